This is an optimization exercise on Yosys and OpenROAD, whose aim is small area, not a production implementation. RTL that was checked went through simulation tests only; none was proved equivalent to the original. Runs are listed by start time; runs that overlapped did not see each other's results, and the first one shown may already differ from the original design. The series may have gaps, and a smaller design here may also do less where the tests do not look. Function not checked in runs 1 to 6, 9 and 10: the RTL went through the layout flow alone. No driver is modelled on the clock port, so clocking that relies on it looks cheaper here than on a real chip.

===== design/flow/design.v =====
module fft_8point(
    input clk,
    input rst,
    input  signed [15:0] x_real_0, input signed [15:0] x_imag_0,
    input  signed [15:0] x_real_1, input signed [15:0] x_imag_1,
    input  signed [15:0] x_real_2, input signed [15:0] x_imag_2,
    input  signed [15:0] x_real_3, input signed [15:0] x_imag_3,
    input  signed [15:0] x_real_4, input signed [15:0] x_imag_4,
    input  signed [15:0] x_real_5, input signed [15:0] x_imag_5,
    input  signed [15:0] x_real_6, input signed [15:0] x_imag_6,
    input  signed [15:0] x_real_7, input signed [15:0] x_imag_7,
    output signed [15:0] X_real_0, output signed [15:0] X_imag_0,
    output signed [15:0] X_real_1, output signed [15:0] X_imag_1,
    output signed [15:0] X_real_2, output signed [15:0] X_imag_2,
    output signed [15:0] X_real_3, output signed [15:0] X_imag_3,
    output signed [15:0] X_real_4, output signed [15:0] X_imag_4,
    output signed [15:0] X_real_5, output signed [15:0] X_imag_5,
    output signed [15:0] X_real_6, output signed [15:0] X_imag_6,
    output signed [15:0] X_real_7, output signed [15:0] X_imag_7
);
    reg signed [15:0] stage1_real [7:0], stage1_imag [7:0];
    reg signed [15:0] stage2_real [7:0], stage2_imag [7:0];
    reg signed [15:0] stage3_real [7:0], stage3_imag [7:0];
    wire signed [15:0] W_real_0, W_real_1, W_real_2, W_real_3;
    wire signed [15:0] W_imag_0, W_imag_1, W_imag_2, W_imag_3;
    twiddle_rom tw_rom(
        .W_real_0(W_real_0), .W_real_1(W_real_1), .W_real_2(W_real_2), .W_real_3(W_real_3),
        .W_imag_0(W_imag_0), .W_imag_1(W_imag_1), .W_imag_2(W_imag_2), .W_imag_3(W_imag_3)
    );
    integer i;
    wire signed [15:0] x_real [7:0];
    wire signed [15:0] x_imag [7:0];
    assign x_real[0] = x_real_0; assign x_imag[0] = x_imag_0;
    assign x_real[1] = x_real_1; assign x_imag[1] = x_imag_1;
    assign x_real[2] = x_real_2; assign x_imag[2] = x_imag_2;
    assign x_real[3] = x_real_3; assign x_imag[3] = x_imag_3;
    assign x_real[4] = x_real_4; assign x_imag[4] = x_imag_4;
    assign x_real[5] = x_real_5; assign x_imag[5] = x_imag_5;
    assign x_real[6] = x_real_6; assign x_imag[6] = x_imag_6;
    assign x_real[7] = x_real_7; assign x_imag[7] = x_imag_7;
    always @(posedge clk or posedge rst) begin
        if (rst) begin
            for (i = 0; i < 8; i = i + 1) begin
                stage1_real[i] <= 0;
                stage1_imag[i] <= 0;
            end
        end else begin
            for (i = 0; i < 4; i = i + 1) begin
                stage1_real[i]     <= x_real[i] + x_real[i+4];
                stage1_imag[i]     <= x_imag[i] + x_imag[i+4];
                stage1_real[i+4]   <= x_real[i] - x_real[i+4];
                stage1_imag[i+4]   <= x_imag[i] - x_imag[i+4];
            end
        end
    end
    wire signed [15:0] mult2_out_real [1:0], mult2_out_imag [1:0];
    genvar g;
    generate
        for (g = 0; g < 2; g = g + 1) begin : g_stage2_mult
            complex_mult u_mult2(
                .a_real(stage1_real[g+6]), .a_imag(stage1_imag[g+6]),
                .b_real(W_real_2), .b_imag(W_imag_2),
                .out_real(mult2_out_real[g]), .out_imag(mult2_out_imag[g])
            );
        end
    endgenerate
    always @(posedge clk or posedge rst) begin
        if (rst) begin
            for (i = 0; i < 8; i = i + 1) begin
                stage2_real[i] <= 0;
                stage2_imag[i] <= 0;
            end
        end else begin
            for (i = 0; i < 2; i = i + 1) begin
                stage2_real[i]     <= stage1_real[i] + stage1_real[i+2];
                stage2_imag[i]     <= stage1_imag[i] + stage1_imag[i+2];
                stage2_real[i+2]   <= stage1_real[i] - stage1_real[i+2];
                stage2_imag[i+2]   <= stage1_imag[i] - stage1_imag[i+2];
                stage2_real[i+4]   <= stage1_real[i+4] + mult2_out_real[i];
                stage2_imag[i+4]   <= stage1_imag[i+4] + mult2_out_imag[i];
                stage2_real[i+6]   <= stage1_real[i+4] - mult2_out_real[i];
                stage2_imag[i+6]   <= stage1_imag[i+4] - mult2_out_imag[i];
            end
        end
    end
    wire signed [15:0] E_real [3:0], E_imag [3:0];
    wire signed [15:0] O_real [3:0], O_imag [3:0];
    assign E_real[0] = stage2_real[0]; assign E_imag[0] = stage2_imag[0];
    assign E_real[1] = stage2_real[4]; assign E_imag[1] = stage2_imag[4];
    assign E_real[2] = stage2_real[2]; assign E_imag[2] = stage2_imag[2];
    assign E_real[3] = stage2_real[6]; assign E_imag[3] = stage2_imag[6];
    assign O_real[0] = stage2_real[1]; assign O_imag[0] = stage2_imag[1];
    assign O_real[1] = stage2_real[5]; assign O_imag[1] = stage2_imag[5];
    assign O_real[2] = stage2_real[3]; assign O_imag[2] = stage2_imag[3];
    assign O_real[3] = stage2_real[7]; assign O_imag[3] = stage2_imag[7];
    wire signed [15:0] Wr [3:0], Wi [3:0];
    assign Wr[0] = W_real_0; assign Wi[0] = W_imag_0;
    assign Wr[1] = W_real_1; assign Wi[1] = W_imag_1;
    assign Wr[2] = W_real_2; assign Wi[2] = W_imag_2;
    assign Wr[3] = W_real_3; assign Wi[3] = W_imag_3;
    wire signed [15:0] mult3_out_real [3:0], mult3_out_imag [3:0];
    generate
        for (g = 0; g < 4; g = g + 1) begin : g_stage3_mult
            complex_mult u_mult3(
                .a_real(O_real[g]), .a_imag(O_imag[g]),
                .b_real(Wr[g]), .b_imag(Wi[g]),
                .out_real(mult3_out_real[g]), .out_imag(mult3_out_imag[g])
            );
        end
    endgenerate
    always @(posedge clk or posedge rst) begin
        if (rst) begin
            for (i = 0; i < 8; i = i + 1) begin
                stage3_real[i] <= 0;
                stage3_imag[i] <= 0;
            end
        end else begin
            for (i = 0; i < 4; i = i + 1) begin
                stage3_real[i]     <= E_real[i] + mult3_out_real[i];
                stage3_imag[i]     <= E_imag[i] + mult3_out_imag[i];
                stage3_real[i+4]   <= E_real[i] - mult3_out_real[i];
                stage3_imag[i+4]   <= E_imag[i] - mult3_out_imag[i];
            end
        end
    end
    assign X_real_0 = stage3_real[0]; assign X_imag_0 = stage3_imag[0];
    assign X_real_1 = stage3_real[1]; assign X_imag_1 = stage3_imag[1];
    assign X_real_2 = stage3_real[2]; assign X_imag_2 = stage3_imag[2];
    assign X_real_3 = stage3_real[3]; assign X_imag_3 = stage3_imag[3];
    assign X_real_4 = stage3_real[4]; assign X_imag_4 = stage3_imag[4];
    assign X_real_5 = stage3_real[5]; assign X_imag_5 = stage3_imag[5];
    assign X_real_6 = stage3_real[6]; assign X_imag_6 = stage3_imag[6];
    assign X_real_7 = stage3_real[7]; assign X_imag_7 = stage3_imag[7];
endmodule
module twiddle_rom(
    output signed [15:0] W_real_0, W_real_1, W_real_2, W_real_3,
    output signed [15:0] W_imag_0, W_imag_1, W_imag_2, W_imag_3
);
    assign W_real_0 = 16'sh7FFF; assign W_imag_0 = 16'sh0000;  
    assign W_real_1 = 16'sh5A82; assign W_imag_1 = 16'shA57E;  
    assign W_real_2 = 16'sh0000; assign W_imag_2 = 16'sh8000;  
    assign W_real_3 = 16'shA57E; assign W_imag_3 = 16'shA57E;  
endmodule
module complex_mult(
    input signed [15:0] a_real, a_imag, b_real, b_imag,
    output signed [15:0] out_real, out_imag
);
    wire signed [31:0] real_part, imag_part;
    assign real_part = (a_real * b_real - a_imag * b_imag) >>> 15;
    assign imag_part = (a_real * b_imag + a_imag * b_real) >>> 15;
    assign out_real = real_part[15:0];
    assign out_imag = imag_part[15:0];
endmodule

===== design/flow/run.sh =====
#!/bin/bash
# synth_recipe.tcl (not shown) runs the flow's synth.tcl, then flattens the netlist and writes it again
# the make line also repeats each setting of config.mk as NAME=value (left out here)
make -C /OpenROAD-flow-scripts/flow DESIGN_CONFIG=/design/flow/config.mk WORK_HOME=/design/flow/orfs CLKGATE_MAP_FILE= SYNTH_SCRIPT=/design/flow/synth_recipe.tcl finish

===== design/flow/constraint.sdc =====
create_clock -name core_clock -period 10.0 [get_ports {clk}]
set_input_delay 2.0000 -clock core_clock [delete_from_list [all_inputs] [get_ports {clk}]]
set_output_delay 2.0000 -clock core_clock [all_outputs]
set_load 0.01 [all_outputs]

===== design/flow/config.mk =====
export PLATFORM = sky130hd
export DESIGN_NAME = fft_8point
export DESIGN_NICKNAME = fft_8point
export VERILOG_FILES = /design/flow/design.v
export SDC_FILE = /design/flow/constraint.sdc
export NUM_CORES = 4
export LEC_CHECK = 0
export CAP_MARGIN = 20
export CORE_MARGIN = 2
export CORE_UTILIZATION = 40
export SLEW_MARGIN = 20

==> metrics.md, run 1 <==
| Metric | Value |
|---|---|
| Outcome | finished clean |
| Post-CTS Resized | 0 |
| Reg area | 18600 um^2 |
| NumNets Final | 14000 |
| Worst Setup End Kind | flip-flop |
| Worst Tran Pin Value | 1100 ps |
| Die height | 500 um |
| Number of synthesized flops with an enable pin | 0 |
| Worst clock skew | 58.7 ps |
| Largest net degree at the start of global routing | 158 |
| DP HPWL | 270 mm |
| Core area | 245000 um^2 |
| Number of global-route vias before repair | 75800 |
| Post-synthesis register bit count | 744 |
| Startpoint types | flip-flop |
| Antenna Nets Post-Route | 0 |
| Wire length per cell | 21.7 um |
| First-pass GRT wire length | 472 mm |
| Die area | 250000 um^2 |
| WL final | 312 mm |
| Cts hold-fix bufs | 0 |
| WS Path Type | reg -> reg |
| Fin cells | 14400 |
| Hold Path End | stage3_real[0][4] |
| Hold depth | 2 |
| # IOs | 514 |
| Initial core utilization | 0.402 |
| Placed cells | 14200 |
| Share of layout cells above drive strength 1 | 0.0356 |
| FF-to-FF path depth | 37 |
| GP Congestion | 0.985 |
| Initial antenna violation count | 56 |
| Syn Nets | 13500 |
| Cts bufs inserted | 99 |
| WP data required | 10590 ps |
| Largest delay contributor family on the critical path | adder cells |
| Worst-path clk slew | 60 ps |
| Gate Count Post-Synth | 10500 |
| Sequential area share after synthesis | 0.189 |
| Die Wd | 500 um |
| Pins Over Slew Limit | 0 |
| Vias/cell | 5.13 |
| DR DRC count | 0 |
| Global route overflow | 0 |
| H-tree depth | 3 |
| Vias | 74000 |
| Max-slew headroom | 0.260 |
| Ys flop type | dfrtp_1 |
| Synth Warn # | 13 |
| Synth cell types | 89 |
| Max Cap Viol | 0 |
| Filler cells | 23300 |
| Fmax | 107 MHz |
| Port Buffer Count | 513 |
| Critical path buffers and inverters | 5 |
| Max Fanout on Critical Path | 9 |
| Final setup vio count | 0 |
| Clk root buf | clkbuf_16 |
| Slowest-stage cell, CP | fa_1 |
| Critical R2R Capture | stage3_imag[5][14] |
| Clock Latency Late Sink | 790 ps |
| Min Tclk post-route | 9360 ps |
| Gr usage total | 0.249 |
| CP most frequent cell | fa_1 |
| RR Startpoint | stage2_real[5][14] |
| Footprint of the multi-input gates | 71000 um^2 |
| Final worst slack | 635 ps |
| Area grow syn2layout | 13.2% |
| First-pass detailed-route iteration total | 8 |
| Average cell area after synthesis | 9.34 um^2 |
| Rows | 182 |
| CTS sink cnt | 744 |
| Asr flop ratio synth | 1.00 |
| Hold Crit Start | stage2_real[0][4] |
| Final hold viol count | 0 |
| Unrepaired setup endpoints after global routing | no |
| Clock tree buffer depth | 3 |
| Tcrit/Tclk final | 0.936 |
| Synthesized area | 98500 um^2 |
| DR iter-0 viols | 4785 |
| Worst reg-to-reg setup slack | 640 ps |
| Min-Delay Path Class | reg -> reg |
| Worst Path Arrival | 9960 ps |
| Crit path largest cell delay | 520 ps |
| Pre-CTS WS | 459 ps |
| TritonCTS clock tree | built |
| Postcts setup bufs | 0 |
worst register-to-register path: cells and delay by family (launching register included):
| family | cells | cell delay (ps) |
|---|---|---|
| DFF | 1 | 390 |
| adders and majority gates | 9 | 4110 |
| AOI/OAI and AO/OA | 12 | 2640 |
| and+or+nand+nor | 8 | 1060 |
| buffers and inverters | 5 | 450 |
| xor gates and xnor gates | 3 | 520 |
cell usage after synthesis, types with 25 or more instances:
| library cell | n | area, um^2 |
|---|---|---|
| o211ai_1 | 56 | 420 |
| nor3_1 | 254 | 1270 |
| clkbuf_1 | 132 | 495 |
| o311ai_0 | 36 | 315 |
| o31ai_1 | 39 | 293 |
| or2_2 | 75 | 469 |
| nand4_1 | 31 | 194 |
| xor2_1 | 287 | 2510 |
| fa_1 | 904 | 18100 |
| inv_1 | 2216 | 8320 |
| o21a_1 | 52 | 390 |
| nor4_1 | 33 | 206 |
| or3_1 | 57 | 357 |
| ha_1 | 1780 | 22300 |
| and3_1 | 90 | 563 |
| xnor2_1 | 767 | 6720 |
| nor3b_1 | 32 | 240 |
| nor2_1 | 459 | 1720 |
| a31oi_1 | 72 | 450 |
| nand2b_1 | 109 | 682 |
| nand3_1 | 137 | 686 |
| o21bai_1 | 152 | 1140 |
| nor2b_1 | 164 | 1030 |
| o21ai_0 | 315 | 1580 |
| nand3b_1 | 25 | 188 |
| a21o_1 | 118 | 886 |
| nand2_1 | 327 | 1230 |
| and2_1 | 34 | 213 |
| a211oi_1 | 53 | 398 |
| a21oi_1 | 586 | 2930 |
| dfrtp_1 | 744 | 18600 |
cell usage in the layout, fill, tap and decap left out, drive strengths merged, types with 34 or more instances in the layout:
| cell | n |
|---|---|
| inv | 2223 |
| ha | 1780 |
| fa | 904 |
| xnor2 | 767 |
| dfrtp | 744 |
| a21oi | 587 |
| clkdlybuf4s50 | 513 |
| nor2 | 459 |
| nand2 | 327 |
| o21ai | 327 |
| xor2 | 287 |
| nor3 | 255 |
| nor2b | 164 |
| o21bai | 153 |
| nand3 | 137 |
| a21o | 118 |
| clkbuf | 110 |
| nand2b | 109 |
| and3 | 90 |
| buf | 80 |
| or2 | 76 |
| a31oi | 72 |
| or3 | 57 |
| o211ai | 56 |
| a211oi | 53 |
| o21a | 52 |
| diode | 43 |
| o31ai | 41 |
| o311ai | 39 |
| clkinv | 35 |
| and2 | 34 |
| nor4 | 34 |
state kept, by name, summed over array words and instances, names as in the netlist:
register / flops
stage1_imag: 124
stage1_real: 124
stage2_imag: 124
stage2_real: 124
stage3_imag: 124
stage3_real: 124
logic make-up (layout without fill, tap and decap cells):
group,count (synthesis),in the layout,share of synthesized area
AND/OR/NAND/NOR,1878,1878,0.0963
other,0,43,0
flip-flops,744,744,0.189
multiplexers,24,24,0.00248
AO/OA/AOI/OAI,1773,1773,0.116
XOR/XNOR,1060,1060,0.0951
adder cells (fa/ha/maj),2684,2684,0.410
buffers and inverters,2378,2996,0.0911
routing by layer:
metal / routed length [um] / GRT usage
met4: 13400 / 0.105
met2: 143000 / 0.395
met3: 13000 / 0.0266
met5: 82 / 0
met1: 143000 / 0.345
worst max-delay path by stage:
stage | start | cells past startpoint | end
after floorplan | rst | 1 | stage1_imag[0][10]
after global placement | stage2_real[7][3] | 32 | stage3_real[3][14]
after detailed placement | stage2_real[7][3] | 33 | stage3_real[3][14]
after CTS | stage2_real[7][3] | 33 | stage3_real[3][14]
after global routing | stage2_imag[5][10] | 41 | stage3_real[1][15]
final | stage2_real[5][14] | 37 | stage3_imag[5][14]
through the flow:
step	hold WS [ps]	setup TNS, ps	util	area, um^2
2_1_floorplan	596	-1634890	-	98500
3_3_place_gp	653	0	0.439	108000
3_5_place_dp	660	0	0.439	108000
4_1_cts	676	0	0.454	111000
5_1_grt	713	0	0.455	111000
6_report	686	0	0.455	112000
area by class of cell:
class	count	area share
diodes	43	0.000965
clock buffers	110	0.0230
clock inverters	73	0.00971
inverters	2220	0.0748
multi-input cells	7419	0.636
flip-flops and latches	744	0.167
well taps	3220	0.0361
repair buffers	593	0.0521
Power of run 1 is not shown: default switching activity piles up to over one toggle a cycle in this logic, so the estimate is an artifact.
==> run 2: too many edits to list; what changed since run 1 <==
design/flow/design.v: 153 -> 2921 lines; modules unchanged: 0
  fft_8point: edited, 134 -> 2913 lines, shown in part
  fa: new, 4 lines
  ha: new, 4 lines
  removed: twiddle_rom, complex_mult
==> module fft_8point as of run 2, first 36 of 2913 lines <==
module fft_8point(
    input clk,
    input rst,
    input  signed [15:0] x_real_0, input signed [15:0] x_imag_0,
    input  signed [15:0] x_real_1, input signed [15:0] x_imag_1,
    input  signed [15:0] x_real_2, input signed [15:0] x_imag_2,
    input  signed [15:0] x_real_3, input signed [15:0] x_imag_3,
    input  signed [15:0] x_real_4, input signed [15:0] x_imag_4,
    input  signed [15:0] x_real_5, input signed [15:0] x_imag_5,
    input  signed [15:0] x_real_6, input signed [15:0] x_imag_6,
    input  signed [15:0] x_real_7, input signed [15:0] x_imag_7,
    output signed [15:0] X_real_0, output signed [15:0] X_imag_0,
    output signed [15:0] X_real_1, output signed [15:0] X_imag_1,
    output signed [15:0] X_real_2, output signed [15:0] X_imag_2,
    output signed [15:0] X_real_3, output signed [15:0] X_imag_3,
    output signed [15:0] X_real_4, output signed [15:0] X_imag_4,
    output signed [15:0] X_real_5, output signed [15:0] X_imag_5,
    output signed [15:0] X_real_6, output signed [15:0] X_imag_6,
    output signed [15:0] X_real_7, output signed [15:0] X_imag_7
);
  wire n1, n2;
  ha u_n1(.a(x_real_0[0]), .b(x_real_4[0]), .s(n1), .co(n2));
  wire n3, n4;
  fa u_n3(.a(x_real_0[1]), .b(x_real_4[1]), .c(n2), .s(n3), .co(n4));
  wire n5, n6;
  fa u_n5(.a(x_real_0[2]), .b(x_real_4[2]), .c(n4), .s(n5), .co(n6));
  wire n7, n8;
  fa u_n7(.a(x_real_0[3]), .b(x_real_4[3]), .c(n6), .s(n7), .co(n8));
  wire n9, n10;
  fa u_n9(.a(x_real_0[4]), .b(x_real_4[4]), .c(n8), .s(n9), .co(n10));
  wire n11, n12;
  fa u_n11(.a(x_real_0[5]), .b(x_real_4[5]), .c(n10), .s(n11), .co(n12));
  wire n13, n14;
  fa u_n13(.a(x_real_0[6]), .b(x_real_4[6]), .c(n12), .s(n13), .co(n14));
  wire n15, n16;
  fa u_n15(.a(x_real_0[7]), .b(x_real_4[7]), .c(n14), .s(n15), .co(n16));
==> module fa as of run 2 <==
module fa(input a, input b, input c, output s, output co);
  assign s = a ^ b ^ c;
  assign co = (a & b) | (a & c) | (b & c);
endmodule
==> module ha as of run 2 <==
module ha(input a, input b, output s, output co);
  assign s = a ^ b;
  assign co = a & b;
endmodule
--- a/design/flow/config.mk
+++ b/design/flow/config.mk
@@ -9,3 +9,5 @@
 export CORE_MARGIN = 2
 export CORE_UTILIZATION = 40
 export SLEW_MARGIN = 20
+export SYNTH_HIERARCHICAL = 1
+export SYNTH_MINIMUM_KEEP_SIZE = 0
==> run 2 against run 1 <==
Clock skew down 36 ps. Global-route usage down 4.5 points. Critical path type unchanged. Count of clock-buffer cells in the layout up 10. Via count down 72%. Register-to-register slack worse by 450 ps. Critical endpoint is now r3_m3i[15]. Cell count down 68%.
==> metrics.md, run 2 <==
| Metric | Value |
|---|---|
| Cts bufs inserted | 84 |
| DP HPWL | 96.8 mm |
| Largest area contributor in the netlist | fa_1 |
| Largest regs | r2_sd1: 33 flops, r2_sd3: 33 flops |
| WL final | 111 mm |
| Final core utilization | 0.478 |
| Die area | 114000 um^2 |
| Die height | 337 um |
| Gate Count Post-Synth | 2730 |
| Met1 WL | 43.6 mm |
| Max Cap Viol | 0 |
| WS Path Type | reg -> reg |
| Asr flop ratio synth | 1.00 |
| Global route overflow | 0 |
| Worst Tran Pin Value | 1270 ps |
| TritonCTS clock tree | built |
| Ys flop type | dfrtp_1 |
| Unrepaired setup endpoints after global routing | yes |
| Gr usage total | 0.204 |
| Commonest non-fill, non-tap cell in the layout | fa_1 |
| Synth cell types | 41 |
| Die Wd | 337 um |
| Worst Setup End Kind | flip-flop |
| Largest net degree at the start of global routing | 144 |
| Min Tclk post-route | 9820 ps |
| Core area | 110000 um^2 |
| Initial core utilization | 0.403 |
| Wire length per cell | 23.8 um |
| DR iter-0 viols | 1097 |
| Final hold viol count | 0 |
| Clock tree buffer depth | 3 |
| Synthesized area | 44400 um^2 |
| Met2 WL | 57.1 mm |
| Pins Over Slew Limit | 0 |
| First-pass GRT wire length | 163 mm |
| Vias/cell | 4.44 |
| Average cell area after synthesis | 16.3 um^2 |
| Antenna Nets Post-Route | 0 |
| Vias | 20700 |
| Worst-path clk slew | 60 ps |
| CTS sink cnt | 753 |
| First-pass detailed-route iteration total | 5 |
| Number of synthesized flops with an enable pin | 0 |
| DR DRC count | 0 |
| Startpoint types | flip-flop |
| Crit path largest cell delay | 550 ps |
| Area grow syn2layout | 18.7% |
| Cts hold-fix bufs | 0 |
| Share of layout cells above drive strength 1 | 0.0608 |
| WL met3 | 6.75 mm |
| Initial antenna violation count | 27 |
| Sequential area share after synthesis | 0.424 |
| Critical path buffers and inverters | 0 |
| Outcome | finished clean |
| Max-slew headroom | 0.145 |
| Clock Latency Late Sink | 650 ps |
| Max Fanout on Critical Path | 4 |
| Final setup vio count | 0 |
| Rows | 122 |
| NumNets Final | 4376 |
| GP Congestion | 0.864 |
| WP data required | 10520 ps |
| Ranking of synthesized cells by area | fa_1 44%, dfrtp_1 42%, buf_4 4.3% |
| Max Used Layer | met5 |
| Top-count cell post-synth | fa_1 |
| Post-synthesis register bit count | 753 |
| Number of global-route vias before repair | 24800 |
| # IOs | 514 |
| Synth top cells by count | 978 x fa_1, 753 x dfrtp_1, 443 x inv_1 |
| Clk root buf | clkbuf_16 |
| Tcrit/Tclk final | 0.982 |
| Min-Delay Path Class | reg -> reg |
| Synth top area share | 0.441 |
| Worst clock skew | 22.4 ps |
| CP most frequent cell | fa_1 |
| Largest delay contributor family on the critical path | adder cells |
| Worst Path Arrival | 10340 ps |
| H-tree depth | 3 |
| Most frequent cells in the layout | 960 x fa_1, 749 x dfrtp_1, 510 x clkdlybuf4s50_1 |
| Fmax | 102 MHz |
| Port Buffer Count | 513 |
| Syn Nets | 4014 |
| Synth Warn # | 7 |
| Slowest-stage cell, CP | fa_1 |
-- run 2: cell count changes in the layout (fill, tap and decap cells not counted), sizes merged, moves of 319 or more --
cell   before  now
inv      2223  447
ha       1780   48
xnor2     767   43
a21oi     587    3
nor2      459   20
o21ai     327    8
-- run 2: through the flow --
stage | instances | worst slack, ps | setup TNS [ps] | hold WS, ps | area, um^2
after CTS | 4640 | 27.1 | 0 | 340 | 52600
after global routing | 4647 | -87.9 | -89.7 | 352 | 52700
after global placement | 4488 | 207 | 0 | 332 | 49700
after detailed placement | 4488 | 91.6 | 0 | 335 | 49700
after floorplan | 2730 | -2320 | -1749460 | 331 | 44400
final | 4651 | 185 | 0 | 337 | 52700
-- run 2: area by class of cell --
cell class,count,area [um^2]
clock buffers,120,2440
multi-input cells,1278,22100
clock inverters,32,490
well taps,1488,1860
repair buffers,532,5340
flip-flops and latches,753,18800
fillers,9468,57600
diodes,5,12.5
inverters,443,1670
-- run 2: worst register-to-register path: stages, from the launching register on --
cell	delay (ps)
dfrtp_1	440
ha_1	240
fa_1	380
fa_1	390
fa_1	550
fa_1	440
fa_1	470
maj3_1	370
o2bb2ai_1	140
o2bb2ai_1	150
fa_1	390
fa_1	390
fa_1	390
fa_1	390
fa_1	390
fa_1	390
fa_1	390
fa_1	390
fa_1	390
fa_1	400
fa_1	390
fa_1	380
fa_1	390
fa_1	410
fa_2	370
xnor2_2	150
xnor2_1	130
-- run 2: cells by family after synthesis --
family                     synth area share
AOI/OAI and AO/OA                   0.00668
xor gates and xnor gates             0.0211
adders and majority gates             0.456
buffers and inverters                0.0807
DFF                                   0.424
and+or+nand+nor                      0.0118
-- run 2: layer usage --
metal,track usage,vias to the layer above
met3,0.0484,151
met4,0.0565,26
met5,0,-
li1,-,8533
met2,0.346,544
met1,0.263,11400
-- run 2: timing repair --
action	4_1_cts	5_1_grt
resized for setup	3	33
setup buffers	0	6
pin swaps	0	5
endpoints found under the setup margin	3	16
-- run 2: path summary, 6_finish.rpt --
check                      startpoint  cells after the start  slack [ps]         end
min in group asynchronous         rst                      2        1830  r2_46i[11]
max reg2reg                 r2_sd3[2]                     26         180  r3_m3i[15]
min                        r2_46r[26]                      0         340  r3_46r[26]
max in group asynchronous         rst                      4        6120    r1r2[21]
max                         r2_sd3[2]                     26         180  r3_m3i[15]
min reg2reg                r2_46r[26]                      0         340  r3_46r[26]
-- run 2: modules after synthesis, one instance, submodules excluded --
module,cells inside,cell area (um^2)
fa,1,20.0
fft_8point,1715,24400
ha,1,12.5
Power of run 2 is left out for the same reason.
==> run 3, diff against run 2 <==
--- a/design/flow/config.mk
+++ b/design/flow/config.mk
@@ -5,9 +5,10 @@
 export SDC_FILE = /design/flow/constraint.sdc
 export NUM_CORES = 4
 export LEC_CHECK = 0
+export ABC_AREA = 1
 export CAP_MARGIN = 20
 export CORE_MARGIN = 2
-export CORE_UTILIZATION = 40
+export CORE_UTILIZATION = 65
 export SLEW_MARGIN = 20
 export SYNTH_HIERARCHICAL = 1
 export SYNTH_MINIMUM_KEEP_SIZE = 0
==> run 3 against run 2 <==
Still clean. Core utilization rose by 28 points. Cell count down 11%. Fmax shrank 0.72%. Worst hold slack barely moved. Routed wire length decreased by 9.0%. Critical path depth down 9. Non-clock buffer count down 12. Global-route usage is 10 points higher. Highest routed layer unchanged.
==> metrics.md, run 3 <==
| Metric | Value |
|---|---|
| Outcome | finished clean |
| RR Startpoint | r2_sd1[18] |
| Fmax | 101 MHz |
| Worst-path clk slew | 60 ps |
| Hold Crit Start | r2_46r[8] |
| Most frequent cells in the layout | 961 x fa_1, 751 x dfrtp_1, 509 x clkdlybuf4s50_1 |
| Vias | 21400 |
| FF-to-FF path depth | 24 |
| Setup TNS Final | 0 ps |
| Syn Nets | 4150 |
| Wire length per cell | 24.3 um |
| Port Buffer Count | 513 |
| Number of global-route vias before repair | 26200 |
| Asr flop ratio synth | 1.00 |
| Largest family of logic cells by synthesized area | adder cells |
| First-pass GRT wire length | 155 mm |
| WS Path Type | reg -> out |
| XOR/XNOR share of the synthesized area | 0.0162 |
| Commonest non-fill, non-tap cell in the layout | fa_1 |
| GP Congestion | 0.908 |
| Max-slew headroom | 0.346 |
| Largest area contributor in the netlist | fa_1 |
| Ys flop type | dfrtp_1 |
| Synth cell types | 32 |
| Min-Delay Path Class | reg -> reg |
| Synth Warn # | 7 |
| Post-Synth Simple-Gate Area | 0.0208 |
| Clock Latency Late Sink | 630 ps |
| DP HPWL | 86.2 mm |
| Average cell area after synthesis | 15.6 um^2 |
| Gr usage total | 0.309 |
| Sequential area share after synthesis | 0.421 |
| Worst Path Arrival | 7890 ps |
| Initial antenna violation count | 10 |
| Hold depth | 0 |
| Final hold viol count | 0 |
| TritonCTS clock tree | built |
| Top-count cell post-synth | fa_1 |
| Worst Tran Pin Value | 982 ps |
| DR iter-0 viols | 1358 |
| NumNets Final | 4490 |
| Vias/cell | 5.16 |
| Hold Path End | r3_46r[8] |
| Clock tree buffer depth | 3 |
| Die area | 70900 um^2 |
| Worst clock skew | 24.3 ps |
| Worst reg-to-reg setup slack | 270 ps |
| Die Wd | 266 um |
| Synth top cells by count | 978 x fa_1, 753 x dfrtp_1, 507 x inv_1 |
| Cts hold-fix bufs | 0 |
| Synthesized area | 44700 um^2 |
| Area after DPL | 49100 um^2 |
| Initial core utilization | 0.655 |
| Die height | 266 um |
| Largest regs | r2_sd1: 33 flops, r2_sd3: 33 flops |
| Ranking of synthesized cells by area | fa_1 44%, dfrtp_1 42%, buf_4 4.3% |
| WL final | 101 mm |
| Max Fanout on Critical Path | 3 |
| Final setup vio count | 0 |
| Rows | 96 |
| Pins Over Slew Limit | 0 |
| Synth Area in Compound Gates | 0.00448 |
| H-tree depth | 3 |
| Final core utilization | 0.758 |
| Max Cap Viol | 0 |
| Global route overflow | 0 |
| Share of layout cells above drive strength 1 | 0.0509 |
| Mux share of post-synthesis cell area | 0 |
| # IOs | 514 |
| Post-route cell area | 51800 um^2 |
| Worst Setup End Kind | output port |
| Post-synthesis register bit count | 753 |
| Area grow syn2layout | 15.9% |
| Synth top area share | 0.438 |
| Number of synthesized flops with an enable pin | 0 |
| CTS sink cnt | 753 |
| Critical R2R Capture | r3_u1i[15] |
| First-pass detailed-route iteration total | 5 |
| Antenna Nets Post-Route | 0 |
| Startpoint types | flip-flop |
| Gate Count Post-Synth | 2866 |
| WP data required | 8000 ps |
| Post-Synth Adder-Cell Area | 0.451 |
| Clk root buf | clkbuf_16 |
| Cts bufs inserted | 78 |
| Core area | 68300 um^2 |
| Postcts setup bufs | 0 |
| Largest net degree at the start of global routing | 177 |
| Tcrit/Tclk final | 0.989 |
| Min Tclk post-route | 9890 ps |
| DR DRC count | 0 |
run 3: changes by cell type in the layout (fill, tap and decap cells not counted), moves of 7 or more:
cell      change
nand2b_1     -12
inv_1        +65
clkbuf_8     -12
nand2_1     +101
xnor2_1       +8
xor2_1       -32
o21ai_0       +7
nand3_1      +11
buf_4        -12
run 3: how the worst max path moves through the flow:
stage / from / endpoint / slack (ps) / depth (start not counted)
2_1_floorplan: rst / r1i0[0] / -2320 / 1
3_3_place_gp: r2_sd3[0] / r3_u3r[15] / 380 / 24
3_5_place_dp: r2_sd3[0] / r3_u3r[15] / 80 / 24
4_1_cts: r3_46i[0] / X_imag_7[15] / 0.3 / 17
5_1_grt: r3_46r[0] / X_real_1[15] / -80 / 17
6_report: r3_46r[0] / X_real_1[15] / 110 / 17
run 3: through the flow:
step                std cells  hold WS, ps  setup slack (ps)
finish                   4148          337               114
global route             4146          350             -76.6
CTS                      4144          341             0.334
detailed placement       4008          335              76.2
global placement         4008          333               375
floorplan                2866          331             -2320
run 3: critical path, stage by stage, from the launching register on:
cell and delay [ps]:
dfrtp_1 420, ha_1 220, fa_1 400, fa_1 390
fa_1 390, fa_1 390, fa_1 420, fa_1 490
fa_1 440, fa_1 430, fa_1 400, fa_1 420
fa_1 400, fa_1 400, fa_1 410, fa_1 390
xnor2_1 260, clkdlybuf4s50_1 590
run 3: per-module statistics from Yosys (local to each module, per instance):
module,times used,flops+latches
fa,978,0
ha,37,0
fft_8point,1,753
run 3: layer usage:
layer / global-route usage / part of all wire
met5: 0 / 0.00032
met2: 0.542 / 0.55
met3: 0.0497 / 0.048
met4: 0.120 / 0.045
met1: 0.391 / 0.36
run 3: cells by family (layout without fill, tap and decap cells):
group	after synthesis	count (layout)
simple gates	202	202
other cells	0	4
xor+xnor	82	82
compound gates	36	36
buf+inv	767	1163
fa+ha+maj	1026	1026
flops	753	753
run 3: what timing repair did:
| action | CTS | global route |
|---|---|---|
| endpoints found under the hold margin | 0 | 0 |
| resized for setup | 1 | 24 |
| setup endpoints to repair | 1 | 15 |
run 3: layout make-up:
| cell class | instances | area [um^2] |
|---|---|---|
| Clock inverter | 35 | 489 |
| Tap cell | 882 | 1100 |
| Antenna cell | 4 | 10.0 |
| Inverter | 507 | 1910 |
| Clock buffer | 101 | 2140 |
| Fill cell | 4124 | 16500 |
| Sequential cell | 753 | 18800 |
| Timing Repair Buffer | 520 | 5240 |
| Multi-Input combinational cell | 1346 | 22100 |
Power of run 3 is left out for the same reason.
==> run 4, diff against run 3 <==
--- a/design/flow/design.v
+++ b/design/flow/design.v
@@ -2810,106 +2810,82 @@
   wire n2762, n2763;
   fa u_n2762(.a(r3_46i[14]), .b(n2761), .c(n2760), .s(n2762), .co(n2763));
   wire n2764 = ~(r3_46i[15] ^ r3_m3i[15] ^ n2763);
-  always @(posedge clk or posedge rst)
-    if (rst) r1r0 <= 31'd0;
-    else r1r0 <= {n77, n75, n72, n69, n66, n63, n60, n57, n54, n51, n48, n45, n42, n39, n36, n31, n29, n27, n25, n23, n21, n19, n17, n15, n13, n11, n9, n7, n5, n3, n1};
-  always @(posedge clk or posedge rst)
-    if (rst) r1i0 <= 31'd0;
-    else r1i0 <= {n154, n152, n149, n146, n143, n140, n137, n134, n131, n128, n125, n122, n119, n116, n113, n108, n106, n104, n102, n100, n98, n96, n94, n92, n90, n88, n86, n84, n82, n80, n78};
-  always @(posedge clk or posedge rst)
-    if (rst) r1r1 <= 31'd0;
-    else r1r1 <= {n231, n229, n226, n223, n220, n217, n214, n211, n208, n205, n202, n199, n196, n193, n190, n185, n183, n181, n179, n177, n175, n173, n171, n169, n167, n165, n163, n161, n159, n157, n155};
-  always @(posedge clk or posedge rst)
-    if (rst) r1i1 <= 31'd0;
-    else r1i1 <= {n308, n306, n303, n300, n297, n294, n291, n288, n285, n282, n279, n276, n273, n270, n267, n262, n260, n258, n256, n254, n252, n250, n248, n246, n244, n242, n240, n238, n236, n234, n232};
-  always @(posedge clk or posedge rst)
-    if (rst) r1r2 <= 31'd0;
-    else r1r2 <= {n385, n383, n380, n377, n374, n371, n368, n365, n362, n359, n356, n353, n350, n347, n344, n339, n337, n335, n333, n331, n329, n327, n325, n323, n321, n319, n317, n315, n313, n311, n309};
-  always @(posedge clk or posedge rst)
-    if (rst) r1i2 <= 31'd0;
-    else r1i2 <= {n462, n460, n457, n454, n451, n448, n445, n442, n439, n436, n433, n430, n427, n424, n421, n416, n414, n412, n410, n408, n406, n404, n402, n400, n398, n396, n394, n392, n390, n388, n386};
-  always @(posedge clk or posedge rst)
-    if (rst) r1r3 <= 31'd0;
-    else r1r3 <= {n539, n537, n534, n531, n528, n525, n522, n519, n516, n513, n510, n507, n504, n501, n498, n493, n491, n489, n487, n485, n483, n481, n479, n477, n475, n473, n471, n469, n467, n465, n463};
-  always @(posedge clk or posedge rst)
-    if (rst) r1i3 <= 31'd0;
-    else r1i3 <= {n616, n614, n611, n608, n605, n602, n599, n596, n593, n590, n587, n584, n581, n578, n575, n570, n568, n566, n564, n562, n560, n558, n556, n554, n552, n550, n548, n546, n544, n542, n540};
-  always @(posedge clk or posedge rst)
-    if (rst) r2_02r <= 31'd0;
-    else r2_02r <= {n693, n691, n688, n685, n682, n679, n676, n673, n670, n667, n664, n661, n658, n655, n652, n647, n645, n643, n641, n639, n637, n635, n633, n631, n629, n627, n625, n623, n621, n619, n617};
-  always @(posedge clk or posedge rst)
-    if (rst) r2_02i <= 31'd0;
-    else r2_02i <= {n770, n768, n765, n762, n759, n756, n753, n750, n747, n744, n741, n738, n735, n732, n729, n724, n722, n720, n718, n716, n714, n712, n710, n708, n706, n704, n702, n700, n698, n696, n694};
-  always @(posedge clk or posedge rst)
-    if (rst) r2_13r <= 31'd0;
-    else r2_13r <= {n847, n845, n842, n839, n836, n833, n830, n827, n824, n821, n818, n815, n812, n809, n806, n801, n799, n797, n795, n793, n791, n789, n787, n785, n783, n781, n779, n777, n775, n773, n771};
-  always @(posedge clk or posedge rst)
-    if (rst) r2_13i <= 31'd0;
-    else r2_13i <= {n924, n922, n919, n916, n913, n910, n907, n904, n901, n898, n895, n892, n889, n886, n883, n878, n876, n874, n872, n870, n868, n866, n864, n862, n860, n858, n856, n854, n852, n850, n848};
-  always @(posedge clk or posedge rst)
-    if (rst) r2_46r <= 31'd0;
-    else r2_46r <= {n1001, n999, n996, n993, n990, n987, n984, n981, n978, n975, n972, n969, n966, n963, n960, n955, n953, n951, n949, n947, n945, n943, n941, n939, n937, n935, n933, n931, n929, n927, n925};
-  always @(posedge clk or posedge rst)
-    if (rst) r2_46i <= 31'd0;
-    else r2_46i <= {n1078, n1076, n1073, n1070, n1067, n1064, n1061, n1058, n1055, n1052, n1049, n1046, n1043, n1040, n1037, n1032, n1030, n1028, n1026, n1024, n1022, n1020, n1018, n1016, n1014, n1012, n1010, n1008, n1006, n1004, n1002};
-  always @(posedge clk or posedge rst)
-    if (rst) r2_sd1 <= 33'd0;
-    else r2_sd1 <= {n1314, n1312, n1309, n1306, n1303, n1300, n1297, n1294, n1291, n1288, n1285, n1282, n1279, n1276, n1273, n1270, n1265, n1263, n1261, n1259, n1257, n1255, n1253, n1251, n1249, n1247, n1245, n1243, n1241, n1239, n1237, n1235, n1233};
-  always @(posedge clk or posedge rst)
-    if (rst) r2_sd3 <= 33'd0;
-    else r2_sd3 <= {n1396, n1394, n1391, n1388, n1385, n1382, n1379, n1376, n1373, n1370, n1367, n1364, n1361, n1358, n1355, n1352, n1347, n1345, n1343, n1341, n1339, n1337, n1335, n1333, n1331, n1329, n1327, n1325, n1323, n1321, n1319, n1317, n1315};
-  always @(posedge clk or posedge rst)
-    if (rst) r3_02r <= 31'd0;
-    else r3_02r <= {r2_02r[30], r2_02r[29], r2_02r[28], r2_02r[27], r2_02r[26], r2_02r[25], r2_02r[24], r2_02r[23], r2_02r[22], r2_02r[21], r2_02r[20], r2_02r[19], r2_02r[18], r2_02r[17], r2_02r[16], r2_02r[15], r2_02r[14], r2_02r[13], r2_02r[12], r2_02r[11], r2_02r[10], r2_02r[9], r2_02r[8], r2_02r[7], r2_02r[6], r2_02r[5], r2_02r[4], r2_02r[3], r2_02r[2], r2_02r[1], r2_02r[0]};
-  always @(posedge clk or posedge rst)
-    if (rst) r3_02i <= 31'd0;
-    else r3_02i <= {r2_02i[30], r2_02i[29], r2_02i[28], r2_02i[27], r2_02i[26], r2_02i[25], r2_02i[24], r2_02i[23], r2_02i[22], r2_02i[21], r2_02i[20], r2_02i[19], r2_02i[18], r2_02i[17], r2_02i[16], r2_02i[15], r2_02i[14], r2_02i[13], r2_02i[12], r2_02i[11], r2_02i[10], r2_02i[9], r2_02i[8], r2_02i[7], r2_02i[6], r2_02i[5], r2_02i[4], r2_02i[3], r2_02i[2], r2_02i[1], r2_02i[0]};
-  always @(posedge clk or posedge rst)
-    if (rst) r3_46r <= 31'd0;
-    else r3_46r <= {r2_46r[30], r2_46r[29], r2_46r[28], r2_46r[27], r2_46r[26], r2_46r[25], r2_46r[24], r2_46r[23], r2_46r[22], r2_46r[21], r2_46r[20], r2_46r[19], r2_46r[18], r2_46r[17], r2_46r[16], r2_46r[15], r2_46r[14], r2_46r[13], r2_46r[12], r2_46r[11], r2_46r[10], r2_46r[9], r2_46r[8], r2_46r[7], r2_46r[6], r2_46r[5], r2_46r[4], r2_46r[3], r2_46r[2], r2_46r[1], r2_46r[0]};
-  always @(posedge clk or posedge rst)
-    if (rst) r3_46i <= 31'd0;
-    else r3_46i <= {r2_46i[30], r2_46i[29], r2_46i[28], r2_46i[27], r2_46i[26], r2_46i[25], r2_46i[24], r2_46i[23], r2_46i[22], r2_46i[21], r2_46i[20], r2_46i[19], r2_46i[18], r2_46i[17], r2_46i[16], r2_46i[15], r2_46i[14], r2_46i[13], r2_46i[12], r2_46i[11], r2_46i[10], r2_46i[9], r2_46i[8], r2_46i[7], r2_46i[6], r2_46i[5], r2_46i[4], r2_46i[3], r2_46i[2], r2_46i[1], r2_46i[0]};
-  always @(posedge clk or posedge rst)
-    if (rst) r3_u0r <= 16'd0;
-    else r3_u0r <= {r2_13r[15], n1457, n1455, n1453, n1451, n1449, n1447, n1445, n1443, n1441, n1439, n1437, n1435, n1433, n1431, n1459};
-  always @(posedge clk or posedge rst)
-    if (rst) r3_u0i <= 16'd0;
-    else r3_u0i <= {r2_13i[15], n1520, n1518, n1516, n1514, n1512, n1510, n1508, n1506, n1504, n1502, n1500, n1498, n1496, n1494, n1522};
-  always @(posedge clk or posedge rst)
-    if (rst) r3_u1r <= 16'd0;
-    else r3_u1r <= {n1675, n1673, n1671, n1669, n1667, n1665, n1663, n1661, n1659, n1657, n1655, n1653, n1651, n1649, n1647, n1645};
-  always @(posedge clk or posedge rst)
-    if (rst) r3_u1i <= 16'd0;
-    else r3_u1i <= {n1828, n1826, n1824, n1822, n1820, n1818, n1816, n1814, n1812, n1810, n1808, n1806, n1804, n1802, n1800, n1798};
-  always @(posedge clk or posedge rst)
-    if (rst) r3_b3i <= 16'd0;
-    else r3_b3i <= {r2_13i[30], r2_13i[29], r2_13i[28], r2_13i[27], r2_13i[26], r2_13i[25], r2_13i[24], r2_13i[23], r2_13i[22], r2_13i[21], r2_13i[20], r2_13i[19], r2_13i[18], r2_13i[17], r2_13i[16], r2_13i[0]};
-  always @(posedge clk or posedge rst)
-    if (rst) r3_b3r <= 16'd0;
-    else r3_b3r <= {r2_13r[30], r2_13r[29], r2_13r[28], r2_13r[27], r2_13r[26], r2_13r[25], r2_13r[24], r2_13r[23], r2_13r[22], r2_13r[21], r2_13r[20], r2_13r[19], r2_13r[18], r2_13r[17], r2_13r[16], r2_13r[0]};
-  always @(posedge clk or posedge rst)
-    if (rst) r3_u3r <= 16'd0;
-    else r3_u3r <= {n1981, n1979, n1977, n1975, n1973, n1971, n1969, n1967, n1965, n1963, n1961, n1959, n1957, n1955, n1953, n1951};
-  always @(posedge clk or posedge rst)
-    if (rst) r3_m3i <= 17'd0;
-    else r3_m3i <= {n2147, n2134, n2132, n2130, n2128, n2126, n2124, n2122, n2120, n2118, n2116, n2114, n2112, n2110, n2108, n2106, n2104};
-  assign X_real_0 = {n2178, n2176, n2174, n2172, n2170, n2168, n2166, n2164, n2162, n2160, n2158, n2156, n2154, n2152, n2150, n2148};
-  assign X_imag_0 = {n2255, n2253, n2251, n2249, n2247, n2245, n2243, n2241, n2239, n2237, n2235, n2233, n2231, n2229, n2227, n2225};
-  assign X_real_1 = {n2332, n2330, n2328, n2326, n2324, n2322, n2320, n2318, n2316, n2314, n2312, n2310, n2308, n2306, n2304, n2302};
-  assign X_imag_1 = {n2409, n2407, n2405, n2403, n2401, n2399, n2397, n2395, n2393, n2391, n2389, n2387, n2385, n2383, n2381, n2379};
-  assign X_real_2 = {n2486, n2484, n2482, n2480, n2478, n2476, n2474, n2472, n2470, n2468, n2466, n2464, n2462, n2460, n2458, n2456};
-  assign X_imag_2 = {n2609, n2607, n2604, n2601, n2598, n2595, n2592, n2589, n2586, n2583, n2580, n2577, n2574, n2571, n2568, n2564};
-  assign X_real_3 = {n2640, n2638, n2636, n2634, n2632, n2630, n2628, n2626, n2624, n2622, n2620, n2618, n2616, n2614, n2612, n2610};
-  assign X_imag_3 = {n2764, n2762, n2759, n2756, n2753, n2750, n2747, n2744, n2741, n2738, n2735, n2732, n2729, n2726, n2723, n2720};
-  assign X_real_4 = {n2224, n2222, n2219, n2216, n2213, n2210, n2207, n2204, n2201, n2198, n2195, n2192, n2189, n2186, n2183, n2179};
-  assign X_imag_4 = {n2301, n2299, n2296, n2293, n2290, n2287, n2284, n2281, n2278, n2275, n2272, n2269, n2266, n2263, n2260, n2256};
-  assign X_real_5 = {n2378, n2376, n2373, n2370, n2367, n2364, n2361, n2358, n2355, n2352, n2349, n2346, n2343, n2340, n2337, n2333};
-  assign X_imag_5 = {n2455, n2453, n2450, n2447, n2444, n2441, n2438, n2435, n2432, n2429, n2426, n2423, n2420, n2417, n2414, n2410};
-  assign X_real_6 = {n2532, n2530, n2527, n2524, n2521, n2518, n2515, n2512, n2509, n2506, n2503, n2500, n2497, n2494, n2491, n2487};
-  assign X_imag_6 = {n2563, n2561, n2559, n2557, n2555, n2553, n2551, n2549, n2547, n2545, n2543, n2541, n2539, n2537, n2535, n2533};
-  assign X_real_7 = {n2686, n2684, n2681, n2678, n2675, n2672, n2669, n2666, n2663, n2660, n2657, n2654, n2651, n2648, n2645, n2641};
-  assign X_imag_7 = {n2717, n2715, n2713, n2711, n2709, n2707, n2705, n2703, n2701, n2699, n2697, n2695, n2693, n2691, n2689, n2687};
+  always @(posedge clk)
+    r1r0 <= {n77, n75, n72, n69, n66, n63, n60, n57, n54, n51, n48, n45, n42, n39, n36, n31, n29, n27, n25, n23, n21, n19, n17, n15, n13, n11, n9, n7, n5, n3, n1};
+  always @(posedge clk)
+    r1i0 <= {n154, n152, n149, n146, n143, n140, n137, n134, n131, n128, n125, n122, n119, n116, n113, n108, n106, n104, n102, n100, n98, n96, n94, n92, n90, n88, n86, n84, n82, n80, n78};
+  always @(posedge clk)
+    r1r1 <= {n231, n229, n226, n223, n220, n217, n214, n211, n208, n205, n202, n199, n196, n193, n190, n185, n183, n181, n179, n177, n175, n173, n171, n169, n167, n165, n163, n161, n159, n157, n155};
+  always @(posedge clk)
+    r1i1 <= {n308, n306, n303, n300, n297, n294, n291, n288, n285, n282, n279, n276, n273, n270, n267, n262, n260, n258, n256, n254, n252, n250, n248, n246, n244, n242, n240, n238, n236, n234, n232};
+  always @(posedge clk)
+    r1r2 <= {n385, n383, n380, n377, n374, n371, n368, n365, n362, n359, n356, n353, n350, n347, n344, n339, n337, n335, n333, n331, n329, n327, n325, n323, n321, n319, n317, n315, n313, n311, n309};
+  always @(posedge clk)
+    r1i2 <= {n462, n460, n457, n454, n451, n448, n445, n442, n439, n436, n433, n430, n427, n424, n421, n416, n414, n412, n410, n408, n406, n404, n402, n400, n398, n396, n394, n392, n390, n388, n386};
+  always @(posedge clk)
+    r1r3 <= {n539, n537, n534, n531, n528, n525, n522, n519, n516, n513, n510, n507, n504, n501, n498, n493, n491, n489, n487, n485, n483, n481, n479, n477, n475, n473, n471, n469, n467, n465, n463};
+  always @(posedge clk)
+    r1i3 <= {n616, n614, n611, n608, n605, n602, n599, n596, n593, n590, n587, n584, n581, n578, n575, n570, n568, n566, n564, n562, n560, n558, n556, n554, n552, n550, n548, n546, n544, n542, n540};
+  always @(posedge clk)
+    r2_02r <= {n693, n691, n688, n685, n682, n679, n676, n673, n670, n667, n664, n661, n658, n655, n652, n647, n645, n643, n641, n639, n637, n635, n633, n631, n629, n627, n625, n623, n621, n619, n617};
+  always @(posedge clk)
+    r2_02i <= {n770, n768, n765, n762, n759, n756, n753, n750, n747, n744, n741, n738, n735, n732, n729, n724, n722, n720, n718, n716, n714, n712, n710, n708, n706, n704, n702, n700, n698, n696, n694};
+  always @(posedge clk)
+    r2_13r <= {n847, n845, n842, n839, n836, n833, n830, n827, n824, n821, n818, n815, n812, n809, n806, n801, n799, n797, n795, n793, n791, n789, n787, n785, n783, n781, n779, n777, n775, n773, n771};
+  always @(posedge clk)
+    r2_13i <= {n924, n922, n919, n916, n913, n910, n907, n904, n901, n898, n895, n892, n889, n886, n883, n878, n876, n874, n872, n870, n868, n866, n864, n862, n860, n858, n856, n854, n852, n850, n848};
+  always @(posedge clk)
+    r2_46r <= {n1001, n999, n996, n993, n990, n987, n984, n981, n978, n975, n972, n969, n966, n963, n960, n955, n953, n951, n949, n947, n945, n943, n941, n939, n937, n935, n933, n931, n929, n927, n925};
+  always @(posedge clk)
+    r2_46i <= {n1078, n1076, n1073, n1070, n1067, n1064, n1061, n1058, n1055, n1052, n1049, n1046, n1043, n1040, n1037, n1032, n1030, n1028, n1026, n1024, n1022, n1020, n1018, n1016, n1014, n1012, n1010, n1008, n1006, n1004, n1002};
+  always @(posedge clk)
+    r2_sd1 <= {n1314, n1312, n1309, n1306, n1303, n1300, n1297, n1294, n1291, n1288, n1285, n1282, n1279, n1276, n1273, n1270, n1265, n1263, n1261, n1259, n1257, n1255, n1253, n1251, n1249, n1247, n1245, n1243, n1241, n1239, n1237, n1235, n1233};
+  always @(posedge clk)
+    r2_sd3 <= {n1396, n1394, n1391, n1388, n1385, n1382, n1379, n1376, n1373, n1370, n1367, n1364, n1361, n1358, n1355, n1352, n1347, n1345, n1343, n1341, n1339, n1337, n1335, n1333, n1331, n1329, n1327, n1325, n1323, n1321, n1319, n1317, n1315};
+  always @(posedge clk)
+    r3_02r <= {r2_02r[30], r2_02r[29], r2_02r[28], r2_02r[27], r2_02r[26], r2_02r[25], r2_02r[24], r2_02r[23], r2_02r[22], r2_02r[21], r2_02r[20], r2_02r[19], r2_02r[18], r2_02r[17], r2_02r[16], r2_02r[15], r2_02r[14], r2_02r[13], r2_02r[12], r2_02r[11], r2_02r[10], r2_02r[9], r2_02r[8], r2_02r[7], r2_02r[6], r2_02r[5], r2_02r[4], r2_02r[3], r2_02r[2], r2_02r[1], r2_02r[0]};
+  always @(posedge clk)
+    r3_02i <= {r2_02i[30], r2_02i[29], r2_02i[28], r2_02i[27], r2_02i[26], r2_02i[25], r2_02i[24], r2_02i[23], r2_02i[22], r2_02i[21], r2_02i[20], r2_02i[19], r2_02i[18], r2_02i[17], r2_02i[16], r2_02i[15], r2_02i[14], r2_02i[13], r2_02i[12], r2_02i[11], r2_02i[10], r2_02i[9], r2_02i[8], r2_02i[7], r2_02i[6], r2_02i[5], r2_02i[4], r2_02i[3], r2_02i[2], r2_02i[1], r2_02i[0]};
+  always @(posedge clk)
+    r3_46r <= {r2_46r[30], r2_46r[29], r2_46r[28], r2_46r[27], r2_46r[26], r2_46r[25], r2_46r[24], r2_46r[23], r2_46r[22], r2_46r[21], r2_46r[20], r2_46r[19], r2_46r[18], r2_46r[17], r2_46r[16], r2_46r[15], r2_46r[14], r2_46r[13], r2_46r[12], r2_46r[11], r2_46r[10], r2_46r[9], r2_46r[8], r2_46r[7], r2_46r[6], r2_46r[5], r2_46r[4], r2_46r[3], r2_46r[2], r2_46r[1], r2_46r[0]};
+  always @(posedge clk)
+    r3_46i <= {r2_46i[30], r2_46i[29], r2_46i[28], r2_46i[27], r2_46i[26], r2_46i[25], r2_46i[24], r2_46i[23], r2_46i[22], r2_46i[21], r2_46i[20], r2_46i[19], r2_46i[18], r2_46i[17], r2_46i[16], r2_46i[15], r2_46i[14], r2_46i[13], r2_46i[12], r2_46i[11], r2_46i[10], r2_46i[9], r2_46i[8], r2_46i[7], r2_46i[6], r2_46i[5], r2_46i[4], r2_46i[3], r2_46i[2], r2_46i[1], r2_46i[0]};
+  always @(posedge clk)
+    r3_u0r <= {r2_13r[15], n1457, n1455, n1453, n1451, n1449, n1447, n1445, n1443, n1441, n1439, n1437, n1435, n1433, n1431, n1459};
+  always @(posedge clk)
+    r3_u0i <= {r2_13i[15], n1520, n1518, n1516, n1514, n1512, n1510, n1508, n1506, n1504, n1502, n1500, n1498, n1496, n1494, n1522};
+  always @(posedge clk)
+    r3_u1r <= {n1675, n1673, n1671, n1669, n1667, n1665, n1663, n1661, n1659, n1657, n1655, n1653, n1651, n1649, n1647, n1645};
+  always @(posedge clk)
+    r3_u1i <= {n1828, n1826, n1824, n1822, n1820, n1818, n1816, n1814, n1812, n1810, n1808, n1806, n1804, n1802, n1800, n1798};
+  always @(posedge clk)
+    r3_b3i <= {r2_13i[30], r2_13i[29], r2_13i[28], r2_13i[27], r2_13i[26], r2_13i[25], r2_13i[24], r2_13i[23], r2_13i[22], r2_13i[21], r2_13i[20], r2_13i[19], r2_13i[18], r2_13i[17], r2_13i[16], r2_13i[0]};
+  always @(posedge clk)
+    r3_b3r <= {r2_13r[30], r2_13r[29], r2_13r[28], r2_13r[27], r2_13r[26], r2_13r[25], r2_13r[24], r2_13r[23], r2_13r[22], r2_13r[21], r2_13r[20], r2_13r[19], r2_13r[18], r2_13r[17], r2_13r[16], r2_13r[0]};
+  always @(posedge clk)
+    r3_u3r <= {n1981, n1979, n1977, n1975, n1973, n1971, n1969, n1967, n1965, n1963, n1961, n1959, n1957, n1955, n1953, n1951};
+  always @(posedge clk)
+    r3_m3i <= {n2147, n2134, n2132, n2130, n2128, n2126, n2124, n2122, n2120, n2118, n2116, n2114, n2112, n2110, n2108, n2106, n2104};
+  reg v1, v2, v3;
+  always @(posedge clk or posedge rst)
+    if (rst) begin v1 <= 1'b0; v2 <= 1'b0; v3 <= 1'b0; end
+    else begin v1 <= 1'b1; v2 <= v1; v3 <= v2; end
+  assign X_real_0 = {16{v3}} & {n2178, n2176, n2174, n2172, n2170, n2168, n2166, n2164, n2162, n2160, n2158, n2156, n2154, n2152, n2150, n2148};
+  assign X_imag_0 = {16{v3}} & {n2255, n2253, n2251, n2249, n2247, n2245, n2243, n2241, n2239, n2237, n2235, n2233, n2231, n2229, n2227, n2225};
+  assign X_real_1 = {16{v3}} & {n2332, n2330, n2328, n2326, n2324, n2322, n2320, n2318, n2316, n2314, n2312, n2310, n2308, n2306, n2304, n2302};
+  assign X_imag_1 = {16{v3}} & {n2409, n2407, n2405, n2403, n2401, n2399, n2397, n2395, n2393, n2391, n2389, n2387, n2385, n2383, n2381, n2379};
+  assign X_real_2 = {16{v3}} & {n2486, n2484, n2482, n2480, n2478, n2476, n2474, n2472, n2470, n2468, n2466, n2464, n2462, n2460, n2458, n2456};
+  assign X_imag_2 = {16{v3}} & {n2609, n2607, n2604, n2601, n2598, n2595, n2592, n2589, n2586, n2583, n2580, n2577, n2574, n2571, n2568, n2564};
+  assign X_real_3 = {16{v3}} & {n2640, n2638, n2636, n2634, n2632, n2630, n2628, n2626, n2624, n2622, n2620, n2618, n2616, n2614, n2612, n2610};
+  assign X_imag_3 = {16{v3}} & {n2764, n2762, n2759, n2756, n2753, n2750, n2747, n2744, n2741, n2738, n2735, n2732, n2729, n2726, n2723, n2720};
+  assign X_real_4 = {16{v3}} & {n2224, n2222, n2219, n2216, n2213, n2210, n2207, n2204, n2201, n2198, n2195, n2192, n2189, n2186, n2183, n2179};
+  assign X_imag_4 = {16{v3}} & {n2301, n2299, n2296, n2293, n2290, n2287, n2284, n2281, n2278, n2275, n2272, n2269, n2266, n2263, n2260, n2256};
+  assign X_real_5 = {16{v3}} & {n2378, n2376, n2373, n2370, n2367, n2364, n2361, n2358, n2355, n2352, n2349, n2346, n2343, n2340, n2337, n2333};
+  assign X_imag_5 = {16{v3}} & {n2455, n2453, n2450, n2447, n2444, n2441, n2438, n2435, n2432, n2429, n2426, n2423, n2420, n2417, n2414, n2410};
+  assign X_real_6 = {16{v3}} & {n2532, n2530, n2527, n2524, n2521, n2518, n2515, n2512, n2509, n2506, n2503, n2500, n2497, n2494, n2491, n2487};
+  assign X_imag_6 = {16{v3}} & {n2563, n2561, n2559, n2557, n2555, n2553, n2551, n2549, n2547, n2545, n2543, n2541, n2539, n2537, n2535, n2533};
+  assign X_real_7 = {16{v3}} & {n2686, n2684, n2681, n2678, n2675, n2672, n2669, n2666, n2663, n2660, n2657, n2654, n2651, n2648, n2645, n2641};
+  assign X_imag_7 = {16{v3}} & {n2717, n2715, n2713, n2711, n2709, n2707, n2705, n2703, n2701, n2699, n2697, n2695, n2693, n2691, n2689, n2687};
 endmodule
 module fa(input a, input b, input c, output s, output co);
   assign s = a ^ b ^ c;
--- a/design/flow/config.mk
+++ b/design/flow/config.mk
@@ -5,10 +5,10 @@
 export SDC_FILE = /design/flow/constraint.sdc
 export NUM_CORES = 4
 export LEC_CHECK = 0
-export ABC_AREA = 1
 export CAP_MARGIN = 20
 export CORE_MARGIN = 2
-export CORE_UTILIZATION = 65
+export CORE_UTILIZATION = 60
+export CTS_BUF_LIST = sky130_fd_sc_hd__clkbuf_4
 export SLEW_MARGIN = 20
 export SYNTH_HIERARCHICAL = 1
 export SYNTH_MINIMUM_KEEP_SIZE = 0
==> run 4 against run 3 <==
Still clean. Count of clock-buffer cells in the layout grew 156. Critical path depth grew 1. Clock skew grew 35 ps. Via count increased by 3.4%. First-iteration DRC count down 24%. Routed wire length down 0.30%. Register-to-register slack got worse by 30 ps. Worst hold slack lost 35 ps. Cell area down 5.0%. Fmax increased by 1.1%. Area after synthesis fell by 9.5%. Critical path type unchanged.
==> metrics.md, run 4 <==
| Metric | Value |
|---|---|
| Outcome | finished clean |
| First-pass GRT wire length | 151 mm |
| H-tree depth | 4 |
| Hold Crit Start | r2_46r[5] |
| RR Startpoint | r2_sd1[18] |
| WS Path Type | reg -> out |
| TritonCTS clock tree | built |
| Synth Warn # | 7 |
| First-pass detailed-route iteration total | 5 |
| Synth top area share | 0.484 |
| DR iter-0 viols | 1026 |
| Min-Delay Path Class | reg -> reg |
| Largest area contributor in the netlist | fa_1 |
| Tcrit/Tclk final | 0.977 |
| Rows | 95 |
| Setup TNS Final | 0 ps |
| Top-count cell post-synth | fa_1 |
| WP data required | 8000 ps |
| Ranking of synthesized cells by area | fa_1 48%, dfxtp_1 37%, inv_1 4.0% |
| DP HPWL | 88.5 mm |
| Global route overflow | 0 |
| Wire length per cell | 22.5 um |
| Clock Latency Late Sink | 1070 ps |
| Largest net degree at the start of global routing | 93 |
| Final hold viol count | 0 |
| Vias/cell | 4.96 |
| WL final | 100 mm |
| Gr usage total | 0.305 |
| Pre-CTS WS | 102 ps |
| Worst Tran Pin Value | 970 ps |
| Max Fanout on Critical Path | 2 |
| Initial antenna violation count | 10 |
| Vias | 22100 |
| Startpoint types | flip-flop |
| Filler cells | 4541 |
| Most frequent cells in the layout | 926 x fa_1, 744 x dfxtp_1, 482 x clkdlybuf4s50_1 |
| Post-synthesis register bit count | 756 |
| Final setup vio count | 0 |
| Largest regs | r2_sd1: 33 flops, r2_sd3: 33 flops |
| Die area | 69500 um^2 |
| Core area | 66900 um^2 |
| Clock tree buffer depth | 3 |
| Cts bufs inserted | 188 |
| Final worst slack | 225 ps |
| Worst-path clk slew | 70 ps |
| Synthesized area | 40500 um^2 |
| Worst Path Arrival | 7770 ps |
| Initial core utilization | 0.605 |
| Area grow syn2layout | 21.7% |
| WHS | 302 ps |
| Fmax | 102 MHz |
| Number of synthesized flops with an enable pin | 0 |
| GP Congestion | 0.933 |
| Antenna Nets Post-Route | 0 |
| Share of layout cells above drive strength 1 | 0.105 |
| Clk root buf | clkbuf_4 |
| # IOs | 514 |
| Die height | 264 um |
| Sequential area share after synthesis | 0.374 |
| Worst Setup SP | r3_u1i[0] |
| Max Cap Viol | 0 |
| Ys flop type | dfxtp_1 |
| CTS sink cnt | 756 |
| Die Wd | 264 um |
| DR DRC count | 0 |
| Syn Nets | 4041 |
| Worst reg-to-reg setup slack | 240 ps |
| Worst clock skew | 59.3 ps |
| Gate Count Post-Synth | 2757 |
| Min Tclk post-route | 9770 ps |
| Cts hold-fix bufs | 0 |
| Port Buffer Count | 513 |
| Worst Setup End Kind | output port |
| Number of global-route vias before repair | 26400 |
| Commonest non-fill, non-tap cell in the layout | fa_1 |
| Pins Over Slew Limit | 0 |
| Max-slew headroom | 0.348 |
| Average cell area after synthesis | 14.7 um^2 |
| Synth top cells by count | 978 x fa_1, 753 x dfxtp_1, 435 x inv_1 |
| NumNets Final | 4722 |
| Synth cell types | 43 |
| Asr flop ratio synth | 0.00397 |
==> run 4: changes by cell type in the layout (fill, tap and decap cells not counted), sizes merged, moves of 22 or more <==
cell           before  now
dfrtp             753    3
clkinv             14   58
dlygate4sd2         1   23
clkbuf            101  259
clkdlybuf4s50     509  482
dfxtp               0  753
and2                0  253
xor2               32   61
inv               511  443
nand2             121   18
==> run 4: worst max-delay path, cell delays in order (launching register included) <==
cell           delay [ps]
dfxtp_1               440
ha_1                  190
inv_1                  50
fa_1                  380
fa_1                  410
fa_1                  400
fa_1                  390
fa_1                  380
fa_1                  400
fa_1                  410
fa_1                  390
fa_1                  400
fa_1                  400
fa_1                  390
fa_1                  390
fa_1                  390
fa_1                  480
and2_1                160
dlygate4sd2_1         280
==> run 4: final timing paths <==
path,end,cells after the start
worst max-delay path,X_imag_5[14],18
max in group asynchronous,v3,2
worst min-delay path,r3_46r[5],0
min in group asynchronous,v1,2
worst max register to register,r3_u1i[15],26
worst min register to register,r3_46r[5],0
==> run 4: timing repair <==
item | in CTS | in global routing
setup endpoints to repair | 33 | 20
gates resized for setup | 73 | 46
pin swaps | 4 | 5
buffers inserted | 0 | 1
==> run 4: cell type report <==
cell class / instances / area [um^2] / share of cell area
Multi-Input combinational cell: 1538 / 23800 / 0.483
Sequential cell: 756 / 15200 / 0.308
Timing Repair Buffer: 519 / 5150 / 0.105
Clock buffer: 257 / 1930 / 0.0392
Inverter: 435 / 1630 / 0.0332
Tap cell: 873 / 1090 / 0.0222
Clock inverter: 73 / 447 / 0.00907
Antenna cell: 9 / 22.5 / 0.000457
==> run 4: modules after synthesis (local to each module, per instance) <==
| module | cell area, um^2 | copies in the design | flip-flops and latches |
|---|---|---|---|
| fft_8point | 20400 | 1 | 756 |
| fa | 20.0 | 978 | 0 |
| ha | 12.5 | 37 | 0 |
==> run 4: cells by family (layout without fill, tap and decap cells) <==
kind of cell / count (synthesis) / count (layout) / synth area share
and+or+nand+nor: 356 / 356 / 0.0526
other: 1 / 10 / 0.0000927
DFF: 756 / 756 / 0.374
adders and majority gates: 1029 / 1029 / 0.499
xor gates and xnor gates: 104 / 104 / 0.0225
buffers and inverters: 463 / 1284 / 0.0430
AOI/OAI and AO/OA: 48 / 48 / 0.00795
==> run 4: routing by layer <==
metal / global-route usage / wire (um) / up-vias
li1: - / - / 9611
met1: 0.361 / 36800 / 11600
met2: 0.538 / 53300 / 697
met3: 0.0672 / 6170 / 187
met4: 0.129 / 4170 / 0
met5: 0 / 0 / -
==> run 4: metrics by stage <==
stage	utilization	instance area, um^2	instances
after floorplan	-	40500	2757
after global placement	0.697	46600	4120
after detailed placement	0.697	46600	4120
after CTS	0.733	49100	4450
after global routing	0.736	49200	4456
final	0.736	49200	4460
Power of run 4 is left out for the same reason.
==> run 5, diff against run 4 <==
--- a/design/flow/config.mk
+++ b/design/flow/config.mk
@@ -8,7 +8,8 @@
 export CAP_MARGIN = 20
 export CORE_MARGIN = 2
 export CORE_UTILIZATION = 60
-export CTS_BUF_LIST = sky130_fd_sc_hd__clkbuf_4
+export CTS_BUF_LIST = sky130_fd_sc_hd__clkbuf_8
+export CTS_CLUSTER_SIZE = 30
 export SLEW_MARGIN = 20
 export SYNTH_HIERARCHICAL = 1
 export SYNTH_MINIMUM_KEEP_SIZE = 0
==> run 5 against run 4 <==
Worst hold slack worse by 0.66 ps. Sequential share of layout area hardly changed. Fmax is 0.27% higher. Highest routed layer unchanged.
==> metrics.md, run 5 <==
| Metric | Value |
|---|---|
| Area after DPL | 46600 um^2 |
| Synth cell types | 43 |
| Synth Warn # | 7 |
| WS Path Type | reg -> reg |
| Die height | 264 um |
| CP most frequent cell | fa_1 |
| First-pass detailed-route iteration total | 5 |
| DR iter-0 viols | 972 |
| Synth top cells by count | 978 x fa_1, 753 x dfxtp_1, 435 x inv_1 |
| Slowest-stage cell, CP | fa_1 |
| Worst-path clk slew | 70 ps |
| Min-Delay Path Class | reg -> reg |
| Port Buffer Count | 513 |
| Initial antenna violation count | 8 |
| Initial core utilization | 0.605 |
| Commonest non-fill, non-tap cell in the layout | fa_1 |
| Final hold viol count | 0 |
| Die area | 69500 um^2 |
| Largest net degree at the start of global routing | 93 |
| XOR/XNOR share of the synthesized area | 0.0225 |
| Largest family of logic cells by synthesized area | adder cells |
| Synth Area in Compound Gates | 0.00795 |
| Post-route cell area | 49200 um^2 |
| WL final | 99.6 mm |
| Clock tree buffer depth | 3 |
| Largest delay contributor family on the critical path | adder cells |
| Min Tclk post-route | 9750 ps |
| Crit path largest cell delay | 550 ps |
| Synthesized area | 40500 um^2 |
| Asr flop ratio synth | 0.00397 |
| Gate Count Post-Synth | 2757 |
| Worst Tran Pin Value | 963 ps |
| TritonCTS clock tree | built |
| Final setup vio count | 0 |
| Ys flop type | dfxtp_1 |
| Top-count cell post-synth | fa_1 |
| Unrepaired setup endpoints after global routing | yes |
| Rows | 95 |
| Max-slew headroom | 0.353 |
| Post-Synth Simple-Gate Area | 0.0526 |
| Wire length per cell | 23.0 um |
| Most frequent cells in the layout | 961 x fa_1, 745 x dfxtp_1, 507 x clkdlybuf4s50_1 |
| Number of global-route vias before repair | 25800 |
| Core area | 66900 um^2 |
| Clk root buf | clkbuf_8 |
| NumNets Final | 4651 |
| Worst clock skew | 26.5 ps |
| Fmax | 103 MHz |
| Worst Setup End Kind | flip-flop |
| Syn Nets | 4041 |
| Tcrit/Tclk final | 0.975 |
| Synth top area share | 0.484 |
| First-pass GRT wire length | 151 mm |
| Vias | 21500 |
| # IOs | 514 |
| Max Cap Viol | 0 |
| Largest regs | r2_sd1: 33 flops, r2_sd3: 33 flops |
| Global route overflow | 0 |
| Ranking of synthesized cells by area | fa_1 48%, dfxtp_1 37%, inv_1 4.0% |
| Antenna Nets Post-Route | 0 |
| DP HPWL | 88.5 mm |
| Post-synthesis register bit count | 756 |
| Gr usage total | 0.301 |
| Largest area contributor in the netlist | fa_1 |
| Cts bufs inserted | 118 |
| Die Wd | 264 um |
| Average cell area after synthesis | 14.7 um^2 |
| Cts hold-fix bufs | 0 |
| Number of synthesized flops with an enable pin | 0 |
| Vias/cell | 4.96 |
| Post-Synth Adder-Cell Area | 0.499 |
| Pins Over Slew Limit | 0 |
| Area grow syn2layout | 21.5% |
| Worst Path Arrival | 10380 ps |
| Share of layout cells above drive strength 1 | 0.0598 |
| CTS sink cnt | 756 |
| GP Congestion | 0.933 |
| Startpoint types | flip-flop |
| Max Fanout on Critical Path | 7 |
| H-tree depth | 3 |
| Sequential area share after synthesis | 0.374 |
| Clock Latency Late Sink | 720 ps |
| DR DRC count | 0 |
| WP data required | 10630 ps |
| Critical path buffers and inverters | 0 |
| Postcts setup bufs | 0 |
| Outcome | finished clean |
| Mux share of post-synthesis cell area | 0 |
run 5: cell types whose count changed in the layout (fill, tap and decap cells not counted), moves of 4 or more:
cell,before,now
clkbuf_4,257,0
clkinv_1,43,0
clkbuf_8,0,146
clkdlybuf4s50_1,482,507
inv_2,4,0
inv_1,434,483
fa_2,52,17
fa_1,926,961
dlygate4sd2_1,23,2
clkinv_2,13,9
run 5: timing repair:
action | in CTS | in global routing
endpoints found under the setup margin | 2 | 20
gates resized for setup | 3 | 36
pin swaps | 0 | 1
run 5: metrics by stage:
stage               cells  hold slack (ps)  TNS, ps   util  setup slack (ps)
floorplan            2757              310        0      -               573
global placement     4120              312        0  0.697               331
detailed placement   4120              312        0  0.697               102
CTS                  4333              288        0  0.733             0.748
global route         4337              313    -24.4  0.735             -24.4
finish               4339              302        0  0.735               251
run 5: kinds of logic after synthesis:
group           after synthesis
other cells                   1
xor+xnor                    104
flops                       756
compound gates               48
simple gates                356
buf+inv                     463
fa+ha+maj                  1029
run 5: final timing paths:
| kind | startpoint | to | slack, ps | cells past startpoint |
|---|---|---|---|---|
| worst max register to register | r2_sd1[0] | r3_u1i[15] | 250 | 26 |
| min in group asynchronous | rst | v1 | 1480 | 2 |
| max in group asynchronous | rst | v3 | 8370 | 2 |
| worst min-delay path | r2_46i[2] | r3_46i[2] | 300 | 0 |
| worst min register to register | r2_46i[2] | r3_46i[2] | 300 | 0 |
| worst max-delay path | r2_sd1[0] | r3_u1i[15] | 250 | 26 |
run 5: final cells by class:
class | count | area (um^2)
flip-flops and latches | 756 | 15200
clock buffers | 146 | 2010
diodes | 6 | 15.0
fillers | 4465 | 17700
clock inverters | 67 | 434
inverters | 435 | 1630
well taps | 873 | 1090
multi-input cells | 1538 | 23700
repair buffers | 518 | 5180
run 5: layer usage:
layer,vias to the layer above,track usage,wire (um)
li1,9368,-,-
met3,182,0.0603,5740
met2,619,0.536,52800
met1,11400,0.363,36800
met5,-,0,0
met4,0,0.117,4320
run 5: worst reg2reg max path, delay by kind of cell (launching register included):
| family | cells | cell delay, ps |
|---|---|---|
| AO/OA/AOI/OAI | 1 | 350 |
| adder cells (fa/ha/maj) | 21 | 8310 |
| XOR/XNOR | 2 | 340 |
| flip-flops | 1 | 370 |
| AND/OR/NAND/NOR | 2 | 290 |
run 5: per-module statistics from Yosys, one instance, submodules excluded:
module | copies in the design | flip-flops and latches | cells inside | cell area (um^2)
fa | 978 | 0 | 1 | 20.0
fft_8point | 1 | 756 | 1742 | 20400
ha | 37 | 0 | 1 | 12.5
Power of run 5 is left out for the same reason.
==> run 6, diff against run 5 <==
--- a/design/flow/config.mk
+++ b/design/flow/config.mk
@@ -8,8 +8,9 @@
 export CAP_MARGIN = 20
 export CORE_MARGIN = 2
 export CORE_UTILIZATION = 60
-export CTS_BUF_LIST = sky130_fd_sc_hd__clkbuf_8
-export CTS_CLUSTER_SIZE = 30
+export CTS_BUF_LIST = sky130_fd_sc_hd__clkbuf_16
+export CTS_CLUSTER_DIAMETER = 120
+export CTS_CLUSTER_SIZE = 24
 export SLEW_MARGIN = 20
 export SYNTH_HIERARCHICAL = 1
 export SYNTH_MINIMUM_KEEP_SIZE = 0
==> run 6 against run 5 <==
Setup slack worse by 21 ps. Non-clock buffer count grew 1. Cell count down 3.9%. Clock skew down 1.2 ps. Critical path depth decreased by 9. Register-to-register slack better by 20 ps. Critical path type is now reg -> out. Highest routed layer is now met5.
==> metrics.md, run 6 <==
| Metric | Value |
|---|---|
| Outcome | finished clean |
| Top-count cell post-synth | fa_1 |
| RR Startpoint | r2_sd1[0] |
| Max-slew headroom | 0.360 |
| TritonCTS clock tree | built |
| Largest area contributor in the netlist | fa_1 |
| GP Congestion | 0.933 |
| Area grow syn2layout | 18.0% |
| Worst Tran Pin Value | 953 ps |
| # IOs | 514 |
| Vias/cell | 5.02 |
| Clk root buf | clkbuf_16 |
| Tcrit/Tclk final | 0.977 |
| Synth Warn # | 7 |
| Worst Setup End Kind | output port |
| WP data required | 8000 ps |
| Number of synthesized flops with an enable pin | 0 |
| DR DRC count | 0 |
| FF-to-FF path depth | 26 |
| Area after DPL | 46600 um^2 |
| Global route overflow | 0 |
| NumNets Final | 4571 |
| CTS sink cnt | 756 |
| Filler cells | 4622 |
| Core area | 66900 um^2 |
| Vias | 20900 |
| Startpoint types | flip-flop |
| Max Cap Viol | 0 |
| Final core utilization | 0.714 |
| Rows | 95 |
| Hold Path End | r3_02r[10] |
| Syn Nets | 4041 |
| Synthesized area | 40500 um^2 |
| Pins Over Slew Limit | 0 |
| Post-route cell area | 47800 um^2 |
| Asr flop ratio synth | 0.00397 |
| Final setup vio count | 0 |
| Ys flop type | dfxtp_1 |
| Most frequent cells in the layout | 965 x fa_1, 748 x dfxtp_1, 511 x clkdlybuf4s50_1 |
| Largest net degree at the start of global routing | 93 |
| Synth top area share | 0.484 |
| Synth top cells by count | 978 x fa_1, 753 x dfxtp_1, 435 x inv_1 |
| H-tree depth | 2 |
| Number of global-route vias before repair | 25200 |
| Die Wd | 264 um |
| Max Fanout on Critical Path | 4 |
| Cts bufs inserted | 37 |
| Hold depth | 0 |
| Port Buffer Count | 513 |
| Largest regs | r2_sd1: 33 flops, r2_sd3: 33 flops |
| Hold Crit Start | r2_02r[10] |
| Average cell area after synthesis | 14.7 um^2 |
| WS Path Type | reg -> out |
| Final hold viol count | 0 |
| Critical R2R Capture | r3_u1i[15] |
| Die area | 69500 um^2 |
| Share of layout cells above drive strength 1 | 0.0243 |
| Commonest non-fill, non-tap cell in the layout | fa_1 |
| Min-Delay Path Class | reg -> reg |
| Wire length per cell | 23.6 um |
| DR iter-0 viols | 908 |
| Synth cell types | 43 |
| Gate Count Post-Synth | 2757 |
| DP HPWL | 88.5 mm |
| Worst Path Arrival | 7770 ps |
| Worst-path clk slew | 100 ps |
| Worst reg-to-reg setup slack | 270 ps |
| First-pass GRT wire length | 148 mm |
| Antenna Nets Post-Route | 0 |
| Fmax | 102 MHz |
| Gr usage total | 0.297 |
| Worst Setup SP | r3_46i[0] |
| First-pass detailed-route iteration total | 5 |
| Clock Latency Late Sink | 600 ps |
| Ranking of synthesized cells by area | fa_1 48%, dfxtp_1 37%, inv_1 4.0% |
| Initial antenna violation count | 13 |
| Worst clock skew | 25.4 ps |
| Post-synthesis register bit count | 756 |
| Min Tclk post-route | 9770 ps |
| Sequential area share after synthesis | 0.374 |
| Die height | 264 um |
| Initial core utilization | 0.605 |
| Clock tree buffer depth | 3 |
| WL final | 98.4 mm |
| WHS | 322 ps |
run 6: cell counts after synthesis:
No cell type changed its count.
run 6: stage by stage:
step | worst slack (ps) | TNS, ps | std cells
floorplan | 573 | 0 | 2757
global placement | 331 | 0 | 4120
detailed placement | 102 | 0 | 4120
CTS | 21.6 | 0 | 4163
global route | -14.6 | -17.7 | 4168
finish | 231 | 0 | 4171
run 6: cell families after synthesis:
family / synth area share
other cells: 0.0000927
flops: 0.374
simple gates: 0.0526
xor+xnor: 0.0225
fa+ha+maj: 0.499
buf+inv: 0.0430
compound gates: 0.00795
run 6: critical path, cell delays in order, from the launching register on:
cell,delay (ps)
dfxtp_2,380
fa_1,450
fa_1,410
fa_1,430
fa_1,400
fa_1,410
fa_1,400
fa_1,400
fa_1,400
fa_1,390
fa_1,400
fa_1,400
fa_2,370
fa_1,400
fa_1,400
fa_1,480
and2_1,120
clkdlybuf4s50_1,540
run 6: how the worst max path moves through the flow:
stage,to,slack [ps]
detailed placement,r3_u1i[15],100
global placement,r3_u1i[15],330
floorplan,r3_u3r[15],570
finish,X_imag_7[14],230
global route,r3_u1r[15],-10
CTS,X_imag_7[15],20
run 6: timing repair:
item / CTS / global route
gates resized for setup: 0 / 32
setup endpoints to repair: 0 / 10
hold buffers: 0 / 0
setup buffers: 0 / 1
run 6: per-module statistics from Yosys, one instance, submodules excluded:
module	flops+latches	area [um^2]
ha	0	12.5
fa	0	20.0
fft_8point	756	20400
run 6: layout make-up:
type                       instances  area (um^2)  area share
sequential                       756        15200       0.317
clock inverter                     6         80.1     0.00168
timing repair buffer             519         5180       0.109
inverter                         435         1630      0.0342
tap                              873         1090      0.0229
clock buffer                      37          926      0.0194
multi-input combinational       1538        23700       0.496
antenna                            7         17.5    0.000367
run 6: per-layer routing:
metal  share of wire  track usage  wire, um
met2            0.52        0.519     51400
met1            0.36        0.343     35400
met3           0.065       0.0739      6400
met5         0.00010            0        10
met4           0.052        0.144      5160
Power of run 6 is left out for the same reason.
## Run 7: large edit since run 6, in outline
design/flow/design.v: 2897 -> 2945 lines; modules unchanged: 2
  fft_8point: edited, 2889 -> 2937 lines, shown in part
==> module fft_8point, changes in run 7, first 45 of 5354 lines <==
@@ -18,2830 +18,2878 @@
     output signed [15:0] X_real_6, output signed [15:0] X_imag_6,
     output signed [15:0] X_real_7, output signed [15:0] X_imag_7
 );
-  wire n1, n2;
-  ha u_n1(.a(x_real_0[0]), .b(x_real_4[0]), .s(n1), .co(n2));
-  wire n3, n4;
-  fa u_n3(.a(x_real_0[1]), .b(x_real_4[1]), .c(n2), .s(n3), .co(n4));
-  wire n5, n6;
-  fa u_n5(.a(x_real_0[2]), .b(x_real_4[2]), .c(n4), .s(n5), .co(n6));
+  wire n1 = ~x_real_0[0];
+  wire n2 = ~x_real_4[0];
+  wire n3 = ~(n1 ^ n2);
+  wire n4 = n1 | n2;
+  wire n5 = ~x_real_0[1];
+  wire n6 = ~x_real_4[1];
   wire n7, n8;
-  fa u_n7(.a(x_real_0[3]), .b(x_real_4[3]), .c(n6), .s(n7), .co(n8));
-  wire n9, n10;
-  fa u_n9(.a(x_real_0[4]), .b(x_real_4[4]), .c(n8), .s(n9), .co(n10));
+  fa u_n7(.a(n5), .b(n6), .c(n4), .s(n7), .co(n8));
+  wire n9 = ~x_real_0[2];
+  wire n10 = ~x_real_4[2];
   wire n11, n12;
-  fa u_n11(.a(x_real_0[5]), .b(x_real_4[5]), .c(n10), .s(n11), .co(n12));
-  wire n13, n14;
-  fa u_n13(.a(x_real_0[6]), .b(x_real_4[6]), .c(n12), .s(n13), .co(n14));
+  fa u_n11(.a(n9), .b(n10), .c(n8), .s(n11), .co(n12));
+  wire n13 = ~x_real_0[3];
+  wire n14 = ~x_real_4[3];
   wire n15, n16;
-  fa u_n15(.a(x_real_0[7]), .b(x_real_4[7]), .c(n14), .s(n15), .co(n16));
-  wire n17, n18;
-  fa u_n17(.a(x_real_0[8]), .b(x_real_4[8]), .c(n16), .s(n17), .co(n18));
+  fa u_n15(.a(n13), .b(n14), .c(n12), .s(n15), .co(n16));
+  wire n17 = ~x_real_0[4];
+  wire n18 = ~x_real_4[4];
   wire n19, n20;
-  fa u_n19(.a(x_real_0[9]), .b(x_real_4[9]), .c(n18), .s(n19), .co(n20));
-  wire n21, n22;
-  fa u_n21(.a(x_real_0[10]), .b(x_real_4[10]), .c(n20), .s(n21), .co(n22));
+  fa u_n19(.a(n17), .b(n18), .c(n16), .s(n19), .co(n20));
+  wire n21 = ~x_real_0[5];
+  wire n22 = ~x_real_4[5];
   wire n23, n24;
removed: design/flow/run.sh
==> design/flow/flow/run.sh (new file) <==
#!/bin/bash
# The standard layout (standard.sh, unchanged synthesis and steps); the only
# difference is the cell used for the port buffers: buf_1 instead of the default.
export BUFFER_PORTS_ARGS="-buffer_cell sky130_fd_sc_hd__buf_1"
bash standard.sh > standard.log 2>&1
==> design/flow/standard.sh (new file) <==
#!/bin/bash
# synth_recipe.tcl (not shown) runs the flow's synth.tcl, then flattens the netlist and writes it again
# the make line also repeats each setting of config.mk as NAME=value (left out here)
make -C /OpenROAD-flow-scripts/flow DESIGN_CONFIG=/design/flow/config.mk WORK_HOME=/design/flow/orfs CLKGATE_MAP_FILE= SYNTH_SCRIPT=/design/flow/synth_recipe.tcl "${@:-finish}"
==> run 7 against run 6 <==
Count of clock-buffer cells in the layout grew 1. Die area shrank 0.95%. Sequential share of layout area grew 2.6 points. Non-clock buffer count grew 1. Setup slack gained 87 ps. Global-route usage grew 0.84 points. Cell area shrank 7.6%. Fmax grew 0.89%. Core utilization shrank 4.5 points. Cell count grew 0.74%. Highest routed layer unchanged.
==> metrics.md, run 7 <==
| Metric | Value |
|---|---|
| Outcome | finished clean |
| Setup TNS Final | 0 ps |
| # IOs | 514 |
| Max-slew headroom | 0.397 |
| Clock tree buffer depth | 3 |
| Core area | 66000 um^2 |
| Clk root buf | clkbuf_16 |
| Startpoint types | flip-flop |
| WL final | 101 mm |
| Worst Path Arrival | 10160 ps |
| Vias/cell | 5.12 |
| Initial core utilization | 0.607 |
| Tcrit/Tclk final | 0.968 |
| Gr usage total | 0.305 |
| Die height | 262 um |
| Number of global-route vias before repair | 25100 |
| NumNets Final | 4624 |
| Wire length per cell | 23.9 um |
| Synth top area share | 0.489 |
| Hold Crit Start | r2_02i[11] |
| Final setup vio count | 0 |
| Syn Nets | 4093 |
| Worst Tran Pin Value | 905 ps |
| Unrepaired setup endpoints after global routing | no |
| Initial antenna violation count | 6 |
| Global route overflow | 0 |
| Asr flop ratio synth | 0.00397 |
| Min Tclk post-route | 9680 ps |
| Ys flop type | dfxtp_1 |
| Commonest non-fill, non-tap cell in the layout | fa_1 |
| Share of layout cells above drive strength 1 | 0.0240 |
| Synth Warn # | 7 |
| GP Congestion | 0.975 |
| Crit path largest cell delay | 530 ps |
| CP most frequent cell | fa_1 |
| Top-count cell post-synth | fa_1 |
| Gate Count Post-Synth | 2803 |
| Vias | 21500 |
| Fmax | 103 MHz |
| Largest regs | r2_sd1: 33 flops, r2_sd3: 33 flops |
| Ranking of synthesized cells by area | fa_1 49%, dfxtp_1 38%, inv_1 4.5% |
| Cts bufs inserted | 37 |
| Min-Delay Path Class | reg -> reg |
| First-pass GRT wire length | 152 mm |
| Synthesized area | 40100 um^2 |
| Worst Setup End Kind | flip-flop |
| WS Path Type | reg -> reg |
| CTS sink cnt | 756 |
| Worst-path clk slew | 90 ps |
| Final hold viol count | 0 |
| Port Buffer Count | 513 |
| Max Fanout on Critical Path | 7 |
| Die Wd | 262 um |
| Die area | 68900 um^2 |
| Worst clock skew | 18.2 ps |
| Largest net degree at the start of global routing | 99 |
| Antenna Nets Post-Route | 0 |
| Worst Setup SP | r2_sd1[0] |
| Slowest-stage cell, CP | fa_1 |
| Synth top cells by count | 978 x fa_1, 753 x dfxtp_1, 478 x inv_1 |
| DR iter-0 viols | 1305 |
| Pins Over Slew Limit | 0 |
| Average cell area after synthesis | 14.3 um^2 |
| Area grow syn2layout | 10.1% |
| RR Startpoint | r2_sd1[0] |
| TritonCTS clock tree | built |
| Max Cap Viol | 0 |
| Post-synthesis register bit count | 756 |
| Number of synthesized flops with an enable pin | 0 |
| H-tree depth | 2 |
| WP data required | 10480 ps |
| DR DRC count | 0 |
| DP HPWL | 90.2 mm |
| Sequential area share after synthesis | 0.378 |
| First-pass detailed-route iteration total | 5 |
| Largest area contributor in the netlist | fa_1 |
| Rows | 94 |
| Most frequent cells in the layout | 967 x fa_1, 750 x dfxtp_1, 513 x buf_1 |
| Clock Latency Late Sink | 600 ps |
| Synth cell types | 47 |
run 7: cell types whose count changed in the layout (fill, tap and decap cells not counted), sizes merged, moves of 8 or more:
cell and change:
buf +514, clkdlybuf4s50 -511, and2 -249, nor2 +249, inv +40, xor2 -12
xnor2 +8
run 7: logic make-up (layout without fill, tap and decap cells):
family / count (synthesis) / in the layout / synth area share
AO/OA/AOI/OAI: 44 / 44 / 0.00768
XOR/XNOR: 100 / 100 / 0.0219
other: 1 / 2 / 0.0000936
AND/OR/NAND/NOR: 357 / 357 / 0.0376
buffers and inverters: 506 / 1040 / 0.0474
multiplexers: 1 / 1 / 0.000281
flip-flops: 756 / 756 / 0.378
adder cells (fa/ha/maj): 1038 / 1038 / 0.507
run 7: cell type report:
| class | instances | area (um^2) |
|---|---|---|
| Inverter | 478 | 1790 |
| Clock inverter | 4 | 40.0 |
| Sequential cell | 756 | 15200 |
| Tap cell | 864 | 1080 |
| Clock buffer | 38 | 951 |
| Fill cell | 4928 | 21900 |
| Multi-Input combinational cell | 1541 | 23100 |
| Antenna cell | 1 | 2.50 |
| Timing Repair Buffer | 520 | 1980 |
run 7: final timing paths:
path / to / slack (ps) / cells past startpoint
max: r3_u1r[15] / 320 / 26
min: r3_02i[11] / 320 / 0
max reg2reg: r3_u1r[15] / 320 / 26
min reg2reg: r3_02i[11] / 320 / 0
max in group asynchronous: nv3 / 8550 / 2
min in group asynchronous: v2 / 1240 / 2
run 7: worst max-delay path: cells and delay by family, from the launching register on:
family | cells | cell delay (ps)
and+or+nand+nor | 2 | 300
DFF | 1 | 390
adders and majority gates | 21 | 8290
xor gates and xnor gates | 2 | 270
AOI/OAI and AO/OA | 1 | 320
run 7: stage by stage:
stage               instances  setup slack, ps  hold WS [ps]  instance area [um^2]   util
floorplan                2803              570           310                 40100      -
global placement         4155              239           312                 43000  0.652
detailed placement       4155             27.9           312                 43000  0.652
CTS                      4197             23.4           326                 44000  0.667
global route             4201             2.32           323                 44100  0.669
finish                   4202              318           323                 44100  0.669
run 7: what timing repair did:
action / 4_1_cts / 5_1_grt
resized for setup: 0 / 27
endpoints found under the setup margin: 0 / 7
hold buffers: 0 / 0
endpoints found under the hold margin: 0 / 0
buffers inserted: 0 / 4
run 7: modules after synthesis, one instance, submodules excluded:
module | flops+latches | times used | cells
fft_8point | 756 | 1 | 1790
ha | 0 | 35 | 1
fa | 0 | 978 | 1
run 7: metal layers:
metal,GRT usage,share of wire,routed length [um]
met2,0.542,0.52,52500
met1,0.398,0.40,40300
met3,0.0525,0.056,5640
met4,0.0648,0.021,2130
met5,0,0.00026,26
Power of run 7 is left out for the same reason.
==> run 8, diff against run 7 <==
==> design/flow/run.sh (new file) <==
#!/bin/bash
# synth_recipe.tcl (not shown) runs the flow's synth.tcl, then flattens the netlist and writes it again
# the make line also repeats each setting of config.mk as NAME=value (left out here)
make -C /OpenROAD-flow-scripts/flow DESIGN_CONFIG=/design/flow/config.mk WORK_HOME=/design/flow/orfs CLKGATE_MAP_FILE= SYNTH_SCRIPT=/design/flow/synth_recipe.tcl finish
--- a/design/flow/config.mk
+++ b/design/flow/config.mk
@@ -9,8 +9,8 @@
 export CORE_MARGIN = 2
 export CORE_UTILIZATION = 60
 export CTS_BUF_LIST = sky130_fd_sc_hd__clkbuf_16
-export CTS_CLUSTER_DIAMETER = 120
-export CTS_CLUSTER_SIZE = 24
+export CTS_CLUSTER_DIAMETER = 140
+export CTS_CLUSTER_SIZE = 30
 export SLEW_MARGIN = 20
 export SYNTH_HIERARCHICAL = 1
 export SYNTH_MINIMUM_KEEP_SIZE = 0
removed: design/flow/flow/run.sh
removed: design/flow/standard.sh
==> run 8 against run 7 <==
Still clean. Register-to-register slack worse by 70 ps. Flip-flop and latch count stayed put. First-iteration DRC count down 0.31%. Count of clock-buffer cells in the layout down 9. Setup slack got worse by 97 ps. Cell count is 0.19% lower. Worst hold slack worse by 10 ps. Cell area up 6.8%. Area after synthesis unchanged.
==> metrics.md, run 8 <==
| Metric | Value |
|---|---|
| Outcome | finished clean |
| GP Congestion | 1.01 |
| Core area | 66000 um^2 |
| Vias/cell | 5.17 |
| Footprint of the multi-input gates | 23100 um^2 |
| Largest regs | r2_sd1: 33 flops, r2_sd3: 33 flops |
| Average cell area after synthesis | 14.3 um^2 |
| Initial antenna violation count | 9 |
| Port Buffer Count | 513 |
| Top-count cell post-synth | fa_1 |
| Pins Over Slew Limit | 0 |
| Global route overflow | 0 |
| Grt met1 use | 0.408 |
| Filler cells | 4363 |
| Number of global-route vias before repair | 25100 |
| Wire length per cell | 24.4 um |
| Synth Warn # | 7 |
| WL final | 102 mm |
| WS Path Type | reg -> out |
| Post-synthesis register bit count | 756 |
| Synthesized area | 40100 um^2 |
| Gate Count Post-Synth | 2803 |
| NumNets Final | 4617 |
| Global-route track usage on met2 | 0.556 |
| Tcrit/Tclk final | 0.978 |
| Unrepaired setup endpoints after global routing | yes |
| Die height | 262 um |
| Antenna Nets Post-Route | 0 |
| Synth top cells by count | 978 x fa_1, 753 x dfxtp_1, 478 x inv_1 |
| Asr flop ratio synth | 0.00397 |
| Min Tclk post-route | 9780 ps |
| Startpoint types | flip-flop |
| Commonest non-fill, non-tap cell in the layout | fa_1 |
| Final hold viol count | 0 |
| WP data required | 8000 ps |
| Fmax | 102 MHz |
| Syn Nets | 4093 |
| Min-Delay Path Class | reg -> reg |
| CTS sink cnt | 756 |
| Ranking of synthesized cells by area | fa_1 49%, dfxtp_1 38%, inv_1 4.5% |
| Sequential area share after synthesis | 0.378 |
| First-pass detailed-route iteration total | 5 |
| Largest area contributor in the netlist | fa_1 |
| Clock Latency Late Sink | 640 ps |
| Max Cap Viol | 0 |
| DR iter-0 viols | 1301 |
| Max-slew headroom | 0.434 |
| H-tree depth | 1 |
| Die Wd | 262 um |
| Vias | 21700 |
| DR DRC count | 0 |
| Clock tree buffer depth | 3 |
| Reg area | 15200 um^2 |
| Cts bufs inserted | 29 |
| Largest net degree at the start of global routing | 122 |
| Worst Setup End Kind | output port |
| WHS | 313 ps |
| Worst clock skew | 28.5 ps |
| Area grow syn2layout | 17.6% |
| Most Used Layer, Global Route | met2 |
| Ys flop type | dfxtp_1 |
| Rows | 94 |
| Die area | 68900 um^2 |
| Number of synthesized flops with an enable pin | 0 |
| Synth cell types | 47 |
| Clk root buf | clkbuf_16 |
| Worst Path Arrival | 7780 ps |
| Initial core utilization | 0.607 |
| Met3 Use GR | 0.0397 |
| Max Fanout on Critical Path | 3 |
| Share of layout cells above drive strength 1 | 0.0219 |
| Gr usage total | 0.310 |
| TritonCTS clock tree | built |
| Synth top area share | 0.489 |
| # IOs | 514 |
| Most frequent cells in the layout | 970 x fa_1, 748 x dfxtp_1, 508 x clkdlybuf4s50_1 |
| Worst Tran Pin Value | 848 ps |
| DP HPWL | 91.6 mm |
| First-pass GRT wire length | 154 mm |
| Final setup vio count | 0 |
| Worst-path clk slew | 120 ps |
[run 8: cells by family (layout without fill, tap and decap cells)]
group / count (synthesis) / after routing / synth area share
XOR/XNOR: 100 / 100 / 0.0219
AO/OA/AOI/OAI: 44 / 44 / 0.00768
other: 1 / 3 / 0.0000936
AND/OR/NAND/NOR: 357 / 357 / 0.0376
buffers and inverters: 506 / 1031 / 0.0474
multiplexers: 1 / 1 / 0.000281
adder cells (fa/ha/maj): 1038 / 1038 / 0.507
flip-flops: 756 / 756 / 0.378
[run 8: timing repair]
action	in CTS	in global routing
endpoints found under the setup margin	3	11
gates resized for setup	2	30
hold buffers	0	0
pin swaps	0	4
setup buffers	0	5
[run 8: final cells by class]
type	count	share of cell area
multi-input cells	1541	0.490
diodes	2	0.000106
well taps	864	0.0229
clock inverters	3	0.000903
inverters	478	0.0381
clock buffers	29	0.0154
flip-flops and latches	756	0.322
repair buffers	521	0.111
[run 8: final timing paths]
| path | start | end | slack (ps) | depth (start not counted) |
|---|---|---|---|---|
| worst max-delay path | r3_02r[0] | X_real_0[14] | 220 | 19 |
| worst min-delay path | r2_02i[10] | r3_02i[10] | 310 | 0 |
| worst max register to register | r2_sd3[18] | r3_u3r[15] | 250 | 26 |
| worst min register to register | r2_02i[10] | r3_02i[10] | 310 | 0 |
| max in group asynchronous | rst | nv3 | 8270 | 2 |
| min in group asynchronous | rst | v2 | 1520 | 2 |
[run 8: layer usage]
metal  share of wire  vias to the layer above
met5         0.00068                        -
met4           0.023                       10
met1            0.39                    11700
li1                -                     9185
met3           0.052                      112
met2            0.53                      685
[run 8: critical path: stages (launching register included)]
cell	delay, ps
dfxtp_1	370
inv_1	90
ha_1	160
inv_1	50
fa_1	370
fa_1	390
fa_1	400
fa_1	390
fa_1	470
fa_1	420
fa_1	390
fa_1	410
fa_1	400
fa_1	390
fa_1	380
fa_1	400
fa_1	400
fa_1	440
nor2_1	210
clkdlybuf4s50_1	600
[run 8: Yosys stat by module (local to each module, per instance)]
module,flops+latches,times used
fa,0,978
fft_8point,756,1
ha,0,35
[run 8: stage by stage]
stage,util,cells,setup TNS [ps],worst slack [ps],area (um^2)
final,0.714,4194,0,221,47100
after global routing,0.714,4192,-94.8,-94.8,47100
after CTS,0.712,4187,0,22.1,47000
after detailed placement,0.700,4155,0,19.5,46200
after global placement,0.700,4155,0,235,46200
after floorplan,-,2803,0,570,40100
Power of run 8 is left out for the same reason.
--- run 9: outline of the changes from run 8 ---
design/flow/design.v: 2945 -> 2935 lines; modules unchanged: 2
  fft_8point: edited, 2937 -> 2927 lines, shown in part
==> module fft_8point, changes in run 9, first 50 of 1234 lines <==
@@ -2221,643 +2221,637 @@
   wire n2185 = n2184 | r2_sd3[11];
   wire n2186 = n2185 | r2_sd3[12];
   wire n2187 = n2186 | r2_sd3[13];
-  reg [30:0] r3_02r;
-  reg [30:0] r3_02i;
-  reg [30:0] r3_46r;
-  reg [30:0] r3_46i;
-  reg [15:0] r3_u0r;
-  reg [15:0] r3_u0i;
-  reg [15:0] r3_u1r;
-  reg [15:0] r3_u1i;
-  reg [15:0] r3_b3i;
-  reg [15:0] r3_b3r;
-  reg [15:0] r3_u3r;
-  reg [16:0] r3_m3i;
-  wire n2188 = ~r3_u0r[0];
-  wire n2189 = ~(r3_02r[0] ^ n2188);
-  wire n2190 = r3_02r[0] | n2188;
-  wire n2191 = ~r3_u0r[1];
+  wire n2188 = ~n1503;
+  wire n2189 = ~(r2_02r[0] ^ n2188);
+  wire n2190 = r2_02r[0] | n2188;
+  wire n2191 = ~n1475;
   wire n2192, n2193;
-  fa u_n2192(.a(r3_02r[1]), .b(n2191), .c(n2190), .s(n2192), .co(n2193));
-  wire n2194 = ~r3_u0r[2];
+  fa u_n2192(.a(r2_02r[1]), .b(n2191), .c(n2190), .s(n2192), .co(n2193));
+  wire n2194 = ~n1477;
   wire n2195, n2196;
-  fa u_n2195(.a(r3_02r[2]), .b(n2194), .c(n2193), .s(n2195), .co(n2196));
-  wire n2197 = ~r3_u0r[3];
+  fa u_n2195(.a(r2_02r[2]), .b(n2194), .c(n2193), .s(n2195), .co(n2196));
+  wire n2197 = ~n1479;
   wire n2198, n2199;
-  fa u_n2198(.a(r3_02r[3]), .b(n2197), .c(n2196), .s(n2198), .co(n2199));
-  wire n2200 = ~r3_u0r[4];
+  fa u_n2198(.a(r2_02r[3]), .b(n2197), .c(n2196), .s(n2198), .co(n2199));
+  wire n2200 = ~n1481;
   wire n2201, n2202;
-  fa u_n2201(.a(r3_02r[4]), .b(n2200), .c(n2199), .s(n2201), .co(n2202));
-  wire n2203 = ~r3_u0r[5];
+  fa u_n2201(.a(r2_02r[4]), .b(n2200), .c(n2199), .s(n2201), .co(n2202));
+  wire n2203 = ~n1483;
   wire n2204, n2205;
-  fa u_n2204(.a(r3_02r[5]), .b(n2203), .c(n2202), .s(n2204), .co(n2205));
-  wire n2206 = ~r3_u0r[6];
+  fa u_n2204(.a(r2_02r[5]), .b(n2203), .c(n2202), .s(n2204), .co(n2205));
+  wire n2206 = ~n1485;
   wire n2207, n2208;
removed: design/flow/run.sh
==> design/flow/flow/run.sh (new file) <==
#!/bin/bash
# The standard layout (standard.sh, unchanged synthesis and steps); the only
# difference is the cell used for the port buffers: buf_1 instead of the default.
export BUFFER_PORTS_ARGS="-buffer_cell sky130_fd_sc_hd__buf_1"
bash standard.sh > standard.log 2>&1
==> design/flow/standard.sh (new file) <==
#!/bin/bash
# synth_recipe.tcl (not shown) runs the flow's synth.tcl, then flattens the netlist and writes it again
# the make line also repeats each setting of config.mk as NAME=value (left out here)
make -C /OpenROAD-flow-scripts/flow DESIGN_CONFIG=/design/flow/config.mk WORK_HOME=/design/flow/orfs CLKGATE_MAP_FILE= SYNTH_SCRIPT=/design/flow/synth_recipe.tcl "${@:-finish}"
--- a/design/flow/config.mk
+++ b/design/flow/config.mk
@@ -9,8 +9,8 @@
 export CORE_MARGIN = 2
 export CORE_UTILIZATION = 60
 export CTS_BUF_LIST = sky130_fd_sc_hd__clkbuf_16
-export CTS_CLUSTER_DIAMETER = 140
-export CTS_CLUSTER_SIZE = 30
+export CTS_CLUSTER_DIAMETER = 120
+export CTS_CLUSTER_SIZE = 24
 export SLEW_MARGIN = 20
 export SYNTH_HIERARCHICAL = 1
 export SYNTH_MINIMUM_KEEP_SIZE = 0
==> run 9 against run 8 <==
Critical path type is now reg -> reg. Critical endpoint is now r3_m3i[15]. Synthesized cell count increased by 0.11%. Routed wire length fell by 4.4%. Flip-flop and latch count is 2 lower.
==> metrics.md, run 9 <==
| Metric | Value |
|---|---|
| Area grow syn2layout | 10.0% |
| Cts hold-fix bufs | 0 |
| RR Startpoint | r2_sd3[0] |
| Average cell area after synthesis | 14.3 um^2 |
| Worst Tran Pin Value | 916 ps |
| Synth top area share | 0.487 |
| Clock Latency Late Sink | 610 ps |
| Sequential area share after synthesis | 0.376 |
| Outcome | finished clean |
| H-tree depth | 2 |
| WL final | 97.9 mm |
| WP data required | 10490 ps |
| Rows | 94 |
| Synth top cells by count | 978 x fa_1, 751 x dfxtp_1, 462 x inv_1 |
| Core area | 66100 um^2 |
| Grt met1 use | 0.382 |
| Post-synthesis register bit count | 754 |
| Fin cells | 4211 |
| Synth Warn # | 7 |
| Global-route track usage on met2 | 0.519 |
| Max Fanout on Critical Path | 7 |
| Setup TNS Final | 0 ps |
| Largest area contributor in the netlist | fa_1 |
| CTS sink cnt | 754 |
| Placed cells | 4149 |
| # IOs | 514 |
| Tcrit/Tclk final | 0.971 |
| Largest regs | r2_sd1: 33 flops, r2_sd3: 33 flops |
| Worst Setup SP | r2_sd3[0] |
| Vias | 21100 |
| Clock tree buffer depth | 3 |
| Die area | 69100 um^2 |
| Ranking of synthesized cells by area | fa_1 49%, dfxtp_1 37%, inv_1 4.3% |
| Gate Count Post-Synth | 2806 |
| Gr usage total | 0.295 |
| Die height | 263 um |
| Worst-path clk slew | 100 ps |
| TritonCTS clock tree | built |
| Vias/cell | 5.02 |
| DR iter-0 viols | 1165 |
| Max Cap Viol | 0 |
| Initial core utilization | 0.609 |
| Global route overflow | 0 |
| Largest net degree at the start of global routing | 99 |
| Top-count cell post-synth | fa_1 |
| Worst Path Arrival | 10200 ps |
| NumNets Final | 4624 |
| Ys flop type | dfxtp_1 |
| Antenna Nets Post-Route | 0 |
| Most Used Layer, Global Route | met2 |
| Final hold viol count | 0 |
| First-pass GRT wire length | 147 mm |
| Commonest non-fill, non-tap cell in the layout | fa_1 |
| Final setup vio count | 0 |
| Filler cells | 5032 |
| DP HPWL | 87.7 mm |
| Synthesized area | 40200 um^2 |
| Clk root buf | clkbuf_16 |
| Synth cell types | 55 |
| Most frequent cells in the layout | 965 x fa_1, 747 x dfxtp_1, 513 x buf_1 |
| Asr flop ratio synth | 0.00398 |
| Worst clock skew | 25.2 ps |
| Number of global-route vias before repair | 24500 |
| Min Tclk post-route | 9710 ps |
| First-pass detailed-route iteration total | 5 |
| Fmax | 103 MHz |
| Met3 Use GR | 0.0559 |
| Worst Setup End Kind | flip-flop |
| Hold Crit Start | r2_46i[3] |
| Syn Nets | 4095 |
| Port Buffer Count | 513 |
| DR DRC count | 0 |
| Pins Over Slew Limit | 0 |
| Number of synthesized flops with an enable pin | 0 |
| WS Path Type | reg -> reg |
| Startpoint types | flip-flop |
| Cts bufs inserted | 37 |
| Die Wd | 263 um |
| Max-slew headroom | 0.387 |
| Initial antenna violation count | 15 |
| Wire length per cell | 23.2 um |
| Share of layout cells above drive strength 1 | 0.0291 |
| GP Congestion | 0.972 |
| Min-Delay Path Class | reg -> reg |
[run 9: final timing paths]
path	to	slack (ps)	cells past startpoint
setup / recovery	r3_m3i[15]	290	25
hold / removal	r3_46i[3]	330	0
setup reg to reg	r3_m3i[15]	290	25
hold reg to reg	r3_46i[3]	330	0
max in group asynchronous	nv3	8570	2
min in group asynchronous	v1	1230	2
[run 9: stage by stage]
step	hold WS, ps	setup WS, ps	area, um^2	util
CTS	329	66.7	44100	0.667
finish	330	286	44300	0.670
global route	336	-3.13	44200	0.669
floorplan	310	556	40200	-
global placement	312	294	43100	0.652
detailed placement	312	93.1	43100	0.652
[run 9: kinds of logic (layout without fill, tap and decap cells)]
group,Yosys count,in the layout,share of synthesized area
adder cells (fa/ha/maj),1038,1038,0.505
flip-flops,754,754,0.376
buffers and inverters,500,1032,0.0476
AND/OR/NAND/NOR,334,334,0.0350
XOR/XNOR,113,113,0.0246
AO/OA/AOI/OAI,59,59,0.0101
multiplexers,7,7,0.00199
other,1,10,0.0000932
[run 9: area by class of cell]
type                       count  area (um^2)  area share
clock inverter                 5         57.6     0.00130
antenna                        9         22.5    0.000509
tap                          864         1080      0.0244
inverter                     462         1730      0.0392
clock buffer                  37          926      0.0209
timing repair buffer         528         2040      0.0460
multi-input combinational   1552        23300       0.526
sequential                   754        15100       0.342
[run 9: repair_timing]
item | in CTS | in global routing
buffers inserted | 0 | 11
resized for setup | 0 | 27
setup endpoints to repair | 0 | 6
[run 9: per-module statistics from Yosys, one instance, submodules excluded]
| module | cells inside | flip-flops and latches | area (um^2) | times used |
|---|---|---|---|---|
| fft_8point | 1793 | 754 | 20200 | 1 |
| fa | 1 | 0 | 20.0 | 978 |
| ha | 1 | 0 | 12.5 | 35 |
[run 9: worst max-delay path: stages, from the launching register on]
cell	delay [ps]
dfxtp_4	390
ha_1	200
fa_1	400
fa_2	360
fa_1	580
fa_1	440
fa_1	490
maj3_1	350
or2_2	280
fa_1	390
fa_1	390
fa_1	400
fa_1	400
fa_1	390
fa_1	400
fa_1	400
fa_1	390
fa_1	390
fa_1	390
fa_1	390
fa_1	390
fa_1	380
fa_1	390
fa_2	360
xnor2_2	150
xnor2_1	130
[run 9: layer usage]
layer | vias to the layer above | wire, um
li1 | 9228 | -
met1 | 11300 | 39200
met2 | 521 | 50800
met3 | 105 | 5500
met4 | 14 | 2340
met5 | - | 91
Power of run 9 is left out for the same reason.
==> run 10, diff against run 9 <==
--- a/design/flow/config.mk
+++ b/design/flow/config.mk
@@ -9,8 +9,8 @@
 export CORE_MARGIN = 2
 export CORE_UTILIZATION = 60
 export CTS_BUF_LIST = sky130_fd_sc_hd__clkbuf_16
-export CTS_CLUSTER_DIAMETER = 120
-export CTS_CLUSTER_SIZE = 24
+export CTS_CLUSTER_DIAMETER = 100
+export CTS_CLUSTER_SIZE = 27
 export SLEW_MARGIN = 20
 export SYNTH_HIERARCHICAL = 1
 export SYNTH_MINIMUM_KEEP_SIZE = 0
==> run 10 against run 9 <==
Still clean on timing, DRC and antenna. Setup slack better by 20 ps. Fmax up 0.21%. Clock skew up 6.9 ps. Die area unchanged. Count of clock-buffer cells in the layout down 1. Routed wire length about the same. Register-to-register slack better by 20 ps. Synthesized cell count unchanged. Via count up 0.39%. First-iteration DRC count down 2.4%. Highest routed layer unchanged.
==> metrics.md, run 10 <==
| Metric | Value |
|---|---|
| Max Fanout on Critical Path | 7 |
| Setup TNS Final | 0 ps |
| Clk root buf | clkbuf_16 |
| Synth Warn # | 7 |
| Worst Setup End Kind | flip-flop |
| Worst Tran Pin Value | 915 ps |
| WL final | 97.8 mm |
| Startpoint types | flip-flop |
| Largest regs | r2_sd1: 33 flops, r2_sd3: 33 flops |
| Hold Crit Start | r2_46r[21] |
| Max-slew headroom | 0.388 |
| Gate Count Post-Synth | 2806 |
| TritonCTS clock tree | built |
| NumNets Final | 4620 |
| Number of global-route vias before repair | 24600 |
| DP HPWL | 87.7 mm |
| Final worst slack | 306 ps |
| Max Cap Viol | 0 |
| # IOs | 514 |
| Final setup vio count | 0 |
| Core area | 66100 um^2 |
| Synth top area share | 0.487 |
| Antenna Nets Post-Route | 0 |
| Share of layout cells above drive strength 1 | 0.0275 |
| First-pass GRT wire length | 147 mm |
| Outcome | finished clean |
| Die height | 263 um |
| WP data required | 10470 ps |
| First-pass detailed-route iteration total | 7 |
| Worst Path Arrival | 10160 ps |
| Post-route cell area | 44300 um^2 |
| Ranking of synthesized cells by area | fa_1 49%, dfxtp_1 37%, inv_1 4.3% |
| Clock Latency Late Sink | 600 ps |
| DR DRC count | 0 |
| Synth cell types | 55 |
| Sequential area share after synthesis | 0.376 |
| Worst clock skew | 32.1 ps |
| Pins Over Slew Limit | 0 |
| Syn Nets | 4095 |
| RR Startpoint | r2_sd3[0] |
| Vias/cell | 5.03 |
| Area grow syn2layout | 10.1% |
| Largest area contributor in the netlist | fa_1 |
| Wire length per cell | 23.2 um |
| Vias | 21200 |
| Commonest non-fill, non-tap cell in the layout | fa_1 |
| WS Path Type | reg -> reg |
| Synth top cells by count | 978 x fa_1, 751 x dfxtp_1, 462 x inv_1 |
| Worst Setup SP | r2_sd3[0] |
| Largest net degree at the start of global routing | 99 |
| Ys flop type | dfxtp_1 |
| Port Buffer Count | 513 |
| Slowest-stage cell, CP | fa_1 |
| Rows | 94 |
| CP most frequent cell | fa_1 |
| Average cell area after synthesis | 14.3 um^2 |
| Top-count cell post-synth | fa_1 |
| CTS sink cnt | 754 |
| GP Congestion | 0.972 |
| Synthesized area | 40200 um^2 |
| Fmax | 103 MHz |
| FF-to-FF path depth | 25 |
| Pre-CTS WS | 93.1 ps |
| Gr usage total | 0.295 |
| DR iter-0 viols | 1137 |
| Initial antenna violation count | 16 |
| Worst-path clk slew | 90 ps |
| Area after DPL | 43100 um^2 |
| Tcrit/Tclk final | 0.969 |
| Die Wd | 263 um |
| Hold depth | 0 |
| Clock tree buffer depth | 3 |
| H-tree depth | 2 |
| Most frequent cells in the layout | 969 x fa_1, 748 x dfxtp_1, 513 x buf_1 |
| Global route overflow | 0 |
| Die area | 69100 um^2 |
| Number of synthesized flops with an enable pin | 0 |
| Min-Delay Path Class | reg -> reg |
| Final hold viol count | 0 |
| Post-synthesis register bit count | 754 |
| Asr flop ratio synth | 0.00398 |
| Initial core utilization | 0.609 |
| Crit path largest cell delay | 580 ps |
| Min Tclk post-route | 9690 ps |
| Cts bufs inserted | 36 |
[run 10: worst paths after layout]
path                         endpoint  slack, ps
max in group asynchronous         nv3       8590
hold reg to reg            r3_46r[21]        330
setup / recovery           r3_m3i[15]        310
setup reg to reg           r3_m3i[15]        310
min in group asynchronous          v2       1210
hold / removal             r3_46r[21]        330
[run 10: what timing repair did]
action | in CTS | in global routing
buffers inserted | 0 | 8
endpoints found under the setup margin | 0 | 6
hold buffers | 0 | 0
gates resized for setup | 0 | 21
[run 10: through the flow]
stage                     utilization  hold WS (ps)  std cells
after global placement          0.652           312       4149
final                           0.670           334       4213
after CTS                       0.668           336       4199
after floorplan                     -           310       2806
after global routing            0.670           340       4209
after detailed placement        0.652           312       4149
[run 10: layer usage]
metal	GRT usage	up-vias	share of wire
met5	0	-	0.00095
met4	0.0715	16	0.030
met3	0.0593	121	0.057
met2	0.518	542	0.51
met1	0.381	11300	0.40
li1	-	9233	-
[run 10: cell type report]
| class | count | area (um^2) |
|---|---|---|
| Sequential cell | 754 | 15100 |
| Antenna cell | 6 | 15.0 |
| Inverter | 462 | 1730 |
| Fill cell | 5059 | 21800 |
| Clock buffer | 36 | 901 |
| Clock inverter | 14 | 141 |
| Tap cell | 864 | 1080 |
| Timing Repair Buffer | 525 | 2020 |
| Multi-Input combinational cell | 1552 | 23300 |
[run 10: critical path: cells and delay by family (launching register included)]
kind | cells | cell delay, ps
and+or+nand+nor | 1 | 280
adders and majority gates | 22 | 8640
xor gates and xnor gates | 2 | 280
DFF | 1 | 380
[run 10: modules after synthesis (local to each module, per instance)]
module / cells / area (um^2)
ha: 1 / 12.5
fft_8point: 1793 / 20200
fa: 1 / 20.0
[run 10: cell families after synthesis]
kind of cell,Yosys count,synth area share
adder cells (fa/ha/maj),1038,0.505
flip-flops,754,0.376
other,1,0.0000932
buffers and inverters,500,0.0476
XOR/XNOR,113,0.0246
AO/OA/AOI/OAI,59,0.0101
multiplexers,7,0.00199
AND/OR/NAND/NOR,334,0.0350
Power of run 10 is left out for the same reason.
## Run 11: large edit since run 10, in outline
design/flow/design.v: 2935 -> 2855 lines; modules unchanged: 2
  fft_8point: edited, 2927 -> 2847 lines, shown in part
==> module fft_8point, changes in run 11, first 45 of 5142 lines <==
@@ -78,2850 +78,2770 @@
   wire n58 = ~x_real_4[14];
   wire n59, n60;
   fa u_n59(.a(n57), .b(n58), .c(n56), .s(n59), .co(n60));
-  wire n61 = ~x_real_0[15];
-  wire n62 = ~x_real_4[15];
-  wire n63 = n61 ^ n62 ^ n60;
-  wire n64 = n1 ^ x_real_4[0];
-  wire n65 = n1 & x_real_4[0];
-  wire n66, n67;
-  fa u_n66(.a(n5), .b(x_real_4[1]), .c(n65), .s(n66), .co(n67));
-  wire n68, n69;
-  fa u_n68(.a(n9), .b(x_real_4[2]), .c(n67), .s(n68), .co(n69));
-  wire n70, n71;
-  fa u_n70(.a(n13), .b(x_real_4[3]), .c(n69), .s(n70), .co(n71));
-  wire n72, n73;
-  fa u_n72(.a(n17), .b(x_real_4[4]), .c(n71), .s(n72), .co(n73));
-  wire n74, n75;
-  fa u_n74(.a(n21), .b(x_real_4[5]), .c(n73), .s(n74), .co(n75));
-  wire n76, n77;
-  fa u_n76(.a(n25), .b(x_real_4[6]), .c(n75), .s(n76), .co(n77));
-  wire n78, n79;
-  fa u_n78(.a(n29), .b(x_real_4[7]), .c(n77), .s(n78), .co(n79));
-  wire n80, n81;
-  fa u_n80(.a(n33), .b(x_real_4[8]), .c(n79), .s(n80), .co(n81));
-  wire n82, n83;
-  fa u_n82(.a(n37), .b(x_real_4[9]), .c(n81), .s(n82), .co(n83));
-  wire n84, n85;
-  fa u_n84(.a(n41), .b(x_real_4[10]), .c(n83), .s(n84), .co(n85));
-  wire n86, n87;
-  fa u_n86(.a(n45), .b(x_real_4[11]), .c(n85), .s(n86), .co(n87));
-  wire n88, n89;
-  fa u_n88(.a(n49), .b(x_real_4[12]), .c(n87), .s(n88), .co(n89));
-  wire n90, n91;
-  fa u_n90(.a(n53), .b(x_real_4[13]), .c(n89), .s(n90), .co(n91));
-  wire n92, n93;
-  fa u_n92(.a(n57), .b(x_real_4[14]), .c(n91), .s(n92), .co(n93));
-  wire n94 = n61 ^ x_real_4[15] ^ n93;
+  wire n61 = x_real_0[15] ^ x_real_4[15];
+  wire n62 = n61 ^ n60;
+  wire n63 = n1 ^ x_real_4[0];
+  wire n64 = n1 & x_real_4[0];
+  wire n65, n66;
+  fa u_n65(.a(n5), .b(x_real_4[1]), .c(n64), .s(n65), .co(n66));
+  wire n67, n68;
--- a/design/flow/config.mk
+++ b/design/flow/config.mk
@@ -9,8 +9,8 @@
 export CORE_MARGIN = 2
 export CORE_UTILIZATION = 60
 export CTS_BUF_LIST = sky130_fd_sc_hd__clkbuf_16
-export CTS_CLUSTER_DIAMETER = 100
-export CTS_CLUSTER_SIZE = 27
+export CTS_CLUSTER_DIAMETER = 120
+export CTS_CLUSTER_SIZE = 24
 export SLEW_MARGIN = 20
 export SYNTH_HIERARCHICAL = 1
 export SYNTH_MINIMUM_KEEP_SIZE = 0
==> run 11 against run 10 <==
Clock skew shrank 13 ps. Critical path type unchanged. Sequential share of layout area rose by 0.65 points. Area after synthesis decreased by 1.6%. Register-to-register slack barely moved. Cell area is 1.9% lower. Core utilization is 0.68 points lower. Flip-flop and latch count did not move. Setup slack gained 13 ps.
==> metrics.md, run 11 <==
| Metric | Value |
|---|---|
| Pins Over Slew Limit | 0 |
| Largest net degree at the start of global routing | 170 |
| CP most frequent cell | fa_1 |
| Die area | 68100 um^2 |
| Number of global-route vias before repair | 23600 |
| Die Wd | 261 um |
| Clock Latency Late Sink | 600 ps |
| DP HPWL | 85.1 mm |
| Final hold viol count | 0 |
| Antenna Nets Post-Route | 0 |
| Synthesized area | 39600 um^2 |
| Reg area | 15100 um^2 |
| Initial antenna violation count | 5 |
| Number of synthesized flops with an enable pin | 0 |
| Share of layout cells above drive strength 1 | 0.0162 |
| Min Tclk post-route | 9680 ps |
| Synth top cells by count | 950 x fa_1, 751 x dfxtp_1, 418 x inv_1 |
| First-pass detailed-route iteration total | 5 |
| Vias | 20700 |
| # IOs | 514 |
| Ys flop type | dfxtp_1 |
| Average cell area after synthesis | 14.4 um^2 |
| Clock tree buffer depth | 3 |
| Global-route track usage on met2 | 0.514 |
| Unrepaired setup endpoints after global routing | no |
| Top-count cell post-synth | fa_1 |
| Filler cells | 4929 |
| Max Fanout on Critical Path | 9 |
| Most Used Layer, Global Route | met2 |
| Vias/cell | 5.00 |
| RR Startpoint | r2_sd3[0] |
| Worst Tran Pin Value | 869 ps |
| Core area | 65500 um^2 |
| Rows | 94 |
| WP data required | 10490 ps |
| GP Congestion | 0.928 |
| Synth cell types | 50 |
| Met3 Use GR | 0.0432 |
| Max Cap Viol | 0 |
| Initial core utilization | 0.604 |
| Synth top area share | 0.480 |
| Cts bufs inserted | 37 |
| WL final | 95.1 mm |
| Slowest-stage cell, CP | fa_1 |
| Worst Setup SP | r2_sd3[0] |
| NumNets Final | 4541 |
| Gate Count Post-Synth | 2749 |
| Syn Nets | 4026 |
| Max-slew headroom | 0.420 |
| Die height | 261 um |
| Largest area contributor in the netlist | fa_1 |
| Min-Delay Path Class | reg -> reg |
| Largest regs | r2_sd1: 33 flops, r2_sd3: 33 flops |
| Fmax | 103 MHz |
| DR iter-0 viols | 1089 |
| Worst-path clk slew | 100 ps |
| Grt met1 use | 0.366 |
| Sequential area share after synthesis | 0.382 |
| First-pass GRT wire length | 139 mm |
| DR DRC count | 0 |
| Port Buffer Count | 513 |
| Worst Setup End Kind | flip-flop |
| TritonCTS clock tree | built |
| Global route overflow | 0 |
| Gr usage total | 0.291 |
| H-tree depth | 2 |
| Postcts setup bufs | 0 |
| Tcrit/Tclk final | 0.968 |
| Outcome | finished clean |
| Synth Warn # | 7 |
| Setup TNS Final | 0 ps |
| Crit path largest cell delay | 560 ps |
| Worst clock skew | 19.0 ps |
| Startpoint types | flip-flop |
| Hold Crit Start | r2_46i[29] |
| Clk root buf | clkbuf_16 |
| Asr flop ratio synth | 0.00398 |
| Post-synthesis register bit count | 754 |
| Worst Path Arrival | 10170 ps |
| Footprint of the multi-input gates | 22700 um^2 |
| CTS sink cnt | 754 |
| Ranking of synthesized cells by area | fa_1 48%, dfxtp_1 38%, inv_1 4.0% |
| Number of diodes | 0 |
| Final setup vio count | 0 |
| Commonest non-fill, non-tap cell in the layout | fa_1 |
| Cts hold-fix bufs | 0 |
| Area grow syn2layout | 9.70% |
| WS Path Type | reg -> reg |
| Most frequent cells in the layout | 950 x fa_1, 749 x dfxtp_1, 513 x buf_1 |
| Wire length per cell | 23.0 um |
==> run 11: changes by cell type in the layout (fill, tap and decap cells not counted), sizes merged, moves of 6 or more <==
cell and delta:
and2 +6, buf -11, diode -6, fa -28
ha +16, inv -47, nand2 +10, xnor2 -23
xor2 +11
==> run 11: what timing repair did <==
item / 4_1_cts / 5_1_grt
resized for setup: 0 / 5
endpoints found under the setup margin: 0 / 5
hold endpoints to repair: 0 / 0
==> run 11: metrics by stage <==
stage / worst slack, ps / instances / area, um^2 / hold slack, ps / util
after floorplan: 670 / 2749 / 39600 / 310 / -
after global placement: 349 / 4089 / 42400 / 311 / 0.648
after detailed placement: 223 / 4089 / 42400 / 312 / 0.648
after CTS: 196 / 4132 / 43400 / 321 / 0.663
after global routing: 9.47 / 4132 / 43400 / 334 / 0.663
final: 320 / 4132 / 43400 / 323 / 0.663
==> run 11: per-layer routing <==
metal  vias to the layer above  routed length (um)
li1                       9078                   -
met1                     10900               36500
met2                       531               50000
met3                       115                4990
met4                         0                3500
met5                         -                   0
==> run 11: kinds of logic after synthesis <==
family | Yosys count | share of synthesized area
simple gates | 352 | 0.0373
fa+ha+maj | 1025 | 0.504
flops | 754 | 0.382
buf+inv | 456 | 0.0442
mux | 6 | 0.00171
xor+xnor | 101 | 0.0223
other cells | 1 | 0.0000947
compound gates | 54 | 0.00901
==> run 11: Yosys stat by module (local to each module, per instance) <==
module / cells / area [um^2] / flip-flops and latches
fa: 1 / 20.0 / 0
fft_8point: 1748 / 19900 / 754
ha: 1 / 12.5 / 0
==> run 11: path summary, 6_finish.rpt <==
check,endpoint,slack (ps),cells after the start
worst max-delay path,r3_u3r[15],320,25
worst min-delay path,r3_46i[29],320,0
worst max register to register,r3_u3r[15],320,25
worst min register to register,r3_46i[29],320,0
max in group asynchronous,nv3,8560,2
min in group asynchronous,v1,1230,2
==> run 11: area by class of cell <==
type	count	share of cell area
clock inverter	6	0.00141
sequential	754	0.348
clock buffer	37	0.0213
multi-input combinational	1539	0.523
tap	864	0.0249
timing repair buffer	514	0.0448
inverter	418	0.0361
==> run 11: critical path, delay by kind of cell, from the launching register on <==
family | cells | cell delay (ps)
adder cells (fa/ha/maj) | 21 | 8370
flip-flops | 1 | 400
AO/OA/AOI/OAI | 1 | 360
AND/OR/NAND/NOR | 2 | 270
XOR/XNOR | 1 | 170
Power of run 11 is left out for the same reason.
==> run 12, diff against run 11 <==
--- a/design/flow/config.mk
+++ b/design/flow/config.mk
@@ -8,9 +8,9 @@
 export CAP_MARGIN = 20
 export CORE_MARGIN = 2
 export CORE_UTILIZATION = 60
-export CTS_BUF_LIST = sky130_fd_sc_hd__clkbuf_16
-export CTS_CLUSTER_DIAMETER = 120
-export CTS_CLUSTER_SIZE = 24
+export CTS_BUF_LIST = sky130_fd_sc_hd__clkbuf_8
+export CTS_CLUSTER_DIAMETER = 60
+export CTS_CLUSTER_SIZE = 14
 export SLEW_MARGIN = 20
 export SYNTH_HIERARCHICAL = 1
 export SYNTH_MINIMUM_KEEP_SIZE = 0
==> run 12 against run 11 <==
Still clean on timing, DRC and antenna. Synthesized cell count is the same. Die area is the same. Clock skew grew 29 ps. Core utilization grew 0.35 points. Highest routed layer unchanged.
==> metrics.md, run 12 <==
| Metric | Value |
|---|---|
| Outcome | finished clean |
| Syn Nets | 4026 |
| Largest area contributor in the netlist | fa_1 |
| Largest regs | r2_sd1: 33 flops, r2_sd3: 33 flops |
| Sequential area share after synthesis | 0.382 |
| Asr flop ratio synth | 0.00398 |
| WS Path Type | reg -> reg |
| Met2 WL | 49.9 mm |
| Wire length per cell | 22.9 um |
| Reg area | 15100 um^2 |
| Min Tclk post-route | 9680 ps |
| Ys flop type | dfxtp_1 |
| Gr usage total | 0.293 |
| Worst clock skew | 47.6 ps |
| Final setup vio count | 0 |
| Clk root buf | clkbuf_8 |
| Synthesized area | 39600 um^2 |
| Area grow syn2layout | 10.3% |
| First-pass detailed-route iteration total | 7 |
| Commonest non-fill, non-tap cell in the layout | fa_1 |
| Initial antenna violation count | 7 |
| Min-Delay Path Class | reg -> reg |
| Average cell area after synthesis | 14.4 um^2 |
| Die Wd | 261 um |
| H-tree depth | 3 |
| Clock Latency Late Sink | 700 ps |
| Final hold viol count | 0 |
| Slowest-stage cell, CP | fa_1 |
| DR iter-0 viols | 1034 |
| Pins Over Slew Limit | 0 |
| Synth top area share | 0.480 |
| CTS sink cnt | 754 |
| NumNets Final | 4572 |
| Worst Path Arrival | 10250 ps |
| WL final | 95.9 mm |
| GP Congestion | 0.928 |
| TritonCTS clock tree | built |
| Clock tree buffer depth | 3 |
| DR DRC count | 0 |
| Number of synthesized flops with an enable pin | 0 |
| CP most frequent cell | fa_1 |
| Setup TNS Final | 0 ps |
| Worst-path clk slew | 90 ps |
| WP data required | 10570 ps |
| Cts bufs inserted | 68 |
| Initial core utilization | 0.604 |
| Startpoint types | flip-flop |
| Gate Count Post-Synth | 2749 |
| Antenna Nets Post-Route | 0 |
| Fmax | 103 MHz |
| WL met3 | 4.88 mm |
| # IOs | 514 |
| Worst Tran Pin Value | 877 ps |
| Rows | 94 |
| Met1 WL | 37.3 mm |
| Port Buffer Count | 513 |
| Post-synthesis register bit count | 754 |
| Max Used Layer | met4 |
| First-pass GRT wire length | 140 mm |
| Share of layout cells above drive strength 1 | 0.0307 |
| Tcrit/Tclk final | 0.968 |
| Unrepaired setup endpoints after global routing | no |
| Vias/cell | 5.01 |
| Filler cells | 4929 |
| Footprint of the multi-input gates | 22700 um^2 |
| Synth Warn # | 7 |
| DP HPWL | 85.1 mm |
| Number of global-route vias before repair | 23800 |
| Synth top cells by count | 950 x fa_1, 751 x dfxtp_1, 418 x inv_1 |
| Global route overflow | 0 |
| Ranking of synthesized cells by area | fa_1 48%, dfxtp_1 38%, inv_1 4.0% |
| Vias | 21000 |
| Die height | 261 um |
| Synth cell types | 50 |
| Top-count cell post-synth | fa_1 |
| Max-slew headroom | 0.415 |
| Max Fanout on Critical Path | 9 |
| Most frequent cells in the layout | 950 x fa_1, 749 x dfxtp_1, 513 x buf_1 |
| Worst Setup End Kind | flip-flop |
| Largest net degree at the start of global routing | 170 |
| Crit path largest cell delay | 560 ps |
| Core area | 65500 um^2 |
| Die area | 68100 um^2 |
| Max Cap Viol | 0 |
==> run 12: cell counts after synthesis <==
No cell type changed its count.
==> run 12: modules after synthesis (local to each module, per instance) <==
module / cells inside / flip-flops and latches / copies in the design
fa: 1 / 0 / 950
fft_8point: 1748 / 754 / 1
ha: 1 / 0 / 51
==> run 12: layer usage <==
layer  vias up  GRT usage
met4         0      0.113
met1     11100      0.369
met2       565      0.511
li1       9148          -
met3       161     0.0490
met5         -          0
==> run 12: per-stage QoR <==
| step | hold WS, ps | instance area (um^2) | setup WS, ps | cells | util |
|---|---|---|---|---|---|
| 2_1_floorplan | 310 | 39600 | 670 | 2749 | - |
| 3_3_place_gp | 311 | 42400 | 349 | 4089 | 0.648 |
| 3_5_place_dp | 312 | 42400 | 223 | 4089 | 0.648 |
| 4_1_cts | 314 | 43700 | 204 | 4184 | 0.666 |
| 5_1_grt | 332 | 43700 | 22.9 | 4185 | 0.666 |
| 6_report | 313 | 43700 | 324 | 4187 | 0.667 |
==> run 12: final timing paths <==
kind	to	slack (ps)	cells after the start	from
hold / removal	r3_46r[11]	310	0	r2_46r[11]
min in group asynchronous	v1	1140	2	rst
setup / recovery	r3_u3r[15]	320	25	r2_sd3[0]
max in group asynchronous	nv3	8650	2	rst
hold reg to reg	r3_46r[11]	310	0	r2_46r[11]
setup reg to reg	r3_u3r[15]	320	25	r2_sd3[0]
==> run 12: logic make-up after synthesis <==
kind of cell / Yosys count / synth area share
compound gates: 54 / 0.00901
xor+xnor: 101 / 0.0223
fa+ha+maj: 1025 / 0.504
buf+inv: 456 / 0.0442
flops: 754 / 0.382
mux: 6 / 0.00171
other cells: 1 / 0.0000947
simple gates: 352 / 0.0373
==> run 12: final cells by class <==
type	count	area share
repair buffers	514	0.0446
clock inverters	21	0.00441
multi-input cells	1539	0.521
clock buffers	74	0.0233
diodes	3	0.000172
flip-flops and latches	754	0.346
inverters	418	0.0359
well taps	864	0.0248
==> run 12: timing repair <==
item / 4_1_cts / 5_1_grt
resized for setup: 0 / 5
setup buffers: 0 / 0
hold buffers: 0 / 0
endpoints found under the setup margin: 0 / 4
==> run 12: critical path, delay by kind of cell, from the launching register on <==
family,cells,cell delay [ps]
fa+ha+maj,21,8390
compound gates,1,360
xor+xnor,1,170
simple gates,2,270
flops,1,390
Power of run 12 is left out for the same reason.
==> run 13, diff against run 12 <==
--- a/design/flow/config.mk
+++ b/design/flow/config.mk
@@ -8,9 +8,9 @@
 export CAP_MARGIN = 20
 export CORE_MARGIN = 2
 export CORE_UTILIZATION = 60
-export CTS_BUF_LIST = sky130_fd_sc_hd__clkbuf_8
-export CTS_CLUSTER_DIAMETER = 60
-export CTS_CLUSTER_SIZE = 14
+export CTS_BUF_LIST = sky130_fd_sc_hd__clkbuf_16
+export CTS_CLUSTER_DIAMETER = 100
+export CTS_CLUSTER_SIZE = 28
 export SLEW_MARGIN = 20
 export SYNTH_HIERARCHICAL = 1
 export SYNTH_MINIMUM_KEEP_SIZE = 0
==> run 13 against run 12 <==
Critical path depth stayed put. Die area did not move. Worst hold slack improved by 19 ps. Sequential share of layout area up 0.20 points. Count of clock-buffer cells in the layout shrank 40. Routed wire length decreased by 1.0%. Synthesized cell count did not move. Critical endpoint unchanged.
==> metrics.md, run 13 <==
| Metric | Value |
|---|---|
| Cts bufs inserted | 34 |
| NumNets Final | 4538 |
| Most frequent cells in the layout | 950 x fa_1, 749 x dfxtp_1, 513 x buf_1 |
| Largest regs | r2_sd1: 33 flops, r2_sd3: 33 flops |
| Synth top area share | 0.480 |
| Largest area contributor in the netlist | fa_1 |
| Wire length per cell | 23.0 um |
| CTS sink cnt | 754 |
| Min Tclk post-route | 9650 ps |
| Rows | 94 |
| Largest delay contributor family on the critical path | adder cells |
| Startpoint types | flip-flop |
| Max Cap Viol | 0 |
| Synthesized area | 39600 um^2 |
| Asr flop ratio synth | 0.00398 |
| H-tree depth | 2 |
| Number of synthesized flops with an enable pin | 0 |
| Crit path largest cell delay | 560 ps |
| Final setup vio count | 0 |
| First-pass GRT wire length | 138 mm |
| Tcrit/Tclk final | 0.965 |
| Share of layout cells above drive strength 1 | 0.0162 |
| Clock Latency Late Sink | 600 ps |
| GP Congestion | 0.928 |
| Worst Path Arrival | 10140 ps |
| Number of diodes | 0 |
| Clk root buf | clkbuf_16 |
| Reg area | 15100 um^2 |
| Post-synthesis register bit count | 754 |
| WP data required | 10490 ps |
| DP HPWL | 85.1 mm |
| # IOs | 514 |
| Top-count cell post-synth | fa_1 |
| Die Wd | 261 um |
| Filler cells | 4937 |
| Worst-path clk slew | 100 ps |
| Ranking of synthesized cells by area | fa_1 48%, dfxtp_1 38%, inv_1 4.0% |
| Critical path buffers and inverters | 0 |
| Post-CTS Resized | 0 |
| Outcome | finished clean |
| Die height | 261 um |
| Cts hold-fix bufs | 0 |
| WL final | 94.9 mm |
| Initial core utilization | 0.604 |
| Area grow syn2layout | 9.64% |
| DR iter-0 viols | 1083 |
| Vias/cell | 5.01 |
| Port Buffer Count | 513 |
| Fmax | 104 MHz |
| Slowest-stage cell, CP | fa_1 |
| Gate Count Post-Synth | 2749 |
| Worst Tran Pin Value | 858 ps |
| Worst clock skew | 31.3 ps |
| Core area | 65500 um^2 |
| Min-Delay Path Class | reg -> reg |
| Setup TNS Final | 0 ps |
| WS Path Type | reg -> reg |
| Postcts setup bufs | 0 |
| TritonCTS clock tree | built |
| Ys flop type | dfxtp_1 |
| Final hold viol count | 0 |
| Initial antenna violation count | 5 |
| Footprint of the multi-input gates | 22700 um^2 |
| Worst Setup SP | r2_sd3[0] |
| CP most frequent cell | fa_1 |
| Max-slew headroom | 0.428 |
| Number of global-route vias before repair | 23500 |
| RR Startpoint | r2_sd3[0] |
| Synth cell types | 50 |
| Synth top cells by count | 950 x fa_1, 751 x dfxtp_1, 418 x inv_1 |
| Synth Warn # | 7 |
| DR DRC count | 0 |
| Unrepaired setup endpoints after global routing | no |
| First-pass detailed-route iteration total | 4 |
| Antenna Nets Post-Route | 0 |
| Pins Over Slew Limit | 0 |
| Die area | 68100 um^2 |
| Commonest non-fill, non-tap cell in the layout | fa_1 |
| Worst Setup End Kind | flip-flop |
| Global route overflow | 0 |
| Average cell area after synthesis | 14.4 um^2 |
| Vias | 20700 |
| Gr usage total | 0.289 |
| Largest net degree at the start of global routing | 170 |
| Hold Crit Start | r2_46r[24] |
| Clock tree buffer depth | 3 |
| Syn Nets | 4026 |
| Max Fanout on Critical Path | 9 |
| Sequential area share after synthesis | 0.382 |
## run 13: final timing paths
check / end / slack (ps) / cells after the start
max: r3_u3r[15] / 350 / 25
min: r3_46r[24] / 330 / 0
max reg2reg: r3_u3r[15] / 350 / 25
min reg2reg: r3_46r[24] / 330 / 0
max in group asynchronous: nv3 / 8550 / 2
min in group asynchronous: v1 / 1240 / 2
## run 13: worst reg2reg max path, delay by kind of cell, from the launching register on
kind            cells  cell delay (ps)
flops               1              390
fa+ha+maj          21             8390
xor+xnor            1              170
simple gates        2              270
compound gates      1              360
## run 13: cells by family after synthesis
group           share of synthesized area
compound gates                    0.00901
other cells                     0.0000947
flops                               0.382
mux                               0.00171
buf+inv                            0.0442
xor+xnor                           0.0223
fa+ha+maj                           0.504
simple gates                       0.0373
## run 13: per-stage QoR
stage	hold slack (ps)	setup WS (ps)	utilization	area [um^2]	std cells
finish	332	349	0.663	43400	4133
global route	338	49.2	0.663	43400	4133
CTS	328	225	0.663	43400	4133
detailed placement	312	223	0.648	42400	4089
global placement	311	349	0.648	42400	4089
floorplan	310	670	-	39600	2749
## run 13: Yosys stat by module (local to each module, per instance)
module | times used | cells inside | area, um^2
fa | 950 | 1 | 20.0
fft_8point | 1 | 1748 | 19900
ha | 51 | 1 | 12.5
## run 13: routing by layer
| metal | wire length [um] | up-vias | GRT usage | share of wire |
|---|---|---|---|---|
| li1 | - | 9068 | - | - |
| met4 | 3430 | 0 | 0.101 | 0.036 |
| met5 | 0 | - | 0 | 0 |
| met2 | 49800 | 521 | 0.510 | 0.52 |
| met3 | 4640 | 114 | 0.0396 | 0.049 |
| met1 | 37000 | 11000 | 0.369 | 0.39 |
## run 13: final cells by class
type / count / area share
multi-input combinational: 1539 / 0.524
sequential: 754 / 0.348
timing repair buffer: 514 / 0.0448
inverter: 418 / 0.0361
tap: 864 / 0.0249
clock buffer: 34 / 0.0196
clock inverter: 10 / 0.00259
Power of run 13 is left out for the same reason.
==> run 14, diff against run 13 <==
==> design/flow/run.sh (new file) <==
#!/bin/bash
# synth_recipe.tcl (not shown) runs the flow's synth.tcl, then flattens the netlist and writes it again
# the make line also repeats each setting of config.mk as NAME=value (left out here)
make -C /OpenROAD-flow-scripts/flow DESIGN_CONFIG=/design/flow/config.mk WORK_HOME=/design/flow/orfs CLKGATE_MAP_FILE= SYNTH_SCRIPT=/design/flow/synth_recipe.tcl finish
removed: design/flow/flow/run.sh
removed: design/flow/standard.sh
==> run 14 against run 13 <==
Global-route usage increased by 1.6 points. Flip-flop and latch count unchanged. Still clean on timing, DRC and antenna. Non-clock buffer count increased by 5. Via count increased by 1.9%. Count of clock-buffer cells in the layout unchanged. Cell area increased by 7.6%. Critical path type unchanged. Routed wire length increased by 4.1%. Critical path depth increased by 1. Cell count increased by 0.22%.
==> metrics.md, run 14 <==
| Metric | Value |
|---|---|
| DP HPWL | 88.0 mm |
| CTS sink cnt | 754 |
| WL final | 98.8 mm |
| Crit path largest cell delay | 560 ps |
| Most frequent cells in the layout | 949 x fa_1, 748 x dfxtp_1, 512 x clkdlybuf4s50_1 |
| Synth cell types | 50 |
| Min Tclk post-route | 9730 ps |
| Max-slew headroom | 0.456 |
| Cts hold-fix bufs | 0 |
| Synth Warn # | 7 |
| Slowest-stage cell, CP | fa_1 |
| Ranking of synthesized cells by area | fa_1 48%, dfxtp_1 38%, inv_1 4.0% |
| H-tree depth | 2 |
| Final hold viol count | 0 |
| Top-count cell post-synth | fa_1 |
| WS Path Type | reg -> reg |
| Initial antenna violation count | 8 |
| Unrepaired setup endpoints after global routing | no |
| CP most frequent cell | fa_1 |
| Die height | 261 um |
| Min-Delay Path Class | reg -> reg |
| Initial core utilization | 0.604 |
| Outcome | finished clean |
| # IOs | 514 |
| Pins Over Slew Limit | 0 |
| Wire length per cell | 23.9 um |
| Setup TNS Final | 0 ps |
| Area grow syn2layout | 18.0% |
| Core area | 65500 um^2 |
| Gate Count Post-Synth | 2749 |
| Synth top cells by count | 950 x fa_1, 751 x dfxtp_1, 418 x inv_1 |
| Die Wd | 261 um |
| DR DRC count | 0 |
| Vias | 21100 |
| Die area | 68100 um^2 |
| Port Buffer Count | 513 |
| First-pass GRT wire length | 147 mm |
| Antenna Nets Post-Route | 0 |
| Asr flop ratio synth | 0.00398 |
| Global route overflow | 0 |
| NumNets Final | 4543 |
| Number of synthesized flops with an enable pin | 0 |
| Clk root buf | clkbuf_16 |
| Worst-path clk slew | 110 ps |
| Largest regs | r2_sd1: 33 flops, r2_sd3: 33 flops |
| Largest net degree at the start of global routing | 101 |
| Final core utilization | 0.713 |
| Clock tree buffer depth | 3 |
| Final setup vio count | 0 |
| Vias/cell | 5.09 |
| Gr usage total | 0.305 |
| Average cell area after synthesis | 14.4 um^2 |
| Rows | 94 |
| Startpoint types | flip-flop |
| Cts bufs inserted | 34 |
| Max Fanout on Critical Path | 5 |
| Tcrit/Tclk final | 0.973 |
| Worst clock skew | 44.8 ps |
| Worst Tran Pin Value | 810 ps |
| Worst Setup End Kind | flip-flop |
| TritonCTS clock tree | built |
| First-pass detailed-route iteration total | 5 |
| Sequential area share after synthesis | 0.382 |
| DR iter-0 viols | 1158 |
| WP data required | 10470 ps |
| Max Cap Viol | 0 |
| Filler cells | 4306 |
| Synthesized area | 39600 um^2 |
| Post-synthesis register bit count | 754 |
| Number of global-route vias before repair | 24400 |
| GP Congestion | 0.972 |
| Synth top area share | 0.480 |
| Largest area contributor in the netlist | fa_1 |
| Clock Latency Late Sink | 620 ps |
| Ys flop type | dfxtp_1 |
| Fmax | 103 MHz |
| Share of layout cells above drive strength 1 | 0.0195 |
| Syn Nets | 4026 |
| Commonest non-fill, non-tap cell in the layout | fa_1 |
| Worst Path Arrival | 10190 ps |
[run 14: cell families after synthesis]
kind of cell    share of synthesized area
compound gates                    0.00901
xor+xnor                           0.0223
fa+ha+maj                           0.504
buf+inv                            0.0442
flops                               0.382
mux                               0.00171
other cells                     0.0000947
simple gates                       0.0373
[run 14: metal layers]
metal  wire (um)  vias to the layer above  track usage
li1            -                     9095            -
met1       37400                    11300        0.383
met2       53500                      541        0.554
met3        5450                       92       0.0468
met4        2540                        0       0.0789
met5           0                        -            0
[run 14: area by class of cell]
type | instances | area, um^2 | area share
diodes | 3 | 7.51 | 0.000161
clock buffers | 34 | 851 | 0.0182
clock inverters | 11 | 129 | 0.00276
inverters | 418 | 1570 | 0.0336
multi-input cells | 1539 | 22700 | 0.487
flip-flops and latches | 754 | 15100 | 0.324
well taps | 864 | 1080 | 0.0231
repair buffers | 519 | 5200 | 0.111
[run 14: critical path: cells and delay by family (launching register included)]
| kind | cells | cell delay [ps] |
|---|---|---|
| flops | 1 | 360 |
| fa+ha+maj | 22 | 8640 |
| xor+xnor | 1 | 170 |
| buf+inv | 1 | 160 |
| compound gates | 2 | 280 |
[run 14: metrics by stage]
step                      cells  worst slack [ps]  instance area [um^2]  hold WS [ps]
after detailed placement   4092               264                 45700           312
final                      4142               273                 46700           330
after global routing       4142            0.0924                 46700           333
after global placement     4092               344                 45700           312
after floorplan            2749               670                 39600           310
after CTS                  4137               134                 46600           332
[run 14: modules after synthesis (local to each module, per instance)]
module,area (um^2),copies in the design,cells
fft_8point,19900,1,1748
ha,12.5,51,1
fa,20.0,950,1
[run 14: final timing paths]
check	from	endpoint	slack, ps	cells after the start
setup / recovery	r2_sd3[0]	r3_m3i[15]	270	26
hold / removal	r2_46i[26]	r3_46i[26]	330	0
setup reg to reg	r2_sd3[0]	r3_m3i[15]	270	26
hold reg to reg	r2_46i[26]	r3_46i[26]	330	0
max in group asynchronous	rst	nv3	8210	2
min in group asynchronous	rst	v2	1580	2
[run 14: repair_timing]
action,CTS,global route
resized for setup,0,10
hold endpoints to repair,0,0
buffers inserted,0,1
setup endpoints to repair,0,8
Power of run 14 is left out for the same reason.
==> run 15, diff against run 14 <==
==> design/flow/flow/run.sh (new file) <==
#!/bin/bash
# The standard layout (standard.sh, unchanged synthesis and steps); the only
# difference is the cell used for the port buffers: buf_1 instead of the default.
export BUFFER_PORTS_ARGS="-buffer_cell sky130_fd_sc_hd__buf_1"
bash standard.sh > standard.log 2>&1
==> design/flow/standard.sh (new file) <==
#!/bin/bash
# synth_recipe.tcl (not shown) runs the flow's synth.tcl, then flattens the netlist and writes it again
# the make line also repeats each setting of config.mk as NAME=value (left out here)
make -C /OpenROAD-flow-scripts/flow DESIGN_CONFIG=/design/flow/config.mk WORK_HOME=/design/flow/orfs CLKGATE_MAP_FILE= SYNTH_SCRIPT=/design/flow/synth_recipe.tcl "${@:-finish}"
--- a/design/flow/config.mk
+++ b/design/flow/config.mk
@@ -9,8 +9,8 @@
 export CORE_MARGIN = 2
 export CORE_UTILIZATION = 60
 export CTS_BUF_LIST = sky130_fd_sc_hd__clkbuf_16
-export CTS_CLUSTER_DIAMETER = 100
-export CTS_CLUSTER_SIZE = 28
+export CTS_CLUSTER_DIAMETER = 70
+export CTS_CLUSTER_SIZE = 36
 export SLEW_MARGIN = 20
 export SYNTH_HIERARCHICAL = 1
 export SYNTH_MINIMUM_KEEP_SIZE = 0
removed: design/flow/run.sh
==> run 15 against run 14 <==
Register-to-register slack better by 30 ps. Die area is the same. Critical path type unchanged. Count of clock-buffer cells in the layout is 6 higher.
==> metrics.md, run 15 <==
| Metric | Value |
|---|---|
| Most Used Layer, Global Route | met2 |
| Synth Warn # | 7 |
| Min Tclk post-route | 9700 ps |
| Final worst slack | 301 ps |
| Filler cells | 4857 |
| Final setup vio count | 0 |
| Worst Tran Pin Value | 877 ps |
| WL final | 95.2 mm |
| Synth top cells by count | 950 x fa_1, 751 x dfxtp_1, 418 x inv_1 |
| Largest area contributor in the netlist | fa_1 |
| Wire length per cell | 22.9 um |
| GP Congestion | 0.928 |
| Most frequent cells in the layout | 949 x fa_1, 750 x dfxtp_1, 513 x buf_1 |
| Largest regs | r2_sd1: 33 flops, r2_sd3: 33 flops |
| WS Path Type | reg -> reg |
| Number of diodes | 0 |
| Antenna Nets Post-Route | 0 |
| Outcome | finished clean |
| CTS sink cnt | 754 |
| Min-Delay Path Class | reg -> reg |
| Clk root buf | clkbuf_16 |
| Worst clock skew | 51.2 ps |
| Pins Over Slew Limit | 0 |
| Grt met1 use | 0.369 |
| Met3 Use GR | 0.0416 |
| First-pass detailed-route iteration total | 5 |
| H-tree depth | 2 |
| Area grow syn2layout | 11.0% |
| # IOs | 514 |
| Initial antenna violation count | 6 |
| Die area | 68100 um^2 |
| Clock Latency Late Sink | 630 ps |
| DR DRC count | 0 |
| Max Fanout on Critical Path | 9 |
| Ys flop type | dfxtp_1 |
| Vias | 20800 |
| Global route overflow | 0 |
| Worst-path clk slew | 120 ps |
| Unrepaired setup endpoints after global routing | no |
| Number of global-route vias before repair | 23600 |
| Asr flop ratio synth | 0.00398 |
| Initial core utilization | 0.604 |
| Die Wd | 261 um |
| Global-route track usage on met2 | 0.513 |
| Cts bufs inserted | 40 |
| Syn Nets | 4026 |
| Top-count cell post-synth | fa_1 |
| Die height | 261 um |
| Number of synthesized flops with an enable pin | 0 |
| Rows | 94 |
| Clock tree buffer depth | 3 |
| Fin cells | 4161 |
| Gr usage total | 0.290 |
| Commonest non-fill, non-tap cell in the layout | fa_1 |
| Startpoint types | flip-flop |
| Max Cap Viol | 0 |
| NumNets Final | 4544 |
| DP HPWL | 85.1 mm |
| Pre-CTS WS | 223 ps |
| Average cell area after synthesis | 14.4 um^2 |
| TritonCTS clock tree | built |
| Synthesized area | 39600 um^2 |
| WHS | 325 ps |
| WP data required | 10490 ps |
| Fmax | 103 MHz |
| Gate Count Post-Synth | 2749 |
| Port Buffer Count | 513 |
| Core area | 65500 um^2 |
| Max-slew headroom | 0.416 |
| Synth cell types | 50 |
| Tcrit/Tclk final | 0.970 |
| Post-synthesis register bit count | 754 |
| DR iter-0 viols | 1123 |
| Placed cells | 4089 |
| Sequential area share after synthesis | 0.382 |
| First-pass GRT wire length | 139 mm |
| Vias/cell | 5.01 |
| Final hold viol count | 0 |
| Synth top area share | 0.480 |
| Worst Setup End Kind | flip-flop |
| Largest net degree at the start of global routing | 170 |
| Share of layout cells above drive strength 1 | 0.0252 |
| Worst Path Arrival | 10190 ps |
| Cts hold-fix bufs | 0 |
| Setup TNS Final | 0 ps |
| Ranking of synthesized cells by area | fa_1 48%, dfxtp_1 38%, inv_1 4.0% |
## run 15: cell types whose count changed in the layout (fill, tap and decap cells not counted), sizes merged
cell	before	now
inv	423	437
diode	3	0
clkinv	4	12
clkbuf	34	40
buf	6	514
bufinv	1	0
clkdlybuf4s50	512	0
dlymetal6s2s	1	0
## run 15: modules after synthesis, one instance, submodules excluded
| module | copies in the design | cell area, um^2 | cells |
|---|---|---|---|
| fft_8point | 1 | 19900 | 1748 |
| fa | 950 | 20.0 | 1 |
| ha | 51 | 12.5 | 1 |
## run 15: worst paths after layout
check                               start  slack, ps  cells past startpoint          to
worst max-delay path            r2_sd3[0]        300                     25  r3_u3r[15]
worst min-delay path            r2_46r[9]        330                      0   r3_46r[9]
worst max register to register  r2_sd3[0]        300                     25  r3_u3r[15]
worst min register to register  r2_46r[9]        330                      0   r3_46r[9]
max in group asynchronous             rst       8570                      2         nv3
min in group asynchronous             rst       1220                      2          v1
## run 15: repair_timing
action	CTS	global route
resized for setup	0	5
buffers inserted	0	0
endpoints found under the setup margin	0	4
## run 15: per-stage QoR
step	utilization	cell area [um^2]
final	0.671	44000
after global routing	0.671	44000
after CTS	0.671	43900
after detailed placement	0.648	42400
after global placement	0.648	42400
after floorplan	-	39600
## run 15: logic make-up (layout without fill, tap and decap cells)
kind of cell,after synthesis,after routing,synth area share
other,1,1,0.0000947
AND/OR/NAND/NOR,352,352,0.0373
XOR/XNOR,101,101,0.0223
flip-flops,754,754,0.382
AO/OA/AOI/OAI,54,54,0.00901
multiplexers,6,6,0.00171
buffers and inverters,456,1004,0.0442
adder cells (fa/ha/maj),1025,1025,0.504
## run 15: layout make-up
class                   instances  area [um^2]  share of cell area
clock buffers                  40         1000              0.0228
clock inverters                32          507              0.0115
inverters                     418         1570              0.0357
multi-input cells            1539        22700               0.517
flip-flops and latches        754        15100               0.344
well taps                     864         1080              0.0246
repair buffers                514         1950              0.0443
## run 15: routing by layer
metal / vias to the layer above / wire [um]
met5: - / 0
met1: 11000 / 37000
li1: 9104 / -
met4: 0 / 3460
met3: 134 / 4730
met2: 548 / 50000
## run 15: critical path, cell delays in order, from the launching register on
cell and delay (ps):
dfxtp_4 400, ha_1 200, fa_1 380, fa_1 400, fa_2 570, fa_1 430, fa_1 450, and2_1 160
a2111oi_1 360, nor3_1 110, fa_1 390, fa_1 400, fa_1 400, fa_1 400, fa_1 390, fa_1 410
fa_1 420, fa_1 400, fa_1 390, fa_1 390, fa_1 410, fa_1 400, fa_1 400, fa_1 390
fa_1 380, xor2_1 170
Power of run 15 is left out for the same reason.
==> run 16, diff against run 15 <==
--- a/design/flow/config.mk
+++ b/design/flow/config.mk
@@ -9,8 +9,8 @@
 export CORE_MARGIN = 2
 export CORE_UTILIZATION = 60
 export CTS_BUF_LIST = sky130_fd_sc_hd__clkbuf_16
-export CTS_CLUSTER_DIAMETER = 70
-export CTS_CLUSTER_SIZE = 36
+export CTS_CLUSTER_DIAMETER = 80
+export CTS_CLUSTER_SIZE = 32
 export SLEW_MARGIN = 20
 export SYNTH_HIERARCHICAL = 1
 export SYNTH_MINIMUM_KEEP_SIZE = 0
==> run 16 against run 15 <==
Still clean on timing, DRC and antenna. Cell count decreased by 0.26%. Area after synthesis stayed put. Critical path depth unchanged. Global-route usage is essentially flat. First-iteration DRC count shrank 3.3%. Routed wire length grew 0.13%.
==> metrics.md, run 16 <==
| Metric | Value |
|---|---|
| Clock tree buffer depth | 3 |
| Average cell area after synthesis | 14.4 um^2 |
| Max-slew headroom | 0.416 |
| Sequential area share after synthesis | 0.382 |
| Top-count cell post-synth | fa_1 |
| Post-route cell area | 43700 um^2 |
| Global-route track usage on met2 | 0.520 |
| WHS | 329 ps |
| DP HPWL | 85.1 mm |
| Synthesized area | 39600 um^2 |
| Antenna Nets Post-Route | 0 |
| Rows | 94 |
| Initial core utilization | 0.604 |
| Unrepaired setup endpoints after global routing | no |
| Share of layout cells above drive strength 1 | 0.0219 |
| WS Path Type | reg -> reg |
| Die Wd | 261 um |
| Grt met1 use | 0.368 |
| Reg area | 15100 um^2 |
| Worst Setup End Kind | flip-flop |
| Global route overflow | 0 |
| Footprint of the multi-input gates | 22700 um^2 |
| Synth Warn # | 7 |
| NumNets Final | 4540 |
| Final hold viol count | 0 |
| Gate Count Post-Synth | 2749 |
| Cts hold-fix bufs | 0 |
| Vias | 20800 |
| Placed cells | 4089 |
| Core area | 65500 um^2 |
| Most frequent cells in the layout | 949 x fa_1, 749 x dfxtp_1, 513 x buf_1 |
| Initial antenna violation count | 6 |
| Largest regs | r2_sd1: 33 flops, r2_sd3: 33 flops |
| H-tree depth | 2 |
| GP Congestion | 0.928 |
| Fmax | 103 MHz |
| DR iter-0 viols | 1086 |
| Port Buffer Count | 513 |
| CTS sink cnt | 754 |
| First-pass GRT wire length | 139 mm |
| First-pass detailed-route iteration total | 5 |
| Min-Delay Path Class | reg -> reg |
| Die height | 261 um |
| DR DRC count | 0 |
| Ranking of synthesized cells by area | fa_1 48%, dfxtp_1 38%, inv_1 4.0% |
| Commonest non-fill, non-tap cell in the layout | fa_1 |
| Ys flop type | dfxtp_1 |
| Largest net degree at the start of global routing | 170 |
| Startpoint types | flip-flop |
| Tcrit/Tclk final | 0.968 |
| Worst-path clk slew | 110 ps |
| Worst clock skew | 36.7 ps |
| Cts bufs inserted | 36 |
| Synth top area share | 0.480 |
| # IOs | 514 |
| Max Cap Viol | 0 |
| Filler cells | 4911 |
| Area grow syn2layout | 10.4% |
| Asr flop ratio synth | 0.00398 |
| Max Fanout on Critical Path | 9 |
| Synth cell types | 50 |
| WL final | 95.3 mm |
| Post-synthesis register bit count | 754 |
| Vias/cell | 5.02 |
| Area after DPL | 42400 um^2 |
| Die area | 68100 um^2 |
| Clock Latency Late Sink | 610 ps |
| Largest area contributor in the netlist | fa_1 |
| Outcome | finished clean |
| Wire length per cell | 23.0 um |
| Fin cells | 4150 |
| Synth top cells by count | 950 x fa_1, 751 x dfxtp_1, 418 x inv_1 |
| TritonCTS clock tree | built |
| Most Used Layer, Global Route | met2 |
| Min Tclk post-route | 9680 ps |
| Pins Over Slew Limit | 0 |
| Number of global-route vias before repair | 23600 |
| Clk root buf | clkbuf_16 |
| Final setup vio count | 0 |
| Worst Path Arrival | 10150 ps |
| Number of synthesized flops with an enable pin | 0 |
| Setup TNS Final | 0 ps |
| WP data required | 10470 ps |
| Met3 Use GR | 0.0445 |
| Gr usage total | 0.291 |
| Syn Nets | 4026 |
| Worst Tran Pin Value | 876 ps |
| Postcts setup bufs | 0 |
## run 16: changes by cell type in the layout (fill, tap and decap cells not counted), moves of 2 or more
cell,change
clkinv_8,+3
clkbuf_16,-3
inv_6,-3
clkinv_16,-5
inv_12,-2
inv_8,-2
## run 16: layer usage
| metal | vias up | routed length [um] |
|---|---|---|
| met2 | 510 | 50500 |
| li1 | 9098 | - |
| met3 | 120 | 4780 |
| met1 | 11100 | 37100 |
| met4 | 0 | 2880 |
| met5 | - | 0 |
## run 16: kinds of logic after synthesis
logic type                 Yosys count  synth area share
AOI/OAI and AO/OA                   54           0.00901
xor gates and xnor gates           101            0.0223
adders and majority gates         1025             0.504
buffers and inverters              456            0.0442
DFF                                754             0.382
muxes                                6           0.00171
other                                1         0.0000947
and+or+nand+nor                    352            0.0373
## run 16: cell type report
class,instances,area share
multi-input combinational,1539,0.520
sequential,754,0.346
timing repair buffer,514,0.0445
inverter,418,0.0359
tap,864,0.0247
clock buffer,37,0.0212
clock inverter,23,0.00707
antenna,1,0.0000573
## run 16: Yosys stat by module, one instance, submodules excluded
module | flip-flops and latches | cells | copies in the design | cell area (um^2)
ha | 0 | 1 | 51 | 12.5
fft_8point | 754 | 1748 | 1 | 19900
fa | 0 | 1 | 950 | 20.0
## run 16: final timing paths
check	start	endpoint	slack (ps)	depth (start not counted)
max	r2_sd3[0]	r3_u3r[15]	320	25
min	r2_46r[9]	r3_46r[9]	330	0
max reg2reg	r2_sd3[0]	r3_u3r[15]	320	25
min reg2reg	r2_46r[9]	r3_46r[9]	330	0
max in group asynchronous	rst	nv3	8560	2
min in group asynchronous	rst	v1	1230	2
## run 16: metrics by stage
stage | worst slack (ps) | utilization
floorplan | 670 | -
global placement | 349 | 0.648
detailed placement | 223 | 0.648
CTS | 169 | 0.667
global route | 39.4 | 0.667
finish | 321 | 0.667
## run 16: timing repair
action,CTS,global route
resized for setup,0,7
hold endpoints to repair,0,0
endpoints found under the setup margin,0,6
## run 16: worst max-delay path, cell delays in order (launching register included)
cell and delay (ps):
dfxtp_4 400, ha_1 200, fa_1 380, fa_1 400
fa_2 570, fa_1 430, fa_1 450, and2_1 170
a2111oi_2 320, nor3_1 110, fa_1 380, fa_1 400
fa_1 400, fa_1 400, fa_1 390, fa_1 410
fa_1 420, fa_1 400, fa_1 390, fa_1 390
fa_1 410, fa_1 410, fa_1 400, fa_1 390
fa_1 380, xor2_1 170
Power of run 16 is left out for the same reason.
==> run 17, diff against run 16 <==
==> design/flow/flow/run.sh (replaced) <==
#!/bin/bash
# The standard layout (standard.sh: unchanged synthesis and steps) with two
# settings changed: buf_1 as the port buffer cell, and no dummy clock loads in CTS.
export BUFFER_PORTS_ARGS="-buffer_cell sky130_fd_sc_hd__buf_1"
export CTS_ARGS="-sink_clustering_enable -repair_clock_nets -buf_list sky130_fd_sc_hd__clkbuf_16 -sink_clustering_size 28 -sink_clustering_max_diameter 100 -dont_use_dummy_load"
bash standard.sh > standard.log 2>&1
--- a/design/flow/config.mk
+++ b/design/flow/config.mk
@@ -9,8 +9,8 @@
 export CORE_MARGIN = 2
 export CORE_UTILIZATION = 60
 export CTS_BUF_LIST = sky130_fd_sc_hd__clkbuf_16
-export CTS_CLUSTER_DIAMETER = 80
-export CTS_CLUSTER_SIZE = 32
+export CTS_CLUSTER_DIAMETER = 100
+export CTS_CLUSTER_SIZE = 28
 export SLEW_MARGIN = 20
 export SYNTH_HIERARCHICAL = 1
 export SYNTH_MINIMUM_KEEP_SIZE = 0
==> run 17 against run 16 <==
Still clean on timing, DRC and antenna. Core utilization is 0.60 points lower. Global-route usage fell by 0.13 points. Worst hold slack improved by 1.1 ps. First-iteration DRC count shrank 7.5%.
==> metrics.md, run 17 <==
| Metric | Value |
|---|---|
| Outcome | finished clean |
| Gate Count Post-Synth | 2749 |
| Setup TNS Final | 0 ps |
| Ys flop type | dfxtp_1 |
| DR DRC count | 0 |
| Vias | 20600 |
| Core area | 65500 um^2 |
| Reg area | 15100 um^2 |
| Hold Path End | r3_46i[22] |
| Die height | 261 um |
| Number of global-route vias before repair | 23500 |
| Max Fanout on Critical Path | 9 |
| Worst Setup End Kind | flip-flop |
| FF-to-FF path depth | 25 |
| Cts hold-fix bufs | 0 |
| Sequential area share after synthesis | 0.382 |
| Gr usage total | 0.289 |
| RR Startpoint | r2_sd3[0] |
| Fmax | 103 MHz |
| Clock tree buffer depth | 3 |
| Worst-path clk slew | 100 ps |
| Global route overflow | 0 |
| Most frequent cells in the layout | 950 x fa_1, 750 x dfxtp_1, 513 x buf_1 |
| Max Cap Viol | 0 |
| Area grow syn2layout | 9.36% |
| Pins Over Slew Limit | 0 |
| Initial antenna violation count | 5 |
| Asr flop ratio synth | 0.00398 |
| Commonest non-fill, non-tap cell in the layout | fa_1 |
| Die Wd | 261 um |
| TritonCTS clock tree | built |
| Synth cell types | 50 |
| H-tree depth | 2 |
| Critical R2R Capture | r3_u3r[15] |
| Wire length per cell | 23.0 um |
| Worst Tran Pin Value | 897 ps |
| Clk root buf | clkbuf_16 |
| Ranking of synthesized cells by area | fa_1 48%, dfxtp_1 38%, inv_1 4.0% |
| Port Buffer Count | 513 |
| Synth Warn # | 7 |
| Top-count cell post-synth | fa_1 |
| GP Congestion | 0.928 |
| Largest regs | r2_sd1: 33 flops, r2_sd3: 33 flops |
| Synthesized area | 39600 um^2 |
| WL final | 94.9 mm |
| Hold Crit Start | r2_46i[22] |
| Number of synthesized flops with an enable pin | 0 |
| Average cell area after synthesis | 14.4 um^2 |
| Startpoint types | flip-flop |
| Share of layout cells above drive strength 1 | 0.0138 |
| Tcrit/Tclk final | 0.970 |
| WHS | 330 ps |
| Clock Latency Late Sink | 600 ps |
| Max-slew headroom | 0.402 |
| Synth top area share | 0.480 |
| Largest net degree at the start of global routing | 170 |
| WS Path Type | reg -> reg |
| Post-synthesis register bit count | 754 |
| DR iter-0 viols | 1005 |
| Final hold viol count | 0 |
| CTS sink cnt | 754 |
| # IOs | 514 |
| Footprint of the multi-input gates | 22700 um^2 |
| Synth top cells by count | 950 x fa_1, 751 x dfxtp_1, 418 x inv_1 |
| First-pass GRT wire length | 138 mm |
| Worst Path Arrival | 10170 ps |
| Syn Nets | 4026 |
| Final setup vio count | 0 |
| First-pass detailed-route iteration total | 5 |
| Cts bufs inserted | 34 |
| Min-Delay Path Class | reg -> reg |
| Vias/cell | 5.00 |
| Min Tclk post-route | 9700 ps |
| Largest area contributor in the netlist | fa_1 |
| Initial core utilization | 0.604 |
| Rows | 94 |
| Hold depth | 0 |
| NumNets Final | 4538 |
| Worst reg-to-reg setup slack | 300 ps |
| DP HPWL | 85.1 mm |
| Worst clock skew | 84.5 ps |
| Die area | 68100 um^2 |
| Unrepaired setup endpoints after global routing | no |
| Filler cells | 4940 |
| Antenna Nets Post-Route | 0 |
| WP data required | 10460 ps |
-- run 17: cell counts after synthesis --
No cell type changed its count.
-- run 17: logic make-up (layout without fill, tap and decap cells) --
family,Yosys count,after routing,share of synthesized area
compound gates,54,54,0.00901
fa+ha+maj,1025,1025,0.504
xor+xnor,101,101,0.0223
simple gates,352,352,0.0373
buf+inv,456,966,0.0442
flops,754,754,0.382
mux,6,6,0.00171
other cells,1,2,0.0000947
-- run 17: Yosys stat by module (local to each module, per instance) --
module	flops+latches	copies in the design
fa	0	950
fft_8point	754	1
ha	0	51
-- run 17: layer usage --
layer  up-vias  part of all wire  track usage
met1     10900              0.39        0.369
met3       126             0.049       0.0394
met4         0             0.038        0.103
met2       526              0.52        0.510
li1       9052                 -            -
met5         -                 0            0
-- run 17: worst max-delay path by stage --
stage / from / end / slack [ps]
after global routing: r2_sd3[0] / r3_u3r[15] / 0.2
after CTS: r2_sd3[0] / r3_u3r[15] / 270
final: r2_sd3[0] / r3_u3r[15] / 300
after global placement: r2_sd3[0] / r3_u3r[15] / 350
after detailed placement: r2_sd3[0] / r3_u3r[15] / 220
after floorplan: r2_sd3[0] / r3_u3r[15] / 670
-- run 17: area by class of cell --
cell class / instances / share of cell area
antenna: 1 / 0.0000578
clock buffer: 34 / 0.0196
inverter: 418 / 0.0362
multi-input combinational: 1539 / 0.525
sequential: 754 / 0.349
tap: 864 / 0.0250
timing repair buffer: 514 / 0.0449
-- run 17: critical path, cell delays in order, from the launching register on --
cell	delay [ps]
dfxtp_1	420
ha_1	260
fa_1	380
fa_1	390
fa_1	560
fa_1	440
fa_1	450
and2_1	160
a2111oi_1	360
nor3_1	110
fa_1	390
fa_1	400
fa_1	400
fa_1	400
fa_1	390
fa_1	410
fa_1	410
fa_1	390
fa_1	390
fa_1	390
fa_1	410
fa_1	410
fa_1	400
fa_1	390
fa_1	380
xor2_1	170
-- run 17: timing repair --
action / in CTS / in global routing
setup endpoints to repair: 0 / 4
buffers inserted: 0 / 0
resized for setup: 0 / 4
-- run 17: stage by stage --
stage / setup WS (ps) / cell area (um^2) / utilization / instances
after floorplan: 670 / 39600 / - / 2749
after detailed placement: 223 / 42400 / 0.648 / 4089
after global placement: 349 / 42400 / 0.648 / 4089
after CTS: 271 / 43300 / 0.661 / 4123
final: 296 / 43300 / 0.661 / 4124
after global routing: 0.226 / 43300 / 0.661 / 4123
Power of run 17 is left out for the same reason.
==> run 18, diff against run 17 <==
==> design/flow/flow/run.sh (replaced) <==
#!/bin/bash
# The standard layout (standard.sh: unchanged synthesis and steps) with two
# settings changed: buf_1 as the port buffer cell, and no dummy clock loads in CTS.
export BUFFER_PORTS_ARGS="-buffer_cell sky130_fd_sc_hd__buf_1"
export CTS_ARGS="-sink_clustering_enable -repair_clock_nets -buf_list sky130_fd_sc_hd__clkbuf_16 -sink_clustering_size 26 -sink_clustering_max_diameter 140 -dont_use_dummy_load"
bash standard.sh > standard.log 2>&1
==> run 18 against run 17 <==
Still clean on timing, DRC and antenna. Clock skew down 57 ps. Setup slack gained 16 ps. Non-clock buffer count unchanged. Critical path depth is the same. Area after synthesis unchanged. Count of clock-buffer cells in the layout unchanged. Cell area is the same. Worst hold slack worse by 7.9 ps. Die area unchanged. Critical path type unchanged. Highest routed layer unchanged.
==> metrics.md, run 18 <==
| Metric | Value |
|---|---|
| Outcome | finished clean |
| Rows | 94 |
| Crit path largest cell delay | 560 ps |
| Synth cell types | 50 |
| Number of synthesized flops with an enable pin | 0 |
| Max Cap Viol | 0 |
| Clock tree buffer depth | 3 |
| Worst Tran Pin Value | 900 ps |
| Average cell area after synthesis | 14.4 um^2 |
| Most frequent cells in the layout | 950 x fa_1, 749 x dfxtp_1, 513 x buf_1 |
| Synth Area in Compound Gates | 0.00901 |
| CTS sink cnt | 754 |
| Worst reg-to-reg setup slack | 310 ps |
| Largest net degree at the start of global routing | 170 |
| Syn Nets | 4026 |
| XOR/XNOR share of the synthesized area | 0.0223 |
| Startpoint types | flip-flop |
| Top-count cell post-synth | fa_1 |
| Reg area | 15100 um^2 |
| Tcrit/Tclk final | 0.969 |
| WP data required | 10450 ps |
| Area grow syn2layout | 9.36% |
| Fmax | 103 MHz |
| Pins Over Slew Limit | 0 |
| Unrepaired setup endpoints after global routing | no |
| Mux share of post-synthesis cell area | 0.00171 |
| Clk root buf | clkbuf_16 |
| Die height | 261 um |
| Min Tclk post-route | 9690 ps |
| First-pass GRT wire length | 138 mm |
| Wire length per cell | 23.0 um |
| H-tree depth | 2 |
| DP HPWL | 85.1 mm |
| Min-Delay Path Class | reg -> reg |
| First-pass detailed-route iteration total | 5 |
| Core area | 65500 um^2 |
| Clock Latency Late Sink | 580 ps |
| TritonCTS clock tree | built |
| Worst Path Arrival | 10140 ps |
| WL final | 95.0 mm |
| Max Fanout on Critical Path | 9 |
| Placed cells | 4089 |
| Synthesized area | 39600 um^2 |
| Worst clock skew | 27.4 ps |
| Sequential area share after synthesis | 0.382 |
| Share of layout cells above drive strength 1 | 0.0141 |
| DR DRC count | 0 |
| Final setup vio count | 0 |
| Largest area contributor in the netlist | fa_1 |
| Footprint of the multi-input gates | 22700 um^2 |
| Initial antenna violation count | 7 |
| Setup TNS Final | 0 ps |
| Postcts setup bufs | 0 |
| Vias/cell | 5.00 |
| Initial core utilization | 0.604 |
| # IOs | 514 |
| Ys flop type | dfxtp_1 |
| Largest delay contributor family on the critical path | adder cells |
| Commonest non-fill, non-tap cell in the layout | fa_1 |
| Die Wd | 261 um |
| Global route overflow | 0 |
| Gate Count Post-Synth | 2749 |
| Gr usage total | 0.289 |
| Largest regs | r2_sd1: 33 flops, r2_sd3: 33 flops |
| Cts bufs inserted | 34 |
| Max-slew headroom | 0.400 |
| Slowest-stage cell, CP | fa_1 |
| Ranking of synthesized cells by area | fa_1 48%, dfxtp_1 38%, inv_1 4.0% |
| Filler cells | 4935 |
| Asr flop ratio synth | 0.00398 |
| Post-synthesis register bit count | 754 |
| Worst Setup End Kind | flip-flop |
| Post-Synth Simple-Gate Area | 0.0373 |
| Critical path buffers and inverters | 0 |
| CP most frequent cell | fa_1 |
| NumNets Final | 4538 |
| Synth top cells by count | 950 x fa_1, 751 x dfxtp_1, 418 x inv_1 |
| Number of global-route vias before repair | 23400 |
| GP Congestion | 0.928 |
| Final hold viol count | 0 |
| DR iter-0 viols | 1040 |
| Fin cells | 4124 |
| Port Buffer Count | 513 |
| Post-Synth Adder-Cell Area | 0.504 |
| Synth Warn # | 7 |
| WS Path Type | reg -> reg |
| Die area | 68100 um^2 |
| Worst-path clk slew | 100 ps |
| Synth top area share | 0.480 |
| Cts hold-fix bufs | 0 |
| Antenna Nets Post-Route | 0 |
| Largest family of logic cells by synthesized area | adder cells |
| Vias | 20600 |
==> run 18: cell count changes in the layout (fill, tap and decap cells not counted) <==
| cell | previous run | this run |
|---|---|---|
| a2111oi_0 | 0 | 1 |
| dfxtp_2 | 1 | 2 |
| dfxtp_1 | 750 | 749 |
| a2111oi_1 | 3 | 2 |
==> run 18: worst register-to-register path, cell delays in order (launching register included) <==
cell and delay (ps):
dfxtp_2 400, ha_1 210, fa_1 380, fa_1 390, fa_1 560, fa_1 440, fa_1 450, and2_1 160
a2111oi_1 360, nor3_1 110, fa_1 390, fa_1 400, fa_1 400, fa_1 400, fa_1 390, fa_1 410
fa_1 420, fa_1 400, fa_1 390, fa_1 390, fa_1 410, fa_1 410, fa_1 400, fa_1 390
fa_1 380, xor2_1 170
==> run 18: kinds of logic (layout without fill, tap and decap cells) <==
kind of cell               Yosys count  count (layout)
AOI/OAI and AO/OA                   54              54
xor gates and xnor gates           101             101
adders and majority gates         1025            1025
buffers and inverters              456             966
DFF                                754             754
muxes                                6               6
other                                1               2
and+or+nand+nor                    352             352
==> run 18: cell type report <==
class                   count  share of cell area
multi-input cells        1539               0.525
flip-flops and latches    754               0.349
repair buffers            514              0.0449
inverters                 418              0.0362
well taps                 864              0.0250
clock buffers              34              0.0196
diodes                      1           0.0000578
==> run 18: modules after synthesis, one instance, submodules excluded <==
module      times used  cells inside  cell area (um^2)  flip-flops and latches
fa                 950             1              20.0                       0
fft_8point           1          1748             19900                     754
ha                  51             1              12.5                       0
==> run 18: final timing paths <==
| path | startpoint | depth (start not counted) | endpoint |
|---|---|---|---|
| max reg2reg | r2_sd3[0] | 25 | r3_u3r[15] |
| max in group asynchronous | rst | 2 | nv3 |
| min in group asynchronous | rst | 2 | v1 |
| min | r2_46r[24] | 0 | r3_46r[24] |
| max | r2_sd3[0] | 25 | r3_u3r[15] |
| min reg2reg | r2_46r[24] | 0 | r3_46r[24] |
==> run 18: per-layer routing <==
layer  part of all wire  routed length (um)  track usage  vias up
li1                   -                   -            -     9060
met1               0.39               37400        0.368    10900
met2               0.52               49800        0.512      526
met3              0.046                4400       0.0397      126
met4              0.036                3380       0.0968        0
met5                  0                   0            0        -
==> run 18: through the flow <==
step	cell area, um^2	utilization	setup WS (ps)	hold WS, ps
detailed placement	42400	0.648	223	312
global route	43300	0.661	3.44	333
global placement	42400	0.648	349	311
finish	43300	0.661	312	322
CTS	43300	0.661	187	323
floorplan	39600	-	670	310
==> run 18: repair_timing <==
action / in CTS / in global routing
hold endpoints to repair: 0 / 0
setup endpoints to repair: 0 / 5
gates resized for setup: 0 / 4
Power of run 18 is left out for the same reason.
==> run 19, diff against run 18 <==
==> design/flow/flow/run.sh (replaced) <==
#!/bin/bash
# The standard layout (standard.sh: unchanged synthesis and steps) with two
# settings changed: buf_1 as the port buffer cell, and no dummy clock loads in CTS.
export BUFFER_PORTS_ARGS="-buffer_cell sky130_fd_sc_hd__buf_1"
export CTS_ARGS="-sink_clustering_enable -repair_clock_nets -buf_list sky130_fd_sc_hd__clkbuf_16 -sink_clustering_size 30 -sink_clustering_max_diameter 130 -dont_use_dummy_load"
bash standard.sh > standard.log 2>&1
==> run 19 against run 18 <==
Still clean. Fmax grew 0.11%. Die area is the same. Flip-flop and latch count is the same. Register-to-register slack is essentially flat. Setup slack gained 10 ps. Worst hold slack gained 9.7 ps. Critical path depth is the same. Routed wire length shrank 0.26%. Cell count is essentially flat. Count of clock-buffer cells in the layout shrank 5. First-iteration DRC count shrank 7.0%. Critical endpoint unchanged. Largest cell class unchanged.
==> metrics.md, run 19 <==
| Metric | Value |
|---|---|
| Antenna Nets Post-Route | 0 |
| DR DRC count | 0 |
| Vias | 20600 |
| Synthesized area | 39600 um^2 |
| Tcrit/Tclk final | 0.968 |
| Gate Count Post-Synth | 2749 |
| Port Buffer Count | 513 |
| Syn Nets | 4026 |
| Cts bufs inserted | 29 |
| Hold depth | 0 |
| Clk root buf | clkbuf_16 |
| Post-synthesis register bit count | 754 |
| WL final | 94.8 mm |
| Largest area contributor in the netlist | fa_1 |
| Final worst slack | 322 ps |
| Worst reg-to-reg setup slack | 320 ps |
| Number of synthesized flops with an enable pin | 0 |
| Area grow syn2layout | 9.06% |
| Rows | 94 |
| Sequential area share after synthesis | 0.382 |
| Worst-path clk slew | 120 ps |
| Hold Path End | r3_46i[26] |
| Die Wd | 261 um |
| Commonest non-fill, non-tap cell in the layout | fa_1 |
| Average cell area after synthesis | 14.4 um^2 |
| Asr flop ratio synth | 0.00398 |
| Worst clock skew | 69.3 ps |
| Synth cell types | 50 |
| Slowest-stage cell, CP | fa_1 |
| Setup TNS Final | 0 ps |
| Clock Latency Late Sink | 630 ps |
| WP data required | 10510 ps |
| Hold Crit Start | r2_46i[26] |
| Initial antenna violation count | 5 |
| Die height | 261 um |
| Outcome | finished clean |
| NumNets Final | 4533 |
| Min Tclk post-route | 9680 ps |
| Core area | 65500 um^2 |
| Fmax | 103 MHz |
| Filler cells | 4969 |
| Share of layout cells above drive strength 1 | 0.0126 |
| Max Cap Viol | 0 |
| Ranking of synthesized cells by area | fa_1 48%, dfxtp_1 38%, inv_1 4.0% |
| WHS | 332 ps |
| # IOs | 514 |
| Largest regs | r2_sd1: 33 flops, r2_sd3: 33 flops |
| First-pass GRT wire length | 138 mm |
| Synth Warn # | 7 |
| Cts hold-fix bufs | 0 |
| Max Fanout on Critical Path | 9 |
| DP HPWL | 85.1 mm |
| Die area | 68100 um^2 |
| GP Congestion | 0.928 |
| Pre-CTS WS | 223 ps |
| Global route overflow | 0 |
| TritonCTS clock tree | built |
| RR Startpoint | r2_sd3[0] |
| FF-to-FF path depth | 25 |
| Worst Setup End Kind | flip-flop |
| DR iter-0 viols | 967 |
| Final setup vio count | 0 |
| Wire length per cell | 23.0 um |
| Initial core utilization | 0.604 |
| Number of global-route vias before repair | 23300 |
| Final hold viol count | 0 |
| Min-Delay Path Class | reg -> reg |
| Crit path largest cell delay | 560 ps |
| Area after DPL | 42400 um^2 |
| Synth top area share | 0.480 |
| Startpoint types | flip-flop |
| CTS sink cnt | 754 |
| Largest net degree at the start of global routing | 170 |
| Gr usage total | 0.287 |
| Unrepaired setup endpoints after global routing | no |
| WS Path Type | reg -> reg |
| Post-route cell area | 43200 um^2 |
| Top-count cell post-synth | fa_1 |
| Vias/cell | 5.00 |
| Synth top cells by count | 950 x fa_1, 751 x dfxtp_1, 418 x inv_1 |
| Worst Path Arrival | 10190 ps |
| Most frequent cells in the layout | 950 x fa_1, 749 x dfxtp_1, 513 x buf_1 |
| H-tree depth | 1 |
| Max-slew headroom | 0.387 |
| First-pass detailed-route iteration total | 7 |
| Clock tree buffer depth | 3 |
| CP most frequent cell | fa_1 |
| Ys flop type | dfxtp_1 |
| Worst Tran Pin Value | 919 ps |
| Critical R2R Capture | r3_u3r[15] |
| Pins Over Slew Limit | 0 |
==> run 19: cell counts after synthesis <==
Identical to the previous run, type by type.
==> run 19: timing repair <==
item	in CTS	in global routing
endpoints found under the setup margin	0	5
buffers inserted	0	0
resized for setup	0	4
==> run 19: cell families after synthesis <==
| logic type | synth area share |
|---|---|
| compound gates | 0.00901 |
| other cells | 0.0000947 |
| flops | 0.382 |
| fa+ha+maj | 0.504 |
| xor+xnor | 0.0223 |
| mux | 0.00171 |
| buf+inv | 0.0442 |
| simple gates | 0.0373 |
==> run 19: area by class of cell <==
cell class	instances	area [um^2]	share of cell area
Tap cell	864	1080	0.0250
Timing Repair Buffer	514	1950	0.0451
Sequential cell	754	15100	0.350
Multi-Input combinational cell	1539	22700	0.526
Antenna cell	3	7.51	0.000174
Inverter	418	1570	0.0363
Clock buffer	29	726	0.0168
==> run 19: routing by layer <==
layer / vias to the layer above / GRT usage / part of all wire
li1: 9047 / - / -
met1: 10900 / 0.368 / 0.39
met5: - / 0 / 0
met4: 0 / 0.0860 / 0.034
met3: 109 / 0.0383 / 0.053
met2: 540 / 0.512 / 0.53
==> run 19: worst max path at each step <==
stage          startpoint         end  slack, ps  depth (start not counted)
2_1_floorplan   r2_sd3[0]  r3_u3r[15]        670                         25
3_3_place_gp    r2_sd3[0]  r3_u3r[15]        350                         25
6_report        r2_sd3[0]  r3_u3r[15]        320                         25
3_5_place_dp    r2_sd3[0]  r3_u3r[15]        220                         25
4_1_cts         r2_sd3[0]  r3_u3r[15]        190                         25
5_1_grt         r2_sd3[0]  r3_u3r[15]         10                         25
==> run 19: stage by stage <==
step           utilization  cells
2_1_floorplan            -   2749
3_3_place_gp         0.648   4089
3_5_place_dp         0.648   4089
4_1_cts              0.659   4118
5_1_grt              0.659   4118
6_report             0.659   4121
==> run 19: Yosys stat by module (local to each module, per instance) <==
module | flip-flops and latches | cells | cell area, um^2 | copies in the design
fa | 0 | 1 | 20.0 | 950
fft_8point | 754 | 1748 | 19900 | 1
ha | 0 | 1 | 12.5 | 51
==> run 19: critical path, delay by kind of cell, from the launching register on <==
| family | cells | cell delay (ps) |
|---|---|---|
| and+or+nand+nor | 2 | 270 |
| adders and majority gates | 21 | 8380 |
| DFF | 1 | 410 |
| xor gates and xnor gates | 1 | 170 |
| AOI/OAI and AO/OA | 1 | 360 |
Power of run 19 is left out for the same reason.
==> run 20, diff against run 19 <==
==> design/flow/flow/run.sh (replaced) <==
#!/bin/bash
# The standard layout (standard.sh: unchanged synthesis and steps) with two
# settings changed: buf_1 as the port buffer cell, and no dummy clock loads in CTS.
export BUFFER_PORTS_ARGS="-buffer_cell sky130_fd_sc_hd__buf_1"
export CTS_ARGS="-sink_clustering_enable -repair_clock_nets -buf_list sky130_fd_sc_hd__clkbuf_16 -sink_clustering_size 28 -sink_clustering_max_diameter 120 -tree_buf sky130_fd_sc_hd__clkbuf_8 -root_buf sky130_fd_sc_hd__clkbuf_8 -dont_use_dummy_load"
bash standard.sh > standard.log 2>&1
==> run 20 against run 19 <==
Still clean. Non-clock buffer count is the same. Area after synthesis is the same. Synthesized cell count is the same. Register-to-register slack is essentially flat. Critical endpoint unchanged.
==> metrics.md, run 20 <==
| Metric | Value |
|---|---|
| Commonest non-fill, non-tap cell in the layout | fa_1 |
| TritonCTS clock tree | built |
| Largest regs | r2_sd1: 33 flops, r2_sd3: 33 flops |
| Wire length per cell | 23.0 um |
| H-tree depth | 1 |
| Sequential area share after synthesis | 0.382 |
| Clock tree buffer depth | 3 |
| Worst Path Arrival | 10310 ps |
| Synth top cells by count | 950 x fa_1, 751 x dfxtp_1, 418 x inv_1 |
| Die height | 261 um |
| Largest net degree at the start of global routing | 170 |
| Core area | 65500 um^2 |
| Unrepaired setup endpoints after global routing | no |
| Vias | 20600 |
| Ranking of synthesized cells by area | fa_1 48%, dfxtp_1 38%, inv_1 4.0% |
| Share of layout cells above drive strength 1 | 0.0129 |
| Critical R2R Capture | r3_u3r[15] |
| Synth cell types | 50 |
| Die area | 68100 um^2 |
| Clk root buf | clkbuf_8 |
| Min-Delay Path Class | reg -> reg |
| WS Path Type | reg -> reg |
| Vias/cell | 5.00 |
| Worst reg-to-reg setup slack | 310 ps |
| Number of global-route vias before repair | 23400 |
| Synthesized area | 39600 um^2 |
| # IOs | 514 |
| CTS sink cnt | 754 |
| WL final | 94.8 mm |
| Number of synthesized flops with an enable pin | 0 |
| RR Startpoint | r2_sd3[0] |
| Global route overflow | 0 |
| Port Buffer Count | 513 |
| First-pass GRT wire length | 138 mm |
| Worst Setup End Kind | flip-flop |
| Max Cap Viol | 0 |
| Asr flop ratio synth | 0.00398 |
| Initial core utilization | 0.604 |
| Final hold viol count | 0 |
| GP Congestion | 0.928 |
| DR iter-0 viols | 1063 |
| DR DRC count | 0 |
| Die Wd | 261 um |
| WP data required | 10620 ps |
| Top-count cell post-synth | fa_1 |
| Outcome | finished clean |
| NumNets Final | 4534 |
| Hold Crit Start | r2_46r[12] |
| Cts bufs inserted | 30 |
| Antenna Nets Post-Route | 0 |
| Syn Nets | 4026 |
| Gr usage total | 0.288 |
| Hold depth | 0 |
| Most frequent cells in the layout | 950 x fa_1, 749 x dfxtp_1, 513 x buf_1 |
| Initial antenna violation count | 6 |
| Tcrit/Tclk final | 0.969 |
| Gate Count Post-Synth | 2749 |
| Post-CTS Resized | 0 |
| Area grow syn2layout | 9.04% |
| Min Tclk post-route | 9690 ps |
| Pins Over Slew Limit | 0 |
| Hold Path End | r3_46r[12] |
| Largest area contributor in the netlist | fa_1 |
| Max Fanout on Critical Path | 9 |
| Setup TNS Final | 0 ps |
| Rows | 94 |
| Worst Tran Pin Value | 898 ps |
| Post-synthesis register bit count | 754 |
| DP HPWL | 85.1 mm |
| Synth Warn # | 7 |
| Max-slew headroom | 0.401 |
| First-pass detailed-route iteration total | 4 |
| Ys flop type | dfxtp_1 |
| Average cell area after synthesis | 14.4 um^2 |
| Postcts setup bufs | 0 |
| Worst clock skew | 74.7 ps |
| Synth top area share | 0.480 |
| Final setup vio count | 0 |
| Worst-path clk slew | 110 ps |
| Clock Latency Late Sink | 780 ps |
| Fmax | 103 MHz |
| Startpoint types | flip-flop |
| FF-to-FF path depth | 25 |
| Cts hold-fix bufs | 0 |
==> run 20: kinds of logic after synthesis <==
kind of cell	Yosys count	share of synthesized area
other cells	1	0.0000947
fa+ha+maj	1025	0.504
flops	754	0.382
mux	6	0.00171
xor+xnor	101	0.0223
simple gates	352	0.0373
compound gates	54	0.00901
buf+inv	456	0.0442
==> run 20: how the worst max path moves through the flow <==
stage,from,to,cells past startpoint,slack [ps]
final,r2_sd3[0],r3_u3r[15],25,310
after global routing,r2_sd3[0],r3_u3r[15],25,10
after CTS,r2_sd3[0],r3_u3r[15],25,190
after detailed placement,r2_sd3[0],r3_u3r[15],25,220
after global placement,r2_sd3[0],r3_u3r[15],25,350
after floorplan,r2_sd3[0],r3_u3r[15],25,670
==> run 20: area by class of cell <==
type                       instances  area [um^2]
antenna                            4         10.0
clock buffer                      30          717
fill                            4963        22300
inverter                         418         1570
multi-input combinational       1539        22700
sequential                       754        15100
tap                              864         1080
timing repair buffer             514         1950
==> run 20: modules after synthesis (local to each module, per instance) <==
| module | cells | area (um^2) | copies in the design | flops+latches |
|---|---|---|---|---|
| fa | 1 | 20.0 | 950 | 0 |
| ha | 1 | 12.5 | 51 | 0 |
| fft_8point | 1748 | 19900 | 1 | 754 |
==> run 20: worst max-delay path, stage by stage (launching register included) <==
cell and delay, ps:
dfxtp_2 400, ha_1 210, fa_1 380, fa_1 390
fa_1 560, fa_1 440, fa_1 450, and2_1 160
a2111oi_1 360, nor3_1 110, fa_1 390, fa_1 400
fa_1 400, fa_1 400, fa_1 390, fa_1 400
fa_1 410, fa_1 390, fa_1 390, fa_1 390
fa_1 410, fa_1 410, fa_1 400, fa_1 390
fa_1 380, xor2_1 170
==> run 20: metrics by stage <==
stage	hold slack (ps)	area [um^2]	cells	utilization	setup slack, ps
6_report	330	43200	4123	0.659	310
4_1_cts	332	43200	4119	0.659	195
3_3_place_gp	311	42400	4089	0.648	349
3_5_place_dp	312	42400	4089	0.648	223
2_1_floorplan	310	39600	2749	-	670
5_1_grt	338	43200	4120	0.659	12.3
==> run 20: per-layer routing <==
metal / global-route usage / wire length (um) / up-vias
li1: - / - / 9053
met1: 0.367 / 36900 / 10900
met4: 0.0937 / 3540 / 0
met2: 0.509 / 49600 / 526
met3: 0.0426 / 4740 / 117
met5: 0 / 0 / -
Power of run 20 is left out for the same reason.
==> run 21, diff against run 20 <==
==> design/flow/flow/run.sh (replaced) <==
#!/bin/bash
# The standard layout (standard.sh: unchanged synthesis and steps) with two
# settings changed: buf_1 as the port buffer cell, and no dummy clock loads in CTS.
export BUFFER_PORTS_ARGS="-buffer_cell sky130_fd_sc_hd__buf_1"
export CTS_ARGS="-sink_clustering_enable -repair_clock_nets -buf_list sky130_fd_sc_hd__clkbuf_16 -sink_clustering_size 28 -sink_clustering_max_diameter 120 -tree_buf sky130_fd_sc_hd__clkbuf_4 -root_buf sky130_fd_sc_hd__clkbuf_8 -dont_use_dummy_load"
bash standard.sh > standard.log 2>&1
==> run 21 against run 20 <==
Clock skew is the same. Critical path depth is the same. Count of clock-buffer cells in the layout is the same. Cell area is the same. Routed wire length is the same. Critical path type unchanged.
==> metrics.md, run 21 <==
| Metric | Value |
|---|---|
| Outcome | finished clean |
| Syn Nets | 4026 |
| Top-count cell post-synth | fa_1 |
| Share of layout cells above drive strength 1 | 0.0129 |
| Postcts setup bufs | 0 |
| Number of global-route vias before repair | 23400 |
| Largest area contributor in the netlist | fa_1 |
| Area grow syn2layout | 9.04% |
| First-pass GRT wire length | 138 mm |
| Clock Latency Late Sink | 780 ps |
| Tcrit/Tclk final | 0.969 |
| Sequential area share after synthesis | 0.382 |
| Pins Over Slew Limit | 0 |
| Final hold viol count | 0 |
| Die Wd | 261 um |
| Average cell area after synthesis | 14.4 um^2 |
| Synth top cells by count | 950 x fa_1, 751 x dfxtp_1, 418 x inv_1 |
| Gr usage total | 0.288 |
| Min-Delay Path Class | reg -> reg |
| # IOs | 514 |
| CTS sink cnt | 754 |
| Core area | 65500 um^2 |
| GP Congestion | 0.928 |
| Die height | 261 um |
| TritonCTS clock tree | built |
| Antenna Nets Post-Route | 0 |
| Synth top area share | 0.480 |
| Initial antenna violation count | 6 |
| Hold Path End | r3_46r[12] |
| Unrepaired setup endpoints after global routing | no |
| Clk root buf | clkbuf_8 |
| Worst Path Arrival | 10310 ps |
| Rows | 94 |
| Setup TNS Final | 0 ps |
| Max-slew headroom | 0.401 |
| Worst reg-to-reg setup slack | 310 ps |
| WP data required | 10620 ps |
| Critical R2R Capture | r3_u3r[15] |
| Filler cells | 4963 |
| Wire length per cell | 23.0 um |
| Die area | 68100 um^2 |
| Largest net degree at the start of global routing | 170 |
| Worst-path clk slew | 110 ps |
| Port Buffer Count | 513 |
| NumNets Final | 4534 |
| Gate Count Post-Synth | 2749 |
| WL final | 94.8 mm |
| Post-synthesis register bit count | 754 |
| Initial core utilization | 0.604 |
| Hold depth | 0 |
| Largest regs | r2_sd1: 33 flops, r2_sd3: 33 flops |
| Max Cap Viol | 0 |
| Synth Warn # | 7 |
| Global route overflow | 0 |
| Footprint of the multi-input gates | 22700 um^2 |
| DP HPWL | 85.1 mm |
| Vias/cell | 5.00 |
| DR iter-0 viols | 1063 |
| WS Path Type | reg -> reg |
| Final setup vio count | 0 |
| Reg area | 15100 um^2 |
| H-tree depth | 1 |
| Ranking of synthesized cells by area | fa_1 48%, dfxtp_1 38%, inv_1 4.0% |
| DR DRC count | 0 |
| Worst clock skew | 74.7 ps |
| Max Fanout on Critical Path | 9 |
| Clock tree buffer depth | 3 |
| Worst Tran Pin Value | 898 ps |
| Cts bufs inserted | 30 |
| Fmax | 103 MHz |
| FF-to-FF path depth | 25 |
| Min Tclk post-route | 9690 ps |
| Worst Setup End Kind | flip-flop |
| Most frequent cells in the layout | 950 x fa_1, 749 x dfxtp_1, 513 x buf_1 |
| Asr flop ratio synth | 0.00398 |
| Number of synthesized flops with an enable pin | 0 |
| Ys flop type | dfxtp_1 |
| Startpoint types | flip-flop |
| Hold Crit Start | r2_46r[12] |
| RR Startpoint | r2_sd3[0] |
| First-pass detailed-route iteration total | 4 |
| Synthesized area | 39600 um^2 |
| Commonest non-fill, non-tap cell in the layout | fa_1 |
| Vias | 20600 |
| Synth cell types | 50 |
-- run 21: cell counts in the layout (fill, tap and decap cells not counted) --
Identical to the previous run, type by type.
-- run 21: per-module statistics from Yosys (local to each module, per instance) --
module | cell area (um^2) | flip-flops and latches | cells inside | times used
fft_8point | 19900 | 754 | 1748 | 1
fa | 20.0 | 0 | 1 | 950
ha | 12.5 | 0 | 1 | 51
-- run 21: metal layers --
metal / vias up / share of wire / track usage
met2: 526 / 0.52 / 0.509
met1: 10900 / 0.39 / 0.367
met5: - / 0 / 0
met3: 117 / 0.050 / 0.0426
met4: 0 / 0.037 / 0.0937
li1: 9053 / - / -
-- run 21: how the worst max path moves through the flow --
stage / from / endpoint / slack, ps / cells after the start
6_report: r2_sd3[0] / r3_u3r[15] / 310 / 25
5_1_grt: r2_sd3[0] / r3_u3r[15] / 10 / 25
4_1_cts: r2_sd3[0] / r3_u3r[15] / 190 / 25
3_5_place_dp: r2_sd3[0] / r3_u3r[15] / 220 / 25
3_3_place_gp: r2_sd3[0] / r3_u3r[15] / 350 / 25
2_1_floorplan: r2_sd3[0] / r3_u3r[15] / 670 / 25
-- run 21: through the flow --
stage | util | cells | hold slack [ps] | setup slack, ps | area, um^2
final | 0.659 | 4123 | 330 | 310 | 43200
after global placement | 0.648 | 4089 | 311 | 349 | 42400
after global routing | 0.659 | 4120 | 338 | 12.3 | 43200
after floorplan | - | 2749 | 310 | 670 | 39600
after CTS | 0.659 | 4119 | 332 | 195 | 43200
after detailed placement | 0.648 | 4089 | 312 | 223 | 42400
-- run 21: layout make-up --
type / instances / share of cell area
tap: 864 / 0.0250
sequential: 754 / 0.350
multi-input combinational: 1539 / 0.527
clock buffer: 30 / 0.0166
antenna: 4 / 0.000232
timing repair buffer: 514 / 0.0451
inverter: 418 / 0.0363
-- run 21: repair_timing --
item	in CTS	in global routing
gates resized for setup	0	4
setup endpoints to repair	0	4
hold buffers	0	0
-- run 21: kinds of logic (layout without fill, tap and decap cells) --
kind of cell    after synthesis  count (layout)  share of synthesized area
buf+inv                     456             962                     0.0442
xor+xnor                    101             101                     0.0223
fa+ha+maj                  1025            1025                      0.504
flops                       754             754                      0.382
simple gates                352             352                     0.0373
mux                           6               6                    0.00171
other cells                   1               5                  0.0000947
compound gates               54              54                    0.00901
-- run 21: worst max-delay path: stages (launching register included) --
cell and delay (ps):
dfxtp_2 400, ha_1 210, fa_1 380, fa_1 390
fa_1 560, fa_1 440, fa_1 450, and2_1 160
a2111oi_1 360, nor3_1 110, fa_1 390, fa_1 400
fa_1 400, fa_1 400, fa_1 390, fa_1 400
fa_1 410, fa_1 390, fa_1 390, fa_1 390
fa_1 410, fa_1 410, fa_1 400, fa_1 390
fa_1 380, xor2_1 170
Power of run 21 is left out for the same reason.
==> run 22, diff against run 21 <==
==> design/flow/flow/run.sh (replaced) <==
#!/bin/bash
# The standard layout (standard.sh: unchanged synthesis and steps) with two
# settings changed: buf_1 as the port buffer cell, and no dummy clock loads in CTS.
export BUFFER_PORTS_ARGS="-buffer_cell sky130_fd_sc_hd__buf_1"
export CTS_ARGS="-sink_clustering_enable -repair_clock_nets -buf_list sky130_fd_sc_hd__clkbuf_16 -sink_clustering_size 28 -sink_clustering_max_diameter 120 -tree_buf sky130_fd_sc_hd__clkbuf_8 -root_buf sky130_fd_sc_hd__clkbuf_8 -dont_use_dummy_load"
bash standard.sh > standard.log 2>&1
--- a/design/flow/config.mk
+++ b/design/flow/config.mk
@@ -7,7 +7,7 @@
 export LEC_CHECK = 0
 export CAP_MARGIN = 20
 export CORE_MARGIN = 2
-export CORE_UTILIZATION = 60
+export CORE_UTILIZATION = 70
 export CTS_BUF_LIST = sky130_fd_sc_hd__clkbuf_16
 export CTS_CLUSTER_DIAMETER = 100
 export CTS_CLUSTER_SIZE = 28
==> run 22 against run 21 <==
Still clean on timing, DRC and antenna. Fmax up 0.34%. Flip-flop and latch count unchanged. Cell count is 2.4% lower. Core utilization increased by 11 points. First-iteration DRC count increased by 14%. Worst hold slack better by 1.2 ps. Area after synthesis did not move. Sequential share of layout area up 0.096 points. Critical path depth did not move. Critical path type unchanged. Highest routed layer is now met5.
==> metrics.md, run 22 <==
| Metric | Value |
|---|---|
| Most frequent cells in the layout | 950 x fa_1, 749 x dfxtp_1, 513 x buf_1 |
| Min Tclk post-route | 9660 ps |
| Initial antenna violation count | 17 |
| DR iter-0 viols | 1212 |
| Setup TNS Final | 0 ps |
| Number of global-route vias before repair | 24400 |
| Post-Synth Simple-Gate Area | 0.0373 |
| Clk root buf | clkbuf_8 |
| Filler cells | 3548 |
| Synth top cells by count | 950 x fa_1, 751 x dfxtp_1, 418 x inv_1 |
| Share of layout cells above drive strength 1 | 0.0129 |
| Antenna Nets Post-Route | 0 |
| Final hold viol count | 0 |
| Startpoint types | flip-flop |
| Tcrit/Tclk final | 0.966 |
| Synth top area share | 0.480 |
| Footprint of the multi-input gates | 22700 um^2 |
| Die height | 242 um |
| Largest regs | r2_sd1: 33 flops, r2_sd3: 33 flops |
| Largest area contributor in the netlist | fa_1 |
| Synthesized area | 39600 um^2 |
| Postcts setup bufs | 0 |
| H-tree depth | 1 |
| Wire length per cell | 23.2 um |
| Synth Area in Compound Gates | 0.00901 |
| Number of synthesized flops with an enable pin | 0 |
| Vias/cell | 5.24 |
| Worst Setup SP | r2_sd3[0] |
| Min-Delay Path Class | reg -> reg |
| Asr flop ratio synth | 0.00398 |
| DR DRC count | 0 |
| Syn Nets | 4026 |
| Pins Over Slew Limit | 0 |
| TritonCTS clock tree | built |
| Largest family of logic cells by synthesized area | adder cells |
| Gr usage total | 0.332 |
| Core area | 56200 um^2 |
| DP HPWL | 83.2 mm |
| FF-to-FF path depth | 25 |
| CTS sink cnt | 754 |
| Fmax | 104 MHz |
| Unrepaired setup endpoints after global routing | no |
| Synth cell types | 50 |
| Reg area | 15100 um^2 |
| RR Startpoint | r2_sd3[0] |
| Port Buffer Count | 513 |
| Max Cap Viol | 0 |
| Final core utilization | 0.767 |
| Clock Latency Late Sink | 750 ps |
| Synth Warn # | 7 |
| Die area | 58500 um^2 |
| Top-count cell post-synth | fa_1 |
| Rows | 87 |
| Vias | 21100 |
| Die Wd | 242 um |
| WL final | 93.4 mm |
| Cts bufs inserted | 30 |
| Worst Tran Pin Value | 875 ps |
| Ys flop type | dfxtp_1 |
| Worst Setup End Kind | flip-flop |
| Ranking of synthesized cells by area | fa_1 48%, dfxtp_1 38%, inv_1 4.0% |
| Gate Count Post-Synth | 2749 |
| Worst-path clk slew | 110 ps |
| CP Capture Point | r3_u3r[15] |
| Largest net degree at the start of global routing | 154 |
| Average cell area after synthesis | 14.4 um^2 |
| Initial core utilization | 0.705 |
| Sequential area share after synthesis | 0.382 |
| Outcome | finished clean |
| WS Path Type | reg -> reg |
| Critical R2R Capture | r3_u3r[15] |
| Worst reg-to-reg setup slack | 340 ps |
| Mux share of post-synthesis cell area | 0.00171 |
| Global route overflow | 0 |
| Commonest non-fill, non-tap cell in the layout | fa_1 |
| Area grow syn2layout | 8.75% |
| NumNets Final | 4534 |
| Final setup vio count | 0 |
| GP Congestion | 1.02 |
| # IOs | 514 |
| Clock tree buffer depth | 3 |
| WP data required | 10620 ps |
| Post-Synth Adder-Cell Area | 0.504 |
| Fin cells | 4022 |
| Placed cells | 3981 |
| Max Fanout on Critical Path | 9 |
| Hold depth | 0 |
| Worst Path Arrival | 10280 ps |
| Post-synthesis register bit count | 754 |
| Worst clock skew | 32.7 ps |
| Max-slew headroom | 0.417 |
| XOR/XNOR share of the synthesized area | 0.0223 |
| First-pass detailed-route iteration total | 5 |
| First-pass GRT wire length | 140 mm |
-- run 22: cell counts after synthesis --
No cell type changed its count.
-- run 22: worst min-delay path by stage --
stage	startpoint	endpoint	slack, ps
3_3_place_gp	r2_46r[1]	r3_46r[1]	310
2_1_floorplan	r2_46i[0]	r3_46i[0]	310
3_5_place_dp	r2_46i[15]	r3_46i[15]	310
4_1_cts	r2_46r[19]	r3_46r[19]	330
5_1_grt	r2_46i[29]	r3_46i[29]	340
6_report	r2_46r[19]	r3_46r[19]	330
-- run 22: stage by stage --
| step | setup slack, ps | cell area [um^2] | hold WS [ps] |
|---|---|---|---|
| after floorplan | 670 | 39600 | 310 |
| after global placement | 380 | 42300 | 310 |
| after detailed placement | 213 | 42300 | 312 |
| after CTS | 189 | 43000 | 332 |
| after global routing | 8.41 | 43100 | 340 |
| final | 343 | 43100 | 331 |
-- run 22: final cells by class --
class | count | area share
diodes | 11 | 0.000639
inverters | 418 | 0.0364
flip-flops and latches | 754 | 0.351
well taps | 756 | 0.0220
clock buffers | 30 | 0.0167
repair buffers | 514 | 0.0452
multi-input cells | 1539 | 0.528
-- run 22: worst max-delay path, stage by stage, from the launching register on --
cell       delay [ps]
dfxtp_2           410
ha_1              220
fa_1              390
fa_1              400
fa_1              560
fa_1              440
fa_1              450
and2_1            160
a2111oi_1         370
nor3_1            120
fa_1              390
fa_1              390
fa_1              390
fa_1              390
fa_1              390
fa_1              390
fa_1              400
fa_1              400
fa_1              390
fa_1              380
fa_1              390
fa_1              390
fa_1              380
fa_1              390
fa_1              380
xor2_1            170
-- run 22: cells by family (layout without fill, tap and decap cells) --
| group | Yosys count | count (layout) |
|---|---|---|
| flops | 754 | 754 |
| other cells | 1 | 12 |
| xor+xnor | 101 | 101 |
| mux | 6 | 6 |
| compound gates | 54 | 54 |
| simple gates | 352 | 352 |
| buf+inv | 456 | 962 |
| fa+ha+maj | 1025 | 1025 |
-- run 22: modules after synthesis (local to each module, per instance) --
module / cell area [um^2] / flops+latches / cells inside / times used
ha: 12.5 / 0 / 1 / 51
fft_8point: 19900 / 754 / 1748 / 1
fa: 20.0 / 0 / 1 / 950
-- run 22: what timing repair did --
action / in CTS / in global routing
hold endpoints to repair: 0 / 0
endpoints found under the setup margin: 0 / 5
resized for setup: 0 / 4
hold buffers: 0 / 0
-- run 22: layer usage --
layer / up-vias / track usage / wire length (um)
met5: - / 0 / 55
met4: 8 / 0.160 / 5520
met3: 193 / 0.0400 / 4330
met2: 620 / 0.562 / 47900
met1: 11200 / 0.435 / 35600
li1: 9058 / - / -
Power of run 22 is left out for the same reason.
==> run 23, diff against run 22 <==
--- a/design/flow/config.mk
+++ b/design/flow/config.mk
@@ -7,7 +7,7 @@
 export LEC_CHECK = 0
 export CAP_MARGIN = 20
 export CORE_MARGIN = 2
-export CORE_UTILIZATION = 70
+export CORE_UTILIZATION = 50
 export CTS_BUF_LIST = sky130_fd_sc_hd__clkbuf_16
 export CTS_CLUSTER_DIAMETER = 100
 export CTS_CLUSTER_SIZE = 28
==> run 23 against run 22 <==
Sequential share of layout area down 0.31 points. Critical path depth unchanged. Count of clock-buffer cells in the layout unchanged. Cell area grew 0.91%. Synthesized cell count is the same. Critical path type unchanged. Largest cell class unchanged.
==> metrics.md, run 23 <==
| Metric | Value |
|---|---|
| Outcome | finished clean |
| Worst Path Arrival | 10270 ps |
| Clock Latency Late Sink | 780 ps |
| Commonest non-fill, non-tap cell in the layout | fa_1 |
| Number of global-route vias before repair | 23800 |
| Die area | 81500 um^2 |
| Synth Warn # | 7 |
| Final worst slack | 355 ps |
| TritonCTS clock tree | built |
| Most frequent cells in the layout | 949 x fa_1, 749 x dfxtp_1, 513 x buf_1 |
| Pins Over Slew Limit | 0 |
| Rows | 103 |
| Top-count cell post-synth | fa_1 |
| Max Cap Viol | 0 |
| WP data required | 10620 ps |
| Fmax | 104 MHz |
| Gr usage total | 0.253 |
| Area grow syn2layout | 9.74% |
| Initial antenna violation count | 16 |
| CTS sink cnt | 754 |
| DP HPWL | 90.4 mm |
| Worst Tran Pin Value | 1170 ps |
| Synth cell types | 50 |
| Wire length per cell | 23.2 um |
| WHS | 330 ps |
| NumNets Final | 4536 |
| Worst Setup SP | r2_sd3[0] |
| Vias/cell | 4.79 |
| Largest delay contributor family on the critical path | adder cells |
| Largest net degree at the start of global routing | 187 |
| Worst Setup End Kind | flip-flop |
| Share of layout cells above drive strength 1 | 0.0144 |
| CP most frequent cell | fa_1 |
| Startpoint types | flip-flop |
| Global route overflow | 0 |
| Min-Delay Path Class | reg -> reg |
| Cts bufs inserted | 30 |
| Max-slew headroom | 0.217 |
| # IOs | 514 |
| Tcrit/Tclk final | 0.964 |
| RR Startpoint | r2_sd3[0] |
| Number of synthesized flops with an enable pin | 0 |
| Min Tclk post-route | 9640 ps |
| Gate Count Post-Synth | 2749 |
| Unrepaired setup endpoints after global routing | no |
| Worst clock skew | 56.2 ps |
| Max Fanout on Critical Path | 6 |
| Hold Crit Start | r2_46r[1] |
| Average cell area after synthesis | 14.4 um^2 |
| Slowest-stage cell, CP | fa_1 |
| Final core utilization | 0.552 |
| DR DRC count | 0 |
| Synthesized area | 39600 um^2 |
| WS Path Type | reg -> reg |
| Initial core utilization | 0.503 |
| Core area | 78700 um^2 |
| Ys flop type | dfxtp_1 |
| DR iter-0 viols | 916 |
| WL final | 100 mm |
| Worst-path clk slew | 110 ps |
| Antenna Nets Post-Route | 0 |
| Crit path largest cell delay | 560 ps |
| Syn Nets | 4026 |
| H-tree depth | 1 |
| First-pass GRT wire length | 148 mm |
| Critical path buffers and inverters | 0 |
| Largest area contributor in the netlist | fa_1 |
| Setup TNS Final | 0 ps |
| Die Wd | 285 um |
| Final hold viol count | 0 |
| Clk root buf | clkbuf_8 |
| First-pass detailed-route iteration total | 4 |
| Die height | 285 um |
| Ranking of synthesized cells by area | fa_1 48%, dfxtp_1 38%, inv_1 4.0% |
| Port Buffer Count | 513 |
| Sequential area share after synthesis | 0.382 |
| GP Congestion | 0.915 |
| Clock tree buffer depth | 3 |
| Asr flop ratio synth | 0.00398 |
| Post-synthesis register bit count | 754 |
| Largest regs | r2_sd1: 33 flops, r2_sd3: 33 flops |
| Final setup vio count | 0 |
| Pre-CTS WS | 196 ps |
| Synth top area share | 0.480 |
| Vias | 20700 |
| Synth top cells by count | 950 x fa_1, 751 x dfxtp_1, 418 x inv_1 |
==> run 23: logic make-up after synthesis <==
group	after synthesis	synth area share
XOR/XNOR	101	0.0223
flip-flops	754	0.382
other	1	0.0000947
buffers and inverters	456	0.0442
multiplexers	6	0.00171
adder cells (fa/ha/maj)	1025	0.504
AND/OR/NAND/NOR	352	0.0373
AO/OA/AOI/OAI	54	0.00901
==> run 23: per-module statistics from Yosys (local to each module, per instance) <==
module / cells / flops+latches
fft_8point: 1748 / 754
ha: 1 / 0
fa: 1 / 0
==> run 23: final cells by class <==
cell class              instances  area, um^2
fillers                      6593       35300
repair buffers                516        1960
diodes                          8        20.0
flip-flops and latches        754       15100
well taps                    1050        1310
inverters                     418        1570
clock buffers                  30         717
multi-input cells            1539       22700
==> run 23: worst reg2reg max path, stage by stage (launching register included) <==
cell       delay (ps)
dfxtp_4           410
ha_1              210
fa_1              380
fa_1              400
fa_1              570
fa_1              440
fa_1              470
maj3_1            380
o2bb2ai_1         140
o2bb2ai_1         150
fa_2              350
fa_1              390
fa_1              390
fa_1              390
fa_1              400
fa_1              400
fa_1              390
fa_1              390
fa_1              390
fa_1              390
fa_1              390
fa_1              390
fa_1              390
fa_1              390
fa_1              390
xor2_1            170
==> run 23: what timing repair did <==
item | in CTS | in global routing
resized for setup | 0 | 9
setup endpoints to repair | 0 | 8
buffers inserted | 0 | 1
hold endpoints to repair | 0 | 0
hold buffers | 0 | 0
==> run 23: path summary, 6_finish.rpt <==
check,end,slack (ps),depth (start not counted)
worst min-delay path,r3_46r[1],330,0
min in group asynchronous,v2,1090,2
worst max register to register,r3_m3i[15],360,25
max in group asynchronous,nv3,8700,2
worst min register to register,r3_46r[1],330,0
worst max-delay path,r3_m3i[15],360,25
==> run 23: routing by layer <==
| metal | GRT usage | routed length [um] |
|---|---|---|
| met5 | 0 | 0 |
| met4 | 0.0397 | 1700 |
| met3 | 0.0231 | 3500 |
| met2 | 0.459 | 53500 |
| met1 | 0.338 | 41500 |
==> run 23: metrics by stage <==
| stage | instance area (um^2) | std cells |
|---|---|---|
| floorplan | 39600 | 2749 |
| global placement | 42700 | 4276 |
| detailed placement | 42700 | 4276 |
| CTS | 43400 | 4306 |
| global route | 43400 | 4310 |
| finish | 43400 | 4315 |
Power of run 23 is left out for the same reason.
==> run 24, diff against run 23 <==
==> design/flow/flow/run.sh (replaced) <==
#!/bin/bash
# The standard layout (standard.sh: unchanged synthesis and steps) with two
# layout settings changed:
#  - the port buffers use the smallest buffer cell (buf_1);
#  - CTS: clkbuf_16 leaf buffers over clusters of up to 28 registers, clkbuf_8
#    for the tree above them, and no dummy clock loads.
export BUFFER_PORTS_ARGS="-buffer_cell sky130_fd_sc_hd__buf_1"
export CTS_ARGS="-sink_clustering_enable -repair_clock_nets -buf_list sky130_fd_sc_hd__clkbuf_16 -sink_clustering_size 28 -sink_clustering_max_diameter 120 -tree_buf sky130_fd_sc_hd__clkbuf_8 -root_buf sky130_fd_sc_hd__clkbuf_8 -dont_use_dummy_load"
bash standard.sh > standard.log 2>&1
--- a/design/flow/config.mk
+++ b/design/flow/config.mk
@@ -7,9 +7,9 @@
 export LEC_CHECK = 0
 export CAP_MARGIN = 20
 export CORE_MARGIN = 2
-export CORE_UTILIZATION = 50
+export CORE_UTILIZATION = 60
 export CTS_BUF_LIST = sky130_fd_sc_hd__clkbuf_16
-export CTS_CLUSTER_DIAMETER = 100
+export CTS_CLUSTER_DIAMETER = 120
 export CTS_CLUSTER_SIZE = 28
 export SLEW_MARGIN = 20
 export SYNTH_HIERARCHICAL = 1
==> run 24 against run 23 <==
Die area fell by 16%. Synthesized cell count did not move. Flip-flop and latch count did not move. Via count fell by 0.26%. Clock skew rose by 18 ps. Setup slack got worse by 45 ps. Register-to-register slack got worse by 50 ps. Count of clock-buffer cells in the layout did not move. First-iteration DRC count rose by 16%. Still clean on timing, DRC and antenna. Largest cell class unchanged. Routed wire length fell by 5.4%.
==> metrics.md, run 24 <==
| Metric | Value |
|---|---|
| Ranking of synthesized cells by area | fa_1 48%, dfxtp_1 38%, inv_1 4.0% |
| Worst Tran Pin Value | 898 ps |
| Min Tclk post-route | 9690 ps |
| Antenna Nets Post-Route | 0 |
| Synth cell types | 50 |
| WS Path Type | reg -> reg |
| Top-count cell post-synth | fa_1 |
| Setup TNS Final | 0 ps |
| Postcts setup bufs | 0 |
| Fin cells | 4123 |
| Average cell area after synthesis | 14.4 um^2 |
| WL final | 94.8 mm |
| Initial core utilization | 0.604 |
| Clk root buf | clkbuf_8 |
| Max Cap Viol | 0 |
| Pre-CTS WS | 223 ps |
| Synthesized area | 39600 um^2 |
| Largest area contributor in the netlist | fa_1 |
| Gate Count Post-Synth | 2749 |
| Critical R2R Capture | r3_u3r[15] |
| Core area | 65500 um^2 |
| WP data required | 10620 ps |
| Clock tree buffer depth | 3 |
| Min-Delay Path Class | reg -> reg |
| FF-to-FF path depth | 25 |
| Asr flop ratio synth | 0.00398 |
| Worst Setup SP | r2_sd3[0] |
| H-tree depth | 1 |
| Port Buffer Count | 513 |
| Pins Over Slew Limit | 0 |
| DP HPWL | 85.1 mm |
| RR Startpoint | r2_sd3[0] |
| Fmax | 103 MHz |
| Startpoint types | flip-flop |
| Largest net degree at the start of global routing | 170 |
| Clock Latency Late Sink | 780 ps |
| Most frequent cells in the layout | 950 x fa_1, 749 x dfxtp_1, 513 x buf_1 |
| Syn Nets | 4026 |
| First-pass GRT wire length | 138 mm |
| CTS sink cnt | 754 |
| WHS | 330 ps |
| Max Fanout on Critical Path | 9 |
| DR iter-0 viols | 1063 |
| GP Congestion | 0.928 |
| Post-CTS Resized | 0 |
| # IOs | 514 |
| Largest regs | r2_sd1: 33 flops, r2_sd3: 33 flops |
| Filler cells | 4963 |
| Ys flop type | dfxtp_1 |
| Synth Warn # | 7 |
| Die area | 68100 um^2 |
| Hold Crit Start | r2_46r[12] |
| Unrepaired setup endpoints after global routing | no |
| Wire length per cell | 23.0 um |
| Post-synthesis register bit count | 754 |
| Worst clock skew | 74.7 ps |
| Die height | 261 um |
| Synth top area share | 0.480 |
| First-pass detailed-route iteration total | 4 |
| Final setup vio count | 0 |
| Vias | 20600 |
| Number of global-route vias before repair | 23400 |
| Sequential area share after synthesis | 0.382 |
| Cts bufs inserted | 30 |
| CP Capture Point | r3_u3r[15] |
| TritonCTS clock tree | built |
| Synth top cells by count | 950 x fa_1, 751 x dfxtp_1, 418 x inv_1 |
| Final worst slack | 310 ps |
| Placed cells | 4089 |
| Commonest non-fill, non-tap cell in the layout | fa_1 |
| Cts hold-fix bufs | 0 |
| Area grow syn2layout | 9.04% |
| Die Wd | 261 um |
| Share of layout cells above drive strength 1 | 0.0129 |
| Worst-path clk slew | 110 ps |
| Worst Path Arrival | 10310 ps |
| Rows | 94 |
| Worst reg-to-reg setup slack | 310 ps |
| NumNets Final | 4534 |
| Initial antenna violation count | 6 |
| Max-slew headroom | 0.401 |
| Gr usage total | 0.288 |
| DR DRC count | 0 |
| Worst Setup End Kind | flip-flop |
| Outcome | finished clean |
| Vias/cell | 5.00 |
| Global route overflow | 0 |
| Final hold viol count | 0 |
| Tcrit/Tclk final | 0.969 |
| Number of synthesized flops with an enable pin | 0 |
-- run 24: through the flow --
stage                     area, um^2   util
after floorplan                39600      -
after global placement         42400  0.648
after detailed placement       42400  0.648
after CTS                      43200  0.659
after global routing           43200  0.659
final                          43200  0.659
-- run 24: worst min path at each step --
| stage | end | depth (start not counted) | slack, ps |
|---|---|---|---|
| after floorplan | r3_46i[0] | 0 | 310 |
| after global routing | r3_46r[1] | 0 | 340 |
| after global placement | r3_46i[20] | 0 | 310 |
| after CTS | r3_46r[7] | 0 | 330 |
| final | r3_46r[12] | 0 | 330 |
| after detailed placement | r3_46i[29] | 0 | 310 |
-- run 24: modules after synthesis (local to each module, per instance) --
| module | cells | cell area (um^2) |
|---|---|---|
| fa | 1 | 20.0 |
| ha | 1 | 12.5 |
| fft_8point | 1748 | 19900 |
-- run 24: final cells by class --
class	count	area (um^2)	area share
tap	864	1080	0.0250
inverter	418	1570	0.0363
timing repair buffer	514	1950	0.0451
sequential	754	15100	0.350
multi-input combinational	1539	22700	0.527
clock buffer	30	717	0.0166
antenna	4	10.0	0.000232
-- run 24: kinds of logic (layout without fill, tap and decap cells) --
group           Yosys count  after routing  share of synthesized area
flops                   754            754                      0.382
other cells               1              5                  0.0000947
xor+xnor                101            101                     0.0223
buf+inv                 456            962                     0.0442
compound gates           54             54                    0.00901
fa+ha+maj              1025           1025                      0.504
mux                       6              6                    0.00171
simple gates            352            352                     0.0373
-- run 24: worst max-delay path: stages, from the launching register on --
cell	delay, ps
dfxtp_2	400
ha_1	210
fa_1	380
fa_1	390
fa_1	560
fa_1	440
fa_1	450
and2_1	160
a2111oi_1	360
nor3_1	110
fa_1	390
fa_1	400
fa_1	400
fa_1	400
fa_1	390
fa_1	400
fa_1	410
fa_1	390
fa_1	390
fa_1	390
fa_1	410
fa_1	410
fa_1	400
fa_1	390
fa_1	380
xor2_1	170
-- run 24: layer usage --
metal | wire (um) | track usage
met1 | 36900 | 0.367
met5 | 0 | 0
met2 | 49600 | 0.509
met4 | 3540 | 0.0937
met3 | 4740 | 0.0426
Power of run 24 is left out for the same reason.
==> run 25, diff against run 24 <==
==> design/flow/flow/run.sh (replaced) <==
#!/bin/bash
# The standard layout (standard.sh: unchanged synthesis and steps) with two
# layout settings changed:
#  - the port buffers use the smallest buffer cell (buf_1);
#  - CTS: clkbuf_16 leaf buffers over clusters of up to 28 registers, clkbuf_8
#    for the tree above them, and no dummy clock loads.
export BUFFER_PORTS_ARGS="-buffer_cell sky130_fd_sc_hd__buf_1"
export CTS_ARGS="-sink_clustering_enable -repair_clock_nets -buf_list sky130_fd_sc_hd__clkbuf_16 -sink_clustering_size 30 -sink_clustering_max_diameter 110 -tree_buf sky130_fd_sc_hd__clkbuf_8 -root_buf sky130_fd_sc_hd__clkbuf_8 -dont_use_dummy_load"
bash standard.sh > standard.log 2>&1
==> run 25 against run 24 <==
Via count shrank 0.13%. Highest routed layer unchanged. Still clean. Non-clock buffer count unchanged. Core utilization about the same. Clock skew grew 39 ps. Global-route usage decreased by 0.10 points. Setup slack better by 38 ps.
==> metrics.md, run 25 <==
| Metric | Value |
|---|---|
| Gate Count Post-Synth | 2749 |
| Commonest non-fill, non-tap cell in the layout | fa_1 |
| DR iter-0 viols | 956 |
| Synth cell types | 50 |
| Port Buffer Count | 513 |
| Setup TNS Final | 0 ps |
| Placed cells | 4089 |
| Final setup vio count | 0 |
| First-pass detailed-route iteration total | 5 |
| TritonCTS clock tree | built |
| Ranking of synthesized cells by area | fa_1 48%, dfxtp_1 38%, inv_1 4.0% |
| Startpoint types | flip-flop |
| First-pass GRT wire length | 138 mm |
| Largest regs | r2_sd1: 33 flops, r2_sd3: 33 flops |
| Core area | 65500 um^2 |
| Clock tree buffer depth | 3 |
| # IOs | 514 |
| GP Congestion | 0.928 |
| Fin cells | 4119 |
| Most frequent cells in the layout | 950 x fa_1, 749 x dfxtp_1, 513 x buf_1 |
| Final hold viol count | 0 |
| RR Startpoint | r2_sd3[0] |
| Min-Delay Path Class | reg -> reg |
| H-tree depth | 1 |
| DR DRC count | 0 |
| Worst Setup End Kind | flip-flop |
| Largest net degree at the start of global routing | 170 |
| Die area | 68100 um^2 |
| Pins Over Slew Limit | 0 |
| Unrepaired setup endpoints after global routing | no |
| Outcome | finished clean |
| Max Fanout on Critical Path | 9 |
| Final worst slack | 348 ps |
| Initial core utilization | 0.604 |
| Cts bufs inserted | 29 |
| Antenna Nets Post-Route | 0 |
| Min Tclk post-route | 9650 ps |
| Max Cap Viol | 0 |
| Initial antenna violation count | 7 |
| Area grow syn2layout | 8.96% |
| Number of global-route vias before repair | 23400 |
| Share of layout cells above drive strength 1 | 0.0126 |
| Post-synthesis register bit count | 754 |
| CP Capture Point | r3_u3r[15] |
| WL final | 94.6 mm |
| Critical R2R Capture | r3_u3r[15] |
| Synth top cells by count | 950 x fa_1, 751 x dfxtp_1, 418 x inv_1 |
| Worst clock skew | 114 ps |
| Vias | 20600 |
| Gr usage total | 0.287 |
| Die height | 261 um |
| Worst-path clk slew | 110 ps |
| Vias/cell | 5.00 |
| NumNets Final | 4533 |
| Tcrit/Tclk final | 0.965 |
| Synth Warn # | 7 |
| Syn Nets | 4026 |
| Synth top area share | 0.480 |
| DP HPWL | 85.1 mm |
| WP data required | 10600 ps |
| CTS sink cnt | 754 |
| Largest area contributor in the netlist | fa_1 |
| Worst Tran Pin Value | 874 ps |
| Max-slew headroom | 0.417 |
| WS Path Type | reg -> reg |
| Global route overflow | 0 |
| Clock Latency Late Sink | 790 ps |
| Sequential area share after synthesis | 0.382 |
| Asr flop ratio synth | 0.00398 |
| Number of synthesized flops with an enable pin | 0 |
| Synthesized area | 39600 um^2 |
| Fmax | 104 MHz |
| FF-to-FF path depth | 25 |
| Rows | 94 |
| Ys flop type | dfxtp_1 |
| Postcts setup bufs | 0 |
| Worst Setup SP | r2_sd3[0] |
| Worst reg-to-reg setup slack | 350 ps |
| Clk root buf | clkbuf_8 |
| Die Wd | 261 um |
| Pre-CTS WS | 223 ps |
| Average cell area after synthesis | 14.4 um^2 |
| Worst Path Arrival | 10260 ps |
| Top-count cell post-synth | fa_1 |
| Wire length per cell | 23.0 um |
[run 25: final cells by class]
cell class | count | area, um^2
Clock buffer | 29 | 692
Antenna cell | 1 | 2.50
Multi-Input combinational cell | 1539 | 22700
Inverter | 418 | 1570
Sequential cell | 754 | 15100
Tap cell | 864 | 1080
Timing Repair Buffer | 514 | 1950
Fill cell | 4976 | 22400
[run 25: repair_timing]
item	4_1_cts	5_1_grt
setup endpoints to repair	0	3
hold buffers	0	0
endpoints found under the hold margin	0	0
gates resized for setup	0	4
[run 25: worst min path at each step]
stage               startpoint          to  cells past startpoint
finish              r2_46i[29]  r3_46i[29]                      0
CTS                 r2_46i[29]  r3_46i[29]                      0
floorplan            r2_46i[0]   r3_46i[0]                      0
global placement    r2_46i[20]  r3_46i[20]                      0
detailed placement  r2_46i[29]  r3_46i[29]                      0
global route        r2_46i[29]  r3_46i[29]                      0
[run 25: through the flow]
step | util | area [um^2] | hold slack [ps]
global placement | 0.648 | 42400 | 311
finish | 0.659 | 43100 | 303
global route | 0.659 | 43100 | 319
CTS | 0.658 | 43100 | 303
floorplan | - | 39600 | 310
detailed placement | 0.648 | 42400 | 312
[run 25: kinds of logic (layout without fill, tap and decap cells)]
| group | count (synthesis) | count (layout) | share of synthesized area |
|---|---|---|---|
| xor gates and xnor gates | 101 | 101 | 0.0223 |
| AOI/OAI and AO/OA | 54 | 54 | 0.00901 |
| buffers and inverters | 456 | 961 | 0.0442 |
| adders and majority gates | 1025 | 1025 | 0.504 |
| and+or+nand+nor | 352 | 352 | 0.0373 |
| DFF | 754 | 754 | 0.382 |
| other | 1 | 2 | 0.0000947 |
| muxes | 6 | 6 | 0.00171 |
[run 25: modules after synthesis (local to each module, per instance)]
module / cell area, um^2 / times used
fft_8point: 19900 / 1
ha: 12.5 / 51
fa: 20.0 / 950
[run 25: routing by layer]
layer	up-vias	global-route usage	share of wire
li1	9045	-	-
met1	10900	0.366	0.39
met2	529	0.510	0.52
met3	106	0.0414	0.051
met4	0	0.0881	0.035
met5	-	0	0
[run 25: worst max-delay path, stage by stage, from the launching register on]
cell       delay, ps
dfxtp_2          390
ha_1             210
fa_1             380
fa_1             390
fa_1             560
fa_1             440
fa_1             450
and2_1           160
a2111oi_1        360
nor3_1           110
fa_1             390
fa_1             400
fa_1             400
fa_1             400
fa_1             390
fa_1             410
fa_1             410
fa_1             390
fa_1             390
fa_1             390
fa_1             410
fa_1             410
fa_1             400
fa_1             390
fa_1             380
xor2_1           170
Power of run 25 is left out for the same reason.
==> run 26, diff against run 25 <==
==> design/flow/flow/run.sh (replaced) <==
#!/bin/bash
# The standard layout (standard.sh: unchanged synthesis and steps) with two
# layout settings changed:
#  - the port buffers use the smallest buffer cell (buf_1);
#  - CTS: clkbuf_16 leaf buffers over clusters of up to 28 registers, clkbuf_8
#    for the tree above them, and no dummy clock loads.
export BUFFER_PORTS_ARGS="-buffer_cell sky130_fd_sc_hd__buf_1"
export CTS_ARGS="-sink_clustering_enable -repair_clock_nets -buf_list {sky130_fd_sc_hd__clkbuf_8 sky130_fd_sc_hd__clkbuf_16} -sink_clustering_size 28 -sink_clustering_max_diameter 120 -tree_buf sky130_fd_sc_hd__clkbuf_8 -root_buf sky130_fd_sc_hd__clkbuf_8 -dont_use_dummy_load"
bash standard.sh > standard.log 2>&1
==> run 26 against run 25 <==
Non-clock buffer count is the same. Register-to-register slack got worse by 40 ps. Flip-flop and latch count did not move. Clock skew decreased by 39 ps. First-iteration DRC count up 11%. Global-route usage up 0.10 points. Area after synthesis stayed put. Count of clock-buffer cells in the layout grew 1. Die area stayed put. Highest routed layer unchanged.
==> metrics.md, run 26 <==
| Metric | Value |
|---|---|
| Outcome | finished clean |
| CTS sink cnt | 754 |
| Max Cap Viol | 0 |
| Vias/cell | 5.00 |
| DR DRC count | 0 |
| Synth cell types | 50 |
| Fmax | 103 MHz |
| WL final | 94.8 mm |
| Unrepaired setup endpoints after global routing | no |
| Cts bufs inserted | 30 |
| Largest net degree at the start of global routing | 170 |
| Setup TNS Final | 0 ps |
| Port Buffer Count | 513 |
| WS Path Type | reg -> reg |
| Hold Crit Start | r2_46r[12] |
| Global route overflow | 0 |
| GP Congestion | 0.928 |
| Top-count cell post-synth | fa_1 |
| Ys flop type | dfxtp_1 |
| WP data required | 10620 ps |
| Ranking of synthesized cells by area | fa_1 48%, dfxtp_1 38%, inv_1 4.0% |
| NumNets Final | 4534 |
| Initial antenna violation count | 6 |
| Max Fanout on Critical Path | 9 |
| # IOs | 514 |
| Clock tree buffer depth | 3 |
| Max-slew headroom | 0.401 |
| Worst clock skew | 74.7 ps |
| Tcrit/Tclk final | 0.969 |
| Worst Tran Pin Value | 898 ps |
| Average cell area after synthesis | 14.4 um^2 |
| Gate Count Post-Synth | 2749 |
| Rows | 94 |
| Gr usage total | 0.288 |
| Pins Over Slew Limit | 0 |
| Synth Warn # | 7 |
| Clk root buf | clkbuf_8 |
| Die Wd | 261 um |
| Post-synthesis register bit count | 754 |
| Number of global-route vias before repair | 23400 |
| Worst reg-to-reg setup slack | 310 ps |
| H-tree depth | 1 |
| First-pass GRT wire length | 138 mm |
| Min-Delay Path Class | reg -> reg |
| Most frequent cells in the layout | 950 x fa_1, 749 x dfxtp_1, 513 x buf_1 |
| Number of synthesized flops with an enable pin | 0 |
| Final setup vio count | 0 |
| Synth top area share | 0.480 |
| Wire length per cell | 23.0 um |
| Hold depth | 0 |
| Final hold viol count | 0 |
| Worst Path Arrival | 10310 ps |
| Share of layout cells above drive strength 1 | 0.0129 |
| Synthesized area | 39600 um^2 |
| Area grow syn2layout | 9.04% |
| Postcts setup bufs | 0 |
| FF-to-FF path depth | 25 |
| Worst Setup End Kind | flip-flop |
| Filler cells | 4963 |
| Startpoint types | flip-flop |
| Reg area | 15100 um^2 |
| Syn Nets | 4026 |
| Critical R2R Capture | r3_u3r[15] |
| Clock Latency Late Sink | 780 ps |
| RR Startpoint | r2_sd3[0] |
| Initial core utilization | 0.604 |
| Worst-path clk slew | 110 ps |
| Commonest non-fill, non-tap cell in the layout | fa_1 |
| Die area | 68100 um^2 |
| Hold Path End | r3_46r[12] |
| Min Tclk post-route | 9690 ps |
| Vias | 20600 |
| Largest area contributor in the netlist | fa_1 |
| Die height | 261 um |
| First-pass detailed-route iteration total | 4 |
| DP HPWL | 85.1 mm |
| DR iter-0 viols | 1063 |
| Footprint of the multi-input gates | 22700 um^2 |
| Sequential area share after synthesis | 0.382 |
| Core area | 65500 um^2 |
| Asr flop ratio synth | 0.00398 |
| Largest regs | r2_sd1: 33 flops, r2_sd3: 33 flops |
| Post-CTS Resized | 0 |
| Cts hold-fix bufs | 0 |
| Antenna Nets Post-Route | 0 |
| Synth top cells by count | 950 x fa_1, 751 x dfxtp_1, 418 x inv_1 |
| TritonCTS clock tree | built |
## run 26: kinds of logic (layout without fill, tap and decap cells)
| kind of cell | Yosys count | in the layout | share of synthesized area |
|---|---|---|---|
| and+or+nand+nor | 352 | 352 | 0.0373 |
| other | 1 | 5 | 0.0000947 |
| adders and majority gates | 1025 | 1025 | 0.504 |
| xor gates and xnor gates | 101 | 101 | 0.0223 |
| DFF | 754 | 754 | 0.382 |
| AOI/OAI and AO/OA | 54 | 54 | 0.00901 |
| muxes | 6 | 6 | 0.00171 |
| buffers and inverters | 456 | 962 | 0.0442 |
## run 26: area by class of cell
cell class                 instances  area share
clock buffer                      30      0.0166
multi-input combinational       1539       0.527
inverter                         418      0.0363
tap                              864      0.0250
antenna                            4    0.000232
timing repair buffer             514      0.0451
sequential                       754       0.350
## run 26: modules after synthesis, one instance, submodules excluded
module | flip-flops and latches | cell area (um^2) | cells | copies in the design
fft_8point | 754 | 19900 | 1748 | 1
fa | 0 | 20.0 | 1 | 950
ha | 0 | 12.5 | 1 | 51
## run 26: through the flow
| stage | instances | setup slack [ps] | utilization | hold slack [ps] | instance area [um^2] |
|---|---|---|---|---|---|
| finish | 4123 | 310 | 0.659 | 330 | 43200 |
| global route | 4120 | 12.3 | 0.659 | 338 | 43200 |
| CTS | 4119 | 195 | 0.659 | 332 | 43200 |
| floorplan | 2749 | 670 | - | 310 | 39600 |
| global placement | 4089 | 349 | 0.648 | 311 | 42400 |
| detailed placement | 4089 | 223 | 0.648 | 312 | 42400 |
## run 26: worst max-delay path, cell delays in order (launching register included)
cell       delay, ps
dfxtp_2          400
ha_1             210
fa_1             380
fa_1             390
fa_1             560
fa_1             440
fa_1             450
and2_1           160
a2111oi_1        360
nor3_1           110
fa_1             390
fa_1             400
fa_1             400
fa_1             400
fa_1             390
fa_1             400
fa_1             410
fa_1             390
fa_1             390
fa_1             390
fa_1             410
fa_1             410
fa_1             400
fa_1             390
fa_1             380
xor2_1           170
## run 26: worst max path at each step
stage	slack, ps	start	depth (start not counted)	endpoint
3_3_place_gp	350	r2_sd3[0]	25	r3_u3r[15]
3_5_place_dp	220	r2_sd3[0]	25	r3_u3r[15]
2_1_floorplan	670	r2_sd3[0]	25	r3_u3r[15]
4_1_cts	190	r2_sd3[0]	25	r3_u3r[15]
6_report	310	r2_sd3[0]	25	r3_u3r[15]
5_1_grt	10	r2_sd3[0]	25	r3_u3r[15]
## run 26: routing by layer
layer	share of wire	global-route usage	vias up
met3	0.050	0.0426	117
met4	0.037	0.0937	0
met2	0.52	0.509	526
li1	-	-	9053
met1	0.39	0.367	10900
met5	0	0	-
Power of run 26 is left out for the same reason.

afterwards: timing with drivers on the ports:
Ports are ideal in the flow. The routed layouts listed here were re-timed in OpenROAD. Step 1, drivers: a clkbuf_16 drives clk and a buf_2 each remaining input, both assumed. Step 2, shift: input delay + t, output delay - t, t = (earliest + latest rising clock arrival at the registers) / 2. This alone moves slack from input paths to output paths. Slacks: ideal / step 1 / step 2; pairs: ideal / step 1.
run | shift t [ns] | setup WS [ns] | latest minus earliest clock arrival (ns) | pins driven straight from the clock port
run 1 | 0.853 | 0.635 / 0.635 / 0.635 | 0.067 / 0.067 | 1
run 2 | 0.710 | 0.185 / 0.157 / 0.185 | 0.024 / 0.025 | 1
run 3 | 0.682 | 0.114 / 0.048 / 0.266 | 0.024 / 0.025 | 1
run 4 | 1.105 | 0.225 / 0.164 / 0.238 | 0.060 / 0.060 | 1
run 5 | 0.767 | 0.251 / 0.194 / 0.251 | 0.028 / 0.028 | 1
run 6 | 0.661 | 0.231 / 0.163 / 0.267 | 0.030 / 0.030 | 1
run 7 | 0.655 | 0.318 / 0.275 / 0.318 | 0.022 / 0.023 | 1
run 8 | 0.692 | 0.221 / 0.153 / 0.250 | 0.033 / 0.034 | 1
run 9 | 0.661 | 0.286 / 0.286 / 0.286 | 0.029 / 0.029 | 1
run 10 | 0.657 | 0.306 / 0.306 / 0.306 | 0.033 / 0.034 | 1
run 11 | 0.657 | 0.320 / 0.320 / 0.320 | 0.020 / 0.020 | 1
run 12 | 0.743 | 0.324 / 0.324 / 0.324 | 0.051 / 0.052 | 1
run 13 | 0.647 | 0.349 / 0.349 / 0.349 | 0.033 / 0.033 | 1
run 14 | 0.657 | 0.273 / 0.247 / 0.273 | 0.054 / 0.054 | 1
run 15 | 0.669 | 0.301 / 0.301 / 0.301 | 0.059 / 0.059 | 1
run 16 | 0.655 | 0.321 / 0.321 / 0.321 | 0.052 / 0.051 | 1
run 17 | 0.621 | 0.296 / 0.296 / 0.296 | 0.085 / 0.085 | 1
run 18 | 0.631 | 0.312 / 0.312 / 0.312 | 0.030 / 0.030 | 1
run 19 | 0.661 | 0.322 / 0.322 / 0.322 | 0.073 / 0.073 | 1
run 20 | 0.810 | 0.310 / 0.310 / 0.310 | 0.078 / 0.078 | 1
run 21 | 0.810 | 0.310 / 0.310 / 0.310 | 0.078 / 0.078 | 1
run 22 | 0.790 | 0.343 / 0.343 / 0.343 | 0.033 / 0.033 | 1
run 23 | 0.814 | 0.355 / 0.355 / 0.355 | 0.057 / 0.058 | 1
run 24 | 0.810 | 0.310 / 0.310 / 0.310 | 0.078 / 0.078 | 1
run 25 | 0.798 | 0.348 / 0.348 / 0.348 | 0.122 / 0.123 | 1
run 26 | 0.810 | 0.310 / 0.310 / 0.310 | 0.078 / 0.078 | 1
After both steps every run listed still meets setup and hold.
